From an optimization exercise on the open Yosys and OpenROAD flow, aimed at small area; shortcuts taken in it are not production practice. In this exercise RTL edits were held to simulation tests only and were not proved equivalent to the original. Runs are listed by start time; runs that overlapped did not see each other's results, and the first one shown may already differ from the original design. The series may have gaps, and a smaller design here may also do less where the tests do not look.

<file path="flow/design.v">
`timescale 1 ns/1 ns
module bBMU_213(HD1,  HD2, HD3, HD4, 
                HD5,  HD6, HD7, HD8, 
                HD9,  HD10, HD11, HD12, 
                HD13, HD14, HD15, HD16,
                Rx, le, clock, reset
               );
   output [1:0]  HD1;
   output [1:0]  HD2;
   output [1:0]  HD3;
   output [1:0]  HD4;
   output [1:0]  HD5;
   output [1:0]  HD6;
   output [1:0]  HD7;
   output [1:0]  HD8;
   output [1:0]  HD9;
   output [1:0]  HD10;
   output [1:0]  HD11;
   output [1:0]  HD12;
   output [1:0]  HD13;
   output [1:0]  HD14;
   output [1:0]  HD15;
   output [1:0]  HD16;   
   input [1:0] 	 Rx;
   input         le;
   input         clock;
   input         reset;
   reg [1:0] 	 HD1;
   reg [1:0] 	 HD2;
   reg [1:0] 	 HD3;
   reg [1:0] 	 HD4;
   reg [1:0] 	 HD5;
   reg [1:0] 	 HD6;
   reg [1:0] 	 HD7;
   reg [1:0] 	 HD8;
   reg [1:0] 	 HD9;
   reg [1:0] 	 HD10;
   reg [1:0] 	 HD11;
   reg [1:0] 	 HD12;
   reg [1:0] 	 HD13;
   reg [1:0] 	 HD14;
   reg [1:0] 	 HD15;
   reg [1:0] 	 HD16;   
   always @(posedge clock or posedge reset)
     begin
       if(reset)
         begin
            HD1 <=0; HD2 <=0; HD3 <=0; HD4 <=0;
            HD5 <=0; HD6 <=0; HD7 <=0; HD8 <=0;
            HD9 <=0; HD10<=0; HD11<=0; HD12<=0;
            HD13<=0; HD14<=0; HD15<=0; HD16<=0;
         end
       else if (le)
         begin
            case (Rx)
               2'b00: begin
                         HD1 <=2'b00; HD2 <=2'b10; HD3 <=2'b01; HD4 <=2'b01;
                         HD5 <=2'b10; HD6 <=2'b00; HD7 <=2'b01; HD8 <=2'b01;
                         HD9 <=2'b10; HD10<=2'b00; HD11<=2'b01; HD12<=2'b01;
                         HD13<=2'b00; HD14<=2'b10; HD15<=2'b01; HD16<=2'b01;
                      end
               2'b01: begin
                         HD1 <=2'b01; HD2 <=2'b01; HD3 <=2'b00; HD4 <=2'b10;
                         HD5 <=2'b01; HD6 <=2'b01; HD7 <=2'b10; HD8 <=2'b00;
                         HD9 <=2'b01; HD10<=2'b01; HD11<=2'b10; HD12<=2'b00;
                         HD13<=2'b01; HD14<=2'b01; HD15<=2'b00; HD16<=2'b10;
                      end
               2'b10: begin
                         HD1 <=2'b01; HD2 <=2'b01; HD3 <=2'b10; HD4 <=2'b00;
                         HD5 <=2'b01; HD6 <=2'b01; HD7 <=2'b00; HD8 <=2'b10;
                         HD9 <=2'b01; HD10<=2'b01; HD11<=2'b00; HD12<=2'b10;
                         HD13<=2'b01; HD14<=2'b01; HD15<=2'b10; HD16<=2'b00;
                      end
               2'b11: begin
                         HD1 <=2'b10; HD2 <=2'b00; HD3 <=2'b01; HD4 <=2'b01;
                         HD5 <=2'b00; HD6 <=2'b10; HD7 <=2'b01; HD8 <=2'b01;
                         HD9 <=2'b00; HD10<=2'b10; HD11<=2'b01; HD12<=2'b01;
                         HD13<=2'b10; HD14<=2'b00; HD15<=2'b01; HD16<=2'b01;
                      end
          endcase  
      end
  end
endmodule 
`timescale 1 ns/1 ns
module bACS_213 (acs_ppm_out, acs_Bx_out, 
                 acs_ppm_ina, HD_ina, acs_ppm_inb, HD_inb,
                 ae, clock, reset);
   output [4-1:0] acs_ppm_out;
   output [1-1:0] acs_Bx_out;
   input [4-1:0]  acs_ppm_ina;
   input [4-1:0]  acs_ppm_inb;   
   input [1:0]  HD_ina;
   input [1:0]  HD_inb;
   input        ae;
   input        clock;
   input        reset;
   reg [4-1:0]    acs_ppm_out;
   reg [1-1:0]    acs_Bx_out;
   reg [4-1:0]    suma;
   reg [4-1:0]    sumb;   
always @(posedge clock or posedge reset)
   begin
      if (reset)
        suma <=0;
      else
	begin
           if (ae && ({1'b0,acs_ppm_ina} + {3'b000,HD_ina}) > 5'd15)
	     suma <= 4'b1111;    
           else if (ae)
             suma <= acs_ppm_ina + {2'b00,HD_ina};
	end
   end
always @(posedge clock or posedge reset)
   begin
      if (reset)
         sumb <=0;
      else
	begin
           if (ae && ({1'b0,acs_ppm_inb} + {3'b000,HD_inb}) > 5'd15)
	     sumb <= 4'b1111;    
	   else if (ae)
             sumb <= acs_ppm_inb + {2'b00,HD_inb};
	end
   end
always @(*)
   begin 
      if (suma <=sumb)
         begin
            acs_ppm_out =suma;
            acs_Bx_out  =1'b0;  
         end
      else
         begin
            acs_ppm_out =sumb;
            acs_Bx_out  =1'b1;  
         end
   end
endmodule
`timescale 1 ns/1 ns
module bACSU_213(acs0_ppm_out, acs1_ppm_out, acs2_ppm_out, acs3_ppm_out, 
                 acs4_ppm_out, acs5_ppm_out, acs6_ppm_out, acs7_ppm_out,
                 acs0_Bx_out,  acs1_Bx_out,  acs2_Bx_out,  acs3_Bx_out, 
                 acs4_Bx_out,  acs5_Bx_out,  acs6_Bx_out,  acs7_Bx_out,
                 acs0_ppm_ina,  acs0_ppm_inb, HD0_ina, HD0_inb,
                 acs1_ppm_ina,  acs1_ppm_inb, HD1_ina, HD1_inb,
                 acs2_ppm_ina,  acs2_ppm_inb, HD2_ina, HD2_inb,
                 acs3_ppm_ina,  acs3_ppm_inb, HD3_ina, HD3_inb,
                 acs4_ppm_ina,  acs4_ppm_inb, HD4_ina, HD4_inb,
                 acs5_ppm_ina,  acs5_ppm_inb, HD5_ina, HD5_inb,
                 acs6_ppm_ina,  acs6_ppm_inb, HD6_ina, HD6_inb,
                 acs7_ppm_ina,  acs7_ppm_inb, HD7_ina, HD7_inb,
                 ae, clock, reset
                );
   output [4-1:0] acs0_ppm_out;
   output [4-1:0] acs1_ppm_out;
   output [4-1:0] acs2_ppm_out;
   output [4-1:0] acs3_ppm_out;
   output [4-1:0] acs4_ppm_out;
   output [4-1:0] acs5_ppm_out;
   output [4-1:0] acs6_ppm_out;
   output [4-1:0] acs7_ppm_out;
   output [1-1:0] acs0_Bx_out;
   output [1-1:0] acs1_Bx_out;
   output [1-1:0] acs2_Bx_out;
   output [1-1:0] acs3_Bx_out;
   output [1-1:0] acs4_Bx_out;
   output [1-1:0] acs5_Bx_out;
   output [1-1:0] acs6_Bx_out;
   output [1-1:0] acs7_Bx_out;
   input [4-1:0]  acs0_ppm_ina;
   input [4-1:0]  acs1_ppm_ina;
   input [4-1:0]  acs2_ppm_ina;
   input [4-1:0]  acs3_ppm_ina;
   input [4-1:0]  acs4_ppm_ina;
   input [4-1:0]  acs5_ppm_ina;
   input [4-1:0]  acs6_ppm_ina;
   input [4-1:0]  acs7_ppm_ina;
   input [4-1:0]  acs0_ppm_inb;
   input [4-1:0]  acs1_ppm_inb;
   input [4-1:0]  acs2_ppm_inb;
   input [4-1:0]  acs3_ppm_inb;
   input [4-1:0]  acs4_ppm_inb;
   input [4-1:0]  acs5_ppm_inb;
   input [4-1:0]  acs6_ppm_inb;
   input [4-1:0]  acs7_ppm_inb;
   input [1:0] 	   HD0_ina;
   input [1:0] 	   HD1_ina;
   input [1:0] 	   HD2_ina;
   input [1:0] 	   HD3_ina;
   input [1:0] 	   HD4_ina;
   input [1:0] 	   HD5_ina;
   input [1:0] 	   HD6_ina;
   input [1:0] 	   HD7_ina;
   input [1:0] 	   HD0_inb;
   input [1:0] 	   HD1_inb;
   input [1:0] 	   HD2_inb;
   input [1:0] 	   HD3_inb;
   input [1:0] 	   HD4_inb;
   input [1:0] 	   HD5_inb;
   input [1:0] 	   HD6_inb;
   input [1:0] 	   HD7_inb;   
   input ae;
   input clock;
   input reset;
bACS_213 ACS0 (.acs_ppm_out(acs0_ppm_out), 
               .acs_Bx_out(acs0_Bx_out),
               .acs_ppm_ina(acs0_ppm_ina), 
               .HD_ina(HD0_ina), 
               .acs_ppm_inb(acs0_ppm_inb), 
               .HD_inb(HD0_inb),
               .ae(ae),
               .clock(clock),
               .reset(reset)
              );
bACS_213 ACS1 (.acs_ppm_out(acs1_ppm_out),
               .acs_Bx_out(acs1_Bx_out), 
               .acs_ppm_ina(acs1_ppm_ina), 
               .HD_ina(HD1_ina), 
               .acs_ppm_inb(acs1_ppm_inb), 
               .HD_inb(HD1_inb),
               .ae(ae),
               .clock(clock),
               .reset(reset)
              );
bACS_213 ACS2 (.acs_ppm_out(acs2_ppm_out), 
               .acs_Bx_out(acs2_Bx_out),
               .acs_ppm_ina(acs2_ppm_ina), 
               .HD_ina(HD2_ina),
               .acs_ppm_inb(acs2_ppm_inb), 
               .HD_inb(HD2_inb),
               .ae(ae),
               .clock(clock),
               .reset(reset)
              );
bACS_213 ACS3 (.acs_ppm_out(acs3_ppm_out), 
               .acs_Bx_out(acs3_Bx_out),
               .acs_ppm_ina(acs3_ppm_ina), 
               .HD_ina(HD3_ina),
               .acs_ppm_inb(acs3_ppm_inb), 
               .HD_inb(HD3_inb),
               .ae(ae),
               .clock(clock),
               .reset(reset)
              );
bACS_213 ACS4 (.acs_ppm_out(acs4_ppm_out), 
               .acs_Bx_out(acs4_Bx_out),
               .acs_ppm_ina(acs4_ppm_ina), 
               .HD_ina(HD4_ina),
               .acs_ppm_inb(acs4_ppm_inb), 
               .HD_inb(HD4_inb),
               .ae(ae),
               .clock(clock),
               .reset(reset)
              );
bACS_213 ACS5 (.acs_ppm_out(acs5_ppm_out), 
               .acs_Bx_out(acs5_Bx_out),
               .acs_ppm_ina(acs5_ppm_ina), 
               .HD_ina(HD5_ina),
               .acs_ppm_inb(acs5_ppm_inb), 
               .HD_inb(HD5_inb),               
               .ae(ae),
               .clock(clock),
               .reset(reset)
               );
bACS_213 ACS6 (.acs_ppm_out(acs6_ppm_out), 
               .acs_Bx_out(acs6_Bx_out),
               .acs_ppm_ina(acs6_ppm_ina), 
               .HD_ina(HD6_ina),
               .acs_ppm_inb(acs6_ppm_inb), 
               .HD_inb(HD6_inb),
               .ae(ae),
               .clock(clock),
               .reset(reset)
              );
bACS_213 ACS7 (.acs_ppm_out(acs7_ppm_out), 
               .acs_Bx_out(acs7_Bx_out),
               .acs_ppm_ina(acs7_ppm_ina), 
               .HD_ina(HD7_ina),
               .acs_ppm_inb(acs7_ppm_inb), 
               .HD_inb(HD7_inb),
               .ae(ae),
               .clock(clock),
               .reset(reset)
              );
endmodule 
`timescale 1 ns/1 ns
module bTBDECISION_213 (best_state,
                        in0, in1, in2, in3, in4, in5, in6, in7);
   output [3-1:0] best_state;
   input [4-1:0]  in0;
   input [4-1:0]  in1;
   input [4-1:0]  in2;
   input [4-1:0]  in3;
   input [4-1:0]  in4;
   input [4-1:0]  in5;
   input [4-1:0]  in6;
   input [4-1:0]  in7;
   reg [3-1:0]    best_state;
   reg [4-1:0]    min_01;
   reg [4-1:0]    min_23;
   reg [4-1:0]    min_45;
   reg [4-1:0]    min_67;
   reg [4-1:0]    min_0123;
   reg [4-1:0]    min_4567;
   reg [4-1:0]    min_metric;   
always @(in0 or in1 or in2 or in3 or in4 or in5 or in6 or in7)
  begin
     if (in0 <=in1)
       min_01=in0;
     else
       min_01=in1;
     if (in2 <=in3)
       min_23=in2;
     else
       min_23=in3;
     if (in4 <=in5)
       min_45=in4;
     else
       min_45=in5;
     if (in6 <=in7)
       min_67=in6;
     else
       min_67=in7;
     if (min_01 <= min_23)
       min_0123 = min_01;
     else
       min_0123 = min_23;
     if (min_45 <= min_67)
       min_4567 = min_45;
     else
       min_4567 = min_67;
     if (min_0123 <= min_4567)
       min_metric = min_0123;
     else
       min_metric = min_4567;
  end 
always @ (in0 or in1 or in2 or in3 or in4 or in5 or in6 or in7 or min_metric)
  begin
     if (in0==min_metric)
       best_state = 3'b000;
     else if (in1==min_metric)
       best_state = 3'b001;
     else if (in2==min_metric)
       best_state = 3'b010;
     else if (in3==min_metric)
       best_state = 3'b011;
     else if (in4==min_metric)
       best_state = 3'b100;
     else if (in5==min_metric)
       best_state = 3'b101;
     else if (in6==min_metric)
       best_state = 3'b110;
     else 
       best_state = 3'b111;
  end
endmodule
`timescale 1 ns/1 ns
module bSYNCERR_213  (error, stage, we, metric, reset, clock
                 );
   output error;
   input [3:0] stage;
   input [2:0] metric;
   input       we;
   input       reset;
   input       clock;
   reg 	       error;
always @(posedge clock or posedge reset)
  begin
     if (reset)
       error <=1'b0;
     else
       begin
          if (we && stage >=4'b0011 && {1'b0,metric} >4'b1000)
            error <=1'b1;
	  else
	    error <=1'b0;
       end
  end
endmodule 
`timescale 1 ns/1 ns
module bCONTROL_213 (Dx, oe, le, ae, sync_error,
                     A0_out, A1_out, A2_out, A3_out, A4_out, A5_out, A6_out, A7_out,
                     A0_in,  A1_in,  A2_in,  A3_in,  A4_in,  A5_in,  A6_in,  A7_in,
                     P0_in,  P1_in,  P2_in,  P3_in,  P4_in,  P5_in,  P6_in,  P7_in,
                     seq_ready, reset, clock 
                    );
   output [1-1:0] Dx;
   output          oe;
   output          le;
   output          ae;
   output          sync_error;
   output [4-1:0] A0_out;
   output [4-1:0] A1_out;
   output [4-1:0] A2_out;
   output [4-1:0] A3_out;
   output [4-1:0] A4_out;
   output [4-1:0] A5_out;
   output [4-1:0] A6_out;
   output [4-1:0] A7_out;
   input [4-1:0] A0_in;
   input [4-1:0] A1_in;
   input [4-1:0] A2_in;
   input [4-1:0] A3_in;
   input [4-1:0] A4_in;
   input [4-1:0] A5_in;
   input [4-1:0] A6_in;
   input [4-1:0] A7_in;
   input [1-1:0] P0_in;
   input [1-1:0] P1_in;
   input [1-1:0] P2_in;
   input [1-1:0] P3_in;
   input [1-1:0] P4_in;
   input [1-1:0] P5_in;
   input [1-1:0] P6_in;
   input [1-1:0] P7_in;
   input 	  seq_ready;
   input 	  reset;
   input 	  clock;
   reg [15-1:0]   P0;
   reg [15-1:0]   P1;
   reg [15-1:0]   P2;
   reg [15-1:0]   P3;
   reg [15-1:0]   P4;
   reg [15-1:0]   P5;
   reg [15-1:0]   P6;
   reg [15-1:0]   P7;
   reg [4-1:0]   A0;
   reg [4-1:0]   A1;
   reg [4-1:0]   A2;
   reg [4-1:0]   A3;
   reg [4-1:0]   A4;
   reg [4-1:0]   A5;
   reg [4-1:0]   A6;
   reg [4-1:0]   A7;
   reg [8:0] 	  symbol_count;
   reg [3:0] 	  write_ptr;
   reg [3:0] 	  trace_ptr;
   reg [2:0] 	  tb_reg;
   reg 		  le;
   reg 		  ae;
   reg 		  we;
   reg 		  te;
   reg 		  oe;
   parameter [6:0] 
                   IDLE           =7'b0000001,
                   LOAD_HD        =7'b0000010,
                   ADD_HD         =7'b0000100,
                   WRITE_METRICS  =7'b0001000,
                   BEST_STATE     =7'b0010000,
                   TRACEBACK      =7'b0100000,
		   OUTPUT_DX      =7'b1000000;
   reg [6:0] NEXT_STATE;
   wire [2:0] min_state;
   bTBDECISION_213 TB_1 (.best_state(min_state), 
                         .in0(A0_out), .in1(A1_out), .in2(A2_out), .in3(A3_out), 
                         .in4(A4_out), .in5(A5_out), .in6(A6_out), .in7(A7_out));
   bSYNCERR_213  SE_1 (.error(sync_error), .stage(write_ptr), .we(we), .metric(min_state), .reset(reset), .clock(clock));
   assign Dx = (oe) ? tb_reg[0] : 1'b0;
   assign A0_out = (write_ptr>0) ? A0_in:A0;
   assign A1_out = (write_ptr>0) ? A1_in:A1;
   assign A2_out = (write_ptr>0) ? A2_in:A2;
   assign A3_out = (write_ptr>0) ? A3_in:A3;
   assign A4_out = (write_ptr>0) ? A4_in:A4;
   assign A5_out = (write_ptr>0) ? A5_in:A5;
   assign A6_out = (write_ptr>0) ? A6_in:A6;
   assign A7_out = (write_ptr>0) ? A7_in:A7;
   always @(posedge clock or posedge reset)
     begin
	if (reset)
	  begin
	     P0 <=0; P1 <=0; P2 <=0; P3 <=0; P4 <=0; P5 <=0; P6 <=0; P7 <=0;
	  end
	else
	  begin
             if (we && write_ptr>0)
               begin
                  P0   <={P0_in, P0[15-1:1]};
                  P1   <={P1_in, P1[15-1:1]};
                  P2   <={P2_in, P2[15-1:1]};
                  P3   <={P3_in, P3[15-1:1]};
                  P4   <={P4_in, P4[15-1:1]};
                  P5   <={P5_in, P5[15-1:1]};
                  P6   <={P6_in, P6[15-1:1]};
                  P7   <={P7_in, P7[15-1:1]};		  
               end
	  end
     end
   always @(posedge clock or posedge reset)
     begin
	if (reset)
	  begin
	     A0 <=0;       A1 <=4'b1111; A2 <=4'b1111; A3 <=4'b1111; 
             A4 <=4'b1111; A5 <=4'b1111; A6 <=4'b1111; A7 <=4'b1111;
	  end
	else
	  begin
             if (we)
               begin
                  A0 <=A0_in; A1 <=A1_in; A2 <=A2_in; A3 <=A3_in; 
                  A4 <=A4_in; A5 <=A5_in; A6 <=A6_in; A7 <=A7_in;
               end
	  end
     end
   always @(posedge clock or posedge reset)
     begin
	if (reset)
	  tb_reg <=0;
	else
	  begin
	     if (NEXT_STATE==WRITE_METRICS)
	        tb_reg <=min_state;
	     else if (te)
               begin
                  case (tb_reg)
                    3'b000 : tb_reg <={P0[trace_ptr],tb_reg[2:1]};
                    3'b001 : tb_reg <={P1[trace_ptr],tb_reg[2:1]};
                    3'b010 : tb_reg <={P2[trace_ptr],tb_reg[2:1]};
                    3'b011 : tb_reg <={P3[trace_ptr],tb_reg[2:1]};
                    3'b100 : tb_reg <={P4[trace_ptr],tb_reg[2:1]};
                    3'b101 : tb_reg <={P5[trace_ptr],tb_reg[2:1]};
                    3'b110 : tb_reg <={P6[trace_ptr],tb_reg[2:1]};
                    3'b111 : tb_reg <={P7[trace_ptr],tb_reg[2:1]};
                  endcase
	       end
	  end
     end
   always @ (posedge clock or posedge reset)
     begin
        if (reset)
          begin
             le <=0; ae <=0; we <=0; te <=0; oe <=0;
	     write_ptr    <=0;
	     trace_ptr    <=0;
	     symbol_count <=0;
             NEXT_STATE   <= IDLE;
          end
        else
          begin
             case(NEXT_STATE) 
               IDLE:      begin
		             if (seq_ready)
			       begin
                                  le <=0; ae <=0; we <=0; te <=0; oe <=0;
                                  NEXT_STATE <=LOAD_HD;
			       end
		             else
			       NEXT_STATE <=IDLE;
                           end  
               LOAD_HD:    begin
                              le <=1; ae <=0; we <=0; te <=0; oe <=0;
                              NEXT_STATE   <= ADD_HD;
                           end  
               ADD_HD:        begin
                              le <=0; ae <=1; we <=0; te <=0; oe <=0;
                              NEXT_STATE   <= WRITE_METRICS;
                           end  
               WRITE_METRICS: begin
                                 if (write_ptr < 15-1)
                                   begin
                                      le <=0; ae <=0; we <=1; te <=0; oe <=0;
				      write_ptr <=write_ptr+1;
                                      NEXT_STATE   <= LOAD_HD;
                                   end
                                else if (write_ptr == 15-1)
                                   begin
				      le <=0; ae <=0; we <=1; te <=0; oe <=0;
				      write_ptr <=write_ptr+1;
                                      NEXT_STATE   <= BEST_STATE;
			           end
                              end  
               BEST_STATE:    begin
                                 le <=0; ae <=0; we <=0; te <=0; oe <=0;
		                 write_ptr    <=15-1;
		  		 trace_ptr    <=15-1;
                                 NEXT_STATE   <= TRACEBACK;
                              end  
               TRACEBACK:     begin
                                 if (trace_ptr >1)
                                   begin
                                      le <=0; ae <=0; we <=0; te <=1; oe <=0;
		                      trace_ptr    <=trace_ptr-1;  
                                      NEXT_STATE   <= TRACEBACK;
                                   end	    
                                 else if (trace_ptr == 1) 
                                   begin
                                      le <=0; ae <=0; we <=0; te <=0; oe <=0;
                                      NEXT_STATE   <= OUTPUT_DX;
	                           end
                              end  
               OUTPUT_DX:     begin
                                 if (symbol_count <=15 + 3)
                                   begin
                                      le <=0; ae <=0; we <=0; te <=0; oe <=1;
	                              symbol_count <=symbol_count+1;				   
                                      NEXT_STATE   <= LOAD_HD;
				   end
	                         else if (symbol_count <20+3)
				   begin
				      le <=0; ae <=0; we <=0; te <=0; oe <=1;
                                      symbol_count  <=symbol_count+1;
                                      NEXT_STATE   <= BEST_STATE;
				   end
		                 else
				   begin
				      le <=0; ae <=0; we <=0; te <=0; oe <=0;
                                      NEXT_STATE   <= IDLE;
				   end
                              end  
	    endcase  
	 end  
   end  
endmodule
`timescale 1 ns/1 ns
module bVITERBI_213 (Dx,            
                     oe,            
                     sync_error,    
                     Rx,            
		     seq_ready,     
                     clock,
                     reset);
   output [1-1:0] Dx;
   output          oe;
   output          sync_error;
   input [2-1:0]  Rx;
   input           seq_ready;
   input           reset;
   input           clock;
   wire [4-1:0] A0_out;
   wire [4-1:0] A1_out;
   wire [4-1:0] A2_out;
   wire [4-1:0] A3_out;
   wire [4-1:0] A4_out;
   wire [4-1:0] A5_out;
   wire [4-1:0] A6_out;
   wire [4-1:0] A7_out;   
   wire [4-1:0] acs0_ppm_out;
   wire [4-1:0] acs1_ppm_out;
   wire [4-1:0] acs2_ppm_out;
   wire [4-1:0] acs3_ppm_out;
   wire [4-1:0] acs4_ppm_out;
   wire [4-1:0] acs5_ppm_out;   
   wire [4-1:0] acs6_ppm_out;   
   wire [4-1:0] acs7_ppm_out;
   wire [1-1:0] acs0_Bx_out;
   wire [1-1:0] acs1_Bx_out;
   wire [1-1:0] acs2_Bx_out;
   wire [1-1:0] acs3_Bx_out;
   wire [1-1:0] acs4_Bx_out;
   wire [1-1:0] acs5_Bx_out;
   wire [1-1:0] acs6_Bx_out;
   wire [1-1:0] acs7_Bx_out;   
   wire [1:0] 	 HD1;
   wire [1:0] 	 HD2;
   wire [1:0] 	 HD3;
   wire [1:0] 	 HD4;
   wire [1:0] 	 HD5;
   wire [1:0] 	 HD6;
   wire [1:0] 	 HD7;
   wire [1:0] 	 HD8;
   wire [1:0] 	 HD9;
   wire [1:0] 	 HD10;
   wire [1:0] 	 HD11;
   wire [1:0] 	 HD12;
   wire [1:0] 	 HD13;
   wire [1:0] 	 HD14;
   wire [1:0] 	 HD15;
   wire [1:0] 	 HD16;  
   wire          le;
   wire          ae;
bBMU_213 U1 (.HD1(HD1),   .HD2(HD2),   .HD3(HD3),   .HD4(HD4),   
             .HD5(HD5),   .HD6(HD6),   .HD7(HD7),   .HD8(HD8),   
             .HD9(HD9),   .HD10(HD10), .HD11(HD11), .HD12(HD12), 
             .HD13(HD13), .HD14(HD14), .HD15(HD15), .HD16(HD16), 
             .Rx(Rx), .le(le), .reset(reset), .clock(clock)
            );
bACSU_213 U2 (.acs0_ppm_out(acs0_ppm_out), .acs1_ppm_out(acs1_ppm_out), 
              .acs2_ppm_out(acs2_ppm_out), .acs3_ppm_out(acs3_ppm_out), 
              .acs4_ppm_out(acs4_ppm_out), .acs5_ppm_out(acs5_ppm_out), 
              .acs6_ppm_out(acs6_ppm_out), .acs7_ppm_out(acs7_ppm_out),
              .acs0_Bx_out(acs0_Bx_out),   .acs1_Bx_out(acs1_Bx_out), 
              .acs2_Bx_out(acs2_Bx_out),   .acs3_Bx_out(acs3_Bx_out), 
              .acs4_Bx_out(acs4_Bx_out),   .acs5_Bx_out(acs5_Bx_out), 
              .acs6_Bx_out(acs6_Bx_out),   .acs7_Bx_out(acs7_Bx_out),
              .acs0_ppm_ina(A0_out),  .acs0_ppm_inb(A4_out), .HD0_ina(HD1), .HD0_inb(HD9),
              .acs1_ppm_ina(A0_out),  .acs1_ppm_inb(A4_out), .HD1_ina(HD2), .HD1_inb(HD10),
              .acs2_ppm_ina(A1_out),  .acs2_ppm_inb(A5_out), .HD2_ina(HD3), .HD2_inb(HD11),
              .acs3_ppm_ina(A1_out),  .acs3_ppm_inb(A5_out), .HD3_ina(HD4), .HD3_inb(HD12),
              .acs4_ppm_ina(A2_out),  .acs4_ppm_inb(A6_out), .HD4_ina(HD5), .HD4_inb(HD13),
              .acs5_ppm_ina(A2_out),  .acs5_ppm_inb(A6_out), .HD5_ina(HD6), .HD5_inb(HD14),
              .acs6_ppm_ina(A3_out),  .acs6_ppm_inb(A7_out), .HD6_ina(HD7), .HD6_inb(HD15),
              .acs7_ppm_ina(A3_out),  .acs7_ppm_inb(A7_out), .HD7_ina(HD8), .HD7_inb(HD16),
	      .ae(ae), .reset(reset), .clock(clock)
              );
bCONTROL_213 U3 (.Dx(Dx), .oe(oe), .le(le), .ae(ae), .sync_error(sync_error), 
                 .A0_out(A0_out), .A1_out(A1_out), .A2_out(A2_out), .A3_out(A3_out), 
                 .A4_out(A4_out), .A5_out(A5_out), .A6_out(A6_out), .A7_out(A7_out),
                 .A0_in(acs0_ppm_out), .A1_in(acs1_ppm_out), .A2_in(acs2_ppm_out), .A3_in(acs3_ppm_out),  
                 .A4_in(acs4_ppm_out), .A5_in(acs5_ppm_out), .A6_in(acs6_ppm_out), .A7_in(acs7_ppm_out),
                 .P0_in(acs0_Bx_out), .P1_in(acs1_Bx_out), .P2_in(acs2_Bx_out), .P3_in(acs3_Bx_out), 
                 .P4_in(acs4_Bx_out), .P5_in(acs5_Bx_out), .P6_in(acs6_Bx_out), .P7_in(acs7_Bx_out),
                 .seq_ready(seq_ready), .reset(reset), .clock(clock)
                );
endmodule
</file>
<file path="flow/run.sh">
#!/bin/bash
# synth_recipe.tcl (not shown) runs the flow's synth.tcl, then flattens the netlist and writes it again
# the make line also repeats each setting of config.mk as NAME=value (left out here)
make -C /OpenROAD-flow-scripts/flow DESIGN_CONFIG=/design/flow/config.mk WORK_HOME=/design/flow/orfs CLKGATE_MAP_FILE= SYNTH_SCRIPT=/design/flow/synth_recipe.tcl finish
</file>
<file path="flow/config.mk">
export PLATFORM = sky130hd
export DESIGN_NAME = bVITERBI_213
export DESIGN_NICKNAME = bVITERBI_213
export VERILOG_FILES = /design/flow/design.v
export SDC_FILE = /design/flow/constraint.sdc
export NUM_CORES = 4
export LEC_CHECK = 0
export CAP_MARGIN = 20
export CORE_MARGIN = 2
export CORE_UTILIZATION = 40
export SLEW_MARGIN = 20
</file>
<file path="flow/constraint.sdc">
create_clock -name core_clock -period 12.0 [get_ports {clock}]
set_input_delay 2.4000 -clock core_clock [delete_from_list [all_inputs] [get_ports {clock}]]
set_output_delay 2.4000 -clock core_clock [all_outputs]
set_load 0.01 [all_outputs]
</file>
==> results list, run 1 <==
- Startpoint type of the worst setup path: register
- Cell chosen for the clock root: sky130_fd_sc_hd__clkbuf_16
- Number of antenna violations at the first check in global routing: 0
- Clock insertion delay at the later pin of the skew report: 580 ps
- Die W: 201 um
- The most used flip-flop cell after synthesis is sky130_fd_sc_hd__dfrtp_1.
- Final hold violation count: 0
- Number of DRC violations after detailed-routing iteration 0: 720
- Wires add up to 37900 um.
- CTS Buf Count: 29
- By area the synthesized netlist is led by sky130_fd_sc_hd__dfrtp_1 36%, sky130_fd_sc_hd__mux2_2 9.4%, sky130_fd_sc_hd__ha_1 7.6%.
- Data on the critical path is required at its endpoint by 12510 ps.
- STA classifies the critical path endpoint as a register.
- Top-level port count: 8
* # Max-Cap Violations: 0
- Along the worst path, the maximum fanout reaches 11.
- In the final timing run, aggregate negative setup slack is 0 ps.
- The number of global-route vias before repair was 11474.
- Antenna-violating nets left: 0
* DRC violation count after routing: 0
- Including well taps, the total number of placed cells is 2021.
- Number of synthesized flops with an enable pin: 0
- By count the netlist is led by 225 x sky130_fd_sc_hd__dfrtp_1, 137 x sky130_fd_sc_hd__nor2_1, 130 x sky130_fd_sc_hd__a21oi_1, 130 x sky130_fd_sc_hd__mux2_2, 108 x sky130_fd_sc_hd__nand2_1.
- Remaining Overflow, GRT: 0
- The post-route netlist has 17.2% of its cells at a drive strength greater than 1.
* Placeable Area: 38600 um2
* Clk slew on worst S/H paths: 60 ps
* Global router's overall resource usage: 18.9%
- Counting flops and latches in the post-synthesis netlist gives 254.
- Nets in the synthesized netlist: 1677
* Crit path kind: reg2reg
- For the final database, setup skew stands at 17.0 ps.
- Pin count of the biggest net entering global routing: 125
- Layout Nets: 1649
* Vias: 11463
- Remaining max-slew budget at the tightest pin: 31.1%
- Routed length per instance: 18.3 um
- Most frequent cell after synthesis: sky130_fd_sc_hd__dfrtp_1
- The min-delay analysis places its worst path in the category reg2reg.
- Post-CTS timing repair inserted 0 buffers for setup.
- Dominant cell type by count on the critical path: sky130_fd_sc_hd__ha_1
- Setup violations remaining at the end of the flow were counted as 0.
- The repair_antennas step left the layout with diodes totalling 0.
- The first global-routing pass estimated 62200 um of wire.
- # hold bufs at CTS: 0
* Post-route non-filler standard cell count: 2075
* Bufs on Longest Clock Path: 3
- HPWL after detailed placement: 27000 um
* Yosys warnings: 5
- After clock tree synthesis, the repair step resized 0 gates.
* Count of input and output buffers: 6
- TritonCTS clock tree: done
* Post-detailed-route via-to-cell ratio: 5.52
- Syn Std Cell Area: 15600 um2
* Part of the Yosys area used for sequential elements: 41.1%
* GP Congestion: 0.923
- The netlist uses 79 different library cells.
- After synthesis, the mean cell area works out to 9.96 um2.
- The clock net in this run drives a total of 254 sinks.
* CP arrival: 9170 ps
* Initial DRT Pass Iterations: 5
- Static timing analysis puts the maximum clock frequency at 115 MHz.
- From synthesis to final layout, the design area changed by 9.56%.
- The largest individual stage delay along the critical path comes from the cell sky130_fd_sc_hd__mux2i_1.
* Async SR Flop Fraction: 100%
- Instance count of the mapped netlist: 1562
- Share of the cycle needed by the critical path after routing: 72.2%
* Tmin final: 8660 ps
- Die height: 201 um
- Summed over all instances, the cell type with the most area after synthesis is sky130_fd_sc_hd__dfrtp_1.
- Number of rows created at floorplan: 72
- Effective utilization at floorplan: 40.3%
- The die covers 40500 um2.
- Maximum single-stage delay on the critical path: 540 ps
- After synthesis, the largest area contributor takes up 36.2% of total cell area.
* Unrepaired setup endpoints after global routing: no
- At the pin with the least slew margin, the transition time is 1030 ps.
- Result of the run: finished clean
* H-tree levels: 1
* Final max-slew violation count: 0
- Final hold analysis gives a worst-case slack of 377 ps.
-- per-stage QoR --
stage / instance area, um2 / worst slack, ps / util [%]
floorplan: 15600 / 2660 / -
global placement: 16100 / 3650 / 41.7
detailed placement: 16100 / 3450 / 41.7
CTS: 17000 / 3430 / 44.2
global route: 17000 / 2670 / 44.2
finish: 17000 / 3340 / 44.2
-- worst paths after layout --
check / from / depth (start not counted) / slack, ps / end
max: U2.ACS0.sumb[1]$_DFFE_PP0P_ / 37 / 3340 / U3.tb_reg[2]$_DFFE_PP0P_
min: U3.symbol_count[6]$_DFFE_PP0P_ / 0 / 380 / U3.symbol_count[6]$_DFFE_PP0P_
max reg2reg: U2.ACS0.sumb[1]$_DFFE_PP0P_ / 37 / 3340 / U3.tb_reg[2]$_DFFE_PP0P_
min reg2reg: U3.symbol_count[6]$_DFFE_PP0P_ / 0 / 380 / U3.symbol_count[6]$_DFFE_PP0P_
max in group asynchronous: reset / 3 / 8030 / U3.P1[13]$_DFFE_PP0P_
min in group asynchronous: reset / 2 / 2360 / U3.write_ptr[1]$_DFFE_PP0P_
-- per-layer routing --
| layer | GRT usage, % | wire length, um |
|---|---|---|
| met2 | 31.7 | 18000 |
| met5 | 0 | 0 |
| met3 | 2.70 | 1580 |
| met4 | 5.75 | 1060 |
| met1 | 25.4 | 17300 |
-- worst max-delay path: cells and delay by family (launching register included) --
| family | cells | cell delay (ps) |
|---|---|---|
| and+or+nand+nor | 11 | 1720 |
| DFF | 1 | 350 |
| AOI/OAI and AO/OA | 16 | 4040 |
| adders and majority gates | 4 | 1080 |
| muxes | 2 | 960 |
| buffers and inverters | 3 | 330 |
| xor gates and xnor gates | 1 | 120 |
-- cells by family after synthesis --
kind of cell / count (synthesis) / share of synthesized area (%)
other: 1 / 0.0241
AO/OA/AOI/OAI: 380 / 15.4
adder cells (fa/ha/maj): 110 / 9.62
multiplexers: 207 / 15.8
buffers and inverters: 180 / 4.45
flip-flops: 254 / 41.1
AND/OR/NAND/NOR: 397 / 11.8
XOR/XNOR: 33 / 1.86
-- cells in the final DEF (no fill, tap or decap), types with 5 or more instances in the layout --
cell type and n:
sky130_fd_sc_hd__a21oi_1 130, sky130_fd_sc_hd__nor2b_1 9, sky130_fd_sc_hd__a31oi_1 20, sky130_fd_sc_hd__mux2i_1 59
sky130_fd_sc_hd__o21ai_0 91, sky130_fd_sc_hd__a22oi_1 7, sky130_fd_sc_hd__nand2_1 107, sky130_fd_sc_hd__inv_1 98
sky130_fd_sc_hd__xor2_1 5, sky130_fd_sc_hd__o21a_1 6, sky130_fd_sc_hd__a211oi_1 7, sky130_fd_sc_hd__buf_4 12
sky130_fd_sc_hd__and3_1 8, sky130_fd_sc_hd__nand4_1 16, sky130_fd_sc_hd__clkbuf_16 29, sky130_fd_sc_hd__nor4_1 6
sky130_fd_sc_hd__fa_1 16, sky130_fd_sc_hd__o211ai_1 19, sky130_fd_sc_hd__dfrtp_1 222, sky130_fd_sc_hd__a21o_1 17
sky130_fd_sc_hd__dfstp_2 29, sky130_fd_sc_hd__o21ai_1 17, sky130_fd_sc_hd__clkbuf_1 10, sky130_fd_sc_hd__and2_1 8
sky130_fd_sc_hd__nand2b_1 13, sky130_fd_sc_hd__a221oi_1 6, sky130_fd_sc_hd__ha_1 94, sky130_fd_sc_hd__mux2_2 130
sky130_fd_sc_hd__nor3_1 30, sky130_fd_sc_hd__o22a_1 11, sky130_fd_sc_hd__clkdlybuf4s50_1 6, sky130_fd_sc_hd__xnor2_1 28
sky130_fd_sc_hd__nand3_1 38, sky130_fd_sc_hd__mux4_2 16, sky130_fd_sc_hd__clkbuf_8 7, sky130_fd_sc_hd__nor2_1 137
sky130_fd_sc_hd__o22ai_1 5
-- final cells by class --
class                   instances  area [um2]
repair buffers                 18         150
inverters                     103         394
fillers                      3722       21500
multi-input cells            1128        8480
clock buffers                  46         860
clock inverters                 8         108
flip-flops and latches        254        6400
well taps                     518         648
Power of run 1 is left out: the tool's default activity adds up to more than one toggle a clock period on the data nets, which glitch-free logic cannot reach.
==> run 2, diff against run 1 <==
==> flow/design.v (replaced) <==
`timescale 1 ns/1 ns
module bBMU_213 (hd, Rx, c);
   output [1:0] hd;
   input  [1:0] Rx;
   input  [1:0] c;
   wire [1:0] x = Rx ^ c;
   assign hd = {x[1] & x[0], x[1] ^ x[0]};
endmodule
`timescale 1 ns/1 ns
module bACS_213 (ppm_out, Bx_out, ppm_a, hd_a, ppm_b, hd_b);
   output [3:0] ppm_out;
   output       Bx_out;
   input  [3:0] ppm_a;
   input  [1:0] hd_a;
   input  [3:0] ppm_b;
   input  [1:0] hd_b;
   function [3:0] satadd;
      input [3:0] p;
      input [1:0] h;
      reg   [3:0] c;     
      reg   [3:0] s;
      begin
         s[0] = p[0] ^ h[0];
         c[0] = p[0] & h[0];
         s[1] = p[1] ^ h[1] ^ c[0];
         c[1] = (p[1] & h[1]) | (p[1] & c[0]) | (h[1] & c[0]);
         s[2] = p[2] ^ c[1];
         c[2] = p[2] & c[1];
         s[3] = p[3] ^ c[2];
         c[3] = p[3] & c[2];
         satadd = s | {4{c[3]}};
      end
   endfunction
   function gt4;
      input [3:0] a;
      input [3:0] b;
      begin
         gt4 = (a[3] & ~b[3]) |
               (~(a[3] ^ b[3]) & ((a[2] & ~b[2]) |
               (~(a[2] ^ b[2]) & ((a[1] & ~b[1]) |
               (~(a[1] ^ b[1]) & (a[0] & ~b[0]))))));
      end
   endfunction
   wire [3:0] sa = satadd(ppm_a, hd_a);
   wire [3:0] sb = satadd(ppm_b, hd_b);
   assign Bx_out  = gt4(sa, sb);
   assign ppm_out = Bx_out ? sb : sa;
endmodule
`timescale 1 ns/1 ns
module bACSU_213 (m_out, d_out, m_in, Rx);
   output [31:0] m_out;    
   output [7:0]  d_out;    
   input  [31:0] m_in;
   input  [1:0]  Rx;
   localparam [15:0] CA = {2'b01,2'b10,2'b00,2'b11,2'b10,2'b01,2'b11,2'b00};
   localparam [15:0] CB = {2'b10,2'b01,2'b11,2'b00,2'b01,2'b10,2'b00,2'b11};
   genvar s;
   generate
      for (s = 0; s < 8; s = s + 1) begin : g
         wire [1:0] hda, hdb;
         bBMU_213 BA (.hd(hda), .Rx(Rx), .c(CA[2*s+1:2*s]));
         bBMU_213 BB (.hd(hdb), .Rx(Rx), .c(CB[2*s+1:2*s]));
         bACS_213 ACS (.ppm_out(m_out[4*s+3:4*s]), .Bx_out(d_out[s]),
                       .ppm_a(m_in[4*(s/2)+3:4*(s/2)]),   .hd_a(hda),
                       .ppm_b(m_in[4*(s/2)+19:4*(s/2)+16]), .hd_b(hdb));
      end
   endgenerate
endmodule
`timescale 1 ns/1 ns
module bTBDECISION_213 (best_state, m);
   output [2:0]  best_state;
   input  [31:0] m;       
   wire [7:0] m3, m2, m1, m0;
   genvar i;
   generate
      for (i = 0; i < 8; i = i + 1) begin : g
         assign m3[i] = m[4*i+3];
         assign m2[i] = m[4*i+2];
         assign m1[i] = m[4*i+1];
         assign m0[i] = m[4*i];
      end
   endgenerate
   wire       a3 = ~&m3;
   wire [7:0] c3 = ~(m3 & {8{a3}});
   wire       a2 = |(c3 & ~m2);
   wire [7:0] c2 = c3 & ~(m2 & {8{a2}});
   wire       a1 = |(c2 & ~m1);
   wire [7:0] c1 = c2 & ~(m1 & {8{a1}});
   wire       a0 = |(c1 & ~m0);
   wire [7:0] c  = c1 & ~(m0 & {8{a0}});
   assign best_state[2] = ~(c[0] | c[1] | c[2] | c[3]);
   assign best_state[1] = ~(c[0] | c[1]) & (c[2] | c[3] | ~(c[4] | c[5]));
   assign best_state[0] = ~c[0] & (c[1] | ~c[2] & (c[3] | ~c[4] & (c[5] | ~c[6])));
endmodule
`timescale 1 ns/1 ns
module bSYNCERR_213 (error);
   output error;
   assign error = 1'b0;
endmodule
`timescale 1 ns/1 ns
module bCONTROL_213 (Dx, oe, Rx, seq_ready, reset, clock);
   output Dx;
   output oe;
   input [1:0] Rx;
   input       seq_ready;
   input       reset;
   input       clock;
   localparam [2:0] IDLE = 3'd0, LOAD = 3'd1, ADD = 3'd2, WRITE = 3'd3,
                    TRACE = 3'd4;
   reg [2:0]  state;
   reg [3:0]  cnt;             
   reg [4:0]  symbol_count;
   reg        oe;
   reg [2:0]  tb_reg;
   reg [31:0] metric;
   reg [13:0] P [0:7];         
   wire [31:0] m_new;
   wire [7:0]  dec;
   wire [2:0]  min_state;
   bACSU_213 ACSU (.m_out(m_new), .d_out(dec), .m_in(metric), .Rx(Rx));
   bTBDECISION_213 TB (.best_state(min_state), .m(metric));
   assign Dx = tb_reg[0];
   wire stage = (state == ADD);
   integer i;
   always @(posedge clock)
     if (stage)
       for (i = 0; i < 8; i = i + 1)
         P[i] <= {dec[i], P[i][13:1]};
   always @(posedge clock or posedge reset)
     if (reset)
       metric <= 32'hFFFF_FFF0;
     else if (stage)
       metric <= m_new;
   wire [13:0] row = P[tb_reg];
   always @(posedge clock)
     if (stage)
       tb_reg <= min_state;
     else if (state == TRACE && cnt >= 2 && cnt <= 14)
       tb_reg <= {row[4'd14 - cnt], tb_reg[2:1]};
   always @(posedge clock or posedge reset)
     if (reset) begin
        state        <= IDLE;
        cnt          <= 0;
        symbol_count <= 0;
        oe           <= 0;
     end else begin
        oe <= 0;
        case (state)
          IDLE:  if (seq_ready) state <= LOAD;
          LOAD:  state <= ADD;
          ADD:   state <= WRITE;
          WRITE: if (symbol_count != 0 || cnt == 15-1) begin
                    cnt   <= 0;
                    state <= TRACE;
                 end else begin
                    cnt   <= cnt + 1'b1;
                    state <= LOAD;
                 end
          TRACE: begin
                    cnt <= cnt + 1'b1;
                    if (cnt == 4'd15) begin
                       if (symbol_count <= 15 + 3) begin
                          oe <= 1;
                          symbol_count <= symbol_count + 1'b1;
                          state <= LOAD;
                       end else if (symbol_count < 20 + 3) begin
                          oe <= 1;
                          symbol_count <= symbol_count + 1'b1;
                       end else
                          state <= IDLE;
                    end
                 end
          default: state <= IDLE;
        endcase
     end
endmodule
`timescale 1 ns/1 ns
module bVITERBI_213 (Dx,            
                     oe,            
                     sync_error,    
                     Rx,            
                     seq_ready,     
                     clock,
                     reset);
   output [1-1:0] Dx;
   output          oe;
   output          sync_error;
   input [2-1:0]  Rx;
   input           seq_ready;
   input           reset;
   input           clock;
   bCONTROL_213 U3 (.Dx(Dx), .oe(oe), .Rx(Rx), .seq_ready(seq_ready),
                    .reset(reset), .clock(clock));
   bSYNCERR_213 SE (.error(sync_error));
endmodule
--- a/flow/config.mk
+++ b/flow/config.mk
@@ -5,6 +5,7 @@
 export SDC_FILE = /design/flow/constraint.sdc
 export NUM_CORES = 4
 export LEC_CHECK = 0
+export ABC_AREA = 1
 export CAP_MARGIN = 20
 export CORE_MARGIN = 2
 export CORE_UTILIZATION = 40
==> run 2 against run 1 <==
Effect of this change:
- final cell count decreased by 44%
- sequential share of layout area increased by 11 points
- hold slack improved by 67 ps
- setup slack improved by 3100 ps
- still clean on timing, DRC and antenna
- critical endpoint is now U3.metric[8]$_DFFE_PP1P_
- critical path depth decreased by 20
- synthesized cell count decreased by 45%
==> results list, run 2 <==
* Result of the run: finished clean
- The diode insertion count for antenna repair was 0 (unchanged).
- Start point of the worst hold path: U3.P[3][8]$_DFFE_PP_
- Top fanout value on the critical path: 7 (-4)
- Yosys cell types: 36 (-54%)
- Crit path capture type: register
* Clock insertion delay at the later pin of the skew report: 430 ps (-150 ps)
- Worst reg2reg path endpoint: U3.tb_reg[1]$_DFFE_PP_
- Remaining Overflow, GRT: 0 (unchanged)
* Flip-flop and latch count after synthesis: 160 (-37%)
* Number of synthesized flops with an enable pin: 115 (+115)
- The net count after synthesis is 940 (-44%).
* Post-detailed-route via-to-cell ratio: 5.30 (-4.0%)
- The minimum clock period after layout came to 5560 ps (-3100 ps).
* Last element of the critical path: U3.metric[8]$_DFFE_PP1P_
- Vias: 6124 (-47%)
- Setup repair after global routing left no endpoint under its margin.
- The met2 layer wire length in the routed design was 8850 um (-51%).
- The cell count of the worst hold path was 0 (unchanged).
- The HPWL reported at the end of detailed placement came to 13400 um (-50%).
- TritonCTS built the clock tree.
* Area share of the leading cell type in the synthesized netlist: 40.0% (+3.8 points)
- Max Fclk: 180 MHz (+56%)
- The layout net count is 954 (-42%).
- The met3 routed wirelength is 822 um (-48%).
* Most used standard cells in the synthesized netlist: 182 x sky130_fd_sc_hd__nand2_1, 115 x sky130_fd_sc_hd__edfxtp_1, 104 x sky130_fd_sc_hd__inv_1
- The routed length on met1 came to 9280 um (-46%).
- The max-cap violation count was 0 (unchanged).
* First-pass GRT wire length: 31100 um (-50%)
* Number of rows created at floorplan: 53 (-26%)
* Worst Hold Class: reg2reg
- Part of the Yosys area used for sequential elements: 53.4% (+12 points)
- The y dimension of the die came to 151 um (-25%).
* Total negative setup slack: 0 ps (unchanged)
- The share of flip-flops with an asynchronous set or reset after synthesis came to 28.1% (-72 points).
- Number of antenna violations at the first check in global routing: 0 (unchanged)
* Effective utilization at floorplan: 40.9% (+0.61 points)
- The total core area was 21100 um2 (-45%).
- # hold bufs at CTS: 0 (unchanged)
* Number of DRC violations after detailed-routing iteration 0: 409 (-43%)
- The number of cells on the worst reg-to-reg path was 24 (-35%).
- Die ar.: 22800 um2 (-44%)
- Count of clock tree sinks: 160 (-37%)
- Count of cells resized by post-cts repair: 0 (unchanged)
* Antenna-violating nets left: 0 (unchanged)
- The average footprint of a synthesized cell was 10.1 um2 (+1.5%).
- CTS Buf Count: 17 (-41%)
- Synth area leaders: sky130_fd_sc_hd__edfxtp_1 40%, sky130_fd_sc_hd__ha_1 9.4%, sky130_fd_sc_hd__dfstp_2 8.5%
* Bufs on Longest Clock Path: 2 (-1)
- Post-Route WL: 19100 um (-50%)
- Endpoints failing setup: 0 (unchanged)
- Initial DRT Pass Iterations: 5 (unchanged)
- Worst setup slack for register-to-register paths: 8640 ps (+5300 ps)
- The period utilization was 46.3% (-26 points).
- Signal routing reaches up to met4.
- GP Congestion: 0.852 (-7.7%)
* Post-synthesis to final-layout area growth: 11.1%
* Crit Reg-Reg Startpoint: U3.metric[27]$_DFFE_PP1P_
- Required time of the critical path: 12320 ps (-190 ps)
- Vias in the first global route: 5961 (-48%)
* Setup Buffers After CTS: 0 (unchanged)
- DRC violation count after routing: 0 (unchanged)
- Most flops, register: U3.P
* Fraction of layout instances using a drive strength above 1: 10.3% (-6.9 points)
* Count of input and output buffers: 6 (unchanged)
- The biggest area contributor in the post-synthesis netlist is sky130_fd_sc_hd__edfxtp_1.
- Cell chosen for the clock root: sky130_fd_sc_hd__clkbuf_16
* Syn Std Cell Area: 8630 um2 (-44%)
- Most frequent cell after synthesis: sky130_fd_sc_hd__nand2_1
- The final max-slew violation count is 0 (unchanged).
- The global routing usage summed across all routing layers was 17.9% (-0.99 points).
- The cell count after synthesis is 854 (-45%).
* CP arrival: 5880 ps (-3290 ps)
* Number of flip-flops under the largest register name: 112
* Top-level port count: 8 (unchanged)
- The H-tree level count is 4 (+3).
- The most used flip-flop cell after synthesis is sky130_fd_sc_hd__edfxtp_1.
- Most frequent cells in the layout: 182 x sky130_fd_sc_hd__nand2_1, 115 x sky130_fd_sc_hd__edfxtp_1, 102 x sky130_fd_sc_hd__inv_1
- Transition time of the tightest slew-check pin: 1020 ps (-17.7 ps)
* Pin count of the biggest net entering global routing: 83 (-34%)
- Leaving out fill and tap cells, the most frequent cell in the layout is sky130_fd_sc_hd__nand2_1.
* Clk slew on worst S/H paths: 70 ps (about the same)
* Largest registers: U3.P: 112 flops, U3.metric: 32 flops, U3.symbol_count: 5 flops
- Start point of the critical path: Rx[0]
- The number of warnings reported in the yosys synthesis log came to 3 (-2).
* Crit path kind: in2reg
- Final hold violation count: 0 (unchanged)
- Final Skew: 7.23 ps (-9.77 ps)
- Remaining max-slew budget at the tightest pin: 32.1% (+0.93 points)
- STA classifies the critical path startpoint as an input port.
- Routed length per instance: 16.6 um (-9.3%)
* Die W: 151 um (-25%)
## run 2: cell type report
| type | count | area, um2 |
|---|---|---|
| fillers | 1991 | 11500 |
| clock inverters | 14 | 121 |
| repair buffers | 13 | 113 |
| clock buffers | 17 | 425 |
| inverters | 105 | 398 |
| well taps | 275 | 344 |
| multi-input cells | 571 | 3580 |
| flip-flops and latches | 160 | 4610 |
## run 2: worst min-delay path by stage
stage,to,slack (ps)
3_3_place_gp,U3.P[0][11]$_DFFE_PP_,430
5_1_grt,U3.P[7][6]$_DFFE_PP_,450
6_report,U3.P[3][7]$_DFFE_PP_,440
4_1_cts,U3.P[3][6]$_DFFE_PP_,450
3_5_place_dp,U3.P[3][5]$_DFFE_PP_,430
2_1_floorplan,U3.P[0][11]$_DFFE_PP_,420
## run 2: cell families (layout without fill, tap and decap cells)
logic type | after synthesis | count (layout) | share of synthesized area [%]
and+or+nand+nor | 289 | 289 | 14.2
adders and majority gates | 81 | 81 | 13.1
DFF | 160 | 160 | 53.4
buffers and inverters | 123 | 149 | 5.45
other | 1 | 1 | 0.0434
AOI/OAI and AO/OA | 195 | 195 | 13.2
xor gates and xnor gates | 5 | 5 | 0.507
## run 2: critical path, stage by stage
cell	delay, ps
sky130_fd_sc_hd__clkdlybuf4s50_1	500
sky130_fd_sc_hd__inv_1	80
sky130_fd_sc_hd__ha_1	420
sky130_fd_sc_hd__inv_1	180
sky130_fd_sc_hd__ha_1	290
sky130_fd_sc_hd__fa_1	400
sky130_fd_sc_hd__ha_1	210
sky130_fd_sc_hd__nand2_1	100
sky130_fd_sc_hd__nand2_1	80
sky130_fd_sc_hd__ha_1	280
sky130_fd_sc_hd__a31oi_1	90
sky130_fd_sc_hd__nor2_1	100
sky130_fd_sc_hd__nor2_1	50
sky130_fd_sc_hd__o21ai_1	350
sky130_fd_sc_hd__a21oi_1	100
sky130_fd_sc_hd__o21ai_0	120
sky130_fd_sc_hd__o21ai_0	120
## run 2: metal layers
metal / global-route usage [%] / vias to the layer above
li1: - / 3002
met4: 4.81 / 0
met5: 0 / -
met3: 3.46 / 12
met1: 25.6 / 2977
met2: 28.0 / 133
## run 2: through the flow
stage	setup slack (ps)	area, um2	std cells	hold WS (ps)	utilization (%)
6_report	6440	9590	1155	444	45.5
2_1_floorplan	7000	8630	854	421	-
3_5_place_dp	6020	9040	1124	432	42.9
5_1_grt	6100	9590	1155	455	45.5
4_1_cts	6460	9590	1155	446	45.5
3_3_place_gp	6050	9030	1123	426	42.8
Power of run 2 is not shown: the default activity estimate is doubtful for this run.
==> run 3, diff against run 2 <==
--- a/flow/config.mk
+++ b/flow/config.mk
@@ -8,5 +8,5 @@
 export ABC_AREA = 1
 export CAP_MARGIN = 20
 export CORE_MARGIN = 2
-export CORE_UTILIZATION = 40
+export CORE_UTILIZATION = 70
 export SLEW_MARGIN = 20
==> run 3 against run 2 <==
Effect of this change:
- area after synthesis unchanged
- die area decreased by 42%
- sequential cell count unchanged
- final cell count decreased by 11%
- critical path depth decreased by 1
- core utilization increased by 33 points
- wire length increased by 3.7%
- global-route usage increased by 14 points
- clock skew increased by 2.1 ps
- hold slack improved by 1.3 ps
- register-to-register slack got worse by 210 ps
- sequential share of layout area increased by 0.71 points
- critical path type unchanged
- critical endpoint is now U3.metric[30]$_DFFE_PP1P_
==> results list, run 3 <==
- Required time of the critical path: 12350 ps (+30 ps)
- Crit path capture type: register
* Most frequent cell after synthesis: sky130_fd_sc_hd__nand2_1
* Start point of the worst hold path: U3.P[2][10]$_DFFE_PP_
- The TritonCTS sink count is 160 (unchanged).
* HPWL after detailed placement: 13600 um (+1.3%)
* Post-route non-filler standard cell count: 1029 (-11%)
- Unrepaired setup endpoints after global routing: no
* Start point of the critical path: Rx[0]
* Fill count: 766 (-62%)
- Syn Std Cell Area: 8630 um2 (unchanged)
- Largest registers: U3.P: 112 flops, U3.metric: 32 flops, U3.symbol_count: 5 flops
- Most flops, register: U3.P
- Part of the Yosys area used for sequential elements: 53.4% (unchanged)
- Post-detailed-route via-to-cell ratio: 6.24 (+18%)
- Fraction of layout instances using a drive strength above 1: 9.52% (-0.82 points)
* Final hold violation count: 0 (unchanged)
- Summed area of non-filler cells in the final layout: 9450 um2 (-1.4%)
* Nets in the synthesized netlist: 940 (unchanged)
- The worst stage delay on the critical path was 510 ps (about the same).
* CTS Buf Count: 17 (unchanged)
- First-pass GRT wire length: 31200 um (+0.29%)
- Die height: 115 um (-24%)
* Yosys warnings: 3 (unchanged)
- The total core area came to 12000 um2 (-43%).
- The hold buffer count at cts is 0 (unchanged).
* Worst reg2reg path endpoint: U3.tb_reg[0]$_DFFE_PP_
- GP Congestion: 0.916 (+7.6%)
- The maximum clock frequency was 174 MHz (-3.3%).
- The total via count after detailed routing was 6419 (+4.8%).
- Cell count after placement: 997 (-11%)
* Die W: 115 um (-24%)
* Effective utilization at floorplan: 71.9% (+31 points)
- Inserted Diodes: 0 (unchanged)
- TritonCTS clock tree: done
- The buffer and inverter count on the worst path came to 3 (unchanged).
* Post-synthesis to final-layout area growth: 9.48%
* Pin count of the biggest net entering global routing: 84 (+1.2%)
* Global router's overall resource usage: 31.6% (+14 points)
- STA classifies the critical path startpoint as an input port.
- Count of cells resized by post-cts repair: 0 (unchanged)
* CP arrival: 6090 ps (+210 ps)
- FF-to-FF path depth: 27 (+13%)
- The area of the die is 13200 um2 (-42%).
- The number of core rows was 40 (-25%).
* Yosys cell types: 36 (unchanged)
- The H-tree level count is 4 (unchanged).
- Final max-slew violation count: 0 (unchanged)
- In this run the critical register-to-register path is launched from U3.metric[27]$_DFFE_PP1P_.
- The insertion delay to the later sink of the worst-skew pair was 430 ps (about the same).
- Number of DRC violations after detailed-routing iteration 0: 676 (+65%)
* Initial DRT Pass Iterations: 5 (unchanged)
* Dominant cell type by count on the critical path: sky130_fd_sc_hd__ha_1
* Setup Buffers After CTS: 0 (unchanged)
- Count of input and output buffers: 6 (unchanged)
- Routed length per instance: 19.3 um (+16%)
- Area share of the leading cell type in the synthesized netlist: 40.0% (unchanged)
- Synth area leaders: sky130_fd_sc_hd__edfxtp_1 40%, sky130_fd_sc_hd__ha_1 9.4%, sky130_fd_sc_hd__dfstp_2 8.5%
- Remaining max-slew budget at the tightest pin: 33.2% (+1.2 points)
- The share of the core filled with cells in the final layout is 78.7% (+33 points).
- Layout Nets: 955 (+0.10%)
- Flip-flop and latch count after synthesis: 160 (unchanged)
- Cell chain of the critical path: clkdlybuf4s50_1 -> inv_1 -> ha_1 -> inv_1 -> ha_1 -> fa_1 -> ha_1 -> a21oi_1 -> ha_1 -> a31oi_1 -> nor2_1 -> nor2_1 -> o21ai_1 -> a21oi_1 -> o21ai_0 -> o21ai_0
- In this design, the largest share of critical-path delay is due to adder cells.
- Top flip-flop cell by instance count after synthesis: sky130_fd_sc_hd__edfxtp_1
* Most frequent cells in the layout: 182 x sky130_fd_sc_hd__nand2_1, 115 x sky130_fd_sc_hd__edfxtp_1, 102 x sky130_fd_sc_hd__inv_1
* Post-synth top area cell: sky130_fd_sc_hd__edfxtp_1
- The post-route clock skew came to 9.31 ps (+2.07 ps).
- The number of global-route vias before repair was 6322 (+6.1%).
- Number of synthesized flops with an enable pin: 115 (unchanged)
- Endpoints failing setup: 0 (unchanged)
* Worst Hold Class: reg2reg
* Share of the cycle needed by the critical path after routing: 47.9% (+1.6 points)
* Instance count along the most critical hold path: 0 (unchanged)
- DRC violation count after routing: 0 (unchanged)
* Worst setup slack for register-to-register paths: 8430 ps (-210 ps)
- The maximum fanout along the worst path came to 7 (unchanged).
- Number of flip-flops under the largest register name: 112 (unchanged)
- The path with the worst hold slack has its endpoint at U3.P[2][9]$_DFFE_PP_.
* Slowest CP cell: sky130_fd_sc_hd__clkdlybuf4s50_1
- Antenna-violating nets left: 0 (unchanged)
* Post-detailed-placement cell area: 8860 um2 (-2.0%)
* Number of antenna violations at the first check in global routing: 0 (unchanged)
* Tmin final: 5750 ps (+189 ps)
* Clk slew on worst S/H paths: 60 ps (about the same)
* Result of the run: finished clean
- Post-Route WL: 19800 um (+3.7%)
* Most common cell after layout, fill and taps aside: sky130_fd_sc_hd__nand2_1
- Instance count of the mapped netlist: 854 (unchanged)
* Top-level port count: 8 (unchanged)
* Crit path kind: in2reg
* Bufs on Longest Clock Path: 2 (unchanged)
- The max-cap violation count was 0 (unchanged).
- The final sum of negative setup slack is 0 ps (unchanged).
* Remaining Overflow, GRT: 0 (unchanged)
- The average footprint of a synthesized cell came to 10.1 um2 (unchanged).
* Transition time of the tightest slew-check pin: 994 ps (-21.3 ps)
* Cell chosen for the clock root: sky130_fd_sc_hd__clkbuf_16
* Most used standard cells in the synthesized netlist: 182 x sky130_fd_sc_hd__nand2_1, 115 x sky130_fd_sc_hd__edfxtp_1, 104 x sky130_fd_sc_hd__inv_1
- The share of flip-flops with an asynchronous set or reset after synthesis is 28.1% (unchanged).
[run 3: cell counts after synthesis]
No cell type changed its count.
[run 3: layout make-up]
class                           instances  area (um2)  area share, %
Clock inverter                          7         103           1.09
Inverter                              105         397           4.20
Timing Repair Buffer                   14         120           1.27
Tap cell                              147         184           1.95
Clock buffer                           25         485           5.14
Multi-Input combinational cell        571        3550           37.6
Sequential cell                       160        4610           48.8
[run 3: stage by stage]
step,hold WS (ps),setup slack [ps]
2_1_floorplan,421,7000
3_3_place_gp,430,6100
3_5_place_dp,432,5980
4_1_cts,449,6330
5_1_grt,456,6110
6_report,445,6250
[run 3: worst reg2reg max path: stages, from the launching register on]
cell                      delay, ps
sky130_fd_sc_hd__dfstp_2        640
sky130_fd_sc_hd__nand2_1        100
sky130_fd_sc_hd__nor2_1         200
sky130_fd_sc_hd__nand2_4        140
sky130_fd_sc_hd__nand2_1        120
sky130_fd_sc_hd__nand2_1         80
sky130_fd_sc_hd__nand2_1        120
sky130_fd_sc_hd__nor2_2          70
sky130_fd_sc_hd__nand2_4        130
sky130_fd_sc_hd__nand2_1        110
sky130_fd_sc_hd__nand3_1         90
sky130_fd_sc_hd__nand2_1        100
sky130_fd_sc_hd__nor2_2         160
sky130_fd_sc_hd__nand2_4        120
sky130_fd_sc_hd__nand2_1        110
sky130_fd_sc_hd__nand3_1         80
sky130_fd_sc_hd__nand2_1        100
sky130_fd_sc_hd__nor2_1          80
sky130_fd_sc_hd__nand2_4        130
sky130_fd_sc_hd__nand2_1         60
sky130_fd_sc_hd__nand2_1         80
sky130_fd_sc_hd__nand2_1         60
sky130_fd_sc_hd__nand2_1         90
sky130_fd_sc_hd__nand2_1         60
sky130_fd_sc_hd__nand2_1         80
sky130_fd_sc_hd__nand2_1         80
sky130_fd_sc_hd__nand2_1         80
sky130_fd_sc_hd__nand2_1         50
[run 3: worst max path at each step]
stage               cells after the start  slack, ps                   endpoint
finish                                 16       6250  U3.metric[30]$_DFFE_PP1P_
global route                           19       6110  U3.metric[30]$_DFFE_PP1P_
global placement                       15       6100  U3.metric[26]$_DFFE_PP1P_
CTS                                    16       6330  U3.metric[30]$_DFFE_PP1P_
detailed placement                     17       5980   U3.metric[8]$_DFFE_PP1P_
floorplan                              15       7000  U3.metric[18]$_DFFE_PP1P_
[run 3: cell families (layout without fill, tap and decap cells)]
logic type,Yosys count,after routing,share of synthesized area (%)
AOI/OAI and AO/OA,195,195,13.2
xor gates and xnor gates,5,5,0.507
and+or+nand+nor,289,289,14.2
DFF,160,160,53.4
adders and majority gates,81,81,13.1
buffers and inverters,123,151,5.45
other,1,1,0.0434
[run 3: per-layer routing]
metal	share of wire, %	vias to the layer above	track usage [%]
met5	0	-	0
met4	3.3	0	13.0
met3	5.9	54	6.59
met2	52	280	56.6
met1	39	3085	37.1
li1	-	3000	-
Power of run 3 is not shown: the default activity estimate is doubtful for this run.
==> run 4, diff against run 3 <==
--- a/flow/design.v
+++ b/flow/design.v
@@ -47,22 +47,23 @@
    assign ppm_out = Bx_out ? sb : sa;
 endmodule
 `timescale 1 ns/1 ns
-module bACSU_213 (m_out, d_out, m_in, Rx);
-   output [31:0] m_out;    
-   output [7:0]  d_out;    
-   input  [31:0] m_in;
+module bACSU_213 (m_out, d_out, up, lo, Rx);
+   output [15:0] m_out;    
+   output [3:0]  d_out;    
+   input  [7:0]  up;       
+   input  [7:0]  lo;       
    input  [1:0]  Rx;
-   localparam [15:0] CA = {2'b01,2'b10,2'b00,2'b11,2'b10,2'b01,2'b11,2'b00};
-   localparam [15:0] CB = {2'b10,2'b01,2'b11,2'b00,2'b01,2'b10,2'b00,2'b11};
+   localparam [7:0] CA = {2'b10,2'b01,2'b11,2'b00};
+   localparam [7:0] CB = {2'b01,2'b10,2'b00,2'b11};
    genvar s;
    generate
-      for (s = 0; s < 8; s = s + 1) begin : g
+      for (s = 0; s < 4; s = s + 1) begin : g
          wire [1:0] hda, hdb;
          bBMU_213 BA (.hd(hda), .Rx(Rx), .c(CA[2*s+1:2*s]));
          bBMU_213 BB (.hd(hdb), .Rx(Rx), .c(CB[2*s+1:2*s]));
          bACS_213 ACS (.ppm_out(m_out[4*s+3:4*s]), .Bx_out(d_out[s]),
-                       .ppm_a(m_in[4*(s/2)+3:4*(s/2)]),   .hd_a(hda),
-                       .ppm_b(m_in[4*(s/2)+19:4*(s/2)+16]), .hd_b(hdb));
+                       .ppm_a(up[4*(s/2)+3:4*(s/2)]), .hd_a(hda),
+                       .ppm_b(lo[4*(s/2)+3:4*(s/2)]), .hd_b(hdb));
       end
    endgenerate
 endmodule
@@ -113,30 +114,52 @@
    reg        oe;
    reg [2:0]  tb_reg;
    reg [31:0] metric;
-   reg [13:0] P [0:7];         
-   wire [31:0] m_new;
-   wire [7:0]  dec;
+   reg [15:0] P [0:7];         
+   wire [15:0] m_new;
+   wire [3:0]  dec;
    wire [2:0]  min_state;
-   bACSU_213 ACSU (.m_out(m_new), .d_out(dec), .m_in(metric), .Rx(Rx));
+   reg  [7:0]  m_old;          
+   reg  [1:0]  Rx_q;           
+   wire        half = (state == WRITE);
+   wire [7:0]  up   = half ? m_old : metric[7:0];
+   wire [7:0]  lo   = half ? metric[31:24] : metric[23:16];
+   bACSU_213 ACSU (.m_out(m_new), .d_out(dec), .up(up), .lo(lo),
+                   .Rx(half ? ~Rx_q : Rx));
    bTBDECISION_213 TB (.best_state(min_state), .m(metric));
-   assign Dx = tb_reg[0];
+   assign Dx = oe & tb_reg[0];
    wire stage = (state == ADD);
+   always @(posedge clock) begin
+      m_old <= metric[15:8];
+      Rx_q  <= Rx;
+   end
    integer i;
-   always @(posedge clock)
-     if (stage)
-       for (i = 0; i < 8; i = i + 1)
-         P[i] <= {dec[i], P[i][13:1]};
+   always @(posedge clock) begin
+      for (i = 0; i < 4; i = i + 1)
+        P[i] <= {stage ? dec[i] : P[i][0], P[i][15:1]};
+      for (i = 0; i < 4; i = i + 1)
+        P[i+4] <= {P[i+4][0], half ? dec[i] : P[i+4][15], P[i+4][14:1]};
+   end
    always @(posedge clock or posedge reset)
      if (reset)
        metric <= 32'hFFFF_FFF0;
-     else if (stage)
-       metric <= m_new;
-   wire [13:0] row = P[tb_reg];
+     else begin
+        if (stage) metric[15:0]  <= m_new;
+        if (half)  metric[31:16] <= m_new;
+     end
+   wire [15:0] row = P[tb_reg];
+   reg         tbit;
+   always @(*)
+     case (cnt[1:0])
+       2'd0: tbit = row[1];
+       2'd1: tbit = row[13];
+       2'd2: tbit = row[9];
+       default: tbit = row[5];
+     endcase
    always @(posedge clock)
      if (stage)
        tb_reg <= min_state;
      else if (state == TRACE && cnt >= 2 && cnt <= 14)
-       tb_reg <= {row[4'd14 - cnt], tb_reg[2:1]};
+       tb_reg <= {tbit, tb_reg[2:1]};
    always @(posedge clock or posedge reset)
      if (reset) begin
         state        <= IDLE;
--- a/flow/config.mk
+++ b/flow/config.mk
@@ -8,5 +8,5 @@
 export ABC_AREA = 1
 export CAP_MARGIN = 20
 export CORE_MARGIN = 2
-export CORE_UTILIZATION = 70
+export CORE_UTILIZATION = 50
 export SLEW_MARGIN = 20
==> run 4 against run 3 <==
Effect of this change:
- critical endpoint is now U3.metric[24]$_DFFE_PP1P_
- sequential share of layout area increased by 2.2 points
- non-clock buffer count decreased by 5
- register-to-register slack got worse by 1100 ps
- count of clock-buffer cells in the layout decreased by 5
- area after synthesis decreased by 19%
- wire length decreased by 28%
- critical path depth increased by 4
- hold slack got worse by 120 ps
- fmax decreased by 4.5%
- first-iteration DRC count decreased by 52%
- critical path type unchanged
- final cell count decreased by 6.0%
- synthesized cell count decreased by 11%
==> results list, run 4 <==
- The remaining global-route overflow was 0 (unchanged).
- Flip-flop and latch count after synthesis: 186 (+16%)
* Top-level port count: 8 (unchanged)
* Count of input and output buffers: 6 (unchanged)
- Nets in the synthesized netlist: 809 (-14%)
- The worst-margin pin slew is 1020 ps (+24.7 ps).
- Fill count: 1244 (+62%)
* Global router's overall resource usage: 21.0% (-11 points)
- Antenna-violating nets left: 0 (unchanged)
- Post-synth top area cell: sky130_fd_sc_hd__dfxtp_1
- Max Fclk: 166 MHz (-4.5%)
* Crit Reg-Reg Startpoint: U3.state[1]$_DFFE_PP0P_
- Worst Hold Endpoint: U3.P[7][15]$_DFF_P_
- Worst setup slack before clock tree synthesis: 5650 ps (-329 ps)
- The commonest cells after synthesis are 194 x sky130_fd_sc_hd__nand2_1, 138 x sky130_fd_sc_hd__dfxtp_1, 106 x sky130_fd_sc_hd__inv_1.
* Effective utilization at floorplan: 50.8% (-21 points)
* DRC violation count after routing: 0 (unchanged)
- HPWL after detailed placement: 10200 um (-25%)
- The width of the chip was 122 um (+6.3%).
* Per-instance average area after synthesis: 9.24 um2 (-8.6%)
* Inserted Diodes: 0 (unchanged)
* Vias in the first global route: 4754 (-25%)
- Post-synthesis to final-layout area growth: 12.6%
- In this run the most critical hold path is launched from U3.P[7][0]$_DFF_P_.
* CP arrival: 6370 ps (+280 ps)
- Largest registers: U3.P: 128 flops, U3.metric: 32 flops, U3.m_old: 8 flops
- Unrepaired setup endpoints after global routing: no
- The number of buffers added by the clock tree synthesis step was 17 (unchanged).
* Vias: 4784 (-25%)
- Layout Nets: 826 (-14%)
- Part of the Yosys area used for sequential elements: 57.4% (+4.0 points)
- Routed length per instance: 14.7 um (-24%)
- First-pass GRT wire length: 23800 um (-24%)
- Crit path max-delay family: compound AO/OA/AOI/OAI gates
- Top fanout value on the critical path: 8 (+1)
* Post-detailed-route via-to-cell ratio: 4.95 (-21%)
- Number of flip-flops under the largest register name: 128 (+14%)
- Worst reg2reg path endpoint: U3.metric[24]$_DFFE_PP1P_
- Pin count of the biggest net entering global routing: 46 (-45%)
- # hold bufs at CTS: 0 (unchanged)
- Number of antenna violations at the first check in global routing: 0 (unchanged)
* H-tree levels: 4 (unchanged)
* Die height: 122 um (+6.3%)
- Most common cell after layout, fill and taps aside: sky130_fd_sc_hd__nand2_1
- The aggregate routed wire length was 14300 um (-28%).
* Number of DRC violations after detailed-routing iteration 0: 323 (-52%)
* Yosys warnings: 3 (unchanged)
- Count of cells resized by post-cts repair: 0 (unchanged)
- The worst stage delay on the critical path came to 640 ps (+130 ps).
- Worst Hold Class: reg2reg
- Most flops, register: U3.P
* Endpoints failing setup: 0 (unchanged)
* Placeable Area: 13800 um2 (+15%)
- The period utilization is 50.1% (+2.2 points).
* Cell chosen for the clock root: sky130_fd_sc_hd__clkbuf_16
- Final max-slew violation count: 0 (unchanged)
* TritonCTS clock tree: done
* Worst setup slack for register-to-register paths: 7330 ps (-1100 ps)
* Bufs on Longest Clock Path: 2 (unchanged)
* Final core utilization: 57.2% (-22 points)
* Total negative setup slack: 0 ps (unchanged)
* Area share of the leading cell type in the synthesized netlist: 39.5% (-0.49 points)
- Tmin final: 6010 ps (+268 ps)
- The number of buffers added for setup after CTS came to 0 (unchanged).
- The run finished with no timing, DRC or antenna violations.
- Syn Std Cell Area: 6990 um2 (-19%)
- FF-to-FF path depth: 22 (-19%)
- The TritonCTS sink count came to 186 (+16%).
- The worst hold slack is 322 ps (-123 ps).
* Number of rows created at floorplan: 43 (+7.5%)
- The cell count of the worst hold path was 0 (unchanged).
* Cell chain of the critical path: clkdlybuf4s50_1 -> nand2_1 -> o21ai_0 -> ha_1 -> inv_1 -> ha_1 -> inv_1 -> fa_1 -> inv_1 -> ha_1 -> inv_1 -> nor2_1 -> nor2_1 -> ha_1 -> a31oi_1 -> nor2_1 -> nor2_1 -> o21bai_1 -> o21ai_0 -> o21ai_0
* # Max-Cap Violations: 0 (unchanged)
- Number of synthesized flops with an enable pin: 3 (-97%)
- The post-layout worst setup margin was 5990 ps (-268 ps).
- The area of the die came to 14900 um2 (+13%).
- The worst setup path is captured at a register.
- The top cell types in the final layout, fill and taps aside, are 194 x sky130_fd_sc_hd__nand2_1, 138 x sky130_fd_sc_hd__dfxtp_1, 105 x sky130_fd_sc_hd__inv_1.
- The worst slew margin relative to its limit was 32.1% (-1.1 points).
- Final Skew: 7.86 ps (-1.45 ps)
- The final weighted congestion of routability-driven global placement is 0.835 (-8.9%).
- In the synthesized netlist the dominant register cell turns out to be sky130_fd_sc_hd__dfxtp_1.
* Final hold violation count: 0 (unchanged)
- By area the synthesized netlist is led by sky130_fd_sc_hd__dfxtp_1 40%, sky130_fd_sc_hd__dfstp_2 11%, sky130_fd_sc_hd__nand2_1 10%.
- Yosys cell types: 39 (+8.3%)
* Clock insertion delay at the later pin of the skew report: 430 ps (about the same)
* Most frequent cell after synthesis: sky130_fd_sc_hd__nand2_1
- Fraction of layout instances using a drive strength above 1: 10.3% (+0.77 points)
- The worst setup path is launched from an input port.
- Among all stages on the critical path, the largest delay is contributed by sky130_fd_sc_hd__o21bai_1.
- Crit path kind: in2reg
* Instance count of the mapped netlist: 757 (-11%)
* Async SR Flop Fraction: 24.2% (-3.9 points)
- Clk slew on worst S/H paths: 70 ps (about the same)
- Initial DRT Pass Iterations: 5 (unchanged)
- Worst Path Buf+Inv: 5 (+2)
- Required time of the critical path: 12350 ps (about the same)
[run 4: kinds of logic after synthesis]
| logic type | after synthesis | synth area share, % |
|---|---|---|
| buffers and inverters | 118 | 6.39 |
| AOI/OAI and AO/OA | 107 | 8.84 |
| DFF | 186 | 57.4 |
| muxes | 2 | 0.286 |
| adders and majority gates | 47 | 9.27 |
| xor gates and xnor gates | 4 | 0.501 |
| other | 1 | 0.0536 |
| and+or+nand+nor | 292 | 17.3 |
[run 4: worst register-to-register path, stage by stage, from the launching register on]
cell and delay [ps]:
sky130_fd_sc_hd__dfrtp_1 410, sky130_fd_sc_hd__nand2_1 110, sky130_fd_sc_hd__nor2_2 50, sky130_fd_sc_hd__inv_2 40, sky130_fd_sc_hd__buf_4 380, sky130_fd_sc_hd__o21ai_0 270, sky130_fd_sc_hd__ha_1 390, sky130_fd_sc_hd__inv_1 130
sky130_fd_sc_hd__ha_1 160, sky130_fd_sc_hd__inv_1 70, sky130_fd_sc_hd__fa_1 360, sky130_fd_sc_hd__inv_1 60, sky130_fd_sc_hd__ha_1 150, sky130_fd_sc_hd__inv_1 40, sky130_fd_sc_hd__nor2_1 190, sky130_fd_sc_hd__nor2_1 80
sky130_fd_sc_hd__ha_1 280, sky130_fd_sc_hd__a31oi_1 90, sky130_fd_sc_hd__nor2_1 90, sky130_fd_sc_hd__nor2_1 50, sky130_fd_sc_hd__o21bai_1 640, sky130_fd_sc_hd__o21ai_0 290, sky130_fd_sc_hd__o21ai_0 240
[run 4: layout make-up]
type	instances	area, um2	share of cell area [%]
Multi-Input combinational cell	453	2530	32.2
Clock inverter	12	153	1.94
Tap cell	180	225	2.86
Sequential cell	186	4010	51.0
Clock buffer	20	467	5.93
Inverter	107	402	5.10
Timing Repair Buffer	9	82.6	1.05
[run 4: how the worst max path moves through the flow]
stage               cells after the start   from                   endpoint
floorplan                              19  Rx[1]  U3.metric[10]$_DFFE_PP1P_
global placement                       20  Rx[0]  U3.metric[24]$_DFFE_PP1P_
detailed placement                     20  Rx[0]  U3.metric[24]$_DFFE_PP1P_
CTS                                    20  Rx[0]  U3.metric[24]$_DFFE_PP1P_
global route                           20  Rx[1]   U3.metric[8]$_DFFE_PP1P_
finish                                 20  Rx[0]  U3.metric[24]$_DFFE_PP1P_
[run 4: per-layer routing]
layer / global-route usage [%] / wire length, um / vias up
li1: - / - / 2422
met1: 27.7 / 6720 / 2215
met2: 33.2 / 6540 / 110
met3: 4.69 / 579 / 37
met4: 9.27 / 420 / 0
met5: 0 / 0 / -
[run 4: metrics by stage]
stage / cell area [um2] / cells
2_1_floorplan: 6990 / 757
3_3_place_gp: 7260 / 935
3_5_place_dp: 7260 / 935
4_1_cts: 7880 / 967
5_1_grt: 7880 / 967
6_report: 7880 / 967
Power of run 4 is not shown: default switching activity piles up to over one toggle a cycle in this logic, so the estimate is an artifact.
==> run 5, diff against run 4 <==
--- a/flow/config.mk
+++ b/flow/config.mk
@@ -9,4 +9,5 @@
 export CAP_MARGIN = 20
 export CORE_MARGIN = 2
 export CORE_UTILIZATION = 50
+export CTS_BUF_LIST = sky130_fd_sc_hd__clkbuf_8
 export SLEW_MARGIN = 20
==> run 5 against run 4 <==
Effect of this change:
- clock skew rose by 1.7 ps
- sequential share of layout area up 1.3 points
- register-to-register slack better by 80 ps
- still clean
- hold slack improved by 5.9 ps
==> results list, run 5 <==
* Number of synthesized flops with an enable pin: 3 (unchanged)
- The cell count after synthesis was 757 (unchanged).
* Count of cells resized by post-cts repair: 0 (unchanged)
* Largest family of logic cells by synthesized area: simple AND/OR/NAND/NOR gates
* Count of input and output buffers: 6 (unchanged)
* Flip-flop and latch count after synthesis: 186 (unchanged)
- Slowest CP cell: sky130_fd_sc_hd__o21bai_1
* Post-synth top area cell: sky130_fd_sc_hd__dfxtp_1
* Vias: 4747 (-0.77%)
* Yosys warnings: 3 (unchanged)
* H-tree levels: 4 (unchanged)
- The number of iterations in the first detailed-routing pass came to 5 (unchanged).
- CTS Buf Count: 17 (unchanged)
- Transition time of the tightest slew-check pin: 1000 ps (-14.8 ps)
- Clk slew on worst S/H paths: 90 ps (+20 ps)
- In the synthesized netlist, the cells that appear most often are 194 x sky130_fd_sc_hd__nand2_1, 138 x sky130_fd_sc_hd__dfxtp_1, 106 x sky130_fd_sc_hd__inv_1.
* Most flops, register: U3.P
- The part of the Yosys area used for sequential elements was 57.4% (unchanged).
* Final core utilization: 55.8% (-1.4 points)
- Crit path capture type: register
- Area share of and/or/nand/nor cells after synthesis: 17.3% (unchanged)
- Remaining max-slew budget at the tightest pin: 33.1% (+0.99 points)
* Count of clock tree sinks: 186 (unchanged)
- Post-detailed-route via-to-cell ratio: 4.91 (-0.77%)
- The final number of hold-violating endpoints came to 0 (unchanged).
- Global-route track usage on met2: 33.1% (-0.10 points)
- Inserted Diodes: 0 (unchanged)
- The library cell used most frequently in the layout, excluding fill and tap cells, is sky130_fd_sc_hd__nand2_1.
* Total negative setup slack: 0 ps (unchanged)
- Placeable Area: 13800 um2 (unchanged)
- The area fraction in compound gates after synthesis came to 8.84% (unchanged).
- Clock insertion delay at the later pin of the skew report: 460 ps (+30 ps)
- Synth area leaders: sky130_fd_sc_hd__dfxtp_1 40%, sky130_fd_sc_hd__dfstp_2 11%, sky130_fd_sc_hd__nand2_1 10%
- Worst setup slack for register-to-register paths: 7410 ps (+80 ps)
- The minimum clock period after layout is 5920 ps (-97.1 ps).
* Nets in the synthesized netlist: 809 (unchanged)
* Global routing usage on met3: 4.83% (+0.14 points)
- Die W: 122 um (unchanged)
- Number of flip-flops under the largest register name: 128 (unchanged)
- Vias in the first global route: 4745 (-0.19%)
- The final max-slew violation count came to 0 (unchanged).
- Largest registers: U3.P: 128 flops, U3.metric: 32 flops, U3.m_old: 8 flops
- The number of buffers between clock root and the deepest sink came to 2 (unchanged).
* Endpoints failing setup: 0 (unchanged)
* Max Fclk: 169 MHz (+1.6%)
- Per-instance average area after synthesis: 9.24 um2 (unchanged)
* Async SR Flop Fraction: 24.2% (unchanged)
- Die height: 122 um (unchanged)
* Effective utilization at floorplan: 50.8% (unchanged)
* Number of DRC violations after detailed-routing iteration 0: 323 (unchanged)
- The routed wire length per instance is 14.6 um (-1.2%).
- Portion of netlist area occupied by mux cells: 0.286% (unchanged)
- The area fraction of the dominant cell type after synthesis is 39.5% (unchanged).
* XOR/XNOR Fraction of Synth Area: 0.501% (unchanged)
* Share of the cycle needed by the critical path after routing: 49.3% (-0.81 points)
- The flow ran to the end and the layout has no timing, DRC or antenna violations.
- The area growth from synthesis to layout is 9.88%.
* Worst Hold Class: reg2reg
- The worst setup path is launched from an input port.
- The maximum number of pins on one net before global-route repair is 46 (unchanged).
- The buffer and inverter count on the worst path was 5 (unchanged).
- Setup repair after global routing left no endpoint under its margin.
- The HPWL reported at the end of detailed placement was 10200 um (unchanged).
- Layout Nets: 826 (unchanged)
- The count of different cell masters after synthesis was 39 (unchanged).
- TritonCTS built the clock tree.
- The number of core rows was 43 (unchanged).
* Met1 capacity usage during global routing: 27.7% (-0.035 points)
* Top-level port count: 8 (unchanged)
* Syn Std Cell Area: 6990 um2 (unchanged)
- Global router's overall resource usage: 20.8% (-0.19 points)
- Required time of the critical path: 12370 ps (+20 ps)
- The remaining global-route overflow came to 0 (unchanged).
- The final weighted congestion of routability-driven global placement was 0.835 (unchanged).
* Adder-cell area share of the yosys netlist: 9.27% (unchanged)
- Layer with the highest usage: met2
- The worst stage delay on the critical path is 610 ps (-30 ps).
- Setup Buffers After CTS: 0 (unchanged)
* Fraction of layout instances using a drive strength above 1: 10.3% (unchanged)
- The area of the die was 14900 um2 (unchanged).
- First-pass GRT wire length: 23600 um (-0.93%)
- Post-Route WL: 14100 um (-1.2%)
* Cell chain of the critical path: clkdlybuf4s50_1 -> nand2_1 -> o21ai_0 -> ha_1 -> inv_1 -> ha_1 -> inv_1 -> fa_1 -> inv_1 -> ha_1 -> inv_1 -> nor2_1 -> nor2_1 -> ha_1 -> a31oi_1 -> nor2_1 -> nor2_1 -> o21bai_1 -> nand2_1 -> o21ai_0 -> o21ai_0
- The initial antenna violation count was 0 (unchanged).
* Fill count: 1260 (+1.3%)
* # hold bufs at CTS: 0 (unchanged)
* Most frequent cells in the layout: 194 x sky130_fd_sc_hd__nand2_1, 138 x sky130_fd_sc_hd__dfxtp_1, 105 x sky130_fd_sc_hd__inv_1
- The post-route clock skew came to 9.55 ps (+1.69 ps).
- DRC violation count after routing: 0 (unchanged)
- Among cell families on the critical path, the largest total delay comes from adder cells.
- # Max-Cap Violations: 0 (unchanged)
- Antenna-violating nets left: 0 (unchanged)
* Most frequent cell after synthesis: sky130_fd_sc_hd__nand2_1
- The arrival time reported for the critical path endpoint is 6280 ps (-90 ps).
- For this run, the leading register cell type out of synthesis is sky130_fd_sc_hd__dfxtp_1.
- Crit path kind: in2reg
- The maximum fanout along the worst path came to 8 (unchanged).
- In this run the clock root is driven by a sky130_fd_sc_hd__clkbuf_8.
run 5: cell types whose count changed in the layout (fill, tap and decap cells not counted):
cell and change:
sky130_fd_sc_hd__clkbuf_8 +17, sky130_fd_sc_hd__clkbuf_16 -17
run 5: final cells by class:
class                      instances  area (um2)  share of cell area [%]
sequential                       186        4010                    52.2
timing repair buffer               9        82.6                    1.07
clock buffer                      20         275                    3.58
clock inverter                    12         153                    1.99
multi-input combinational        453        2530                    33.0
inverter                         107         402                    5.23
tap                              180         225                    2.93
run 5: through the flow:
stage	hold slack, ps	cell area [um2]	worst slack, ps	cells
6_report	328	7680	6080	967
2_1_floorplan	310	6990	6900	757
5_1_grt	328	7680	5680	967
3_3_place_gp	310	7260	5750	935
4_1_cts	329	7680	6150	967
3_5_place_dp	312	7260	5650	935
run 5: logic make-up (layout without fill, tap and decap cells):
family,after synthesis,after routing
simple gates,292,292
buf+inv,118,148
flops,186,186
compound gates,107,107
mux,2,2
other cells,1,1
fa+ha+maj,47,47
xor+xnor,4,4
run 5: worst reg2reg max path, cell delays in order, from the launching register on:
cell	delay, ps
sky130_fd_sc_hd__dfrtp_1	400
sky130_fd_sc_hd__nand2_1	100
sky130_fd_sc_hd__nor2_2	130
sky130_fd_sc_hd__inv_2	40
sky130_fd_sc_hd__buf_4	260
sky130_fd_sc_hd__o21ai_0	390
sky130_fd_sc_hd__ha_1	340
sky130_fd_sc_hd__inv_1	130
sky130_fd_sc_hd__ha_1	160
sky130_fd_sc_hd__inv_1	70
sky130_fd_sc_hd__fa_1	360
sky130_fd_sc_hd__inv_1	60
sky130_fd_sc_hd__ha_1	150
sky130_fd_sc_hd__inv_1	40
sky130_fd_sc_hd__nor2_1	180
sky130_fd_sc_hd__nor2_1	80
sky130_fd_sc_hd__ha_1	280
sky130_fd_sc_hd__a31oi_1	90
sky130_fd_sc_hd__nor2_1	90
sky130_fd_sc_hd__nor2_1	50
sky130_fd_sc_hd__o21bai_1	610
sky130_fd_sc_hd__nand2_1	170
sky130_fd_sc_hd__o21ai_0	190
sky130_fd_sc_hd__o21ai_0	130
run 5: per-layer routing:
layer	routed length, um	up-vias	share of wire (%)
li1	-	2424	-
met2	6490	94	46
met4	337	0	2.4
met3	536	21	3.8
met1	6730	2208	48
met5	0	-	0
run 5: path summary, 6_finish.rpt:
kind / start / cells past startpoint / to
max in group asynchronous: reset / 2 / U3.metric[3]$_DFFE_PP0P_
min reg2reg: U3.P[7][0]$_DFF_P_ / 0 / U3.P[7][15]$_DFF_P_
max reg2reg: U3.state[1]$_DFFE_PP0P_ / 23 / U3.metric[8]$_DFFE_PP1P_
min: U3.P[7][0]$_DFF_P_ / 0 / U3.P[7][15]$_DFF_P_
min in group asynchronous: reset / 2 / U3.symbol_count[2]$_DFFE_PP0P_
max: Rx[0] / 21 / U3.metric[8]$_DFFE_PP1P_
Power of run 5 is left out for the same reason.
==> run 6, diff against run 5 <==
--- a/flow/design.v
+++ b/flow/design.v
@@ -113,25 +113,35 @@
    reg [4:0]  symbol_count;
    reg        oe;
    reg [2:0]  tb_reg;
-   reg [31:0] metric;
+   reg [3:0]  XA, XB, YA, YB, O1, O2, O3, O4;    
    reg [15:0] P [0:7];         
    wire [15:0] m_new;
    wire [3:0]  dec;
    wire [2:0]  min_state;
-   reg  [7:0]  m_old;          
    reg  [1:0]  Rx_q;           
-   wire        half = (state == WRITE);
-   wire [7:0]  up   = half ? m_old : metric[7:0];
-   wire [7:0]  lo   = half ? metric[31:24] : metric[23:16];
-   bACSU_213 ACSU (.m_out(m_new), .d_out(dec), .up(up), .lo(lo),
+   wire        stage = (state == ADD);      
+   wire        half  = (state == WRITE);    
+   bACSU_213 ACSU (.m_out(m_new), .d_out(dec), .up({XB, XA}), .lo({YB, YA}),
                    .Rx(half ? ~Rx_q : Rx));
-   bTBDECISION_213 TB (.best_state(min_state), .m(metric));
+   bTBDECISION_213 TB (.best_state(min_state),
+                       .m({O4, O3, YB, YA, O2, O1, XB, XA}));
    assign Dx = oe & tb_reg[0];
-   wire stage = (state == ADD);
-   always @(posedge clock) begin
-      m_old <= metric[15:8];
-      Rx_q  <= Rx;
-   end
+   always @(posedge clock)
+      Rx_q <= Rx;
+   always @(posedge clock or posedge reset)
+     if (reset) begin
+        XA <= 4'd0;  XB <= 4'd15; O1 <= 4'd15; O2 <= 4'd15;
+        YA <= 4'd15; YB <= 4'd15; O3 <= 4'd15; O4 <= 4'd15;
+     end else if (stage || half) begin
+        XA <= O1;
+        XB <= O2;
+        YA <= stage ? O3 : m_new[3:0];
+        YB <= stage ? O4 : m_new[7:4];
+        O1 <= stage ? m_new[3:0] : O3;
+        O2 <= stage ? m_new[7:4] : O4;
+        O3 <= m_new[11:8];
+        O4 <= m_new[15:12];
+     end
    integer i;
    always @(posedge clock) begin
       for (i = 0; i < 4; i = i + 1)
@@ -139,13 +149,6 @@
       for (i = 0; i < 4; i = i + 1)
         P[i+4] <= {P[i+4][0], half ? dec[i] : P[i+4][15], P[i+4][14:1]};
    end
-   always @(posedge clock or posedge reset)
-     if (reset)
-       metric <= 32'hFFFF_FFF0;
-     else begin
-        if (stage) metric[15:0]  <= m_new;
-        if (half)  metric[31:16] <= m_new;
-     end
    wire [15:0] row = P[tb_reg];
    reg         tbit;
    always @(*)
==> run 6 against run 5 <==
Effect of this change:
- setup slack better by 5.1 ps
- sequential cell count shrank 8
- register-to-register slack worse by 1300 ps
- wire length fell by 1.7%
- sequential share of layout area grew 0.15 points
- area after synthesis shrank 4.1%
- critical path depth down 1
- count of clock-buffer cells in the layout down 3
- critical endpoint is now U3.O3[2]$_DFFE_PP1P_
- synthesized cell count shrank 8.2%
- hold slack improved by 1.6 ps
- clock skew about the same
- still clean on timing, DRC and antenna
==> results list, run 6 <==
- Remaining Overflow, GRT: 0 (unchanged)
- The width of the chip was 120 um (-2.0%).
- The library cell used most frequently in the layout, excluding fill and tap cells, is sky130_fd_sc_hd__nand2_1.
- The insertion delay to the later sink of the worst-skew pair came to 460 ps (about the same).
- The net count after synthesis came to 747 (-7.7%).
- Share of the cycle needed by the critical path after routing: 49.3% (about the same)
* Top flip-flop cell by instance count after synthesis: sky130_fd_sc_hd__dfxtp_1
- The maximum fanout along the worst path came to 26 (+18).
- Tmin final: 5910 ps (-5.12 ps)
- Die height: 120 um (-2.0%)
- The post-synthesis instance area was 6710 um2 (-4.1%).
- Setup slack of the critical path after layout: 6090 ps (+5.12 ps)
- The critical path is of the reg2reg type.
- The cell count of the worst hold path was 0 (unchanged).
* Count of cells resized by post-cts repair: 0 (unchanged)
- The tightest min-delay check is of the reg2reg type.
- Antenna-violating nets left: 0 (unchanged)
- The number of failing setup endpoints in the final timing report came to 0 (unchanged).
* Flip-flop and latch count after synthesis: 178 (-4.3%)
- Number of DRC violations after detailed-routing iteration 0: 367 (+14%)
- TritonCTS built the clock tree.
- The number of core rows is 42 (-2.3%).
* Most frequent cell after synthesis: sky130_fd_sc_hd__nand2_1
- Most flops, register: U3.P
- The part of the Yosys area used for sequential elements is 57.5% (about the same).
- The number of iterations in the first detailed-routing pass is 5 (unchanged).
- Synth area leaders: sky130_fd_sc_hd__dfxtp_1 39%, sky130_fd_sc_hd__dfstp_2 11%, sky130_fd_sc_hd__nand2_1 9.8%
- The average footprint of a synthesized cell came to 9.65 um2 (+4.5%).
- The final max-slew violation count is 0 (unchanged).
- Fill count: 1153 (-8.5%)
- Result of the run: finished clean
- Clk slew on worst S/H paths: 90 ps (about the same)
* Final hold violation count: 0 (unchanged)
- Worst setup slack before clock tree synthesis: 5740 ps (+87.9 ps)
- Max Fclk: 169 MHz (about the same)
- Cell chosen for the clock root: sky130_fd_sc_hd__clkbuf_8
* Die ar.: 14400 um2 (-3.9%)
* Layout Nets: 761 (-7.9%)
* Global router's overall resource usage: 21.3% (+0.48 points)
- The global-route wire length before repair came to 23000 um (-2.5%).
* Number of synthesized flops with an enable pin: 3 (unchanged)
- The hold buffer count at cts was 0 (unchanged).
- The critical path data required time is 12390 ps (+20 ps).
* Count of input and output buffers: 6 (unchanged)
- By count the netlist is led by 176 x sky130_fd_sc_hd__nand2_1, 130 x sky130_fd_sc_hd__dfxtp_1, 81 x sky130_fd_sc_hd__inv_1.
- H-tree levels: 4 (unchanged)
- Post-synth top area cell: sky130_fd_sc_hd__dfxtp_1
* Worst setup slack for register-to-register paths: 6090 ps (-1320 ps)
- Routed length per instance: 15.4 um (+5.8%)
- Startpoint type of the worst setup path: register
- Most frequent cells in the layout: 176 x sky130_fd_sc_hd__nand2_1, 130 x sky130_fd_sc_hd__dfxtp_1, 83 x sky130_fd_sc_hd__inv_1
- The number of buffers between clock root and the deepest sink came to 2 (unchanged).
- The HPWL reported at the end of detailed placement was 9790 um (-4.1%).
* Setup Buffers After CTS: 0 (unchanged)
- The aggregate routed wire length is 13900 um (-1.7%).
* Inserted Diodes: 0 (unchanged)
- Instance count of the mapped netlist: 695 (-8.2%)
- The cell count after placement is 866 (-7.4%).
- The number of global-route vias before repair was 4569 (-3.7%).
- Post-synthesis to final-layout area growth: 9.66%
- Number of flip-flops under the largest register name: 128 (unchanged)
- The maximum number of pins on one net before global-route repair was 46 (unchanged).
* GP Congestion: 0.896 (+7.3%)
- The post-route clock skew was 9.66 ps (+0.108 ps).
- Yosys warnings: 3 (unchanged)
- The area fraction of the dominant cell type after synthesis came to 38.8% (-0.71 points).
- The final sum of negative setup slack is 0 ps (unchanged).
- In the final layout, the registers with the most flip-flops are U3.P: 128 flops, U3.symbol_count: 5 flops.
* Crit Reg-Reg Startpoint: U3.state[1]$_DFFE_PP0P_
* Remaining max-slew budget at the tightest pin: 36.4% (+3.3 points)
* DRC violation count after routing: 0 (unchanged)
- Transition time of the tightest slew-check pin: 953 ps (-50.9 ps)
* Worst reg2reg path endpoint: U3.O3[2]$_DFFE_PP1P_
* # Max-Cap Violations: 0 (unchanged)
- Async SR Flop Fraction: 25.3% (+1.1 points)
- CTS Buf Count: 17 (unchanged)
- Yosys cell types: 42 (+7.7%)
- Top-level port count: 8 (unchanged)
* Placeable Area: 13200 um2 (-4.2%)
- The starting density of the core was 50.9% (+0.082 points).
- Setup repair after global routing left no endpoint under its margin.
* Post-detailed-route via-to-cell ratio: 5.13 (+4.5%)
* Start point of the worst hold path: U3.P[5][4]$_DFF_P_
- The TritonCTS sink count is 178 (-4.3%).
* Post-route non-filler standard cell count: 898 (-7.1%)
* Vias: 4605 (-3.0%)
- CP arrival: 6300 ps (+20 ps)
* FF-to-FF path depth: 20 (-13%)
* Worst Hold Endpoint: U3.P[5][3]$_DFF_P_
- STA classifies the critical path endpoint as a register.
- The fraction of final layout cells with drive strength greater than 1 came to 11.1% (+0.79 points).
- The initial antenna violation count came to 0 (unchanged).
run 6: changes by cell type after synthesis, sizes merged, moves of 4 or more:
cell / change
or2: +4
nand2: -17
dfxtp: -8
inv: -26
o221ai: +13
o21ai: -34
a22oi: +4
nor2: -14
o211ai: +5
a21oi: +10
run 6: area by class of cell:
| cell class | instances | area (um2) | area share, % |
|---|---|---|---|
| clock buffers | 17 | 234 | 3.18 |
| inverters | 82 | 308 | 4.18 |
| clock inverters | 15 | 185 | 2.52 |
| flip-flops and latches | 178 | 3850 | 52.4 |
| multi-input cells | 423 | 2490 | 33.8 |
| repair buffers | 7 | 67.6 | 0.919 |
| well taps | 176 | 220 | 2.99 |
run 6: worst max-delay path, stage by stage (launching register included):
cell,delay (ps)
sky130_fd_sc_hd__dfrtp_1,390
sky130_fd_sc_hd__nand2_1,80
sky130_fd_sc_hd__nor2_1,650
sky130_fd_sc_hd__clkinv_1,980
sky130_fd_sc_hd__o21ai_0,650
sky130_fd_sc_hd__ha_1,290
sky130_fd_sc_hd__inv_1,110
sky130_fd_sc_hd__ha_1,230
sky130_fd_sc_hd__fa_1,380
sky130_fd_sc_hd__ha_1,200
sky130_fd_sc_hd__nand2_1,90
sky130_fd_sc_hd__inv_1,60
sky130_fd_sc_hd__or2_2,290
sky130_fd_sc_hd__ha_1,280
sky130_fd_sc_hd__a31oi_1,110
sky130_fd_sc_hd__nor2_1,110
sky130_fd_sc_hd__nor2_1,50
sky130_fd_sc_hd__o21bai_1,490
sky130_fd_sc_hd__nand2_1,140
sky130_fd_sc_hd__o211ai_1,140
sky130_fd_sc_hd__o21ai_0,130
run 6: cells by family after synthesis:
kind of cell	after synthesis	synth area share [%]
AO/OA/AOI/OAI	104	9.96
AND/OR/NAND/NOR	267	16.9
flip-flops	178	57.5
buffers and inverters	94	5.47
XOR/XNOR	4	0.522
adder cells (fa/ha/maj)	47	9.66
other	1	0.0559
run 6: how the worst max path moves through the flow:
stage / endpoint / cells past startpoint / slack, ps / from
after CTS: U3.O4[0]$_DFFE_PP1P_ / 19 / 6250 / Rx[0]
after global routing: U3.O3[2]$_DFFE_PP1P_ / 20 / 5700 / U3.state[0]$_DFFE_PP0P_
after global placement: U3.O3[2]$_DFFE_PP1P_ / 19 / 5850 / Rx[1]
final: U3.O3[2]$_DFFE_PP1P_ / 20 / 6090 / U3.state[1]$_DFFE_PP0P_
after floorplan: U3.O3[0]$_DFFE_PP1P_ / 18 / 6750 / Rx[1]
after detailed placement: U3.O4[0]$_DFFE_PP1P_ / 19 / 5740 / Rx[0]
run 6: routing by layer:
metal | global-route usage, % | wire length (um)
met5 | 0 | 0
met4 | 8.09 | 310
met3 | 5.75 | 788
met2 | 33.1 | 6310
met1 | 28.5 | 6440
run 6: through the flow:
step | cell area [um2] | hold slack, ps | utilization (%)
final | 7360 | 329 | 55.8
after global routing | 7360 | 330 | 55.8
after CTS | 7360 | 330 | 55.8
after detailed placement | 6940 | 312 | 52.6
after global placement | 6940 | 310 | 52.6
after floorplan | 6710 | 310 | -
Power of run 6 is not shown: the default activity estimate is doubtful for this run.
==> run 7, diff against run 6 <==
--- a/flow/config.mk
+++ b/flow/config.mk
@@ -10,4 +10,6 @@
 export CORE_MARGIN = 2
 export CORE_UTILIZATION = 50
 export CTS_BUF_LIST = sky130_fd_sc_hd__clkbuf_8
+export CTS_CLUSTER_DIAMETER = 100
+export CTS_CLUSTER_SIZE = 40
 export SLEW_MARGIN = 20
==> run 7 against run 6 <==
Effect of this change:
- area after synthesis unchanged
- clock skew unchanged
- die area unchanged
- sequential cell count unchanged
- global-route usage unchanged
- synthesized cell count unchanged
- critical path depth unchanged
- wire length unchanged
- critical path type unchanged
==> results list, run 7 <==
- The run finished with no timing, DRC or antenna violations.
- Yosys cell types: 42 (unchanged)
* XOR/XNOR Fraction of Synth Area: 0.522% (unchanged)
- Worst Hold Class: reg2reg
- The share of flip-flops with an asynchronous set or reset after synthesis is 25.3% (unchanged).
* Number of rows created at floorplan: 42 (unchanged)
- The period utilization came to 49.3% (unchanged).
- For this run, the leading register cell type out of synthesis is sky130_fd_sc_hd__dfxtp_1.
- Syn Std Cell Area: 6710 um2 (unchanged)
- The TritonCTS sink count was 178 (unchanged).
- The commonest cells after synthesis are 176 x sky130_fd_sc_hd__nand2_1, 130 x sky130_fd_sc_hd__dfxtp_1, 81 x sky130_fd_sc_hd__inv_1.
- Layout Nets: 761 (unchanged)
* Global router's overall resource usage: 21.3% (unchanged)
- The minimum clock period after layout was 5910 ps (unchanged).
* Setup Buffers After CTS: 0 (unchanged)
- Transition time of the tightest slew-check pin: 953 ps (unchanged)
- TritonCTS clock tree: done
- The number of port buffers came to 6 (unchanged).
* Number of antenna violations at the first check in global routing: 0 (unchanged)
- Part of the Yosys area used for sequential elements: 57.5% (unchanged)
* Post-detailed-route via-to-cell ratio: 5.13 (unchanged)
- The critical path depth in cells was 20 (unchanged).
* Worst Path Buf+Inv: 3 (unchanged)
* H-tree levels: 4 (unchanged)
- The insertion delay to the later sink of the worst-skew pair was 460 ps (about the same).
- CTS Buf Count: 17 (unchanged)
* Initial DRT Pass Iterations: 5 (unchanged)
- The DRC violation total after the first TritonRoute iteration came to 367 (unchanged).
- Final max-slew violation count: 0 (unchanged)
- Clk slew on worst S/H paths: 90 ps (about the same)
- The maximum number of pins on one net before global-route repair is 46 (unchanged).
* Post-synth top area cell: sky130_fd_sc_hd__dfxtp_1
- FF-to-FF path depth: 20 (unchanged)
- The global routing stage identified its most utilized layer as met2.
* Placeable Area: 13200 um2 (unchanged)
* Routed length per instance: 15.4 um (unchanged)
- HPWL after detailed placement: 9790 um (unchanged)
- The starting density of the core was 50.9% (unchanged).
- The residual antenna-violating net count after detailed routing is 0 (unchanged).
* Crit path capture type: register
- The maximum clock frequency is 169 MHz (unchanged).
- Endpoints failing setup: 0 (unchanged)
* Post-Route WL: 13900 um (unchanged)
- The worst slew margin relative to its limit was 36.4% (unchanged).
- The number of buffers between clock root and the deepest sink was 2 (unchanged).
* Vias: 4605 (unchanged)
- The critical path goes through nand2_1 -> nor2_1 -> clkinv_1 -> o21ai_0 -> ha_1 -> inv_1 -> ha_1 -> fa_1 -> ha_1 -> nand2_1 -> inv_1 -> or2_2 -> ha_1 -> a31oi_1 -> nor2_1 -> nor2_1 -> o21bai_1 -> nand2_1 -> o211ai_1 -> o21ai_0.
- Compound-cell area share of the yosys netlist: 9.96% (unchanged)
* Most common cell after layout, fill and taps aside: sky130_fd_sc_hd__nand2_1
- The final weighted congestion of routability-driven global placement came to 0.896 (unchanged).
* Die W: 120 um (unchanged)
* Most frequent cells in the layout: 176 x sky130_fd_sc_hd__nand2_1, 130 x sky130_fd_sc_hd__dfxtp_1, 83 x sky130_fd_sc_hd__inv_1
* Per-instance average area after synthesis: 9.65 um2 (unchanged)
* Maximum single-stage delay on the critical path: 980 ps (about the same)
- The global-route wire length before repair is 23000 um (unchanged).
- The setup slack of the most critical reg-to-reg path came to 6090 ps (about the same).
* Vias in the first global route: 4569 (unchanged)
- Top fanout value on the critical path: 26 (unchanged)
* Required time of the critical path: 12390 ps (about the same)
- The remaining global-route overflow was 0 (unchanged).
- Number of flip-flops under the largest register name: 128 (unchanged)
- The max-cap violation count came to 0 (unchanged).
- The count of flip-flops with a built-in enable after synthesis came to 3 (unchanged).
- Instance count along the most critical hold path: 0 (unchanged)
* Area share of and/or/nand/nor cells after synthesis: 16.9% (unchanged)
- Unrepaired setup endpoints after global routing: no
- The post-route clock skew came to 9.66 ps (unchanged).
* Count of cells resized by post-cts repair: 0 (unchanged)
* Worst setup slack before clock tree synthesis: 5740 ps (unchanged)
* Global routing usage on met3: 5.75% (unchanged)
* Met1 capacity usage during global routing: 28.5% (unchanged)
- sky130_fd_sc_hd__nand2_1 is the most common cell in the netlist.
- Crit path kind: reg2reg
* Post-synthesis to final-layout area growth: 9.66% (unchanged)
* Summed area of non-filler cells in the final layout: 7360 um2 (unchanged)
- The cell count after synthesis is 695 (unchanged).
- The fraction of final layout cells with drive strength greater than 1 came to 11.1% (unchanged).
* Die height: 120 um (unchanged)
* Adder-cell area share of the yosys netlist: 9.66% (unchanged)
- The total placed instance area came to 6940 um2 (unchanged).
- The proportion of synthesized area in mux cells is 0% (unchanged).
* Largest registers: U3.P: 128 flops, U3.symbol_count: 5 flops
- # hold bufs at CTS: 0 (unchanged)
- Startpoint type of the worst setup path: register
- The number of flip-flops and latches in the synthesized netlist was 178 (unchanged).
* Total negative setup slack: 0 ps (unchanged)
- Nets in the synthesized netlist: 747 (unchanged)
- The largest individual stage delay along the critical path comes from the cell sky130_fd_sc_hd__clkinv_1.
- CP arrival: 6300 ps (about the same)
* Yosys warnings: 3 (unchanged)
- Top-level port count: 8 (unchanged)
* Largest family of logic cells by synthesized area: simple AND/OR/NAND/NOR gates
- In the post-synthesis netlist, the biggest area contributors are sky130_fd_sc_hd__dfxtp_1 39%, sky130_fd_sc_hd__dfstp_2 11%, sky130_fd_sc_hd__nand2_1 9.8%.
- Counting stages on the worst path, the most repeated cell is sky130_fd_sc_hd__ha_1.
- Crit path max-delay family: compound AO/OA/AOI/OAI gates
* Area share of the leading cell type in the synthesized netlist: 38.8% (unchanged)
* Cell chosen for the clock root: sky130_fd_sc_hd__clkbuf_8
- The register with the most flip-flops in the final layout is U3.P.
- The diode insertion count for antenna repair is 0 (unchanged).
- Final core utilization: 55.8% (unchanged)
* Final hold violation count: 0 (unchanged)
* Global-route track usage on met2: 33.1% (unchanged)
- The post-layout worst setup margin came to 6090 ps (unchanged).
- Die ar.: 14400 um2 (unchanged)
- DRC violation count after routing: 0 (unchanged)
[run 7: cell families (layout without fill, tap and decap cells)]
logic type / count (synthesis) / in the layout
xor gates and xnor gates: 4 / 4
adders and majority gates: 47 / 47
other: 1 / 1
buffers and inverters: 94 / 121
DFF: 178 / 178
AOI/OAI and AO/OA: 104 / 104
and+or+nand+nor: 267 / 267
[run 7: area by class of cell]
| cell class | count | area, um2 |
|---|---|---|
| clock inverters | 15 | 185 |
| inverters | 82 | 308 |
| clock buffers | 17 | 234 |
| well taps | 176 | 220 |
| flip-flops and latches | 178 | 3850 |
| fillers | 1153 | 5830 |
| repair buffers | 7 | 67.6 |
| multi-input cells | 423 | 2490 |
[run 7: per-layer routing]
metal | share of wire, % | up-vias
met5 | 0 | -
met4 | 2.2 | 0
met3 | 5.7 | 32
met2 | 46 | 127
met1 | 47 | 2157
li1 | - | 2289
[run 7: worst paths after layout]
check                                   startpoint                 endpoint
setup reg to reg           U3.state[1]$_DFFE_PP0P_     U3.O3[2]$_DFFE_PP1P_
min in group asynchronous                    reset  U3.state[1]$_DFFE_PP0P_
setup / recovery           U3.state[1]$_DFFE_PP0P_     U3.O3[2]$_DFFE_PP1P_
max in group asynchronous                    reset     U3.XA[2]$_DFFE_PP0P_
hold / removal                  U3.P[5][4]$_DFF_P_       U3.P[5][3]$_DFF_P_
hold reg to reg                 U3.P[5][4]$_DFF_P_       U3.P[5][3]$_DFF_P_
[run 7: through the flow]
step / instances / hold slack (ps)
5_1_grt: 898 / 330
6_report: 898 / 329
2_1_floorplan: 695 / 310
3_5_place_dp: 866 / 312
4_1_cts: 898 / 330
3_3_place_gp: 866 / 310
Power of run 7 is not shown: the default activity estimate is doubtful for this run.
==> run 8, diff against run 7 <==
==> flow/flow/run.sh (new file) <==
#!/bin/bash
# Layout flow: the standard flow (standard.sh), with a different ABC
# mapping script for the synthesis step and without Yosys's full/half-adder
# extraction, so that ABC maps the whole combinational logic itself.
# Registers, their names and cell types are those of the standard synthesis.
set -e
cd "$(dirname "$0")/.."
WORK=$PWD
cp standard.sh flow_standard.sh.txt
rm -rf myscripts
cp -r "$FLOW_HOME/scripts" myscripts
cp flow/abc_area.script myscripts/abc_area.script
export SCRIPTS_DIR=$WORK/myscripts
export ADDER_MAP_FILE=
bash standard.sh > standard.log 2>&1
==> flow/flow/abc_area.script (new file) <==
strash
dch -f
amap
topo
stime -c
buffer -c
upsize -c
dnsize -c
==> flow/standard.sh (new file) <==
#!/bin/bash
# synth_recipe.tcl (not shown) runs the flow's synth.tcl, then flattens the netlist and writes it again
# the make line also repeats each setting of config.mk as NAME=value (left out here)
make -C /OpenROAD-flow-scripts/flow DESIGN_CONFIG=/design/flow/config.mk WORK_HOME=/design/flow/orfs CLKGATE_MAP_FILE= SYNTH_SCRIPT=/design/flow/synth_recipe.tcl "${@:-finish}"
--- a/flow/config.mk
+++ b/flow/config.mk
@@ -10,6 +10,4 @@
 export CORE_MARGIN = 2
 export CORE_UTILIZATION = 50
 export CTS_BUF_LIST = sky130_fd_sc_hd__clkbuf_8
-export CTS_CLUSTER_DIAMETER = 100
-export CTS_CLUSTER_SIZE = 40
 export SLEW_MARGIN = 20
removed: flow/run.sh
==> run 8 against run 7 <==
Effect of this change:
- sequential cell count unchanged
- clock skew is 1.2 ps higher
- wire length fell by 4.0%
- global-route usage rose by 1.1 points
- critical path depth is 1 lower
- critical path type is now in2reg
- register-to-register slack gained 1500 ps
==> results list, run 8 <==
- Largest family of logic cells by synthesized area: compound AO/OA/AOI/OAI gates
- Remaining max-slew budget at the tightest pin: 30.4% (-6.0 points)
- The initial antenna violation count was 0 (unchanged).
- The y dimension of the die was 114 um (-4.5%).
- The arrival time reported for the critical path endpoint was 5940 ps (-360 ps).
- The number of iterations in the first detailed-routing pass is 5 (unchanged).
- The number of buffers added for setup after CTS is 0 (unchanged).
* Most common cell after layout, fill and taps aside: sky130_fd_sc_hd__dfxtp_1
* Post-detailed-route via-to-cell ratio: 5.66 (+10%)
- Routed length per instance: 17.1 um (+11%)
- The count of different cell masters after synthesis came to 47 (+12%).
* Cell chosen for the clock root: sky130_fd_sc_hd__clkbuf_8
- Placeable Area: 12000 um2 (-9.3%)
- Layout Nets: 624 (-18%)
- The synthesized design spends more area on one cell type than any other, namely sky130_fd_sc_hd__dfxtp_1.
- Transition time of the tightest slew-check pin: 1040 ps (+89.7 ps)
- The global routing usage summed across all routing layers is 22.4% (+1.1 points).
- Post-synthesis to final-layout area growth: 9.94%
* First-pass GRT wire length: 22000 um (-4.6%)
- The area fraction of the dominant cell type after synthesis is 42.7% (+3.9 points).
- The post-route clock skew is 10.9 ps (+1.23 ps).
- The number of global-route vias before repair came to 4264 (-6.7%).
* Share of the cycle needed by the critical path after routing: 46.4% (-2.9 points)
- Worst hold margin: 327 ps (-2.68 ps)
- The total via count after detailed routing came to 4405 (-4.3%).
- Setup repair after global routing left no endpoint under its margin.
- CTS Buf Count: 17 (unchanged)
* XOR/XNOR Fraction of Synth Area: 0% (-0.52 points)
* Summed area of non-filler cells in the final layout: 6700 um2 (-8.9%)
- Reg area: 3850 um2 (unchanged)
* Instance count of the mapped netlist: 603 (-13%)
- Inserted Diodes: 0 (unchanged)
* Required time of the critical path: 12370 ps (-20 ps)
- Bufs on Longest Clock Path: 2 (unchanged)
* Number of synthesized flops with an enable pin: 3 (unchanged)
- Number of flip-flops under the largest register name: 128 (unchanged)
* Count of cells resized by post-cts repair: 0 (unchanged)
- Crit path capture type: register
- The worst hold path belongs to the class reg2reg.
- Crit path kind: in2reg
- Most frequent cells in the layout: 130 x sky130_fd_sc_hd__dfxtp_1, 83 x sky130_fd_sc_hd__nor2_1, 66 x sky130_fd_sc_hd__inv_1
- The final weighted congestion of routability-driven global placement came to 0.911 (+1.6%).
- The minimum clock period after layout came to 5560 ps (-347 ps).
- For this run, the leading register cell type out of synthesis is sky130_fd_sc_hd__dfxtp_1.
- Adder-cell area share of the yosys netlist: 0% (-9.7 points)
- The largest registers in the layout are U3.P: 128 flops, U3.symbol_count: 5 flops.
- Clock insertion delay at the later pin of the skew report: 450 ps (about the same)
- Endpoints failing setup: 0 (unchanged)
* Most used standard cells in the synthesized netlist: 130 x sky130_fd_sc_hd__dfxtp_1, 83 x sky130_fd_sc_hd__nor2_1, 67 x sky130_fd_sc_hd__inv_1
* Per-instance average area after synthesis: 10.1 um2 (+4.7%)
- Number of rows created at floorplan: 40 (-4.8%)
- Max Fclk: 180 MHz (+6.2%)
- Compound-cell area share of the yosys netlist: 18.6% (+8.7 points)
- The post-synthesis instance area was 6090 um2 (-9.2%).
* DRC violation count after routing: 0 (unchanged)
- The register clock-pin slew on the reported worst setup and hold paths is 90 ps (about the same).
- # hold bufs at CTS: 0 (unchanged)
- # Max-Cap Violations: 0 (unchanged)
- Worst setup slack for register-to-register paths: 7620 ps (+1530 ps)
* H-tree levels: 4 (unchanged)
- The count of boundary I/O pins was 8 (unchanged).
* Synth area leaders: sky130_fd_sc_hd__dfxtp_1 43%, sky130_fd_sc_hd__dfstp_2 12%, sky130_fd_sc_hd__dfrtp_1 7.0%
- Count of clock tree sinks: 178 (unchanged)
* Remaining Overflow, GRT: 0 (unchanged)
- The residual antenna-violating net count after detailed routing was 0 (unchanged).
- In the post-synthesis netlist, the cell with the most instances is sky130_fd_sc_hd__dfxtp_1.
- The number of port buffers came to 6 (unchanged).
- Fraction of layout instances using a drive strength above 1: 12.7% (+1.6 points)
- The final sum of negative setup slack is 0 ps (unchanged).
- The DRC violation total after the first TritonRoute iteration came to 365 (-0.54%).
- Area share of and/or/nand/nor cells after synthesis: 12.6% (-4.3 points)
- Nets in the synthesized netlist: 608 (-19%)
- The worst setup path is launched from an input port.
- Post-Route WL: 13300 um (-4.0%)
- The area of the multi-input gates was 1910 um2 (-23%).
- Portion of netlist area occupied by mux cells: 0% (unchanged)
- TritonCTS clock tree: done
- Most flops, register: U3.P
- The width of the chip came to 114 um (-4.5%).
- The area of the die came to 13100 um2 (-8.9%).
- HPWL after detailed placement: 9410 um (-3.8%)
- Result of the run: finished clean
- The maximum number of pins on one net before global-route repair was 46 (unchanged).
- Final hold violation count: 0 (unchanged)
* Top fanout value on the critical path: 8 (-69%)
- The total placed instance area came to 6300 um2 (-9.2%).
* Part of the Yosys area used for sequential elements: 63.3% (+5.8 points)
- Yosys warnings: 3 (unchanged)
* Async SR Flop Fraction: 25.3% (unchanged)
- Fill count: 1059 (-8.2%)
- Effective utilization at floorplan: 50.9% (+0.077 points)
* Final max-slew violation count: 0 (unchanged)
* Flip-flop and latch count after synthesis: 178 (unchanged)
## run 8: area by class of cell
cell class / count / area share (%)
repair buffers: 9 / 1.23
well taps: 147 / 2.75
clock inverters: 14 / 2.47
clock buffers: 17 / 3.49
multi-input cells: 341 / 28.5
inverters: 72 / 4.04
flip-flops and latches: 178 / 57.5
## run 8: per-layer routing
metal	global-route usage, %	vias up	part of all wire, %
met2	33.2	138	45
li1	-	2144	-
met4	9.67	0	2.7
met5	0	-	0
met3	6.62	28	5.3
met1	30.5	2095	47
## run 8: path summary, 6_finish.rpt
path / from / end / cells past startpoint
worst max-delay path: Rx[0] / U3.O1[2]$_DFFE_PP1P_ / 19
worst min-delay path: U3.P[3][10]$_DFF_P_ / U3.P[3][9]$_DFF_P_ / 0
worst max register to register: U3.YA[3]$_DFFE_PP1P_ / U3.tb_reg[0]$_DFFE_PP_ / 18
worst min register to register: U3.P[3][10]$_DFF_P_ / U3.P[3][9]$_DFF_P_ / 0
max in group asynchronous: reset / U3.cnt[2]$_DFFE_PP0P_ / 3
min in group asynchronous: reset / U3.XA[2]$_DFFE_PP0P_ / 3
## run 8: logic make-up after synthesis
group / count (synthesis)
AOI/OAI and AO/OA: 166
buffers and inverters: 84
DFF: 178
other: 1
and+or+nand+nor: 174
## run 8: stage by stage
stage	worst slack, ps	instances	utilization (%)
finish	6440	778	56.0
global route	6000	778	56.0
CTS	6520	778	56.0
detailed placement	6030	747	52.7
global placement	6150	747	52.7
floorplan	7160	603	-
## run 8: critical path: stages
cell	delay (ps)
sky130_fd_sc_hd__clkdlybuf4s50_1	470
sky130_fd_sc_hd__nand2_1	50
sky130_fd_sc_hd__o21ai_0	150
sky130_fd_sc_hd__nor2_1	160
sky130_fd_sc_hd__nor2_2	280
sky130_fd_sc_hd__inv_1	100
sky130_fd_sc_hd__nor2_1	250
sky130_fd_sc_hd__o21ai_0	190
sky130_fd_sc_hd__nor2_1	200
sky130_fd_sc_hd__inv_1	80
sky130_fd_sc_hd__o22ai_1	230
sky130_fd_sc_hd__a211oi_1	110
sky130_fd_sc_hd__nor2_1	140
sky130_fd_sc_hd__a222oi_1	80
sky130_fd_sc_hd__nor2_1	490
sky130_fd_sc_hd__nor2_1	80
sky130_fd_sc_hd__a21oi_1	210
sky130_fd_sc_hd__a22oi_1	100
sky130_fd_sc_hd__o22ai_1	160
Power of run 8 is not shown: the default activity estimate is doubtful for this run.
==> run 9, diff against run 8 <==
--- a/flow/design.v
+++ b/flow/design.v
@@ -128,8 +128,8 @@
    assign Dx = oe & tb_reg[0];
    always @(posedge clock)
       Rx_q <= Rx;
-   always @(posedge clock or posedge reset)
-     if (reset) begin
+   always @(posedge clock)
+     if (state == IDLE) begin
         XA <= 4'd0;  XB <= 4'd15; O1 <= 4'd15; O2 <= 4'd15;
         YA <= 4'd15; YB <= 4'd15; O3 <= 4'd15; O4 <= 4'd15;
      end else if (stage || half) begin
==> flow/flow/abc_area.script (replaced) <==
strash
dch -f
amap
==> run 9 against run 8 <==
Effect of this change:
- register-to-register slack worse by 380 ps
- core utilization up 0.69 points
- die area down 4.9%
- critical path depth unchanged
- sequential share of layout area down 0.77 points
- non-clock buffer count unchanged
- fmax down 3.1%
- final area down 3.8%
- clock skew up 9.9 ps
- count of clock-buffer cells in the layout unchanged
- critical path type unchanged
- critical endpoint is now U3.O3[0]$_SDFFE_PN1P_
==> results list, run 9 <==
- Result of the run: finished clean
- Top-level port count: 8 (unchanged)
- The fraction of final layout cells with drive strength greater than 1 was 5.68% (-7.0 points).
* Cell chain of the critical path: clkdlybuf4s50_1 -> nand2_1 -> o21ai_0 -> clkinv_1 -> nor2_1 -> nor2_1 -> nor2b_1 -> nor2_1 -> nor2_1 -> nand2_1 -> nor2_1 -> nor2_1 -> o32a_1 -> nor2_1 -> a21oi_1 -> o32ai_1 -> clkinv_1 -> o22ai_1 -> o22a_1
* Yosys cell types: 36 (-23%)
- Dominant cell type by count on the critical path: sky130_fd_sc_hd__nor2_1
* Most flops, register: U3.P
- Initial DRT Pass Iterations: 5 (unchanged)
- The number of buffers added by the clock tree synthesis step was 17 (unchanged).
- The number of failing setup endpoints in the final timing report came to 0 (unchanged).
* Required time of the critical path: 12410 ps (+40 ps)
- Instance count of the mapped netlist: 594 (-1.5%)
* Die ar.: 12400 um2 (-4.9%)
- Antenna-violating nets left: 0 (unchanged)
- Worst Hold Class: reg2reg
- Crit path kind: in2reg
* Layout Nets: 626 (+0.32%)
- The minimum clock period after layout was 5740 ps (+177 ps).
* Post-detailed-route via-to-cell ratio: 5.71 (+0.83%)
* Clock insertion delay at the later pin of the skew report: 470 ps (+20 ps)
- Worst reg2reg path endpoint: U3.O3[0]$_SDFFE_PN1P_
- DRC violation count after routing: 0 (unchanged)
- Post-Route WL: 12800 um (-4.0%)
- The final number of hold-violating endpoints came to 0 (unchanged).
- Clk slew on worst S/H paths: 100 ps (about the same)
- Total negative setup slack: 0 ps (unchanged)
- The worst-margin pin slew came to 892 ps (-150 ps).
* Most common cell after layout, fill and taps aside: sky130_fd_sc_hd__dfxtp_1
- Global router's overall resource usage: 21.5% (-0.92 points)
- The number of core rows came to 39 (-2.5%).
- H-tree levels: 4 (unchanged)
- The number of global-route vias before repair was 4110 (-3.6%).
- For this run, the leading register cell type out of synthesis is sky130_fd_sc_hd__dfxtp_1.
- Pin count of the biggest net entering global routing: 31 (-33%)
- Number of flip-flops under the largest register name: 128 (unchanged)
- The area fraction of the dominant cell type after synthesis came to 56.1% (+13 points).
- Yosys warnings: 3 (unchanged)
* Top fanout value on the critical path: 6 (-2)
- The part of the Yosys area used for sequential elements came to 63.3% (about the same).
- The setup slack of the most critical reg-to-reg path is 7240 ps (-380 ps).
- The largest registers in the layout are U3.P: 128 flops, U3.symbol_count: 5 flops.
- The y dimension of the die came to 112 um (-2.5%).
- Nets in the synthesized netlist: 599 (-1.5%)
- The diode insertion count for antenna repair came to 0 (unchanged).
* Number of antenna violations at the first check in global routing: 0 (unchanged)
- Die W: 112 um (-2.5%)
- The remaining global-route overflow is 0 (unchanged).
- Count of input and output buffers: 6 (unchanged)
* Setup Buffers After CTS: 0 (unchanged)
- In this run the clock root is driven by a sky130_fd_sc_hd__clkbuf_8.
- The maximum clock frequency was 174 MHz (-3.1%).
- STA classifies the critical path startpoint as an input port.
* Async SR Flop Fraction: 7.30% (-18 points)
- The HPWL reported at the end of detailed placement was 8970 um (-4.7%).
- The worst slew margin relative to its limit came to 40.1% (+9.7 points).
* Start point of the worst hold path: U3.P[4][3]$_DFF_P_
- Share of the cycle needed by the critical path after routing: 47.8% (+1.5 points)
* Maximum single-stage delay on the critical path: 470 ps (-20 ps)
- For hold timing, the worst endpoint is U3.P[4][2]$_DFF_P_.
* TritonCTS clock tree: done
- The number of fill cells is 988 (-6.7%).
- FF-to-FF path depth: 20 (+2)
- Syn Std Cell Area: 5780 um2 (-5.1%)
- The DRC violation total after the first TritonRoute iteration was 333 (-8.8%).
- Crit path capture type: register
* Vias: 4436 (+0.70%)
- The final max-slew violation count came to 0 (unchanged).
- The number of buffers between clock root and the deepest sink is 2 (unchanged).
* Crit Reg-Reg Startpoint: U3.state[1]$_DFFE_PP0P_
* Effective utilization at floorplan: 50.9% (-0.078 points)
- GP Congestion: 0.961 (+5.5%)
- Per-instance average area after synthesis: 9.73 um2 (-3.7%)
* Count of cells resized by post-cts repair: 0 (unchanged)
- Final Skew: 20.8 ps (+9.91 ps)
- The routed wire length per instance came to 16.4 um (-3.9%).
- The global-route wire length before repair is 20600 um (-6.1%).
* # hold bufs at CTS: 0 (unchanged)
- Number of synthesized flops with an enable pin: 3 (unchanged)
- The total core area is 11400 um2 (-4.9%).
* Unrepaired setup endpoints after global routing: no
* Flip-flop and latch count after synthesis: 178 (unchanged)
* Most used standard cells in the synthesized netlist: 162 x sky130_fd_sc_hd__dfxtp_1, 94 x sky130_fd_sc_hd__nor2_1, 61 x sky130_fd_sc_hd__clkinv_1
* Post-synth top area cell: sky130_fd_sc_hd__dfxtp_1
* Most frequent cell after synthesis: sky130_fd_sc_hd__dfxtp_1
* Count of clock tree sinks: 178 (unchanged)
- The arrival time reported for the critical path endpoint was 6150 ps (+210 ps).
- Most frequent cells in the layout: 162 x sky130_fd_sc_hd__dfxtp_1, 94 x sky130_fd_sc_hd__nor2_1, 61 x sky130_fd_sc_hd__clkinv_1
- # Max-Cap Violations: 0 (unchanged)
- In the post-synthesis netlist, the biggest area contributors are sky130_fd_sc_hd__dfxtp_1 56%, sky130_fd_sc_hd__nor2_1 6.1%, sky130_fd_sc_hd__dfrtp_1 5.6%.
* Instance count along the most critical hold path: 0 (unchanged)
* Post-synthesis to final-layout area growth: 11.5%
- On the critical path, the stage with the largest delay is an instance of sky130_fd_sc_hd__clkdlybuf4s50_1.
[run 9: cell count changes after synthesis, moves of 8 or more]
| cell | delta |
|---|---|
| sky130_fd_sc_hd__dfstp_2 | -28 |
| sky130_fd_sc_hd__o32ai_1 | -8 |
| sky130_fd_sc_hd__clkinv_1 | +60 |
| sky130_fd_sc_hd__o21ai_0 | +25 |
| sky130_fd_sc_hd__dfxtp_1 | +32 |
| sky130_fd_sc_hd__nor2_1 | +11 |
| sky130_fd_sc_hd__inv_1 | -67 |
[run 9: worst max path at each step]
stage,from,end,slack (ps),cells past startpoint
CTS,Rx[0],U3.O3[0]$_SDFFE_PN1P_,6350,19
finish,Rx[0],U3.O3[0]$_SDFFE_PN1P_,6260,19
global route,Rx[0],U3.O3[0]$_SDFFE_PN1P_,5900,19
floorplan,Rx[0],U3.O4[2]$_SDFFE_PN1P_,7010,19
detailed placement,Rx[0],U3.O3[0]$_SDFFE_PN1P_,5860,19
global placement,Rx[0],U3.O3[0]$_SDFFE_PN1P_,5980,19
[run 9: worst max-delay path, delay by kind of cell]
kind	cells	cell delay (ps)
simple gates	10	1590
compound gates	6	1260
buf+inv	3	900
[run 9: cell families (layout without fill, tap and decap cells)]
logic type / count (synthesis) / count (layout) / share of synthesized area [%]
and+or+nand+nor: 173 / 173 / 12.3
AOI/OAI and AO/OA: 180 / 180 / 20.3
buffers and inverters: 62 / 102 / 4.09
other: 1 / 1 / 0.0649
DFF: 178 / 178 / 63.3
[run 9: per-stage QoR]
| step | hold WS [ps] | utilization (%) | instance area [um2] | std cells | worst slack, ps |
|---|---|---|---|---|---|
| floorplan | 310 | - | 5780 | 594 | 7010 |
| global placement | 310 | 53.0 | 6030 | 744 | 5980 |
| detailed placement | 312 | 53.0 | 6030 | 744 | 5860 |
| CTS | 334 | 56.6 | 6430 | 776 | 6350 |
| global route | 336 | 56.7 | 6440 | 777 | 5900 |
| finish | 331 | 56.7 | 6440 | 777 | 6260 |
[run 9: layout make-up]
cell class,instances,area [um2],share of cell area (%)
Multi-Input combinational cell,354,1890,29.4
Timing Repair Buffer,9,82.6,1.28
Clock inverter,15,169,2.62
Inverter,61,229,3.55
Clock buffer,17,234,3.63
Tap cell,143,179,2.78
Sequential cell,178,3660,56.8
[run 9: routing by layer]
layer	vias up	global-route usage [%]	wire length (um)
li1	2172	-	-
met1	2069	32.0	6340
met2	172	29.4	5260
met3	23	5.44	905
met4	0	9.55	260
met5	-	0	0
Power of run 9 is not shown: the default activity estimate is doubtful for this run.
==> run 10, diff against run 9 <==
==> flow/run.sh (new file) <==
#!/bin/bash
# synth_recipe.tcl (not shown) runs the flow's synth.tcl, then flattens the netlist and writes it again
# the make line also repeats each setting of config.mk as NAME=value (left out here)
make -C /OpenROAD-flow-scripts/flow DESIGN_CONFIG=/design/flow/config.mk WORK_HOME=/design/flow/orfs CLKGATE_MAP_FILE= SYNTH_SCRIPT=/design/flow/synth_recipe.tcl finish
removed: flow/flow/run.sh
removed: flow/flow/abc_area.script
removed: flow/standard.sh
==> run 10 against run 9 <==
Effect of this change:
- final area rose by 12%
- clock skew shrank 10 ps
- first-iteration DRC count shrank 9.3%
- sequential share of layout area fell by 5.9 points
- sequential cell count unchanged
- area after synthesis is 14% higher
- non-clock buffer count decreased by 1
- global-route usage shrank 1.2 points
- fmax up 2.2%
- highest routed layer unchanged
- core utilization decreased by 0.16 points
- hold slack got worse by 8.0 ps
- synthesized cell count increased by 20%
==> results list, run 10 <==
- The insertion delay to the later sink of the worst-skew pair was 450 ps (-20 ps).
- The part of the Yosys area used for sequential elements came to 55.6% (-7.6 points).
* Worst setup slack before clock tree synthesis: 5930 ps (+68.0 ps)
- Top-level port count: 8 (unchanged)
- Bufs on Longest Clock Path: 2 (unchanged)
- The final sum of negative setup slack was 0 ps (unchanged).
- The final weighted congestion of routability-driven global placement came to 0.876 (-8.9%).
- The arrival time reported for the critical path endpoint was 5920 ps (-230 ps).
- Unrepaired setup endpoints after global routing: no
* Count of input and output buffers: 6 (unchanged)
* Vias: 4625 (+4.3%)
- The number of iterations in the first detailed-routing pass is 5 (unchanged).
- The total core area is 12700 um2 (+12%).
* Crit path capture type: register
- CTS Buf Count: 17 (unchanged)
- Inserted Diodes: 0 (unchanged)
* Share of the cycle needed by the critical path after routing: 46.8% (-1.0 points)
- Post-synth top area cell: sky130_fd_sc_hd__dfxtp_1
- The worst-margin pin slew is 871 ps (-21.0 ps).
- Tmin final: 5620 ps (-125 ps)
- Count of clock tree sinks: 178 (unchanged)
- Most used standard cells in the synthesized netlist: 162 x sky130_fd_sc_hd__dfxtp_1, 153 x sky130_fd_sc_hd__nand2_1, 101 x sky130_fd_sc_hd__inv_1
- The worst stage delay on the critical path came to 470 ps (about the same).
- The count of placed standard cells in the final layout, fillers left out came to 915 (+18%).
* HPWL after detailed placement: 9900 um (+10%)
* Die W: 119 um (+6.4%)
- DRC violation count after routing: 0 (unchanged)
- The number of flip-flops and latches in the synthesized netlist is 178 (unchanged).
- The worst hold slack was 323 ps (-8.00 ps).
* Count of cells resized by post-cts repair: 0 (unchanged)
- Die height: 119 um (+6.4%)
- Remaining Overflow, GRT: 0 (unchanged)
* # hold bufs at CTS: 0 (unchanged)
- STA classifies the critical path startpoint as an input port.
* Synth area leaders: sky130_fd_sc_hd__dfxtp_1 49%, sky130_fd_sc_hd__nand2_1 8.7%, sky130_fd_sc_hd__ha_1 7.4%
* Setup slack of the critical path after layout: 6380 ps (+125 ps)
- In this run the worst hold path is classified as reg2reg.
* Number of rows created at floorplan: 41 (+5.1%)
- The routed wire length per instance was 14.8 um (-9.9%).
- Footprint of the multi-input gates: 2470 um2 (+31%)
- Yosys warnings: 3 (unchanged)
- Most flops, register: U3.P
- The net count after synthesis is 767 (+28%).
- Slowest CP cell: sky130_fd_sc_hd__o21bai_1
* Endpoints failing setup: 0 (unchanged)
- Post-detailed-route via-to-cell ratio: 5.05 (-11%)
- The aggregate routed wire length is 13600 um (+6.2%).
- Antenna-violating nets left: 0 (unchanged)
* # Max-Cap Violations: 0 (unchanged)
* Remaining max-slew budget at the tightest pin: 41.5% (+1.4 points)
* Area share of the leading cell type in the synthesized netlist: 49.3% (-6.8 points)
* Crit path max-delay family: adder cells
- The area used by sequential logic in the layout came to 3660 um2 (unchanged).
* Final max-slew violation count: 0 (unchanged)
- Max Fclk: 178 MHz (+2.2%)
- The maximum number of pins on one net before global-route repair was 31 (unchanged).
- The library cell used most frequently in the layout, excluding fill and tap cells, is sky130_fd_sc_hd__dfxtp_1.
- The number of fill cells is 1203 (+22%).
- The cell count after synthesis is 715 (+20%).
* Number of synthesized flops with an enable pin: 3 (unchanged)
- Async SR Flop Fraction: 7.30% (unchanged)
- The fraction of final layout cells with drive strength greater than 1 was 6.86% (+1.2 points).
- The maximum fanout along the worst path is 8 (+2).
- The number of global-route vias before repair is 4336 (+5.5%).
- Post-synthesis to final-layout area growth: 9.34%
- Die ar.: 14100 um2 (+13%)
- Most frequent cells in the layout: 162 x sky130_fd_sc_hd__dfxtp_1, 153 x sky130_fd_sc_hd__nand2_1, 102 x sky130_fd_sc_hd__inv_1
- H-tree levels: 4 (unchanged)
- TritonCTS clock tree: done
- Cell chain of the critical path: clkdlybuf4s50_1 -> nand2_1 -> o21ai_0 -> ha_1 -> ha_1 -> inv_1 -> fa_1 -> inv_1 -> ha_1 -> a21oi_1 -> inv_1 -> ha_1 -> inv_1 -> nor2_1 -> nor2_1 -> o21bai_1 -> nand2_1 -> o21ai_0 -> o221ai_1
- The cell count after placement is 884 (+19%).
* Final hold violation count: 0 (unchanged)
* Clk slew on worst S/H paths: 90 ps (about the same)
- The average footprint of a synthesized cell was 9.20 um2 (-5.5%).
* Largest registers: U3.P: 128 flops, U3.symbol_count: 5 flops
- The critical path is of the in2reg type.
* Top flip-flop cell by instance count after synthesis: sky130_fd_sc_hd__dfxtp_1
- Required time of the critical path: 12300 ps (-110 ps)
- The DRC violation total after the first TritonRoute iteration came to 302 (-9.3%).
- Final Skew: 10.3 ps (-10.5 ps)
- Result of the run: finished clean
* Worst Path Buf+Inv: 5 (+2)
- The number of flip-flops in the largest register was 128 (unchanged).
- The global routing usage summed across all routing layers came to 20.3% (-1.2 points).
- Yosys cell types: 39 (+8.3%)
* Layout Nets: 783 (+25%)
- The post-synthesis instance area was 6580 um2 (+14%).
- Effective utilization at floorplan: 51.7% (+0.84 points)
- Number of antenna violations at the first check in global routing: 0 (unchanged)
- Cell chosen for the clock root: sky130_fd_sc_hd__clkbuf_8
- The global-route wire length before repair was 22100 um (+6.9%).
- Yosys instantiated no cell more often than sky130_fd_sc_hd__dfxtp_1.
- Setup Buffers After CTS: 0 (unchanged)
==> run 10: area by class of cell <==
| type | instances | area share, % |
|---|---|---|
| Multi-Input combinational cell | 422 | 34.4 |
| Clock buffer | 18 | 3.45 |
| Tap cell | 172 | 2.99 |
| Clock inverter | 13 | 1.79 |
| Timing Repair Buffer | 8 | 1.04 |
| Sequential cell | 178 | 50.9 |
| Inverter | 104 | 5.43 |
==> run 10: path summary, 6_finish.rpt <==
path	endpoint	cells after the start	start	slack [ps]
worst max-delay path	U3.YA[0]$_SDFFE_PN1P_	19	Rx[0]	6380
worst min-delay path	U3.P[0][13]$_DFF_P_	0	U3.P[0][14]$_DFF_P_	320
worst max register to register	U3.YA[0]$_SDFFE_PN1P_	16	U3.state[0]$_DFFE_PP0P_	6820
worst min register to register	U3.P[0][13]$_DFF_P_	0	U3.P[0][14]$_DFF_P_	320
max in group asynchronous	U3.symbol_count[3]$_DFFE_PP0P_	2	reset	9410
min in group asynchronous	U3.state[1]$_DFFE_PP0P_	2	reset	2260
==> run 10: per-layer routing <==
metal | wire, um | track usage (%) | up-vias
met5 | 0 | 0 | -
met4 | 119 | 6.47 | 0
met3 | 532 | 4.05 | 10
met2 | 6290 | 32.0 | 87
met1 | 6610 | 27.9 | 2185
li1 | - | - | 2343
==> run 10: metrics by stage <==
| step | cell area, um2 | util (%) |
|---|---|---|
| finish | 7190 | 56.5 |
| global route | 7190 | 56.5 |
| CTS | 7190 | 56.5 |
| detailed placement | 6810 | 53.6 |
| global placement | 6810 | 53.6 |
| floorplan | 6580 | - |
==> run 10: worst register-to-register path, delay by kind of cell, from the launching register on <==
| kind | cells | cell delay (ps) |
|---|---|---|
| flops | 1 | 410 |
| simple gates | 4 | 530 |
| buf+inv | 1 | 790 |
| compound gates | 6 | 1750 |
| fa+ha+maj | 5 | 1550 |
==> run 10: kinds of logic after synthesis <==
| logic type | count (synthesis) | synth area share [%] |
|---|---|---|
| flops | 178 | 55.6 |
| fa+ha+maj | 47 | 9.86 |
| compound gates | 120 | 11.1 |
| other cells | 1 | 0.0570 |
| buf+inv | 115 | 6.74 |
| xor+xnor | 4 | 0.533 |
| simple gates | 250 | 16.1 |
Power of run 10 is not shown: default switching activity piles up to over one toggle a cycle in this logic, so the estimate is an artifact.
==> run 11, diff against run 10 <==
==> flow/flow/run.sh (new file) <==
#!/bin/bash
# Layout flow: the standard flow (standard.sh), with a different ABC
# mapping script for the synthesis step and without Yosys's full/half-adder
# extraction, so that ABC maps the whole combinational logic itself.
# Registers, their names and cell types are those of the standard synthesis.
set -e
cd "$(dirname "$0")/.."
WORK=$PWD
cp standard.sh flow_standard.sh.txt
rm -rf myscripts
cp -r "$FLOW_HOME/scripts" myscripts
cp flow/abc_area.script myscripts/abc_area.script
export SCRIPTS_DIR=$WORK/myscripts
export ADDER_MAP_FILE=
bash standard.sh > standard.log 2>&1
==> flow/flow/abc_area.script (new file) <==
strash
dch -f
amap
==> flow/standard.sh (new file) <==
#!/bin/bash
# synth_recipe.tcl (not shown) runs the flow's synth.tcl, then flattens the netlist and writes it again
# the make line also repeats each setting of config.mk as NAME=value (left out here)
make -C /OpenROAD-flow-scripts/flow DESIGN_CONFIG=/design/flow/config.mk WORK_HOME=/design/flow/orfs CLKGATE_MAP_FILE= SYNTH_SCRIPT=/design/flow/synth_recipe.tcl "${@:-finish}"
--- a/flow/config.mk
+++ b/flow/config.mk
@@ -6,8 +6,8 @@
 export NUM_CORES = 4
 export LEC_CHECK = 0
 export ABC_AREA = 1
-export CAP_MARGIN = 20
+export CAP_MARGIN = 0
 export CORE_MARGIN = 2
 export CORE_UTILIZATION = 50
 export CTS_BUF_LIST = sky130_fd_sc_hd__clkbuf_8
-export SLEW_MARGIN = 20
+export SLEW_MARGIN = 0
removed: flow/run.sh
==> run 11 against run 10 <==
Effect of this change:
- largest cell class unchanged
- still clean on timing, DRC and antenna
- critical path type unchanged
- die area decreased by 12%
- wire length decreased by 6.2%
- core utilization about the same
- synthesized cell count decreased by 17%
==> results list, run 11 <==
- The run finished with no timing, DRC or antenna violations.
* Clock insertion delay at the later pin of the skew report: 460 ps (about the same)
- The minimum clock period after layout came to 5680 ps (+61.8 ps).
* Number of flip-flops under the largest register name: 128 (unchanged)
- The number of cells upsized or downsized after cts is 0 (unchanged).
* CTS Buf Count: 17 (unchanged)
* Top-level port count: 8 (unchanged)
* Area share of the leading cell type in the synthesized netlist: 56.1% (+6.8 points)
* Die height: 112 um (-6.0%)
* Slowest CP cell: sky130_fd_sc_hd__clkdlybuf4s50_1
- The path class of the tightest hold or removal check is reg2reg.
- The share of flip-flops with an asynchronous set or reset after synthesis is 7.30% (unchanged).
* Post-synthesis to final-layout area growth: 11.2%
- Most used standard cells in the synthesized netlist: 162 x sky130_fd_sc_hd__dfxtp_1, 94 x sky130_fd_sc_hd__nor2_1, 61 x sky130_fd_sc_hd__clkinv_1
- The routed wire length per instance is 16.4 um (+11%).
* Die W: 112 um (-6.0%)
- Per-instance average area after synthesis: 9.73 um2 (+5.8%)
- Dominant cell type by count on the critical path: sky130_fd_sc_hd__nor2_1
- HPWL after detailed placement: 8970 um (-9.3%)
* Most common cell after layout, fill and taps aside: sky130_fd_sc_hd__dfxtp_1
* Largest registers: U3.P: 128 flops, U3.symbol_count: 5 flops
* DRC violation count after routing: 0 (unchanged)
- Global router's overall resource usage: 21.5% (+1.2 points)
- Vias in the first global route: 4110 (-5.2%)
- The routed via count divided by cell count is 5.66 (+12%).
- Pin count of the biggest net entering global routing: 31 (unchanged)
- The critical path data required time came to 12410 ps (+110 ps).
* Post-Route WL: 12700 um (-6.2%)
* Total negative setup slack: 0 ps (unchanged)
- The number of failing setup endpoints in the final timing report was 0 (unchanged).
- The starting density of the core was 50.9% (-0.84 points).
- The worst-margin pin slew is 1210 ps (+339 ps).
- The hold buffer count at cts is 0 (unchanged).
* Max Fclk: 176 MHz (-1.1%)
- The part of the Yosys area used for sequential elements is 63.3% (+7.6 points).
- The initial antenna violation count was 0 (unchanged).
- Fraction of layout instances using a drive strength above 1: 5.37% (-1.5 points)
- The critical path is of the in2reg type.
- TritonCTS clock tree: done
* Count of input and output buffers: 6 (unchanged)
* Share of the cycle needed by the critical path after routing: 47.3% (+0.52 points)
* Nets in the synthesized netlist: 599 (-22%)
- The number of buffers between clock root and the deepest sink is 2 (unchanged).
- Top fanout value on the critical path: 6 (-2)
- Walking the worst path, the cells encountered are clkdlybuf4s50_1 -> nand2_1 -> o21ai_0 -> clkinv_1 -> nor2_1 -> nor2_1 -> nor2b_1 -> nor2_1 -> nor2_1 -> nand2_1 -> nor2_1 -> nor2_1 -> o32a_1 -> nor2_1 -> a21oi_1 -> o32ai_1 -> clkinv_1 -> o22ai_1 -> o22a_1.
* Inserted Diodes: 0 (unchanged)
- Unrepaired setup endpoints after global routing: no
- Final Skew: 21.4 ps (+11.0 ps)
- First-pass GRT wire length: 20600 um (-6.4%)
* Placeable Area: 11400 um2 (-11%)
- In the synthesized netlist the dominant register cell turns out to be sky130_fd_sc_hd__dfxtp_1.
* Maximum single-stage delay on the critical path: 470 ps (about the same)
- Yosys cell types: 36 (-7.7%)
* Count of clock tree sinks: 178 (unchanged)
- Most frequent cells in the layout: 162 x sky130_fd_sc_hd__dfxtp_1, 94 x sky130_fd_sc_hd__nor2_1, 61 x sky130_fd_sc_hd__clkinv_1
- Crit path capture type: register
* Yosys warnings: 3 (unchanged)
- Instance count of the mapped netlist: 594 (-17%)
- The count of flip-flops with a built-in enable after synthesis was 3 (unchanged).
- Post-synth top area cell: sky130_fd_sc_hd__dfxtp_1
- STA classifies the critical path startpoint as an input port.
- Final max-slew violation count: 0 (unchanged)
- The final number of hold-violating endpoints came to 0 (unchanged).
* Synth area leaders: sky130_fd_sc_hd__dfxtp_1 56%, sky130_fd_sc_hd__nor2_1 6.1%, sky130_fd_sc_hd__dfrtp_1 5.6%
- Remaining max-slew budget at the tightest pin: 18.5% (-23 points)
* GP Congestion: 0.961 (+9.7%)
- The area of the die is 12400 um2 (-12%).
- The most common cell in the synthesized netlist is sky130_fd_sc_hd__dfxtp_1.
- The register clock-pin slew on the reported worst setup and hold paths is 100 ps (about the same).
* # Max-Cap Violations: 0 (unchanged)
- The cell sitting at the root of the clock tree is a sky130_fd_sc_hd__clkbuf_8.
* Flip-flop and latch count after synthesis: 178 (unchanged)
- The remaining global-route overflow is 0 (unchanged).
- Initial DRT Pass Iterations: 6 (+1)
- Antenna-violating nets left: 0 (unchanged)
- Layout Nets: 625 (-20%)
- The number of core rows came to 39 (-4.9%).
- The post-synthesis instance area was 5780 um2 (-12%).
- Most flops, register: U3.P
* CP arrival: 6090 ps (+170 ps)
- Vias: 4391 (-5.1%)
- H-tree levels: 4 (unchanged)
- Number of DRC violations after detailed-routing iteration 0: 336 (+11%)
- Setup Buffers After CTS: 0 (unchanged)
## run 11: routing by layer
metal	global-route usage (%)	wire length [um]	up-vias
met2	29.4	5270	139
met4	9.55	264	0
met5	0	0	-
met3	5.44	809	27
li1	-	-	2170
met1	32.0	6380	2055
## run 11: path summary, 6_finish.rpt
| path | from | end | slack (ps) | depth (start not counted) |
|---|---|---|---|---|
| hold reg to reg | U3.P[4][3]$_DFF_P_ | U3.P[4][2]$_DFF_P_ | 330 | 0 |
| setup reg to reg | U3.state[1]$_DFFE_PP0P_ | U3.O3[0]$_SDFFE_PN1P_ | 7320 | 20 |
| hold / removal | U3.P[4][3]$_DFF_P_ | U3.P[4][2]$_DFF_P_ | 330 | 0 |
| min in group asynchronous | reset | U3.oe$_DFF_PP0_ | 2210 | 2 |
| max in group asynchronous | reset | U3.state[1]$_DFFE_PP0P_ | 9530 | 2 |
| setup / recovery | Rx[0] | U3.O3[0]$_SDFFE_PN1P_ | 6320 | 19 |
## run 11: cells by family (layout without fill, tap and decap cells)
logic type | Yosys count | after routing | synth area share [%]
AO/OA/AOI/OAI | 180 | 180 | 20.3
flip-flops | 178 | 178 | 63.3
AND/OR/NAND/NOR | 173 | 173 | 12.3
other | 1 | 1 | 0.0649
buffers and inverters | 62 | 101 | 4.09
## run 11: per-stage QoR
step                area [um2]  hold WS, ps  cells  worst slack, ps  utilization, %
floorplan                 5780          310    594             7010               -
finish                    6430          331    776             6320            56.6
detailed placement        6030          312    744             5860            53.0
global placement          6030          310    744             5980            53.0
global route              6430          336    776             5900            56.6
CTS                       6430          334    776             6350            56.6
## run 11: worst max-delay path, delay by kind of cell
| family | cells | cell delay [ps] |
|---|---|---|
| AO/OA/AOI/OAI | 6 | 1250 |
| buffers and inverters | 3 | 880 |
| AND/OR/NAND/NOR | 10 | 1560 |
## run 11: layout make-up
| class | count | area (um2) |
|---|---|---|
| Fill cell | 987 | 4940 |
| Sequential cell | 178 | 3660 |
| Multi-Input combinational cell | 354 | 1890 |
| Clock buffer | 17 | 234 |
| Inverter | 61 | 229 |
| Tap cell | 143 | 179 |
| Clock inverter | 15 | 169 |
| Timing Repair Buffer | 8 | 75.1 |
Power of run 11 is not shown: the default activity estimate is doubtful for this run.
==> run 12, diff against run 11 <==
--- a/flow/config.mk
+++ b/flow/config.mk
@@ -9,5 +9,5 @@
 export CAP_MARGIN = 0
 export CORE_MARGIN = 2
 export CORE_UTILIZATION = 50
-export CTS_BUF_LIST = sky130_fd_sc_hd__clkbuf_8
+export CTS_BUF_LIST = sky130_fd_sc_hd__clkbuf_4 sky130_fd_sc_hd__clkbuf_8
 export SLEW_MARGIN = 0
==> run 12 against run 11 <==
Effect of this change:
- still clean
- via count unchanged
- clock skew stayed put
- fmax unchanged
- count of clock-buffer cells in the layout unchanged
- synthesized cell count stayed put
- core utilization is the same
- global-route usage is the same
- sequential share of layout area unchanged
- first-iteration DRC count did not move
==> results list, run 12 <==
* Instance count of the mapped netlist: 594 (unchanged)
- The worst slew margin relative to its limit is 18.5% (unchanged).
- First-pass GRT wire length: 20600 um (unchanged)
- Post-detailed-route via-to-cell ratio: 5.66 (unchanged)
- Top fanout value on the critical path: 6 (unchanged)
- The final weighted congestion of routability-driven global placement is 0.961 (unchanged).
- # hold bufs at CTS: 0 (unchanged)
- Yosys warnings: 3 (unchanged)
- The number of buffers added for setup after CTS was 0 (unchanged).
* Max Fclk: 176 MHz (unchanged)
- Most flops, register: U3.P
- DRC violation count after routing: 0 (unchanged)
- # Max-Cap Violations: 0 (unchanged)
- The post-route clock skew came to 21.4 ps (unchanged).
- Global router's overall resource usage: 21.5% (unchanged)
- The min-delay analysis places its worst path in the category reg2reg.
- The DRC violation total after the first TritonRoute iteration was 336 (unchanged).
* Number of synthesized flops with an enable pin: 3 (unchanged)
- The minimum clock period after layout is 5680 ps (unchanged).
* Die ar.: 12400 um2 (unchanged)
* Most used standard cells in the synthesized netlist: 162 x sky130_fd_sc_hd__dfxtp_1, 94 x sky130_fd_sc_hd__nor2_1, 61 x sky130_fd_sc_hd__clkinv_1
- Post-Route WL: 12700 um (unchanged)
- STA classifies the critical path startpoint as an input port.
- Number of flip-flops under the largest register name: 128 (unchanged)
- The maximum number of pins on one net before global-route repair was 31 (unchanged).
- Most frequent cell after synthesis: sky130_fd_sc_hd__dfxtp_1
- Unrepaired setup endpoints after global routing: no
- Flip-flop and latch count after synthesis: 178 (unchanged)
- Count of input and output buffers: 6 (unchanged)
* Most common cell after layout, fill and taps aside: sky130_fd_sc_hd__dfxtp_1
- Layout Nets: 625 (unchanged)
* Final max-slew violation count: 0 (unchanged)
* CP arrival: 6090 ps (about the same)
- The number of cells upsized or downsized after cts is 0 (unchanged).
* Placeable Area: 11400 um2 (unchanged)
* Post-synth top area cell: sky130_fd_sc_hd__dfxtp_1
- H-tree levels: 4 (unchanged)
- The diode insertion count for antenna repair was 0 (unchanged).
- The share of flip-flops with an asynchronous set or reset after synthesis was 7.30% (unchanged).
- The number of cells on the worst reg-to-reg path came to 20 (unchanged).
* Top-level port count: 8 (unchanged)
* Final hold violation count: 0 (unchanged)
- The number of iterations in the first detailed-routing pass came to 6 (unchanged).
- Vias: 4391 (unchanged)
- The number of buffers added by the clock tree synthesis step was 17 (unchanged).
- The TritonCTS sink count is 178 (unchanged).
- The y dimension of the die is 112 um (unchanged).
- Required time of the critical path: 12410 ps (about the same)
- Part of the Yosys area used for sequential elements: 63.3% (unchanged)
- The remaining global-route overflow is 0 (unchanged).
* Fill count: 987 (unchanged)
* Clock insertion delay at the later pin of the skew report: 460 ps (about the same)
- Clk slew on worst S/H paths: 100 ps (about the same)
* Nets in the synthesized netlist: 599 (unchanged)
* Top flip-flop cell by instance count after synthesis: sky130_fd_sc_hd__dfxtp_1
- Vias in the first global route: 4110 (unchanged)
- Die W: 112 um (unchanged)
- In this run the clock root is driven by a sky130_fd_sc_hd__clkbuf_8.
- Synth area leaders: sky130_fd_sc_hd__dfxtp_1 56%, sky130_fd_sc_hd__nor2_1 6.1%, sky130_fd_sc_hd__dfrtp_1 5.6%
- HPWL after detailed placement: 8970 um (unchanged)
* Crit path kind: in2reg
* Effective utilization at floorplan: 50.9% (unchanged)
- Routed length per instance: 16.4 um (unchanged)
- Transition time of the tightest slew-check pin: 1210 ps (unchanged)
- Post-synthesis to final-layout area growth: 11.2% (unchanged)
- Crit path capture type: register
- In the layout the commonest cells are 162 x sky130_fd_sc_hd__dfxtp_1, 94 x sky130_fd_sc_hd__nor2_1, 61 x sky130_fd_sc_hd__clkinv_1.
- Fraction of layout instances using a drive strength above 1: 5.37% (unchanged)
- Largest registers: U3.P: 128 flops, U3.symbol_count: 5 flops
* Number of rows created at floorplan: 39 (unchanged)
* Area share of the leading cell type in the synthesized netlist: 56.1% (unchanged)
- Number of antenna violations at the first check in global routing: 0 (unchanged)
- TritonCTS clock tree: done
- The average footprint of a synthesized cell was 9.73 um2 (unchanged).
- Instance count along the most critical hold path: 0 (unchanged)
- The residual antenna-violating net count after detailed routing is 0 (unchanged).
- Endpoints failing setup: 0 (unchanged)
- The final sum of negative setup slack was 0 ps (unchanged).
* Share of the cycle needed by the critical path after routing: 47.3% (unchanged)
- The count of different cell masters after synthesis came to 36 (unchanged).
* Result of the run: finished clean
- The number of buffers between clock root and the deepest sink came to 2 (unchanged).
* Syn Std Cell Area: 5780 um2 (unchanged)
[run 12: cell counts after synthesis]
No cell type changed its count.
[run 12: final cells by class]
class	count	area, um2	area share [%]
clock buffers	17	234	3.64
clock inverters	15	169	2.63
inverters	61	229	3.56
multi-input cells	354	1890	29.3
flip-flops and latches	178	3660	56.9
well taps	143	179	2.78
repair buffers	8	75.1	1.17
[run 12: metrics by stage]
stage / util [%] / cells / area [um2] / setup WS (ps) / hold slack [ps]
after floorplan: - / 594 / 5780 / 7010 / 310
after global placement: 53.0 / 744 / 6030 / 5980 / 310
after detailed placement: 53.0 / 744 / 6030 / 5860 / 312
after CTS: 56.6 / 776 / 6430 / 6350 / 334
after global routing: 56.6 / 776 / 6430 / 5900 / 336
final: 56.6 / 776 / 6430 / 6320 / 331
[run 12: worst max-delay path: stages]
cell and delay [ps]:
sky130_fd_sc_hd__clkdlybuf4s50_1 470, sky130_fd_sc_hd__nand2_1 50, sky130_fd_sc_hd__o21ai_0 140, sky130_fd_sc_hd__clkinv_1 140
sky130_fd_sc_hd__nor2_1 260, sky130_fd_sc_hd__nor2_1 170, sky130_fd_sc_hd__nor2b_1 230, sky130_fd_sc_hd__nor2_1 80
sky130_fd_sc_hd__nor2_1 190, sky130_fd_sc_hd__nand2_1 130, sky130_fd_sc_hd__nor2_1 250, sky130_fd_sc_hd__nor2_1 110
sky130_fd_sc_hd__o32a_1 300, sky130_fd_sc_hd__nor2_1 90, sky130_fd_sc_hd__a21oi_1 50, sky130_fd_sc_hd__o32ai_1 420
sky130_fd_sc_hd__clkinv_1 270, sky130_fd_sc_hd__o22ai_1 200, sky130_fd_sc_hd__o22a_1 140
[run 12: worst paths after layout]
path	endpoint	slack, ps	from
worst max-delay path	U3.O3[0]$_SDFFE_PN1P_	6320	Rx[0]
worst min-delay path	U3.P[4][2]$_DFF_P_	330	U3.P[4][3]$_DFF_P_
worst max register to register	U3.O3[0]$_SDFFE_PN1P_	7320	U3.state[1]$_DFFE_PP0P_
worst min register to register	U3.P[4][2]$_DFF_P_	330	U3.P[4][3]$_DFF_P_
max in group asynchronous	U3.state[1]$_DFFE_PP0P_	9530	reset
min in group asynchronous	U3.oe$_DFF_PP0_	2210	reset
[run 12: routing by layer]
layer / GRT usage (%) / up-vias / wire length [um]
li1: - / 2170 / -
met1: 32.0 / 2055 / 6380
met2: 29.4 / 139 / 5270
met3: 5.44 / 27 / 809
met4: 9.55 / 0 / 264
met5: 0 / - / 0
[run 12: cell families (layout without fill, tap and decap cells)]
family,Yosys count,count (layout),share of synthesized area [%]
compound gates,180,180,20.3
flops,178,178,63.3
simple gates,173,173,12.3
buf+inv,62,101,4.09
other cells,1,1,0.0649
Power of run 12 is not shown: the default activity estimate is doubtful for this run.
==> run 13, diff against run 12 <==
--- a/flow/flow/run.sh
+++ b/flow/flow/run.sh
@@ -2,6 +2,7 @@
 # Layout flow: the standard flow (standard.sh), with a different ABC
 # mapping script for the synthesis step and without Yosys's full/half-adder
 # extraction, so that ABC maps the whole combinational logic itself.
+# The clock tree is built without dummy loads.
 # Registers, their names and cell types are those of the standard synthesis.
 set -e
 cd "$(dirname "$0")/.."
@@ -12,4 +13,6 @@
 cp flow/abc_area.script myscripts/abc_area.script
 export SCRIPTS_DIR=$WORK/myscripts
 export ADDER_MAP_FILE=
+# clock tree: the standard arguments, without dummy loads on the clock nets
+export CTS_ARGS="-sink_clustering_enable -repair_clock_nets -buf_list sky130_fd_sc_hd__clkbuf_8 -dont_use_dummy_load"
 bash standard.sh > standard.log 2>&1
--- a/flow/config.mk
+++ b/flow/config.mk
@@ -9,5 +9,5 @@
 export CAP_MARGIN = 0
 export CORE_MARGIN = 2
 export CORE_UTILIZATION = 50
-export CTS_BUF_LIST = sky130_fd_sc_hd__clkbuf_4 sky130_fd_sc_hd__clkbuf_8
+export CTS_BUF_LIST = sky130_fd_sc_hd__clkbuf_8
 export SLEW_MARGIN = 0
==> run 13 against run 12 <==
Effect of this change:
- wire length fell by 0.56%
- sequential share of layout area rose by 1.5 points
- synthesized cell count did not move
- global-route usage fell by 0.27 points
- first-iteration DRC count fell by 5.1%
- register-to-register slack got worse by 30 ps
- critical path type unchanged
- largest cell class unchanged
==> results list, run 13 <==
- The count of different cell masters after synthesis was 36 (unchanged).
- The critical path data required time is 12380 ps (-30 ps).
- TritonCTS clock tree: done
- Area share of and/or/nand/nor cells after synthesis: 12.3% (unchanged)
* Area share of the leading cell type in the synthesized netlist: 56.1% (unchanged)
* XOR/XNOR Fraction of Synth Area: 0% (unchanged)
- Worst hold margin: 316 ps (-14.7 ps)
* H-tree levels: 4 (unchanged)
- # Max-Cap Violations: 0 (unchanged)
- Setup Buffers After CTS: 0 (unchanged)
* Global router's overall resource usage: 21.2% (-0.27 points)
- Crit path kind: in2reg
* FF-to-FF path depth: 20 (unchanged)
- The period utilization was 48.1% (+0.77 points).
- The area of the die was 12400 um2 (unchanged).
- Tmin final: 5770 ps (+91.9 ps)
* Count of cells resized by post-cts repair: 0 (unchanged)
- Most frequent cell after synthesis: sky130_fd_sc_hd__dfxtp_1
- Per-instance average area after synthesis: 9.73 um2 (unchanged)
* Nets in the synthesized netlist: 599 (unchanged)
- The maximum number of pins on one net before global-route repair came to 31 (unchanged).
- Bufs on Longest Clock Path: 2 (unchanged)
- CTS Buf Count: 17 (unchanged)
* Post-synth top area cell: sky130_fd_sc_hd__dfxtp_1
* Number of flip-flops under the largest register name: 128 (unchanged)
- Top fanout value on the critical path: 6 (unchanged)
- The final weighted congestion of routability-driven global placement was 0.961 (unchanged).
- Top flip-flop cell by instance count after synthesis: sky130_fd_sc_hd__dfxtp_1
- Flip-flop and latch count after synthesis: 178 (unchanged)
* HPWL after detailed placement: 8970 um (unchanged)
- Leaving out fill and tap cells, the most frequent cell in the layout is sky130_fd_sc_hd__dfxtp_1.
* Instance count of the mapped netlist: 594 (unchanged)
- The initial antenna violation count was 0 (unchanged).
- Portion of netlist area occupied by mux cells: 0% (unchanged)
- Clk slew on worst S/H paths: 90 ps (about the same)
- The total core area is 11400 um2 (unchanged).
- The share of flip-flops with an asynchronous set or reset after synthesis is 7.30% (unchanged).
* Number of synthesized flops with an enable pin: 3 (unchanged)
* Clock insertion delay at the later pin of the skew report: 440 ps (-20 ps)
- The fraction of final layout cells with drive strength greater than 1 is 3.07% (-2.3 points).
* DRC violation count after routing: 0 (unchanged)
- Inserted Diodes: 0 (unchanged)
- Transition time of the tightest slew-check pin: 1210 ps (-2.18 ps)
- # hold bufs at CTS: 0 (unchanged)
- The final sum of negative setup slack is 0 ps (unchanged).
- The worst slew margin relative to its limit came to 18.7% (+0.15 points).
- Largest family of logic cells by synthesized area: compound AO/OA/AOI/OAI gates
* First-pass GRT wire length: 20400 um (-1.1%)
- Yosys warnings: 3 (unchanged)
- The share of synthesized cell area in full adder, half adder and majority cells is 0% (unchanged).
* Effective utilization at floorplan: 50.9% (unchanged)
* Initial DRT Pass Iterations: 5 (-1)
* Most flops, register: U3.P
- Routed length per instance: 16.6 um (+1.4%)
* Most used standard cells in the synthesized netlist: 162 x sky130_fd_sc_hd__dfxtp_1, 94 x sky130_fd_sc_hd__nor2_1, 61 x sky130_fd_sc_hd__clkinv_1
- Antenna-violating nets left: 0 (unchanged)
* Post-synthesis to final-layout area growth: 8.31%
- STA classifies the critical path startpoint as an input port.
- Max Fclk: 173 MHz (-1.6%)
- The area fraction in compound gates after synthesis is 20.3% (unchanged).
- Instance count along the most critical hold path: 0 (unchanged)
- Part of the Yosys area used for sequential elements: 63.3% (unchanged)
- The TritonCTS sink count came to 178 (unchanged).
- The number of port buffers is 6 (unchanged).
* Most frequent cells in the layout: 162 x sky130_fd_sc_hd__dfxtp_1, 94 x sky130_fd_sc_hd__nor2_1, 61 x sky130_fd_sc_hd__clkinv_1
- The final number of hold-violating endpoints is 0 (unchanged).
- The layout net count is 625 (unchanged).
- Result of the run: finished clean
- The final max-slew violation count is 0 (unchanged).
* CP arrival: 6150 ps (+60 ps)
- Setup repair after global routing left no endpoint under its margin.
- Die W: 112 um (unchanged)
- The number of failing setup endpoints in the final timing report is 0 (unchanged).
- Synth area leaders: sky130_fd_sc_hd__dfxtp_1 56%, sky130_fd_sc_hd__nor2_1 6.1%, sky130_fd_sc_hd__dfrtp_1 5.6%
- Remaining Overflow, GRT: 0 (unchanged)
- Worst Hold Class: reg2reg
- The routed via count divided by cell count came to 5.75 (+1.6%).
- The number of global-route vias before repair came to 4094 (-0.39%).
* Number of DRC violations after detailed-routing iteration 0: 319 (-5.1%)
- The aggregate routed wire length was 12700 um (-0.56%).
* Die height: 112 um (unchanged)
- The number of core rows was 39 (unchanged).
* Final Skew: 25.9 ps (+4.54 ps)
* Cell chosen for the clock root: sky130_fd_sc_hd__clkbuf_8
- The post-synthesis instance area is 5780 um2 (unchanged).
- Top-level port count: 8 (unchanged)
- Crit path capture type: register
- Largest registers: U3.P: 128 flops, U3.symbol_count: 5 flops
- Vias: 4375 (-0.36%)
## run 13: area by class of cell
type,count,area [um2]
Tap cell,143,179
Inverter,61,229
Timing Repair Buffer,8,75.1
Clock buffer,17,234
Multi-Input combinational cell,354,1890
Sequential cell,178,3660
Fill cell,993,5110
## run 13: critical path, cell delays in order
cell and delay, ps:
sky130_fd_sc_hd__clkdlybuf4s50_1 470, sky130_fd_sc_hd__nand2_1 50, sky130_fd_sc_hd__o21ai_0 140, sky130_fd_sc_hd__clkinv_1 140, sky130_fd_sc_hd__nor2_1 260, sky130_fd_sc_hd__nor2_1 170
sky130_fd_sc_hd__nor2b_1 230, sky130_fd_sc_hd__nor2_1 80, sky130_fd_sc_hd__nor2_1 190, sky130_fd_sc_hd__nand2_1 130, sky130_fd_sc_hd__nor2_1 260, sky130_fd_sc_hd__nor2_1 110
sky130_fd_sc_hd__o32a_1 310, sky130_fd_sc_hd__nor2_1 90, sky130_fd_sc_hd__a21oi_1 50, sky130_fd_sc_hd__o32ai_1 430, sky130_fd_sc_hd__clkinv_1 290, sky130_fd_sc_hd__o22ai_1 210
sky130_fd_sc_hd__o22a_1 140
## run 13: per-layer routing
| layer | GRT usage [%] | vias up | routed length, um | share of wire (%) |
|---|---|---|---|---|
| li1 | - | 2152 | - | - |
| met1 | 31.7 | 2049 | 6400 | 51 |
| met2 | 28.8 | 155 | 5190 | 41 |
| met3 | 5.61 | 19 | 887 | 7.0 |
| met4 | 9.05 | 0 | 177 | 1.4 |
| met5 | 0 | - | 0 | 0 |
## run 13: through the flow
step / cell area, um2 / worst slack (ps) / utilization [%] / std cells
5_1_grt: 6260 / 5870 / 55.1 / 761
4_1_cts: 6260 / 6330 / 55.1 / 761
2_1_floorplan: 5780 / 7010 / - / 594
6_report: 6260 / 6230 / 55.1 / 761
3_5_place_dp: 6030 / 5860 / 53.0 / 744
3_3_place_gp: 6030 / 5980 / 53.0 / 744
## run 13: logic make-up (layout without fill, tap and decap cells)
logic type,after synthesis,in the layout
compound gates,180,180
flops,178,178
simple gates,173,173
buf+inv,62,86
other cells,1,1
## run 13: path summary, 6_finish.rpt
check	start	to	slack [ps]
worst max-delay path	Rx[0]	U3.O3[0]$_SDFFE_PN1P_	6230
worst min-delay path	U3.P[3][7]$_DFF_P_	U3.P[3][6]$_DFF_P_	320
worst max register to register	U3.state[1]$_DFFE_PP0P_	U3.O3[0]$_SDFFE_PN1P_	7290
worst min register to register	U3.P[3][7]$_DFF_P_	U3.P[3][6]$_DFF_P_	320
max in group asynchronous	reset	U3.state[1]$_DFFE_PP0P_	9490
min in group asynchronous	reset	U3.oe$_DFF_PP0_	2230
Power of run 13 is not shown: the default activity estimate is doubtful for this run.
==> run 14, diff against run 13 <==
--- a/flow/flow/run.sh
+++ b/flow/flow/run.sh
@@ -2,7 +2,8 @@
 # Layout flow: the standard flow (standard.sh), with a different ABC
 # mapping script for the synthesis step and without Yosys's full/half-adder
 # extraction, so that ABC maps the whole combinational logic itself.
-# The clock tree is built without dummy loads.
+# The clock tree is built without dummy loads, and the port buffers are
+# the smallest buffer cell.
 # Registers, their names and cell types are those of the standard synthesis.
 set -e
 cd "$(dirname "$0")/.."
@@ -15,4 +16,6 @@
 export ADDER_MAP_FILE=
 # clock tree: the standard arguments, without dummy loads on the clock nets
 export CTS_ARGS="-sink_clustering_enable -repair_clock_nets -buf_list sky130_fd_sc_hd__clkbuf_8 -dont_use_dummy_load"
+# port buffers: the smallest buffer cell
+export BUFFER_PORTS_ARGS="-buffer_cell sky130_fd_sc_hd__buf_1"
 bash standard.sh > standard.log 2>&1
==> run 14 against run 13 <==
Effect of this change:
- core utilization down 0.33 points
- die area stayed put
- wire length fell by 0.40%
- hold slack worse by 5.7 ps
- via count rose by 0.23%
- first-iteration DRC count up 13%
- sequential share of layout area increased by 0.35 points
- area after synthesis is the same
- setup slack better by 320 ps
- register-to-register slack lost 140 ps
- global-route usage grew 0.39 points
==> results list, run 14 <==
* Die W: 112 um (unchanged)
* First-pass GRT wire length: 21000 um (+2.9%)
* Placeable Area: 11400 um2 (unchanged)
* GP Congestion: 0.947 (-1.4%)
- Part of the Yosys area used for sequential elements: 63.3% (unchanged)
- Most frequent cell after synthesis: sky130_fd_sc_hd__dfxtp_1
- Number of flip-flops under the largest register name: 128 (unchanged)
- Tmin final: 5450 ps (-324 ps)
- Async SR Flop Fraction: 7.30% (unchanged)
- Most flops, register: U3.P
* Routed length per instance: 16.6 um (-0.40%)
- The number of failing setup endpoints in the final timing report was 0 (unchanged).
* Count of cells resized by post-cts repair: 0 (unchanged)
* Clock insertion delay at the later pin of the skew report: 440 ps (about the same)
- Most used standard cells in the synthesized netlist: 162 x sky130_fd_sc_hd__dfxtp_1, 94 x sky130_fd_sc_hd__nor2_1, 61 x sky130_fd_sc_hd__clkinv_1
- Worst setup slack for register-to-register paths: 7150 ps (-140 ps)
- Count of input and output buffers: 6 (unchanged)
* Fraction of layout instances using a drive strength above 1: 3.07% (unchanged)
- Largest registers: U3.P: 128 flops, U3.symbol_count: 5 flops
- The H-tree level count is 4 (unchanged).
- The cell count after synthesis is 594 (unchanged).
* Final Skew: 28.6 ps (+2.71 ps)
* TritonCTS clock tree: done
- Area share of the leading cell type in the synthesized netlist: 56.1% (unchanged)
* Most frequent cells in the layout: 162 x sky130_fd_sc_hd__dfxtp_1, 94 x sky130_fd_sc_hd__nor2_1, 61 x sky130_fd_sc_hd__clkinv_1
- The biggest area contributor in the post-synthesis netlist is sky130_fd_sc_hd__dfxtp_1.
- The number of buffers added for setup after CTS was 0 (unchanged).
- The area of the multi-input gates was 1890 um2 (unchanged).
* Fill count: 1005 (+1.2%)
- Top-level port count: 8 (unchanged)
- Layout Nets: 625 (unchanged)
- Inserted Diodes: 0 (unchanged)
- The maximum fanout along the worst path is 6 (unchanged).
- The total via count after detailed routing was 4385 (+0.23%).
* Worst reg2reg path endpoint: U3.O3[0]$_SDFFE_PN1P_
* Worst Hold Class: reg2reg
- Number of antenna violations at the first check in global routing: 0 (unchanged)
* Remaining Overflow, GRT: 0 (unchanged)
- Count of clock tree sinks: 178 (unchanged)
* Yosys warnings: 3 (unchanged)
- The register clock-pin slew on the reported worst setup and hold paths was 90 ps (about the same).
- The period utilization was 45.4% (-2.7 points).
- The area of the die was 12400 um2 (unchanged).
* CTS Buf Count: 17 (unchanged)
* Total negative setup slack: 0 ps (unchanged)
- The maximum clock frequency came to 184 MHz (+6.0%).
- The maximum number of pins on one net before global-route repair is 31 (unchanged).
* Post-synthesis to final-layout area growth: 7.66%
* # Max-Cap Violations: 0 (unchanged)
- # hold bufs at CTS: 0 (unchanged)
- The HPWL reported at the end of detailed placement was 9050 um (+0.86%).
- Leaving out fill and tap cells, the most frequent cell in the layout is sky130_fd_sc_hd__dfxtp_1.
- Last element of the critical path: U3.O3[0]$_SDFFE_PN1P_
- The net count after synthesis is 599 (unchanged).
* Startpoint type of the worst setup path: input port
- The worst setup path is captured at a register.
- The starting density of the core is 50.9% (unchanged).
- Post-Route WL: 12600 um (-0.40%)
- Syn Std Cell Area: 5780 um2 (unchanged)
* Remaining max-slew budget at the tightest pin: 16.3% (-2.4 points)
- Result of the run: finished clean
- Crit path kind: in2reg
- Top flip-flop cell by instance count after synthesis: sky130_fd_sc_hd__dfxtp_1
- The routed via count divided by cell count was 5.76 (+0.23%).
* Bufs on Longest Clock Path: 2 (unchanged)
* Synth area leaders: sky130_fd_sc_hd__dfxtp_1 56%, sky130_fd_sc_hd__nor2_1 6.1%, sky130_fd_sc_hd__dfrtp_1 5.6%
* Antenna-violating nets left: 0 (unchanged)
* Vias in the first global route: 4115 (+0.51%)
* Transition time of the tightest slew-check pin: 1240 ps (+36.0 ps)
* Unrepaired setup endpoints after global routing: no
* FF-to-FF path depth: 20 (unchanged)
- The number of core rows is 39 (unchanged).
- CTS placed an instance of sky130_fd_sc_hd__clkbuf_8 at the clock tree root.
* CP arrival: 5810 ps (-340 ps)
- The count of flip-flops with a built-in enable after synthesis was 3 (unchanged).
* Global router's overall resource usage: 21.6% (+0.39 points)
* Final hold violation count: 0 (unchanged)
* Flip-flop and latch count after synthesis: 178 (unchanged)
- The DRC violation total after the first TritonRoute iteration was 360 (+13%).
- Final max-slew violation count: 0 (unchanged)
- Yosys cell types: 36 (unchanged)
- Per-instance average area after synthesis: 9.73 um2 (unchanged)
- Start point of the critical path: Rx[1]
- The number of iterations in the first detailed-routing pass came to 5 (unchanged).
- The area used by sequential logic in the layout was 3660 um2 (unchanged).
* DRC violation count after routing: 0 (unchanged)
- Die height: 112 um (unchanged)
- The worst register-to-register path begins at U3.state[1]$_DFFE_PP0P_.
* Required time of the critical path: 12370 ps (about the same)
[run 14: cell counts after synthesis]
Identical to the previous run, type by type.
[run 14: how the worst min path moves through the flow]
stage / endpoint / from / slack, ps / cells past startpoint
2_1_floorplan: U3.P[0][10]$_DFF_P_ / U3.P[0][11]$_DFF_P_ / 310 / 0
3_3_place_gp: U3.P[1][2]$_DFF_P_ / U3.P[1][3]$_DFF_P_ / 310 / 0
3_5_place_dp: U3.P[6][1]$_DFF_P_ / U3.P[6][2]$_DFF_P_ / 310 / 0
4_1_cts: U3.P[3][5]$_DFF_P_ / U3.P[3][6]$_DFF_P_ / 310 / 0
5_1_grt: U3.P[3][5]$_DFF_P_ / U3.P[3][6]$_DFF_P_ / 310 / 0
6_report: U3.P[3][5]$_DFF_P_ / U3.P[3][6]$_DFF_P_ / 310 / 0
[run 14: final cells by class]
cell class / count / share of cell area [%]
flip-flops and latches: 178 / 58.8
multi-input cells: 354 / 30.3
clock buffers: 17 / 3.76
inverters: 61 / 3.68
well taps: 143 / 2.87
repair buffers: 8 / 0.603
[run 14: logic make-up (layout without fill, tap and decap cells)]
kind of cell / count (synthesis) / in the layout / share of synthesized area, %
AO/OA/AOI/OAI: 180 / 180 / 20.3
flip-flops: 178 / 178 / 63.3
other: 1 / 1 / 0.0649
buffers and inverters: 62 / 86 / 4.09
AND/OR/NAND/NOR: 173 / 173 / 12.3
[run 14: metal layers]
metal	wire length, um	global-route usage (%)	up-vias	share of wire [%]
met1	6350	31.9	2093	50
met5	0	0	-	0
met2	5240	30.8	128	42
met4	178	6.91	0	1.4
met3	836	5.88	16	6.6
li1	-	-	2148	-
[run 14: through the flow]
step	hold WS [ps]	setup slack, ps	std cells	area (um2)	utilization, %
6_report	310	6550	761	6220	54.7
5_1_grt	307	6110	761	6220	54.7
4_1_cts	310	6650	761	6220	54.7
3_5_place_dp	312	6190	744	5990	52.7
3_3_place_gp	310	6270	744	5990	52.7
2_1_floorplan	310	7010	594	5780	-
[run 14: worst max-delay path: stages]
cell and delay (ps):
sky130_fd_sc_hd__buf_1 80, sky130_fd_sc_hd__nand2_1 50, sky130_fd_sc_hd__o21ai_0 160, sky130_fd_sc_hd__clkinv_1 160, sky130_fd_sc_hd__nor2_1 280, sky130_fd_sc_hd__nor2_1 180, sky130_fd_sc_hd__nor2b_1 260, sky130_fd_sc_hd__nor2_1 90
sky130_fd_sc_hd__nor2_1 190, sky130_fd_sc_hd__nand2_1 130, sky130_fd_sc_hd__nor2_1 250, sky130_fd_sc_hd__nor2_1 110, sky130_fd_sc_hd__o32a_1 300, sky130_fd_sc_hd__nor2_1 90, sky130_fd_sc_hd__a21oi_1 50, sky130_fd_sc_hd__o32ai_1 410
sky130_fd_sc_hd__clkinv_1 280, sky130_fd_sc_hd__o22ai_1 200, sky130_fd_sc_hd__o22a_1 140
Power of run 14 is not shown: the default activity estimate is doubtful for this run.
==> run 15, diff against run 14 <==
--- a/flow/design.v
+++ b/flow/design.v
@@ -114,7 +114,7 @@
    reg        oe;
    reg [2:0]  tb_reg;
    reg [3:0]  XA, XB, YA, YB, O1, O2, O3, O4;    
-   reg [15:0] P [0:7];         
+   reg [15:0] P [0:6];         
    wire [15:0] m_new;
    wire [3:0]  dec;
    wire [2:0]  min_state;
@@ -142,22 +142,32 @@
         O3 <= m_new[11:8];
         O4 <= m_new[15:12];
      end
+   wire       p1 = ^Rx;              
+   wire       p2 = ^Rx_q;            
+   wire [2:0] enc1 = p1 ? {dec[3], dec[2], dec[0]} : {dec[1], dec[0], dec[2]};
+   wire [2:0] enc2 = p2 ? {dec[3], dec[2], dec[0]} : {dec[1], dec[0], dec[2]};
    integer i;
    always @(posedge clock) begin
-      for (i = 0; i < 4; i = i + 1)
-        P[i] <= {stage ? dec[i] : P[i][0], P[i][15:1]};
-      for (i = 0; i < 4; i = i + 1)
-        P[i+4] <= {P[i+4][0], half ? dec[i] : P[i+4][15], P[i+4][14:1]};
+      for (i = 0; i < 3; i = i + 1) begin
+        P[i]   <= {stage ? enc1[i] : P[i][0], P[i][15:1]};
+        P[i+3] <= {P[i+3][0], half ? enc2[i] : P[i+3][15], P[i+3][14:1]};
+      end
+      P[6] <= {stage ? p1 : P[6][0], P[6][15:1]};
    end
-   wire [15:0] row = P[tb_reg];
-   reg         tbit;
+   reg [6:0] col;
+   integer k;
    always @(*)
-     case (cnt[1:0])
-       2'd0: tbit = row[1];
-       2'd1: tbit = row[13];
-       2'd2: tbit = row[9];
-       default: tbit = row[5];
-     endcase
+     for (k = 0; k < 7; k = k + 1)
+       case (cnt[1:0])
+         2'd0: col[k] = P[k][1];
+         2'd1: col[k] = P[k][13];
+         2'd2: col[k] = P[k][9];
+         default: col[k] = P[k][5];
+       endcase
+   wire cE = tb_reg[2] ? col[3] : col[0];
+   wire cF = tb_reg[2] ? (tb_reg[0] ? col[5] : col[4])
+                       : (tb_reg[0] ? col[2] : col[1]);
+   wire tbit = (tb_reg[1] ^ col[6]) ? cE : cF;
    always @(posedge clock)
      if (stage)
        tb_reg <= min_state;
==> run 15 against run 14 <==
Effect of this change:
- first-iteration DRC count is 6.1% higher
- still clean on timing, DRC and antenna
- critical path depth is 2 higher
- sequential cell count down 16
- critical path type is now reg2reg
- wire length up 4.4%
- register-to-register slack worse by 970 ps
- highest routed layer unchanged
- die area shrank 4.7%
- non-clock buffer count did not move
- synthesized cell count decreased by 0.67%
- setup slack got worse by 370 ps
- critical endpoint is now U3.P[4][14]$_DFF_P_
==> results list, run 15 <==
* Tmin final: 5820 ps (+373 ps)
* Endpoints failing setup: 0 (unchanged)
* Number of rows created at floorplan: 38 (-2.6%)
- From synthesis to final layout, the design area changed by 7.98%.
- Routed length per instance: 17.5 um (+5.4%)
- TritonCTS clock tree: done
- Flip-flop and latch count after synthesis: 162 (-9.0%)
* Clock insertion delay at the later pin of the skew report: 440 ps (about the same)
* Clk slew on worst S/H paths: 80 ps (about the same)
- The count of boundary I/O pins came to 8 (unchanged).
* Initial DRT Pass Iterations: 6 (+1)
- The number of global-route vias before repair was 3954 (-3.9%).
- Effective utilization at floorplan: 51.0% (+0.11 points)
- The aggregate routed wire length came to 13200 um (+4.4%).
* Startpoint type of the worst setup path: register
- The number of buffers added by the clock tree synthesis step came to 17 (unchanged).
- Most frequent cell after synthesis: sky130_fd_sc_hd__dfxtp_1
* Syn Std Cell Area: 5500 um2 (-4.9%)
- The number of fill cells came to 949 (-5.6%).
- Count of cells resized by post-cts repair: 0 (unchanged)
- The H-tree level count is 4 (unchanged).
* Final hold violation count: 0 (unchanged)
* Post-synth top area cell: sky130_fd_sc_hd__dfxtp_1
- The final sum of negative setup slack was 0 ps (unchanged).
* Top flip-flop cell by instance count after synthesis: sky130_fd_sc_hd__dfxtp_1
* Result of the run: finished clean
* Post-detailed-route via-to-cell ratio: 5.66 (-1.8%)
* Die W: 109 um (-2.4%)
- Count of clock tree sinks: 162 (-9.0%)
- Per-instance average area after synthesis: 9.32 um2 (-4.2%)
- Share of the cycle needed by the critical path after routing: 48.5% (+3.1 points)
- The DRC violation total after the first TritonRoute iteration was 382 (+6.1%).
- Die ar.: 11900 um2 (-4.7%)
- CP arrival: 6090 ps (+280 ps)
* HPWL after detailed placement: 9540 um (+5.4%)
- The number of flip-flops in the largest register came to 112 (-13%).
- Most frequent cells in the layout: 146 x sky130_fd_sc_hd__dfxtp_1, 86 x sky130_fd_sc_hd__nor2_1, 63 x sky130_fd_sc_hd__clkinv_1
- Setup Buffers After CTS: 0 (unchanged)
- The area fraction of the dominant cell type after synthesis is 53.1% (-3.0 points).
- The number of port buffers came to 6 (unchanged).
- The remaining global-route overflow came to 0 (unchanged).
- Crit path capture type: register
* Number of antenna violations at the first check in global routing: 0 (unchanged)
- Cell chosen for the clock root: sky130_fd_sc_hd__clkbuf_8
* Yosys cell types: 35 (-2.8%)
- The cell count after synthesis is 590 (-0.67%).
* Most flops, register: U3.P
- The maximum number of pins on one net before global-route repair is 21 (-32%).
- Transition time of the tightest slew-check pin: 1080 ps (-165 ps)
- Leaving out fill and tap cells, the most frequent cell in the layout is sky130_fd_sc_hd__dfxtp_1.
* Final Skew: 26.2 ps (-2.38 ps)
* Unrepaired setup endpoints after global routing: no
- The count of flip-flops with a built-in enable after synthesis is 3 (unchanged).
- Most used standard cells in the synthesized netlist: 146 x sky130_fd_sc_hd__dfxtp_1, 86 x sky130_fd_sc_hd__nor2_1, 63 x sky130_fd_sc_hd__clkinv_1
- The layout net count is 621 (-0.64%).
* Max Fclk: 172 MHz (-6.4%)
- Worst Hold Class: reg2reg
* # Max-Cap Violations: 0 (unchanged)
* Vias: 4268 (-2.7%)
- The diode insertion count for antenna repair came to 0 (unchanged).
- The largest registers in the layout are U3.P: 112 flops, U3.symbol_count: 5 flops.
- Synth area leaders: sky130_fd_sc_hd__dfxtp_1 53%, sky130_fd_sc_hd__dfrtp_1 5.9%, sky130_fd_sc_hd__nor2_1 5.9%
* Placeable Area: 10800 um2 (-5.1%)
- The hold buffer count at cts came to 0 (unchanged).
- Required time of the critical path: 12270 ps (-100 ps)
- The worst setup path is of the reg2reg kind.
- The final max-slew violation count was 0 (unchanged).
* First-pass GRT wire length: 21000 um (-0.16%)
- The final weighted congestion of routability-driven global placement was 0.999 (+5.6%).
* Remaining max-slew budget at the tightest pin: 27.4% (+11 points)
- The y dimension of the die is 109 um (-2.4%).
* Global router's overall resource usage: 24.0% (+2.4 points)
* Top fanout value on the critical path: 20 (+14)
* Fraction of layout instances using a drive strength above 1: 3.09% (+0.020 points)
- Antenna-violating nets left: 0 (unchanged)
- The net count after synthesis is 595 (-0.67%).
- The number of warnings reported in the yosys synthesis log came to 3 (unchanged).
* Part of the Yosys area used for sequential elements: 60.7% (-2.6 points)
- The number of buffers between clock root and the deepest sink was 2 (unchanged).
- The share of flip-flops with an asynchronous set or reset after synthesis is 8.02% (+0.72 points).
- DRC violation count after routing: 0 (unchanged)
-- run 15: worst paths after layout --
path	to	slack, ps	depth (start not counted)	start
min in group asynchronous	U3.cnt[2]$_DFFE_PP0P_	1890	2	reset
worst min-delay path	U3.P[1][7]$_DFF_P_	310	0	U3.P[1][8]$_DFF_P_
max in group asynchronous	U3.cnt[1]$_DFFE_PP0P_	9860	2	reset
worst max register to register	U3.P[4][14]$_DFF_P_	6180	21	U3.state[1]$_DFFE_PP0P_
worst max-delay path	U3.P[4][14]$_DFF_P_	6180	21	U3.state[1]$_DFFE_PP0P_
worst min register to register	U3.P[1][7]$_DFF_P_	310	0	U3.P[1][8]$_DFF_P_
-- run 15: cell families after synthesis --
family	synth area share (%)
AOI/OAI and AO/OA	22.5
and+or+nand+nor	12.3
DFF	60.7
buffers and inverters	4.44
other	0.0682
-- run 15: critical path, stage by stage, from the launching register on --
cell                       delay, ps
sky130_fd_sc_hd__dfrtp_1         380
sky130_fd_sc_hd__clkinv_1         70
sky130_fd_sc_hd__nor2_1           40
sky130_fd_sc_hd__buf_4           210
sky130_fd_sc_hd__nand2_1         620
sky130_fd_sc_hd__clkinv_1        680
sky130_fd_sc_hd__o22ai_1         470
sky130_fd_sc_hd__clkinv_1        140
sky130_fd_sc_hd__nor2_1          240
sky130_fd_sc_hd__nor2_1          190
sky130_fd_sc_hd__nor2b_1         310
sky130_fd_sc_hd__nor2_1          130
sky130_fd_sc_hd__nor3_1          410
sky130_fd_sc_hd__nand2_1         170
sky130_fd_sc_hd__o21ai_0         150
sky130_fd_sc_hd__o22ai_1         130
sky130_fd_sc_hd__a21oi_1         160
sky130_fd_sc_hd__a21oi_1          60
sky130_fd_sc_hd__o22ai_1         470
sky130_fd_sc_hd__clkinv_1        280
sky130_fd_sc_hd__a22oi_1         260
sky130_fd_sc_hd__o21ai_0         100
-- run 15: layer usage --
metal	GRT usage (%)	up-vias	routed length, um
met2	37.2	123	5820
met4	9.52	0	340
met1	32.0	1991	6300
met5	0	-	0
met3	6.34	28	694
li1	-	2126	-
-- run 15: area by class of cell --
cell class | count | area [um2] | area share, %
well taps | 140 | 175 | 2.95
flip-flops and latches | 162 | 3340 | 56.2
multi-input cells | 364 | 1920 | 32.3
inverters | 63 | 236 | 3.98
clock buffers | 17 | 234 | 3.94
repair buffers | 8 | 37.5 | 0.632
-- run 15: stage by stage --
stage | cells | cell area [um2] | setup WS [ps] | utilization, % | hold slack (ps)
CTS | 754 | 5940 | 6280 | 55.0 | 307
detailed placement | 737 | 5710 | 5850 | 52.9 | 312
global route | 754 | 5940 | 5560 | 55.0 | 317
global placement | 737 | 5710 | 5910 | 52.9 | 310
finish | 754 | 5940 | 6180 | 55.0 | 306
floorplan | 590 | 5500 | 6690 | - | 310
Power of run 15 is not shown: the default activity estimate is doubtful for this run.
==> run 16, diff against run 15 <==
--- a/flow/flow/run.sh
+++ b/flow/flow/run.sh
@@ -15,7 +15,7 @@
 export SCRIPTS_DIR=$WORK/myscripts
 export ADDER_MAP_FILE=
 # clock tree: the standard arguments, without dummy loads on the clock nets
-export CTS_ARGS="-sink_clustering_enable -repair_clock_nets -buf_list sky130_fd_sc_hd__clkbuf_8 -dont_use_dummy_load"
+export CTS_ARGS="-sink_clustering_enable -repair_clock_nets -buf_list sky130_fd_sc_hd__clkbuf_16 -dont_use_dummy_load"
 # port buffers: the smallest buffer cell
 export BUFFER_PORTS_ARGS="-buffer_cell sky130_fd_sc_hd__buf_1"
 bash standard.sh > standard.log 2>&1
==> run 16 against run 15 <==
Effect of this change:
- first-iteration DRC count grew 2.1%
- non-clock buffer count is the same
- setup slack gained 37 ps
- largest cell class unchanged
- fmax grew 0.65%
- final area grew 3.2%
- global-route usage grew 0.29 points
- count of clock-buffer cells in the layout is the same
- still clean
- sequential cell count is the same
- hold slack gained 3.6 ps
- core utilization grew 1.8 points
- die area is the same
==> results list, run 16 <==
* Result of the run: finished clean
* Post-synthesis to final-layout area growth: 11.5%
* Antenna-violating nets left: 0 (unchanged)
- Endpoints failing setup: 0 (unchanged)
- The global routing usage summed across all routing layers came to 24.3% (+0.29 points).
- Initial DRT Pass Iterations: 5 (-1)
- The worst stage delay on the critical path was 440 ps (-240 ps).
* Startpoint type of the worst setup path: input port
* Number of synthesized flops with an enable pin: 3 (unchanged)
- Total negative setup slack: 0 ps (unchanged)
* Fraction of layout instances using a drive strength above 1: 3.09% (unchanged)
* CP arrival: 6070 ps (-20 ps)
- Layout Nets: 621 (unchanged)
- The number of buffers added by the clock tree synthesis step is 17 (unchanged).
- The post-synthesis instance area is 5500 um2 (unchanged).
* Count of cells resized by post-cts repair: 0 (unchanged)
* Number of antenna violations at the first check in global routing: 0 (unchanged)
- Remaining Overflow, GRT: 0 (unchanged)
* WP depth: 18 (-14%)
* Final max-slew violation count: 0 (unchanged)
- Max Fclk: 173 MHz (+0.65%)
- The maximum number of pins on one net before global-route repair came to 21 (unchanged).
- Among all stages on the critical path, the largest delay is contributed by sky130_fd_sc_hd__o22ai_1.
- The post-route clock skew came to 16.7 ps (-9.49 ps).
- The y dimension of the die was 109 um (unchanged).
- In the synthesized netlist the dominant register cell turns out to be sky130_fd_sc_hd__dfxtp_1.
- The critical path data required time is 12290 ps (+20 ps).
- Number of rows created at floorplan: 38 (unchanged)
- The cell count of the worst hold path was 0 (unchanged).
- The setup slack of the most critical reg-to-reg path is 6270 ps (+90 ps).
- Most frequent cell after synthesis: sky130_fd_sc_hd__dfxtp_1
- Part of the Yosys area used for sequential elements: 60.7% (unchanged)
- The final weighted congestion of routability-driven global placement was 0.999 (unchanged).
- Top fanout value on the critical path: 7 (-65%)
- The H-tree level count is 4 (unchanged).
- The total core area was 10800 um2 (unchanged).
* Vias in the first global route: 4077 (+3.1%)
* Routed length per instance: 17.6 um (+0.78%)
* Remaining max-slew budget at the tightest pin: 26.8% (-0.63 points)
* Area share of the leading cell type in the synthesized netlist: 53.1% (unchanged)
* Bufs on Longest Clock Path: 2 (unchanged)
* Count of input and output buffers: 6 (unchanged)
- The DRC violation count after routing came to 0 (unchanged).
- The met3 routed wirelength is 652 um (-6.1%).
- Yosys cell types: 35 (unchanged)
* Worst Hold Class: reg2reg
* Cell chain of the critical path: buf_1 -> clkinv_1 -> o22ai_1 -> clkinv_1 -> nor2_1 -> nor2_1 -> nor2b_1 -> nor2_1 -> nor3_1 -> nand2_1 -> o21ai_0 -> o22ai_1 -> a21oi_1 -> a21oi_1 -> o22ai_1 -> clkinv_1 -> a222oi_1 -> clkinv_1
* Instance count of the mapped netlist: 590 (unchanged)
* Share of the cycle needed by the critical path after routing: 48.2% (-0.31 points)
* Top-level port count: 8 (unchanged)
- In the final layout, the registers with the most flip-flops are U3.P: 112 flops, U3.symbol_count: 5 flops.
- The TritonCTS sink count came to 162 (unchanged).
- Most used standard cells in the synthesized netlist: 146 x sky130_fd_sc_hd__dfxtp_1, 86 x sky130_fd_sc_hd__nor2_1, 63 x sky130_fd_sc_hd__clkinv_1
* Worst Path Buf+Inv: 5 (unchanged)
- HPWL after detailed placement: 9540 um (unchanged)
* Per-instance average area after synthesis: 9.32 um2 (unchanged)
- Crit path max-delay family: simple AND/OR/NAND/NOR gates
- The width of the chip is 109 um (unchanged).
* Most frequent cells in the layout: 146 x sky130_fd_sc_hd__dfxtp_1, 86 x sky130_fd_sc_hd__nor2_1, 63 x sky130_fd_sc_hd__clkinv_1
* Number of DRC violations after detailed-routing iteration 0: 390 (+2.1%)
- Die ar.: 11900 um2 (unchanged)
- The minimum clock period after layout was 5780 ps (-37.4 ps).
* Crit path capture type: register
- Number of flip-flops under the largest register name: 112 (unchanged)
- The starting density of the core was 51.0% (unchanged).
- FF-to-FF path depth: 21 (unchanged)
- Inserted Diodes: 0 (unchanged)
- Clk slew on worst S/H paths: 60 ps (-20 ps)
* DR WL met2: 5980 um (+2.7%)
* Cell chosen for the clock root: sky130_fd_sc_hd__clkbuf_16
- Unrepaired setup endpoints after global routing: no
* TritonCTS clock tree: done
- The worst setup path is of the in2reg kind.
* Synth area leaders: sky130_fd_sc_hd__dfxtp_1 53%, sky130_fd_sc_hd__dfrtp_1 5.9%, sky130_fd_sc_hd__nor2_1 5.9%
- The aggregate routed wire length was 13300 um (+0.78%).
- The final number of hold-violating endpoints was 0 (unchanged).
* Post-detailed-route via-to-cell ratio: 5.65 (-0.21%)
* Most flops, register: U3.P
- The insertion delay to the later sink of the worst-skew pair is 420 ps (-20 ps).
- First-pass GRT wire length: 21100 um (+0.85%)
- Highest signal layer in the routed design: met4
- The max-cap violation count was 0 (unchanged).
- The net count after synthesis came to 595 (unchanged).
* Yosys warnings: 3 (unchanged)
* Transition time of the tightest slew-check pin: 1090 ps (+9.33 ps)
* Met1 Routed Length: 6310 um (about the same)
- Vias: 4259 (-0.21%)
- The share of flip-flops with an asynchronous set or reset after synthesis was 8.02% (unchanged).
- Setup Buffers After CTS: 0 (unchanged)
* Dominant cell type by count on the critical path: sky130_fd_sc_hd__clkinv_1
- Summed over all instances, the cell type with the most area after synthesis is sky130_fd_sc_hd__dfxtp_1.
* Most common cell after layout, fill and taps aside: sky130_fd_sc_hd__dfxtp_1
- # hold bufs at CTS: 0 (unchanged)
- The number of flip-flops and latches in the synthesized netlist came to 162 (unchanged).
run 16: cell count changes in the layout (fill, tap and decap cells not counted):
cell,delta
sky130_fd_sc_hd__clkbuf_8,-17
sky130_fd_sc_hd__clkbuf_16,+17
run 16: metrics by stage:
| stage | cell area (um2) | util, % | setup WS [ps] | hold WS [ps] | cells |
|---|---|---|---|---|---|
| after floorplan | 5500 | - | 6690 | 310 | 590 |
| after global placement | 5710 | 52.9 | 5910 | 310 | 737 |
| after detailed placement | 5710 | 52.9 | 5850 | 312 | 737 |
| after CTS | 6130 | 56.8 | 6260 | 312 | 754 |
| after global routing | 6130 | 56.8 | 5560 | 322 | 754 |
| final | 6130 | 56.8 | 6220 | 309 | 754 |
run 16: kinds of logic after synthesis:
group	after synthesis	share of synthesized area (%)
buf+inv	64	4.44
flops	162	60.7
simple gates	165	12.3
other cells	1	0.0682
compound gates	198	22.5
run 16: layer usage:
metal / GRT usage (%) / vias to the layer above
met4: 10.3 / 0
met5: 0 / -
met3: 6.87 / 30
met2: 38.2 / 109
li1: - / 2129
met1: 31.3 / 1991
run 16: path summary, 6_finish.rpt:
path                                         end                     from
hold reg to reg               U3.P[1][7]$_DFF_P_       U3.P[1][8]$_DFF_P_
setup reg to reg             U3.P[1][15]$_DFF_P_  U3.state[1]$_DFFE_PP0P_
max in group asynchronous  U3.cnt[0]$_DFFE_PP0P_                    reset
setup / recovery             U3.P[1][15]$_DFF_P_                    Rx[0]
hold / removal                U3.P[1][7]$_DFF_P_       U3.P[1][8]$_DFF_P_
min in group asynchronous  U3.cnt[2]$_DFFE_PP0P_                    reset
run 16: final cells by class:
class / count / area [um2]
Fill cell: 921 / 4660
Inverter: 63 / 236
Tap cell: 140 / 175
Clock buffer: 17 / 425
Sequential cell: 162 / 3340
Multi-Input combinational cell: 364 / 1920
Timing Repair Buffer: 8 / 37.5
Power of run 16 is not shown: the default activity estimate is doubtful for this run.
==> run 17, diff against run 16 <==
--- a/flow/flow/run.sh
+++ b/flow/flow/run.sh
@@ -15,7 +15,7 @@
 export SCRIPTS_DIR=$WORK/myscripts
 export ADDER_MAP_FILE=
 # clock tree: the standard arguments, without dummy loads on the clock nets
-export CTS_ARGS="-sink_clustering_enable -repair_clock_nets -buf_list sky130_fd_sc_hd__clkbuf_16 -dont_use_dummy_load"
+export CTS_ARGS="-sink_clustering_enable -repair_clock_nets -buf_list \"sky130_fd_sc_hd__clkbuf_8 sky130_fd_sc_hd__clkbuf_16\" -dont_use_dummy_load"
 # port buffers: the smallest buffer cell
 export BUFFER_PORTS_ARGS="-buffer_cell sky130_fd_sc_hd__buf_1"
 bash standard.sh > standard.log 2>&1
==> run 17 against run 16 <==
Effect of this change:
- count of clock-buffer cells in the layout unchanged
- area after synthesis did not move
- critical path type is now reg2reg
- sequential share of layout area increased by 0.10 points
- sequential cell count unchanged
- still clean
- highest routed layer unchanged
==> results list, run 17 <==
- The flow ran to the end and the layout has no timing, DRC or antenna violations.
- The proportion of synthesized area in mux cells was 0% (unchanged).
- Die W: 109 um (unchanged)
- Cell chain of the critical path: clkinv_1 -> nor2_1 -> buf_4 -> nand2_1 -> clkinv_1 -> o22ai_1 -> clkinv_1 -> nor2_1 -> nor2_1 -> nor2b_1 -> nor2_1 -> nor3_1 -> nand2_1 -> o21ai_0 -> o22ai_1 -> a21oi_1 -> a21oi_1 -> o22ai_1 -> clkinv_1 -> a222oi_1 -> clkinv_1
* Worst reg2reg path endpoint: U3.P[1][15]$_DFF_P_
- The area of the multi-input gates was 1920 um2 (unchanged).
* Startpoint type of the worst setup path: register
- The number of buffers between clock root and the deepest sink came to 2 (unchanged).
* Antenna-violating nets left: 0 (unchanged)
* Share of the cycle needed by the critical path after routing: 48.0% (-0.14 points)
- Count of clock tree sinks: 162 (unchanged)
* Max Fclk: 173 MHz (+0.29%)
- Clk slew on worst S/H paths: 60 ps (about the same)
- Crit path kind: reg2reg
* Yosys cell types: 35 (unchanged)
- In this run the critical register-to-register path is launched from U3.state[1]$_DFFE_PP0P_.
- Yosys warnings: 3 (unchanged)
- TritonCTS clock tree: done
- Worst Path Buf+Inv: 6 (+1)
* Required time of the critical path: 12400 ps (+110 ps)
- The HPWL reported at the end of detailed placement is 9540 um (unchanged).
- The global-route wire length before repair was 21100 um (unchanged).
- Cell chosen for the clock root: sky130_fd_sc_hd__clkbuf_8
- CTS Buf Count: 17 (unchanged)
- The DRC violation total after the first TritonRoute iteration came to 384 (-1.5%).
- The number of iterations in the first detailed-routing pass came to 5 (unchanged).
- The maximum fanout along the worst path was 20 (+13).
- Met1 capacity usage during global routing: 31.3% (unchanged)
* FF-to-FF path depth: 21 (unchanged)
* Reg area: 3340 um2 (unchanged)
* Flip-flop and latch count after synthesis: 162 (unchanged)
* # Max-Cap Violations: 0 (unchanged)
- The diode insertion count for antenna repair was 0 (unchanged).
- The share of synthesized cell area in full adder, half adder and majority cells is 0% (unchanged).
- The total via count after detailed routing is 4273 (+0.33%).
* Number of synthesized flops with an enable pin: 3 (unchanged)
- Die height: 109 um (unchanged)
* Compound-cell area share of the yosys netlist: 22.5% (unchanged)
- The final number of hold-violating endpoints was 0 (unchanged).
- Vias in the first global route: 4077 (unchanged)
- Layout Nets: 621 (unchanged)
- Unrepaired setup endpoints after global routing: no
* Instance count of the mapped netlist: 590 (unchanged)
- The worst stage delay on the critical path is 670 ps (+230 ps).
* Top-level port count: 8 (unchanged)
- The final weighted congestion of routability-driven global placement was 0.999 (unchanged).
- Yosys instantiated no cell more often than sky130_fd_sc_hd__dfxtp_1.
* # hold bufs at CTS: 0 (unchanged)
* Largest registers: U3.P: 112 flops, U3.symbol_count: 5 flops
- STA classifies the critical path endpoint as a register.
* Routed length per instance: 17.6 um (+0.22%)
* Worst Hold Class: reg2reg
- The number of fill cells came to 922 (+0.11%).
* Synth area leaders: sky130_fd_sc_hd__dfxtp_1 53%, sky130_fd_sc_hd__dfrtp_1 5.9%, sky130_fd_sc_hd__nor2_1 5.9%
* XOR/XNOR Fraction of Synth Area: 0% (unchanged)
* Async SR Flop Fraction: 8.02% (unchanged)
- Dominant cell type by count on the critical path: sky130_fd_sc_hd__clkinv_1
- Most used standard cells in the synthesized netlist: 146 x sky130_fd_sc_hd__dfxtp_1, 86 x sky130_fd_sc_hd__nor2_1, 63 x sky130_fd_sc_hd__clkinv_1
- Remaining Overflow, GRT: 0 (unchanged)
* Post-detailed-route via-to-cell ratio: 5.67 (+0.33%)
- Global-route track usage on met2: 38.2% (unchanged)
- Slowest CP cell: sky130_fd_sc_hd__clkinv_1
- Post-Route WL: 13300 um (+0.22%)
- The largest total area in the synthesized netlist belongs to sky130_fd_sc_hd__dfxtp_1.
- Most flops, register: U3.P
- Endpoints failing setup: 0 (unchanged)
- Crit path max-delay family: simple AND/OR/NAND/NOR gates
* Count of cells resized by post-cts repair: 0 (unchanged)
* Global router's overall resource usage: 24.3% (unchanged)
- The global routing stage identified its most utilized layer as met2.
* Clock insertion delay at the later pin of the skew report: 530 ps (+110 ps)
- From synthesis to final layout, the design area changed by 11.3%.
- Area share of the leading cell type in the synthesized netlist: 53.1% (unchanged)
- Count of input and output buffers: 6 (unchanged)
- Most common cell after layout, fill and taps aside: sky130_fd_sc_hd__dfxtp_1
- The most used flip-flop cell after synthesis is sky130_fd_sc_hd__dfxtp_1.
- Effective utilization at floorplan: 51.0% (unchanged)
- The post-synthesis instance area was 5500 um2 (unchanged).
* Total negative setup slack: 0 ps (unchanged)
- The initial antenna violation count was 0 (unchanged).
- Remaining max-slew budget at the tightest pin: 26.7% (-0.11 points)
- Setup Buffers After CTS: 0 (unchanged)
* WP depth: 21 (+3)
- The area of the die came to 11900 um2 (unchanged).
* Placeable Area: 10800 um2 (unchanged)
- Largest family of logic cells by synthesized area: compound AO/OA/AOI/OAI gates
* Number of flip-flops under the largest register name: 112 (unchanged)
- Tmin final: 5770 ps (-16.5 ps)
* Global routing usage on met3: 6.87% (unchanged)
- Transition time of the tightest slew-check pin: 1090 ps (+1.61 ps)
- Most frequent cells in the layout: 146 x sky130_fd_sc_hd__dfxtp_1, 86 x sky130_fd_sc_hd__nor2_1, 63 x sky130_fd_sc_hd__clkinv_1
* Worst setup slack for register-to-register paths: 6240 ps (-30 ps)
- Final Skew: 18.6 ps (+1.92 ps)
- Fraction of layout instances using a drive strength above 1: 3.09% (unchanged)
- The average footprint of a synthesized cell came to 9.32 um2 (unchanged).
- Final max-slew violation count: 0 (unchanged)
- Area share of and/or/nand/nor cells after synthesis: 12.3% (unchanged)
* Last element of the critical path: U3.P[1][15]$_DFF_P_
- DRC violation count after routing: 0 (unchanged)
* Nets in the synthesized netlist: 595 (unchanged)
- CP arrival: 6160 ps (+90 ps)
- The maximum number of pins on one net before global-route repair came to 21 (unchanged).
- Part of the Yosys area used for sequential elements: 60.7% (unchanged)
- Number of rows created at floorplan: 38 (unchanged)
- Start point of the critical path: U3.state[1]$_DFFE_PP0P_
- H-tree levels: 4 (unchanged)
[run 17: cell counts after synthesis]
No cell type changed its count.
[run 17: logic make-up after synthesis]
| group | count (synthesis) |
|---|---|
| AOI/OAI and AO/OA | 198 |
| and+or+nand+nor | 165 |
| DFF | 162 |
| buffers and inverters | 64 |
| other | 1 |
[run 17: metrics by stage]
step / hold WS [ps] / util, % / cells / setup slack (ps) / area (um2)
6_report: 310 / 56.7 / 754 / 6240 / 6120
5_1_grt: 322 / 56.7 / 754 / 5560 / 6120
4_1_cts: 313 / 56.7 / 754 / 6290 / 6120
3_5_place_dp: 312 / 52.9 / 737 / 5850 / 5710
3_3_place_gp: 310 / 52.9 / 737 / 5910 / 5710
2_1_floorplan: 310 / - / 590 / 6690 / 5500
[run 17: per-layer routing]
metal	routed length (um)	share of wire (%)	vias to the layer above
li1	-	-	2129
met1	6310	48	1991
met2	5980	45	123
met3	670	5.0	30
met4	323	2.4	0
met5	0	0	-
[run 17: layout make-up]
cell class	instances	share of cell area (%)
clock buffers	17	6.77
inverters	63	3.86
multi-input cells	364	31.3
flip-flops and latches	162	54.5
well taps	140	2.86
repair buffers	8	0.613
[run 17: worst min-delay path by stage]
stage | from | end | slack (ps) | depth (start not counted)
6_report | U3.P[1][8]$_DFF_P_ | U3.P[1][7]$_DFF_P_ | 310 | 0
5_1_grt | U3.P[4][14]$_DFF_P_ | U3.P[4][13]$_DFF_P_ | 320 | 0
4_1_cts | U3.P[1][8]$_DFF_P_ | U3.P[1][7]$_DFF_P_ | 310 | 0
3_5_place_dp | U3.P[1][2]$_DFF_P_ | U3.P[1][1]$_DFF_P_ | 310 | 0
3_3_place_gp | U3.P[6][12]$_DFF_P_ | U3.P[6][11]$_DFF_P_ | 310 | 0
2_1_floorplan | U3.P[0][11]$_DFF_P_ | U3.P[0][10]$_DFF_P_ | 310 | 0
[run 17: worst register-to-register path, stage by stage, from the launching register on]
cell                       delay [ps]
sky130_fd_sc_hd__dfrtp_1          370
sky130_fd_sc_hd__clkinv_1          70
sky130_fd_sc_hd__nor2_1            40
sky130_fd_sc_hd__buf_4            210
sky130_fd_sc_hd__nand2_1          600
sky130_fd_sc_hd__clkinv_1         670
sky130_fd_sc_hd__o22ai_1          460
sky130_fd_sc_hd__clkinv_1         140
sky130_fd_sc_hd__nor2_1           230
sky130_fd_sc_hd__nor2_1           190
sky130_fd_sc_hd__nor2b_1          330
sky130_fd_sc_hd__nor2_1           140
sky130_fd_sc_hd__nor3_1           420
sky130_fd_sc_hd__nand2_1          170
sky130_fd_sc_hd__o21ai_0          150
sky130_fd_sc_hd__o22ai_1          130
sky130_fd_sc_hd__a21oi_1          150
sky130_fd_sc_hd__a21oi_1           50
sky130_fd_sc_hd__o22ai_1          460
sky130_fd_sc_hd__clkinv_1         280
sky130_fd_sc_hd__a222oi_1         280
sky130_fd_sc_hd__clkinv_1         100
Power of run 17 is not shown: the default activity estimate is doubtful for this run.

re-timing with driven ports:
The flow's constraints put no driver on any port. The routed layouts listed below were extracted and timed again, unchanged, in two steps. Step 1 (the two cells are an assumption about what drives the block):
set clk [get_ports {clock}]
set_driving_cell -lib_cell sky130_fd_sc_hd__clkbuf_16 $clk
set_driving_cell -lib_cell sky130_fd_sc_hd__buf_2 [delete_from_list [all_inputs] $clk]
Step 2 also shifts input and output timing later by t, the mid clock arrival at the registers, as if the neighbouring blocks saw the same clock. Slacks: no drivers / after step 1 / after step 2; pairs: no drivers / after step 1.
run | t (ns) | setup WS [ns] | hold slack, ns | clock arrival spread, ns | worst data-port slew with drivers (ns)
run 1 | 0.627 | 3.340 / 3.340 / 3.340 | 0.377 / 0.377 / 0.377 | 0.017 / 0.017 | 0.06
run 2 | 0.466 | 6.444 / 6.466 / 6.000 | 0.444 / 0.444 / 0.444 | 0.010 / 0.010 | 0.03
run 3 | 0.472 | 6.255 / 6.274 / 5.803 | 0.445 / 0.445 / 0.445 | 0.010 / 0.009 | 0.03
run 4 | 0.464 | 5.987 / 6.000 / 5.536 | 0.322 / 0.322 / 0.322 | 0.008 / 0.008 | 0.04
run 5 | 0.489 | 6.084 / 6.097 / 5.607 | 0.328 / 0.328 / 0.328 | 0.009 / 0.009 | 0.04
run 6 | 0.497 | 6.089 / 6.089 / 5.632 | 0.329 / 0.329 / 0.329 | 0.010 / 0.009 | 0.03
run 7 | 0.497 | 6.089 / 6.089 / 5.632 | 0.329 / 0.329 / 0.329 | 0.010 / 0.009 | 0.03
run 8 | 0.483 | 6.436 / 6.448 / 5.965 | 0.327 / 0.327 / 0.327 | 0.012 / 0.012 | 0.04
run 9 | 0.489 | 6.259 / 6.266 / 5.776 | 0.331 / 0.331 / 0.331 | 0.021 / 0.021 | 0.03
run 10 | 0.484 | 6.384 / 6.402 / 5.917 | 0.323 / 0.323 / 0.323 | 0.011 / 0.011 | 0.03
run 11 | 0.488 | 6.322 / 6.329 / 5.841 | 0.331 / 0.331 / 0.331 | 0.021 / 0.022 | 0.03
run 12 | 0.488 | 6.322 / 6.329 / 5.841 | 0.331 / 0.331 / 0.331 | 0.021 / 0.022 | 0.03
run 13 | 0.467 | 6.230 / 6.237 / 5.771 | 0.316 / 0.316 / 0.316 | 0.039 / 0.039 | 0.03
run 14 | 0.459 | 6.554 / 6.565 / 6.107 | 0.310 / 0.310 / 0.310 | 0.029 / 0.029 | 0.03
run 15 | 0.466 | 6.181 / 6.181 / 5.747 | 0.306 / 0.306 / 0.306 | 0.028 / 0.029 | 0.03
run 16 | 0.449 | 6.219 / 6.236 / 5.787 | 0.309 / 0.309 / 0.309 | 0.018 / 0.019 | 0.03
run 17 | 0.552 | 6.235 / 6.235 / 5.762 | 0.310 / 0.310 / 0.310 | 0.019 / 0.019 | 0.03
After both steps setup and hold are still met in every run listed. For run 9, which loses most, drivers alone change the setup slack by +0.007 ns; drivers and shift together by -0.483 ns.
